Context: an optimization exercise on an open-source flow, tuned for small area. The choices shown serve that exercise and are no tape-out recipe.
Where RTL was checked, it was by simulation tests only, not by an equivalence proof against the original.
Order is by start time. A run may have started before the one above it ended, and the first run may already hold edits.
The series may have gaps, and a smaller design here may also do less where the tests do not look.
Function not checked in runs 1 to 5: the RTL went through the layout flow alone.
No activity file was given, so power comes from the tool's default toggle rates. The clock port is modelled as an ideal driver; clocking choices that lean on that would not hold on a real chip.

## flow/run.sh

```bash
#!/bin/bash
# synth_recipe.tcl (not shown) runs the flow's synth.tcl, then flattens the netlist and writes it again
# the make line also repeats each setting of config.mk as NAME=value (left out here)
make -C /OpenROAD-flow-scripts/flow DESIGN_CONFIG=/design/flow/config.mk WORK_HOME=/design/flow/orfs CLKGATE_MAP_FILE= SYNTH_SCRIPT=/design/flow/synth_recipe.tcl finish
```

## flow/config.mk

```make
export PLATFORM = sky130hd
export DESIGN_NAME = draw_regctrl
export DESIGN_NICKNAME = draw_regctrl
export VERILOG_FILES = /design/flow/design.v
export SDC_FILE = /design/flow/constraint.sdc
export NUM_CORES = 4
export LEC_CHECK = 0
export CAP_MARGIN = 20
export CORE_MARGIN = 2
export CORE_UTILIZATION = 40
export SLEW_MARGIN = 20
```

## flow/constraint.sdc

```tcl
create_clock -name core_clock -period 3.3 [get_ports {CLK}]
set_input_delay 0.6600 -clock core_clock [delete_from_list [all_inputs] [get_ports {CLK}]]
set_output_delay 0.6600 -clock core_clock [all_outputs]
set_load 0.01 [all_outputs]
```

## flow/design.v

```verilog
module plusegen
(
  input  CLK,
  input  RST_X,
  input  IN,
  output OUT
);
reg r_in;
always @ (posedge CLK or negedge RST_X) begin
        if( !RST_X )
                r_in <= 0;
        else
                r_in <= IN;
end
assign OUT = IN & !r_in;
endmodule
module fifoSecond_32in32out_1024depth
(
  input         clk,
  input         rst,
  input  [31:0] din,
  input         wr_en,
  input         rd_en,
  output [31:0] dout,
  output        full,
  output        empty,
  output        valid,
  output        overflow,
  output        underflow,
  output [9:0]  data_count
);
parameter DEPTH = 16;
parameter AW    = 4;
reg [31:0]   mem [0:DEPTH-1];
reg [AW-1:0] wptr, rptr;
reg [AW:0]   count;
reg [31:0]   r_dout;
reg          r_valid, r_over, r_under;
wire do_wr = wr_en & (count != DEPTH);
wire do_rd = rd_en & (count != 0);
always @ (posedge clk) begin
        if(do_wr)
                mem[wptr] <= din;
end
always @ (posedge clk or posedge rst) begin
        if(rst) begin
                wptr    <= 0;
                rptr    <= 0;
                count   <= 0;
                r_dout  <= 0;
                r_valid <= 0;
                r_over  <= 0;
                r_under <= 0;
        end else begin
                if(do_wr)
                        wptr <= wptr + 1'b1;
                if(do_rd) begin
                        rptr   <= rptr + 1'b1;
                        r_dout <= mem[rptr];
                end
                if(do_wr & !do_rd)
                        count <= count + 1'b1;
                else if(do_rd & !do_wr)
                        count <= count - 1'b1;
                r_valid <= do_rd;
                r_over  <= wr_en & (count == DEPTH);
                r_under <= rd_en & (count == 0);
        end
end
assign dout       = r_dout;
assign full       = (count == DEPTH);
assign empty      = (count == 0);
assign valid      = r_valid;
assign overflow   = r_over;
assign underflow  = r_under;
assign data_count = {{(10-AW-1){1'b0}}, count};
endmodule
module draw_regctrl_reg
(
  input 		CLK,
  input 		RST_X,
  input 		INIT,
  input [11:0]	ERROR,
  input 		WORKINGDRW,
  input 		CIF_DRWSEL,
  input [3:0]	CIF_REGWRITE,
  input 		CIF_REGREAD,
  input [3:0]	CIF_REGADR,
  input [31:0]	CIF_REGWDATA,
  input       	RBUF_FULL,
  input       	RBUF_EMPTY,
  input [10:0]	RBUF_WCOUNT,
  output [31:0]	DRW_REGRDATA,
  output [31:0]	CMD,
  output       	ERR_REG,
  output 		INIT_REG,
  output       	EXE_FLAG,
  output       	BUF_WR,
  output [9:0]	REQ_ON_COUNT,
  output [9:0]	REQ_OFF_COUNT
);
parameter A_DRAWCTRL    = 0;
parameter A_DRAWSTAT    = 1;
parameter A_DRAWBUFSTAT = 2;
parameter A_DRAWCMD     = 3;
parameter A_REQ_ON_COUNT  = 4;
parameter A_REQ_OFF_COUNT = 5;
parameter A_DEBUG     = 6;
parameter INIT_EXE      = 2;
reg [1:0] r_EXE;
reg [31:0] r_CMD;
reg [3:0]  rWrSave;
reg [3:0] r_DEBUG;  
wire      wWrPlus;
reg [31:0] r_REGDATA;
reg [11:0] rErrSave;
reg r_ERR;
reg init_reg;
reg exe_reg;
reg [9:0] r_REQ_ON_COUNT;
reg [9:0] r_REQ_OFF_COUNT;
always @ (posedge CLK or negedge RST_X) begin
        if( !RST_X )
                r_EXE <= INIT_EXE;
        else if(INIT)
                r_EXE <= INIT_EXE;
        else if( CIF_DRWSEL == 1 && CIF_REGWRITE[0] == 1 && CIF_REGADR == A_DRAWCTRL ) begin
                r_EXE <= CIF_REGWDATA[0];
        end
end
always @ (posedge CLK or negedge RST_X) begin
        if( !RST_X )
                r_CMD <= 0;
        else if(INIT)
                r_CMD <= 0;
        else if( CIF_DRWSEL == 1 && CIF_REGADR == A_DRAWCMD ) begin
                if(CIF_REGWRITE[3] == 1)
                        r_CMD[31:24] <= CIF_REGWDATA[31:24];
                if(CIF_REGWRITE[2] == 1)
                        r_CMD[23:16] <= CIF_REGWDATA[23:16];
                if(CIF_REGWRITE[1] == 1)
                        r_CMD[15:8] <= CIF_REGWDATA[15:8];
                if(CIF_REGWRITE[0] == 1)
                        r_CMD[7:0] <= CIF_REGWDATA[7:0];
        end
end
always @ (posedge CLK or negedge RST_X) begin
        if( !RST_X )
                rWrSave <= 0;
        else if(INIT)
                rWrSave <= 0;
        else if(!CIF_DRWSEL)
                rWrSave <= 0;
        else if(CIF_REGADR != A_DRAWCMD)
                rWrSave <= 0;
        else begin
                if(CIF_REGWRITE[3] == 1)
                        rWrSave[3] <= 1'b1;
                else if(wWrPlus)
                        rWrSave[3] <= 0;
                if(CIF_REGWRITE[2] == 1)
                        rWrSave[2] <= 1'b1;
                else if(wWrPlus)
                        rWrSave[2] <= 0;
                if(CIF_REGWRITE[1] == 1)
                        rWrSave[1] <= 1'b1;
                else if(wWrPlus)
                        rWrSave[1] <= 0;
                if(CIF_REGWRITE[0] == 1)
                        rWrSave[0] <= 1'b1;
                else if(wWrPlus)
                        rWrSave[0] <= 0;
        end
end
assign wWrPlus = &(rWrSave);
always @ (posedge CLK or negedge RST_X) begin
        if( !RST_X )
                r_REQ_ON_COUNT <= 0;
        else if(INIT)
                r_REQ_ON_COUNT <= 0;
        else if( CIF_DRWSEL == 1 && CIF_REGADR == A_REQ_ON_COUNT ) begin
                r_REQ_ON_COUNT[9:0] <= CIF_REGWDATA[9:0];
        end
end
always @ (posedge CLK or negedge RST_X) begin
        if( !RST_X )
                r_REQ_OFF_COUNT <= 0;
        else if(INIT)
                r_REQ_OFF_COUNT <= 0;
        else if( CIF_DRWSEL == 1 && CIF_REGADR == A_REQ_OFF_COUNT ) begin
                r_REQ_OFF_COUNT[9:0] <= CIF_REGWDATA[9:0];
        end
end
always @ (posedge CLK or negedge RST_X) begin
        if( !RST_X )
                r_DEBUG <= 0;
        else
                r_DEBUG <= 8;
end
wire wErrDetect = |(ERROR);
always @ (posedge CLK or negedge RST_X) begin
        if( !RST_X )
                rErrSave <= 0;
        else if(INIT)
                rErrSave <= 0;
        else if(wErrDetect)
                rErrSave <= ERROR;
end
always @ (posedge CLK or negedge RST_X) begin
        if( !RST_X )
                r_REGDATA <= 0;
        else if(INIT)
                r_REGDATA <= 0;
        else if( CIF_DRWSEL == 1 && CIF_REGREAD == 1) begin
                case ( CIF_REGADR )
                        A_DRAWCTRL: begin
                                r_REGDATA[0]      <= r_EXE[0];
                                r_REGDATA[31:1]   <= 31'b0;
                        end
                        A_DRAWSTAT: begin
                                r_REGDATA[31:28]  <= 4'b0;
                                r_REGDATA[27:16]  <= rErrSave;
                                r_REGDATA[15:1]  <= 15'b0;
                                r_REGDATA[0]    <= WORKINGDRW;
                        end
                        A_DRAWBUFSTAT: begin
                                r_REGDATA[31:18]  <= 13'b0;
                                r_REGDATA[17]  <= RBUF_FULL;
                                r_REGDATA[16]  <= RBUF_EMPTY;
                                r_REGDATA[15:11]  <= 5'b0;
                                r_REGDATA[10:0]   <= RBUF_WCOUNT;
                        end
                        A_REQ_ON_COUNT: begin
                                r_REGDATA[31:10]   <= 0;
                                r_REGDATA[9:0]    <= r_REQ_ON_COUNT[9:0];
                        end
                        A_REQ_OFF_COUNT: begin
                                r_REGDATA[31:10]   <= 0;
                                r_REGDATA[9:0]    <= r_REQ_OFF_COUNT[9:0];
                        end
                        A_DEBUG: begin
                                r_REGDATA[31:4]   <= 0;
                                r_REGDATA[3:0]    <= r_DEBUG;
                        end
                        default:
                                r_REGDATA[31:0]     <= r_REGDATA[31:0];
                endcase  
        end       
end          
always @ (posedge CLK or negedge RST_X) begin
        if( !RST_X )
                r_ERR <= 0;
        else if(INIT)
                r_ERR <= 0;
        else if( (CIF_DRWSEL == 1) && (CIF_REGADR > A_DEBUG) ) begin
                r_ERR <= 1;
        end
end
always @* begin
        if(r_EXE == 0)
                init_reg <= 1;
        else
                init_reg <= 0;
end
always @* begin
        if(r_EXE == 1)
                exe_reg <= 1;
        else
                exe_reg <= 0;
end
       assign DRW_REGRDATA = r_REGDATA;
       assign ERR_REG = r_ERR;
       plusegen initpls
       (
               .CLK(CLK),
               .RST_X(RST_X),
               .OUT(INIT_REG),
               .IN(init_reg)
       );
       plusegen exepls
       (
               .CLK(CLK),
               .RST_X(RST_X),
               .OUT(EXE_FLAG),
               .IN(exe_reg)
       );
       assign CMD = r_CMD;
       assign BUF_WR = wWrPlus;
       assign REQ_ON_COUNT = r_REQ_ON_COUNT;
       assign REQ_OFF_COUNT = r_REQ_OFF_COUNT;
       endmodule
module draw_regctrl_buf
(
  input 		CLK,
  input 		RST_X,
  input 		INIT,
  input [31:0]	INDATA,
  input       	BUF_WR,
  input       	BUF_RD,
  output [31:0]	OUTDATA,
  output       	DATAVALID,
  output       	FULL_REG,
  output       	EMPTY_REG,
  output [10:0]	WCOUNT,
  output       	FULL_DEC,
  output       	EMPTY_DEC,
  output [1:0]	ERR_BUF
);
wire full_fifo, empty_fifo, over_fifo, under_fifo;
wire fvalid;
wire [31:0] fout;
wire [9:0]  wWcount;
fifoSecond_32in32out_1024depth cmd_fifo
(
        .clk          (CLK),
        .din          (INDATA),
        .rd_en        (BUF_RD),
        .rst          (!RST_X),
        .wr_en        (BUF_WR),
        .data_count (wWcount),
        .dout         (fout),
        .empty        (empty_fifo),
        .full         (full_fifo),
        .overflow     (over_fifo),
        .valid        (fvalid),
        .underflow    (under_fifo)
);
assign OUTDATA = fout;
assign DATAVALID = fvalid;
assign FULL_REG = full_fifo;
assign EMPTY_REG = empty_fifo;
assign FULL_DEC = full_fifo;
assign EMPTY_DEC = empty_fifo;
assign ERR_BUF = {over_fifo, under_fifo};
assign WCOUNT[10] = 0;
assign WCOUNT[9:0] = wWcount;
endmodule
module draw_regctrl_dec
(
  input 		CLK,
  input 		RST_X,
  input 		INIT,
  input       	EXE,
  input 		BUSY_PIXEL,
  input 		BUSY_ADD,
  input 		BUSY_INTERR,
  input [31:0]	BUFDATA,
  input       	DATAVALID,
  input       	FULL,
  input       	EMPTY,
  output       	BUF_RD,
  output 		EODL,
  output [22:0]	REG_SETFRAME_VRAMADR,
  output [9:0]	REG_SETFRAME_WIDTH,
  output [9:0]	REG_SETFRAME_HEIGHT,
  output [9:0]	REG_SETDRAWAREA_POSX,
  output [9:0]	REG_SETDRAWAREA_POSY,
  output [9:0]	REG_SETDRAWAREA_SIZX,
  output [9:0]	REG_SETDRAWAREA_SIZY,
  output 		REG_SETTEXTURE_FMT,
  output [22:0]	REG_SETTEXTURE_VRAMADR,
  output [9:0]	REG_SETTEXTURE_WIDTH,
  output [9:0]	REG_SETTEXTURE_HEIGHT,
  output [31:0]	REG_SETFCOLOR,
  output 		REG_SETSTMODE,
  output [3:0]	REG_SETSCOLOR_MASK,
  output [31:0]	REG_SETSCOLOR_L,
  output [31:0]	REG_SETSCOLOR_H,
  output 		REG_SETBLENDOFF,
  output [2:0]	REG_SETBLENDALPHA_A,
  output [2:0]	REG_SETBLENDALPHA_B,
  output [2:0]	REG_SETBLENDALPHA_C,
  output [2:0]	REG_SETBLENDALPHA_D,
  output [2:0]	REG_SETBLENDALPHA_E,
  output [7:0]	REG_SETBLENDALPHA_SRCCA,
  output [31:0]	REG_SETBLENDALPHA_COEF0,
  output [31:0]	REG_SETBLENDALPHA_COEF1,
  output [10:0]	REG_PATBLT_DPOSX,
  output [10:0]	REG_PATBLT_DPOSY,
  output [9:0]	REG_PATBLT_DSIZX,
  output [9:0]	REG_PATBLT_DSIZY,
  output [10:0]	REG_BITBLT_DPOSX,
  output [10:0]	REG_BITBLT_DPOSY,
  output [9:0]	REG_BITBLT_DSIZX,
  output [9:0]	REG_BITBLT_DSIZY,
  output [9:0]	REG_BITBLT_SPOSX,
  output [9:0]	REG_BITBLT_SPOSY,
  output 		READYPAT_ADD,
  output 		READYBIT_ADD,
  output 		STARTBLT_ADD,
  output 		READYPAT_PIXEL,
  output 		READYBIT_PIXEL,
  output 		STARTBLT_PIXEL,
  output       	ERR_DEC
);
parameter IDLE  = 0;
parameter CMD1 = 1;
parameter CMD2 = 2;
parameter CMD3 = 3;
parameter CMD4 = 4;
parameter NOP = 0;
parameter P_EODL = 8'h0F;
parameter SETFRAME = 8'h20;
parameter SETDRAWAREA = 8'h21;
parameter SETTEXTURE = 8'h22;
parameter SETFCOLOR = 8'h23;
parameter SETSTMODE = 8'h30;
parameter SETSCOLOR = 8'h31;
parameter SETBLENDOFF = 8'h32;
parameter SETBLENDALPHA = 8'h33;
parameter PATBLT = 8'h81;
parameter BITBLT = 8'h82;
reg exe_valid;
reg [3:0] current, next;
reg sNextCmd1;
reg [7:0] cmdName;
reg [31:0] r_stkdata;
reg r_eodl;
reg [22:0]	r_setframe_vramadr;
reg [9:0]	r_setframe_width;
reg [9:0]	r_setframe_height;
reg [9:0]	r_setdrawarea_posx;
reg [9:0]	r_setdrawarea_posy;
reg [9:0]	r_setdrawarea_sizx;
reg [9:0]	r_setdrawarea_sizy;
reg      	r_settexture_fmt;
reg [22:0]	r_settexture_vramadr;
reg [9:0]	r_settexture_width;
reg [9:0]	r_settexture_height;
reg [31:0]	r_setfcolor;
reg       	r_setstmode;
reg [3:0]	r_setscolor_mask;
reg [31:0]	r_setscolor_l;
reg [31:0]	r_setscolor_h;
reg      	r_setblendoff;
reg [2:0]	r_setblendalpha_a;
reg [2:0]	r_setblendalpha_b;
reg [2:0]	r_setblendalpha_c;
reg [2:0]	r_setblendalpha_d;
reg [2:0]	r_setblendalpha_e;
reg [7:0]	r_setblendalpha_srcca;
reg [31:0]	r_setblendalpha_coef0;
reg [31:0]	r_setblendalpha_coef1;
reg [10:0]	r_patblt_dposx;
reg [10:0]	r_patblt_dposy;
reg [9:0]	r_patblt_dsizx;
reg [9:0]	r_patblt_dsizy;
reg [10:0]	r_bitblt_dposx;
reg [10:0]	r_bitblt_dposy;
reg [9:0]	r_bitblt_dsizx;
reg [9:0]	r_bitblt_dsizy;
reg [9:0]	r_bitblt_sposx;
reg [9:0]	r_bitblt_sposy;
reg  sEmpty;
wire ifRead;
wire executable;
wire wAnyBusy;
assign wAnyBusy = BUSY_PIXEL | BUSY_ADD | BUSY_INTERR;
assign ifRead = !EMPTY & exe_valid & !wAnyBusy;
assign executable = exe_valid & !wAnyBusy;
reg             r_readyBitAdd, r_readyPatAdd, r_readyPatPixel, r_readyBitPixel;
reg r_start;
always @ (posedge CLK or negedge RST_X) begin
        if( !RST_X )
                exe_valid <= 0;
        else if(INIT)
                exe_valid <= 0;
        else if(EXE)
                exe_valid <= 1;
end
always @ (posedge CLK or negedge RST_X) begin
        if( !RST_X )
                cmdName <= 0;
        else if(INIT)
                cmdName <= 0;
        else if(!executable)
                cmdName <= cmdName;
        else if(next == CMD1)
                cmdName <= BUFDATA[31:24];
end
always @ (posedge CLK or negedge RST_X) begin
        if( !RST_X )
                r_stkdata <= 0;
        else if(INIT)
                r_stkdata <= 0;
        else if(!executable)
                r_stkdata <= r_stkdata;
        else
                r_stkdata <= BUFDATA;
end
always @ (posedge CLK or negedge RST_X) begin
        if( !RST_X )
                current <= IDLE;
        else if(INIT)
                current <= IDLE;
        else
                current <= next;
end
always @ (posedge CLK or negedge RST_X) begin
        if( !RST_X )
                sNextCmd1 <= IDLE;
        else if(INIT)
                sNextCmd1 <= IDLE;
        else if(executable)
                sNextCmd1 <= 1;
end
always @ (posedge CLK or negedge RST_X) begin
        if( !RST_X )
                sEmpty <= 0;
        else if(INIT)
                sEmpty <= 0;
        else if(EMPTY)
                sEmpty <= 1;
        else
                sEmpty <= 0;
end
always @* begin
        case(current)
                IDLE: begin
                        if(sNextCmd1)
                                next <= CMD1;
                        else
                                next <= IDLE;
                end
                CMD1: begin
                        if(!executable)
                                next <= CMD1;
                        else if(
                                r_stkdata[31:24] == P_EODL        ||
                                r_stkdata[31:24] == NOP           ||
                                r_stkdata[31:24] == SETSTMODE     ||
                                r_stkdata[31:24] == SETBLENDOFF
                        )
                        next <= CMD1;
                        else if(
                                r_stkdata[31:24] == SETFRAME       ||
                                r_stkdata[31:24] == SETDRAWAREA    ||
                                r_stkdata[31:24] == SETTEXTURE     ||
                                r_stkdata[31:24] == SETFCOLOR      ||
                                r_stkdata[31:24] == SETSCOLOR      ||
                                r_stkdata[31:24] == SETBLENDALPHA  ||
                                r_stkdata[31:24] == PATBLT         ||
                                r_stkdata[31:24] == BITBLT           
                        )
                        next <= CMD2;
                        else
                                next <= CMD1;
                end
                CMD2: begin
                        if(!executable)
                                next <= CMD2;
                        else if(
                                cmdName == SETFRAME       ||
                                cmdName == SETDRAWAREA    ||
                                cmdName == SETTEXTURE     ||
                                cmdName == SETSCOLOR      ||
                                cmdName == SETBLENDALPHA  ||
                                cmdName == PATBLT         ||
                                cmdName == BITBLT           
                        )
                                next <= CMD3;
                        else
                                next <= CMD1;
                end
                CMD3: begin
                        if(!executable)
                                next <= CMD3;
                        else if(cmdName == BITBLT)
                                next <= CMD4;
                        else
                                next <= CMD1;
                end
                CMD4: begin
                        if(!executable)
                                next <= CMD4;
                        else
                                next <= CMD1;
                end
                default: begin
                        next <= IDLE;
                end
        endcase
end
always @ (posedge CLK or negedge RST_X) begin
        if( !RST_X )
                r_eodl <= 0;
        else if(INIT)
                r_eodl <= 0;
        else if(current == CMD1 && r_stkdata[31:24] == P_EODL && executable )
                r_eodl <= 1;
        else
                r_eodl <= 0;
end
always @ (posedge CLK or negedge RST_X) begin
        if( !RST_X )
                r_setframe_vramadr <= 0;
        else if(INIT)
                r_setframe_vramadr <= 0;
        else if(current == CMD2 && cmdName == SETFRAME && executable )
                r_setframe_vramadr <= r_stkdata[22:0];
end
always @ (posedge CLK or negedge RST_X) begin
        if( !RST_X )
                r_setframe_width <= 0;
        else if(INIT)
                r_setframe_width <= 0;
        else if(current == CMD3 && cmdName == SETFRAME && executable )
                r_setframe_width <= r_stkdata[25:16];
end
always @ (posedge CLK or negedge RST_X) begin
        if( !RST_X )
                r_setframe_height <= 0;
        else if(INIT)
                r_setframe_height <= 0;
        else if(current == CMD3 && cmdName == SETFRAME && executable )
                r_setframe_height <= r_stkdata[9:0];
end
always @ (posedge CLK or negedge RST_X) begin
        if( !RST_X )
                r_setdrawarea_posx <= 0;
        else if(INIT)
                r_setdrawarea_posx <= 0;
        else if(current == CMD2 && cmdName == SETDRAWAREA && executable )
                r_setdrawarea_posx <= r_stkdata[25:16];
end
always @ (posedge CLK or negedge RST_X) begin
        if( !RST_X )
                r_setdrawarea_posy <= 0;
        else if(INIT)
                r_setdrawarea_posy <= 0;
        else if(current == CMD2 && cmdName == SETDRAWAREA && executable )
                r_setdrawarea_posy <= r_stkdata[9:0];
end
always @ (posedge CLK or negedge RST_X) begin
        if( !RST_X )
                r_setdrawarea_sizx <= 0;
        else if(INIT)
                r_setdrawarea_sizx <= 0;
        else if(current == CMD3 && cmdName == SETDRAWAREA && executable )
                r_setdrawarea_sizx <= r_stkdata[25:16];
end
always @ (posedge CLK or negedge RST_X) begin
        if( !RST_X )
                r_setdrawarea_sizy <= 0;
        else if(INIT)
                r_setdrawarea_sizy <= 0;
        else if(current == CMD3 && cmdName == SETDRAWAREA && executable )
                r_setdrawarea_sizy <= r_stkdata[9:0];
end
always @ (posedge CLK or negedge RST_X) begin
        if( !RST_X )
                r_settexture_fmt <= 0;
        else if(INIT)
                r_settexture_fmt <= 0;
        else if(current == CMD1 && r_stkdata[31:24] == SETTEXTURE && executable )
                r_settexture_fmt <= r_stkdata[0];
end
always @ (posedge CLK or negedge RST_X) begin
        if( !RST_X )
                r_settexture_vramadr <= 0;
        else if(INIT)
                r_settexture_vramadr <= 0;
        else if(current == CMD2 && cmdName == SETTEXTURE && executable )
                r_settexture_vramadr <= r_stkdata[22:0];
end
always @ (posedge CLK or negedge RST_X) begin
        if( !RST_X )
                r_settexture_width <= 0;
        else if(INIT)
                r_settexture_width <= 0;
        else if(current == CMD3 && cmdName == SETTEXTURE && executable )
                r_settexture_width <= r_stkdata[25:16];
end
always @ (posedge CLK or negedge RST_X) begin
        if( !RST_X )
                r_settexture_height <= 0;
        else if(INIT)
                r_settexture_height <= 0;
        else if(current == CMD3 && cmdName == SETTEXTURE && executable )
                r_settexture_height <= r_stkdata[9:0];
end
always @ (posedge CLK or negedge RST_X) begin
        if( !RST_X )
                r_setfcolor <= 0;
        else if(INIT)
                r_setfcolor <= 0;
        else if(current == CMD2 && cmdName == SETFCOLOR && executable )
                r_setfcolor <= r_stkdata[31:0];
end
always @ (posedge CLK or negedge RST_X) begin
        if( !RST_X )
                r_setstmode <= 0;
        else if(INIT)
                r_setstmode <= 0;
        else if(current == CMD1 && r_stkdata[31:24] == SETSTMODE && executable )
                r_setstmode <= r_stkdata[0];
end
always @ (posedge CLK or negedge RST_X) begin
        if( !RST_X )
                r_setscolor_mask <= 0;
        else if(INIT)
                r_setscolor_mask <= 0;
        else if(current == CMD1 && r_stkdata[31:24] == SETSCOLOR && executable )
                r_setscolor_mask <= r_stkdata[3:0];
end
always @ (posedge CLK or negedge RST_X) begin
        if( !RST_X )
                r_setscolor_l <= 0;
        else if(INIT)
                r_setscolor_l <= 0;
        else if(current == CMD2 && cmdName == SETSCOLOR && executable )
                r_setscolor_l <= r_stkdata[31:0];
end
always @ (posedge CLK or negedge RST_X) begin
        if( !RST_X )
                r_setscolor_h <= 0;
        else if(INIT)
                r_setscolor_h <= 0;
        else if(current == CMD3 && cmdName == SETSCOLOR && executable )
                r_setscolor_h <= r_stkdata[31:0];
end
always @ (posedge CLK or negedge RST_X) begin
        if( !RST_X )
                r_setblendoff <= 0;
        else if(INIT)
                r_setblendoff <= 0;
        else if(current == CMD1 && r_stkdata[31:24] == SETBLENDOFF && executable )
                r_setblendoff <= 1;
        else if(current == CMD1 && r_stkdata[31:24] == SETBLENDALPHA && executable )
                r_setblendoff <= 0;
end
always @ (posedge CLK or negedge RST_X) begin
        if( !RST_X )
                r_setblendalpha_a <= 0;
        else if(INIT)
                r_setblendalpha_a <= 0;
        else if(current == CMD1 && r_stkdata[31:24] == SETBLENDALPHA && executable )
                r_setblendalpha_a <= r_stkdata[22:20];
        else if(current == CMD1 && r_stkdata[31:24] == SETBLENDOFF && executable )
                r_setblendalpha_a <= 0;
end
always @ (posedge CLK or negedge RST_X) begin
        if( !RST_X )
                r_setblendalpha_b <= 0;
        else if(INIT)
                r_setblendalpha_b <= 0;
        else if(current == CMD1 && r_stkdata[31:24] == SETBLENDALPHA && executable )
                r_setblendalpha_b <= r_stkdata[19:17];
        else if(current == CMD1 && r_stkdata[31:24] == SETBLENDOFF && executable )
                r_setblendalpha_b <= 0;
end
always @ (posedge CLK or negedge RST_X) begin
        if( !RST_X )
                r_setblendalpha_c <= 0;
        else if(INIT)
                r_setblendalpha_c <= 0;
        else if(current == CMD1 && r_stkdata[31:24] == SETBLENDALPHA && executable )
                r_setblendalpha_c <= r_stkdata[16:14];
        else if(current == CMD1 && r_stkdata[31:24] == SETBLENDOFF && executable )
                r_setblendalpha_c <= 0;
end
always @ (posedge CLK or negedge RST_X) begin
        if( !RST_X )
                r_setblendalpha_d <= 0;
        else if(INIT)
                r_setblendalpha_d <= 0;
        else if(current == CMD1 && r_stkdata[31:24] == SETBLENDALPHA && executable )
                r_setblendalpha_d <= r_stkdata[13:11];
        else if(current == CMD1 && r_stkdata[31:24] == SETBLENDOFF && executable )
                r_setblendalpha_d <= 0;
end
always @ (posedge CLK or negedge RST_X) begin
        if( !RST_X )
                r_setblendalpha_e <= 0;
        else if(INIT)
                r_setblendalpha_e <= 0;
        else if(current == CMD1 && r_stkdata[31:24] == SETBLENDALPHA && executable )
                r_setblendalpha_e <= r_stkdata[10:8];
        else if(current == CMD1 && r_stkdata[31:24] == SETBLENDOFF && executable )
                r_setblendalpha_e <= 0;
end
always @ (posedge CLK or negedge RST_X) begin
        if( !RST_X )
                r_setblendalpha_srcca <= 0;
        else if(INIT)
                r_setblendalpha_srcca <= 0;
        else if(current == CMD1 && r_stkdata[31:24] == SETBLENDALPHA && executable )
                r_setblendalpha_srcca <= r_stkdata[7:0];
        else if(current == CMD1 && r_stkdata[31:24] == SETBLENDOFF && executable )
                r_setblendalpha_srcca <= 0;
end
always @ (posedge CLK or negedge RST_X) begin
        if( !RST_X )
                r_setblendalpha_coef0 <= 0;
        else if(INIT)
                r_setblendalpha_coef0 <= 0;
        else if(current == CMD2 && cmdName == SETBLENDALPHA && executable )
                r_setblendalpha_coef0 <= r_stkdata[31:0];
        else if(current == CMD1 && r_stkdata[31:24] == SETBLENDOFF && executable )
                r_setblendalpha_coef0 <= 0;
end
always @ (posedge CLK or negedge RST_X) begin
        if( !RST_X )
                r_setblendalpha_coef1 <= 0;
        else if(INIT)
                r_setblendalpha_coef1 <= 0;
        else if(current == CMD3 && cmdName == SETBLENDALPHA && executable )
                r_setblendalpha_coef1 <= r_stkdata[31:0];
end
always @ (posedge CLK or negedge RST_X) begin
        if( !RST_X )
                r_patblt_dposx <= 0;
        else if(INIT)
                r_patblt_dposx <= 0;
        else if(current == CMD2 && cmdName == PATBLT && executable )
                r_patblt_dposx <= r_stkdata[26:16];
end
always @ (posedge CLK or negedge RST_X) begin
        if( !RST_X )
                r_patblt_dposy <= 0;
        else if(INIT)
                r_patblt_dposy <= 0;
        else if(current == CMD2 && cmdName == PATBLT && executable )
                r_patblt_dposy <= r_stkdata[10:0];
end
always @ (posedge CLK or negedge RST_X) begin
        if( !RST_X )
                r_patblt_dsizx <= 0;
        else if(INIT)
                r_patblt_dsizx <= 0;
        else if(current == CMD3 && cmdName == PATBLT && executable )
                r_patblt_dsizx <= r_stkdata[25:16];
end
always @ (posedge CLK or negedge RST_X) begin
        if( !RST_X )
                r_patblt_dsizy <= 0;
        else if(INIT)
                r_patblt_dsizy <= 0;
        else if(current == CMD3 && cmdName == PATBLT && executable )
                r_patblt_dsizy <= r_stkdata[9:0];
end
always @ (posedge CLK or negedge RST_X) begin
        if( !RST_X )
                r_bitblt_dposx <= 0;
        else if(INIT)
                r_bitblt_dposx <= 0;
        else if(current == CMD2 && cmdName == BITBLT && executable )
                r_bitblt_dposx <= r_stkdata[26:16];
end
always @ (posedge CLK or negedge RST_X) begin
        if( !RST_X )
                r_bitblt_dposy <= 0;
        else if(INIT)
                r_bitblt_dposy <= 0;
        else if(current == CMD2 && cmdName == BITBLT && executable )
                r_bitblt_dposy <= r_stkdata[10:0];
end
always @ (posedge CLK or negedge RST_X) begin
        if( !RST_X )
                r_bitblt_dsizx <= 0;
        else if(INIT)
                r_bitblt_dsizx <= 0;
        else if(current == CMD3 && cmdName == BITBLT && executable )
                r_bitblt_dsizx <= r_stkdata[25:16];
end
always @ (posedge CLK or negedge RST_X) begin
        if( !RST_X )
                r_bitblt_dsizy <= 0;
        else if(INIT)
                r_bitblt_dsizy <= 0;
        else if(current == CMD3 && cmdName == BITBLT && executable )
                r_bitblt_dsizy <= r_stkdata[9:0];
end
always @ (posedge CLK or negedge RST_X) begin
        if( !RST_X )
                r_bitblt_sposx <= 0;
        else if(INIT)
                r_bitblt_sposx <= 0;
        else if(current == CMD4 && cmdName == BITBLT && executable )
                r_bitblt_sposx <= r_stkdata[25:16];
end
always @ (posedge CLK or negedge RST_X) begin
        if( !RST_X )
                r_bitblt_sposy <= 0;
        else if(INIT)
                r_bitblt_sposy <= 0;
        else if(current == CMD4 && cmdName == BITBLT && executable )
                r_bitblt_sposy <= r_stkdata[9:0];
end
always @ (posedge CLK or negedge RST_X) begin
        if( !RST_X )
                r_readyBitAdd <= 0;
        else if(INIT)
                r_readyBitAdd <= 0;
        else if(current == CMD4 && cmdName == BITBLT)
                r_readyBitAdd <= 1;
        else if(current == CMD3 && cmdName == PATBLT)
                r_readyBitAdd <= 0;
end
always @ (posedge CLK or negedge RST_X) begin
        if( !RST_X )
                r_readyPatAdd <= 0;
        else if(INIT)
                r_readyPatAdd <= 0;
        else if(current == CMD3 && cmdName == PATBLT)
                r_readyPatAdd <= 1;
        else if(current == CMD4 && cmdName == BITBLT)
                r_readyPatAdd <= 0;
end
always @ (posedge CLK or negedge RST_X) begin
        if( !RST_X )
                r_readyBitPixel <= 0;
        else if(INIT)
                r_readyBitPixel <= 0;
        else if(current == CMD4 && cmdName == BITBLT)
                r_readyBitPixel <= 1;
        else if(current == CMD3 && cmdName == PATBLT)
                r_readyBitPixel <= 0;
end
always @ (posedge CLK or negedge RST_X) begin
        if( !RST_X )
                r_readyPatPixel <= 0;
        else if(INIT)
                r_readyPatPixel <= 0;
        else if(current == CMD3 && cmdName == PATBLT)
                r_readyPatPixel <= 1;
        else if(current == CMD4 && cmdName == BITBLT)
                r_readyPatPixel <= 0;
end
assign BUF_RD = ifRead;
assign EODL = r_eodl;
assign REG_SETFRAME_VRAMADR =    r_setframe_vramadr;   
assign REG_SETFRAME_WIDTH =      r_setframe_width;     
assign REG_SETFRAME_HEIGHT =     r_setframe_height;    
assign REG_SETDRAWAREA_POSX =    r_setdrawarea_posx;   
assign REG_SETDRAWAREA_POSY =    r_setdrawarea_posy;   
assign REG_SETDRAWAREA_SIZX =    r_setdrawarea_sizx;   
assign REG_SETDRAWAREA_SIZY =    r_setdrawarea_sizy;   
assign REG_SETTEXTURE_FMT =      r_settexture_fmt;     
assign REG_SETTEXTURE_VRAMADR =  r_settexture_vramadr; 
assign REG_SETTEXTURE_WIDTH =    r_settexture_width;   
assign REG_SETTEXTURE_HEIGHT =   r_settexture_height;  
assign REG_SETFCOLOR =           r_setfcolor;          
assign REG_SETSTMODE =           r_setstmode;          
assign REG_SETSCOLOR_MASK =      r_setscolor_mask;     
assign REG_SETSCOLOR_L =         r_setscolor_l;        
assign REG_SETSCOLOR_H =         r_setscolor_h;        
assign REG_SETBLENDOFF =         r_setblendoff;        
assign REG_SETBLENDALPHA_A =     r_setblendalpha_a;    
assign REG_SETBLENDALPHA_B =     r_setblendalpha_b;    
assign REG_SETBLENDALPHA_C =     r_setblendalpha_c;    
assign REG_SETBLENDALPHA_D =     r_setblendalpha_d;    
assign REG_SETBLENDALPHA_E =     r_setblendalpha_e;    
assign REG_SETBLENDALPHA_SRCCA = r_setblendalpha_srcca;
assign REG_SETBLENDALPHA_COEF0 = r_setblendalpha_coef0;
assign REG_SETBLENDALPHA_COEF1 = r_setblendalpha_coef1;
assign REG_PATBLT_DPOSX =        r_patblt_dposx;       
assign REG_PATBLT_DPOSY =        r_patblt_dposy;       
assign REG_PATBLT_DSIZX =        r_patblt_dsizx;       
assign REG_PATBLT_DSIZY =        r_patblt_dsizy;       
assign REG_BITBLT_DPOSX =        r_bitblt_dposx;       
assign REG_BITBLT_DPOSY =        r_bitblt_dposy;       
assign REG_BITBLT_DSIZX =        r_bitblt_dsizx;       
assign REG_BITBLT_DSIZY =        r_bitblt_dsizy;       
assign REG_BITBLT_SPOSX =        r_bitblt_sposx;       
assign REG_BITBLT_SPOSY =        r_bitblt_sposy;       
assign READYBIT_ADD     =        r_readyBitAdd;
assign READYPAT_ADD     =        r_readyPatAdd;
assign READYBIT_PIXEL   =        r_readyBitPixel;
assign READYPAT_PIXEL   =        r_readyPatPixel;
always @ (posedge CLK or negedge RST_X) begin
        if( !RST_X )
                r_start <= 0;
        else if(INIT)
                r_start <= 0;
        else if((current == CMD4 && cmdName == BITBLT) || (current == CMD3 && cmdName == PATBLT))
                r_start <= 1;
        else
                r_start <= 0;
end
assign STARTBLT_ADD   = r_start;
assign STARTBLT_PIXEL = r_start;
assign ERR_DEC = 0;
endmodule
module draw_regctrl
(
  input       	CLK,
  input       	RST_X,
  input       	INIT,
  input [11:0]	ERROR,
  input       	CIF_DRWSEL,
  input [3:0]	CIF_REGWRITE,
  input       	CIF_REGREAD,
  input [3:0]	CIF_REGADR,
  input [31:0]	CIF_REGWDATA,
  input       	BUSY_PIXEL,
  input       	BUSY_ADD,
  input       	BUSY_INTERR,
  input       	WORKINGDRW,
  output [31:0]	DRW_REGRDATA,
  output       	REG_EODL,
  output [22:0]	REG_SETFRAME_VRAMADR,
  output [9:0]	REG_SETFRAME_WIDTH,
  output [9:0]	REG_SETFRAME_HEIGHT,
  output [9:0]	REG_SETDRAWAREA_POSX,
  output [9:0]	REG_SETDRAWAREA_POSY,
  output [9:0]	REG_SETDRAWAREA_SIZX,
  output [9:0]	REG_SETDRAWAREA_SIZY,
  output       	REG_SETTEXTURE_FMT,
  output [22:0]	REG_SETTEXTURE_VRAMADR,
  output [9:0]	REG_SETTEXTURE_WIDTH,
  output [9:0]	REG_SETTEXTURE_HEIGHT,
  output [31:0]	REG_SETFCOLOR,
  output       	REG_SETSTMODE,
  output [3:0]	REG_SETSCOLOR_MASK,
  output [31:0]	REG_SETSCOLOR_L,
  output [31:0]	REG_SETSCOLOR_H,
  output       	REG_SETBLENDOFF,
  output [2:0]	REG_SETBLENDALPHA_A,
  output [2:0]	REG_SETBLENDALPHA_B,
  output [2:0]	REG_SETBLENDALPHA_C,
  output [2:0]	REG_SETBLENDALPHA_D,
  output [2:0]	REG_SETBLENDALPHA_E,
  output [7:0]	REG_SETBLENDALPHA_SRCCA,
  output [31:0]	REG_SETBLENDALPHA_COEF0,
  output [31:0]	REG_SETBLENDALPHA_COEF1,
  output [10:0]	REG_PATBLT_DPOSX,
  output [10:0]	REG_PATBLT_DPOSY,
  output [9:0]	REG_PATBLT_DSIZX,
  output [9:0]	REG_PATBLT_DSIZY,
  output [10:0]	REG_BITBLT_DPOSX,
  output [10:0]	REG_BITBLT_DPOSY,
  output [9:0]	REG_BITBLT_DSIZX,
  output [9:0]	REG_BITBLT_DSIZY,
  output [9:0]	REG_BITBLT_SPOSX,
  output [9:0]	REG_BITBLT_SPOSY,
  output       	READYPAT_ADD,
  output       	READYBIT_ADD,
  output       	STARTBLT_ADD,
  output       	READYPAT_PIXEL,
  output       	READYBIT_PIXEL,
  output       	STARTBLT_PIXEL,
  output [3:0]	ERROR_REGCTRL,
  output       	INIT_REGCTRL,
  output [9:0]	REQ_ON_COUNT,
  output [9:0]	REQ_OFF_COUNT
);
wire err_RegOut;
wire exe_RegDec, wr_RegBuf;
wire [31:0] data_RegBuf;
wire full_BufReg, empty_BufReg;
wire [10:0] wcount_BufReg;
wire full_BufDec, empty_BufDec;
wire [31:0] data_BufDec;
wire valid_BufDec;
wire [1:0] err_BufOut;
wire rd_DecBuf;
wire err_DecOut;
assign ERROR_REGCTRL[3:0] = {err_DecOut, err_BufOut, err_RegOut};
draw_regctrl_reg regctrl_reg
(
        .CLK(CLK),
        .RST_X(RST_X),
        .INIT(INIT),
        .ERROR(ERROR),
        .WORKINGDRW(WORKINGDRW),
        .CIF_DRWSEL(CIF_DRWSEL),
        .CIF_REGWRITE(CIF_REGWRITE),
        .CIF_REGREAD(CIF_REGREAD),
        .CIF_REGADR(CIF_REGADR),
        .CIF_REGWDATA(CIF_REGWDATA),
        .RBUF_FULL(full_BufReg),
        .RBUF_EMPTY(empty_BufReg),
        .RBUF_WCOUNT(wcount_BufReg),
        .DRW_REGRDATA(DRW_REGRDATA),
        .CMD(data_RegBuf),
        .ERR_REG(err_RegOut),
        .INIT_REG(INIT_REGCTRL),
        .EXE_FLAG(exe_RegDec),
        .BUF_WR(wr_RegBuf),
        .REQ_ON_COUNT(REQ_ON_COUNT),
        .REQ_OFF_COUNT(REQ_OFF_COUNT)
);
draw_regctrl_buf regctrl_buf
(
        .CLK(CLK),
        .RST_X(RST_X),
        .INIT(INIT),
        .INDATA(data_RegBuf),
        .BUF_WR(wr_RegBuf),
        .BUF_RD(rd_DecBuf),
        .OUTDATA(data_BufDec),
        .DATAVALID(valid_BufDec),
        .FULL_REG(full_BufReg),
        .EMPTY_REG(empty_BufReg),
        .WCOUNT(wcount_BufReg),
        .FULL_DEC(full_BufDec),
        .EMPTY_DEC(empty_BufDec),
        .ERR_BUF(err_BufOut)
);
draw_regctrl_dec regctrl_dec
(
        .CLK(CLK),
        .RST_X(RST_X),
        .INIT(INIT),
        .EXE(exe_RegDec),
        .BUSY_PIXEL(BUSY_PIXEL),
        .BUSY_ADD(BUSY_ADD),
        .BUSY_INTERR(BUSY_INTERR),
        .BUFDATA(data_BufDec),
        .DATAVALID(valid_BufDec),
        .FULL(full_BufDec),
        .EMPTY(empty_BufDec),
        .BUF_RD(rd_DecBuf),
        .EODL(REG_EODL),
     .REG_SETFRAME_VRAMADR      (REG_SETFRAME_VRAMADR),
     .REG_SETFRAME_WIDTH        (REG_SETFRAME_WIDTH),
     .REG_SETFRAME_HEIGHT       (REG_SETFRAME_HEIGHT),
     .REG_SETDRAWAREA_POSX      (REG_SETDRAWAREA_POSX),
     .REG_SETDRAWAREA_POSY      (REG_SETDRAWAREA_POSY),
     .REG_SETDRAWAREA_SIZX      (REG_SETDRAWAREA_SIZX),
     .REG_SETDRAWAREA_SIZY      (REG_SETDRAWAREA_SIZY),
     .REG_SETTEXTURE_FMT    (REG_SETTEXTURE_FMT),
     .REG_SETTEXTURE_VRAMADR    (REG_SETTEXTURE_VRAMADR),
     .REG_SETTEXTURE_WIDTH      (REG_SETTEXTURE_WIDTH),
     .REG_SETTEXTURE_HEIGHT     (REG_SETTEXTURE_HEIGHT),
     .REG_SETFCOLOR             (REG_SETFCOLOR),
     .REG_SETSTMODE             (REG_SETSTMODE),
     .REG_SETSCOLOR_MASK        (REG_SETSCOLOR_MASK),
     .REG_SETSCOLOR_L           (REG_SETSCOLOR_L),
     .REG_SETSCOLOR_H           (REG_SETSCOLOR_H),
     .REG_SETBLENDOFF           (REG_SETBLENDOFF),
     .REG_SETBLENDALPHA_A       (REG_SETBLENDALPHA_A),
     .REG_SETBLENDALPHA_B       (REG_SETBLENDALPHA_B),
     .REG_SETBLENDALPHA_C       (REG_SETBLENDALPHA_C),
     .REG_SETBLENDALPHA_D       (REG_SETBLENDALPHA_D),
     .REG_SETBLENDALPHA_E       (REG_SETBLENDALPHA_E),
     .REG_SETBLENDALPHA_SRCCA   (REG_SETBLENDALPHA_SRCCA),
     .REG_SETBLENDALPHA_COEF0   (REG_SETBLENDALPHA_COEF0),
     .REG_SETBLENDALPHA_COEF1   (REG_SETBLENDALPHA_COEF1),
     .REG_PATBLT_DPOSX          (REG_PATBLT_DPOSX),
     .REG_PATBLT_DPOSY          (REG_PATBLT_DPOSY),
     .REG_PATBLT_DSIZX          (REG_PATBLT_DSIZX),
     .REG_PATBLT_DSIZY          (REG_PATBLT_DSIZY),
     .REG_BITBLT_DPOSX          (REG_BITBLT_DPOSX),
     .REG_BITBLT_DPOSY          (REG_BITBLT_DPOSY),
     .REG_BITBLT_DSIZX          (REG_BITBLT_DSIZX),
     .REG_BITBLT_DSIZY          (REG_BITBLT_DSIZY),
     .REG_BITBLT_SPOSX          (REG_BITBLT_SPOSX),
     .REG_BITBLT_SPOSY          (REG_BITBLT_SPOSY),
     .READYPAT_ADD              (READYPAT_ADD),
     .READYBIT_ADD              (READYBIT_ADD),
     .STARTBLT_ADD              (STARTBLT_ADD),
     .READYPAT_PIXEL               (READYPAT_PIXEL),
     .READYBIT_PIXEL               (READYBIT_PIXEL),
     .STARTBLT_PIXEL            (STARTBLT_PIXEL),
        .ERR_DEC(err_DecOut)
);
endmodule
```

==> summary.md, run 1 <==
The flow ran to the end and the layout has no timing, DRC or antenna violations. Cell family with the largest share of critical-path delay: simple AND/OR/NAND/NOR gates. The number of antenna violations at the first check in global routing was 1.

All-layer global routing usage: 0.2369. The run gives 28.51k as the via count of the first global-routing pass. The share of the clock period used by the worst path came out at 0.8961. The core utilization of the finished layout is 0.5091, and the mean routed wirelength per cell is 24.88 um. The tools report the initial core utilization as 0.4026. After the flow finishes, the layout carries non-filler instances totaling 5491. The worst-case IR drop observed on VDD is 417.0 uV. The number of nets at the end of the flow was 3973; the data arrival time of the worst path was 3.53 ns.

For the maximum clock insertion buffer count, the log shows 3. On the worst path, the slowest cell contributes a delay of 0.86 ns. The run gives 122 as the number of placement rows. The detailed router placed 29.17k vias in this run. Cell with the largest stage delay on the worst path: or4b_2.

TritonCTS built the clock tree. The class of the most critical hold timing path was input port to flop. The layout overhead on the synthesized area is 26.47%. The share of flip-flops with an asynchronous set or reset is 0.5445, and the mapped cell area is 44490 um^2. The least setup slack across all paths after layout was 0.3427 ns; the power density of the placed cells was 493.2 nW/um^2. The library cell used most frequently in the layout, excluding fill and tap cells, is nand2_1. The region available for standard cell placement spans 110500 um^2.

The post-synthesis average cell area came out at 13.23 um^2. The final period demand of the worst path is 2.957 ns. The critical path goes through clkdlybuf4s50_1, or4b_2, buf_4, or3_1, nor4_2, nor3_2, buf_12, a22o_1.

The height of the chip was 337.5 um. After layout, the design draws a total of 27750 uW. The worst setup timing slack at the placement stage came out at -0.3387 ns.

The die covers 113900 um^2. After detailed routing, the number of remaining DRC violations is 0. The setup slack of the worst register-to-register path is 0.41 ns. Yosys mapped the design onto 62 distinct sky130hd cell types. The number of enable flip-flop cells after synthesis was 512. The logs give 89310 um for the sum of net half-perimeters after detailed placement and 0 for the leftover overflow at the end of global routing. STA puts the critical path data required time at 3.87 ns. For the number of setup buffers added after CTS, the log shows 0. Setup repair after global routing left no endpoint under its margin. For the remaining antenna violation count after routing, the log shows 0.

The share of final-layout standard cells stronger than drive strength 1 was 0.1419. The critical path buffer and inverter count works out to 3. The worst setup path is captured at a flop.

The layout has 9544 filler cells. Along the worst path, the maximum fanout reaches 23. The logs give 198600 um for the first-pass GRT wire length and 0.6899 for the portion of the post-synthesis area used by sequential elements. The run gives 0 as the final number of hold-violating endpoints. After detailed routing, the number of vias per cell comes to 5.312. For the worst relative slew slack, the log shows 0.1949.

The most used flip-flop cell after synthesis is dfrtp_1. For the pin with the worst max-slew slack, the measured transition is 1.208 ns. The final estimated routing congestion in global placement is 0.8597. In this run the static leakage power is 0.01976 uW. Summed over all layers, the routed wires come to 136600 um.

The warning count from the yosys run is 4, and the source-to-sink clock delay at the later pin of the worst-skew pair is 0.70 ns. The setup path with the least slack is of type input port to flop. Buffers placed on the I/O ports in this run total 533.

In this run, the number of DRC markers left after iteration 0 of detailed routing was 2621. The run gives 115 as the number of buffers created by CTS. The number of detailed-routing iterations run before antenna repair was 5; the final count of pins violating max slew was 0.

For this design the top-level I/O count stands at 545. Type of origin of the critical path: an input port. The run gives 0.02937 ns as the clock skew.

The run gives 3 as the number of H-tree levels. CTS placed an instance of clkbuf_16 at the clock tree root. Largest net degree at the start of global routing: 148. Leaving out fill and tap cells, the most frequent cells in the layout are nand2_1 (787), dfrtp_1 (605), clkdlybuf4s50_1 (531). The maximum frequency from static timing analysis is 338.2 MHz, and the count of clock tree sinks is 1124. Chip width: 337.5 um. After clock tree synthesis, the clock-pin slew on the worst setup and hold paths is 0.06 ns. After detailed placement, the design holds a cell count of 5272.

Max-capacitance violation count: 0. Synthesis inferred 1124 register bits. The tools report the minimum hold slack as 0.3599 ns. Synthesis produced a netlist whose cell count is 3362. For the setup-violating endpoint count in the final report, the log shows 0.
cell type report:
class,count,area [um^2],area share
diodes,1,2.502,0.00004447
clock buffers,181,3362,0.05975
clock inverters,36,287.8,0.005115
inverters,28,105.1,0.001868
multi-input cells,1936,12630,0.2244
flip-flops and latches,1124,30700,0.5457
well taps,1488,1862,0.03309
repair buffers,697,7317,0.1300
logic make-up (layout without fill, tap and decap cells):
kind of cell	count (synthesis)	in the layout	share of synthesized area
AO/OA/AOI/OAI	546	546	0.06753
XOR/XNOR	13	13	0.002559
adder cells (fa/ha/maj)	10	10	0.002981
buffers and inverters	313	942	0.02956
flip-flops	1124	1124	0.6899
multiplexers	254	254	0.1031
other	2	14	0.0001688
AND/OR/NAND/NOR	1100	1100	0.1042
layer usage:
layer | GRT usage | vias up | part of all wire
met4 | 0.09135 | 0 | 0.038
met3 | 0.03619 | 206 | 0.062
met5 | 0 | - | 0
met1 | 0.3227 | 14950 | 0.42
met2 | 0.3841 | 993 | 0.48
li1 | - | 13019 | -
registers in the layout, summed over array words and instances, names as in the netlist, 11 cells and up:
register                           flops
regctrl_buf.cmd_fifo.mem             512
regctrl_buf.cmd_fifo.r_dout           32
regctrl_dec.r_bitblt_dposx            11
regctrl_dec.r_bitblt_dposy            11
regctrl_dec.r_patblt_dposx            11
regctrl_dec.r_patblt_dposy            11
regctrl_dec.r_setblendalpha_coef0     32
regctrl_dec.r_setblendalpha_coef1     32
regctrl_dec.r_setfcolor               32
regctrl_dec.r_setframe_vramadr        23
regctrl_dec.r_setscolor_h             32
regctrl_dec.r_setscolor_l             32
regctrl_dec.r_settexture_vramadr      23
regctrl_dec.r_stkdata                 32
regctrl_reg.rErrSave                  12
regctrl_reg.r_CMD                     32
regctrl_reg.r_REGDATA                 22
stage by stage:
step           TNS, ns  cell area (um^2)
6_report             0             56270
2_1_floorplan        0             44530
3_3_place_gp    -59.84             52600
5_1_grt              0             56260
3_5_place_dp    -69.40             52600
4_1_cts              0             56260
report_power, final:
part           switching [uW]  internal [uW]
Sequential               24.2          14600
Combinational             382            159
Clock                    5450           7150
Total                    5860          21900
repair_timing:
action / 4_1_cts / 5_1_grt
endpoints found under the hold margin: 38 / 0
hold buffers: 1 / 0
gates resized for setup: 0 / 0
path summary, 6_finish.rpt:
check                                                    from                                    end  depth (start not counted)
worst max register to register          regctrl_dec.exe_valid  regctrl_dec.r_setblendalpha_coef0[10]                          7
worst max-delay path                                 BUSY_ADD  regctrl_dec.r_setblendalpha_coef0[10]                          8
min in group asynchronous                               RST_X          regctrl_dec.r_bitblt_sposx[0]                          2
worst min register to register  regctrl_dec.r_bitblt_sposy[9]          regctrl_dec.r_bitblt_sposy[9]                          2
worst min-delay path                                     INIT           regctrl_dec.r_setscolor_l[6]                          2
max in group asynchronous                               RST_X              regctrl_dec.r_stkdata[17]                          3
cells in the mapped netlist (5+ instances only):
cell      instances  area (um^2)
nand2b_1         25        156.4
clkbuf_1        206        773.2
buf_4            19        142.6
xnor2_1          11        96.34
mux2i_1          59        590.6
and2_1           22        137.6
o21ai_0          46        230.2
nand4_1           6        37.54
nor2_1           97        364.1
mux4_2          160         3603
a22o_1           47        411.6
mux2_2           35        394.1
nor2b_1           5        31.28
edfxtp_1        512        15370
nor3_1           17        85.08
nand3_1          92        460.4
buf_1            20        75.07
nand2_1         787         2954
a211oi_1          8        60.06
nor4b_1           6        52.55
ha_1              9        112.6
nor4_1            6        37.54
buf_2            37        185.2
inv_1            27        101.4
dfrtp_1         611        15290
a21oi_1         421         2107
or2_2             5        31.28
or3_1             7        43.79
==> inputs of run 2 (changes only) <==
==> flow/design.v (replaced) <==
module draw_regctrl
(
  input       	CLK,
  input       	RST_X,
  input       	INIT,
  input [11:0]	ERROR,
  input       	CIF_DRWSEL,
  input [3:0]	CIF_REGWRITE,
  input       	CIF_REGREAD,
  input [3:0]	CIF_REGADR,
  input [31:0]	CIF_REGWDATA,
  input       	BUSY_PIXEL,
  input       	BUSY_ADD,
  input       	BUSY_INTERR,
  input       	WORKINGDRW,
  output [31:0]	DRW_REGRDATA,
  output       	REG_EODL,
  output [22:0]	REG_SETFRAME_VRAMADR,
  output [9:0]	REG_SETFRAME_WIDTH,
  output [9:0]	REG_SETFRAME_HEIGHT,
  output [9:0]	REG_SETDRAWAREA_POSX,
  output [9:0]	REG_SETDRAWAREA_POSY,
  output [9:0]	REG_SETDRAWAREA_SIZX,
  output [9:0]	REG_SETDRAWAREA_SIZY,
  output       	REG_SETTEXTURE_FMT,
  output [22:0]	REG_SETTEXTURE_VRAMADR,
  output [9:0]	REG_SETTEXTURE_WIDTH,
  output [9:0]	REG_SETTEXTURE_HEIGHT,
  output [31:0]	REG_SETFCOLOR,
  output       	REG_SETSTMODE,
  output [3:0]	REG_SETSCOLOR_MASK,
  output [31:0]	REG_SETSCOLOR_L,
  output [31:0]	REG_SETSCOLOR_H,
  output       	REG_SETBLENDOFF,
  output [2:0]	REG_SETBLENDALPHA_A,
  output [2:0]	REG_SETBLENDALPHA_B,
  output [2:0]	REG_SETBLENDALPHA_C,
  output [2:0]	REG_SETBLENDALPHA_D,
  output [2:0]	REG_SETBLENDALPHA_E,
  output [7:0]	REG_SETBLENDALPHA_SRCCA,
  output [31:0]	REG_SETBLENDALPHA_COEF0,
  output [31:0]	REG_SETBLENDALPHA_COEF1,
  output [10:0]	REG_PATBLT_DPOSX,
  output [10:0]	REG_PATBLT_DPOSY,
  output [9:0]	REG_PATBLT_DSIZX,
  output [9:0]	REG_PATBLT_DSIZY,
  output [10:0]	REG_BITBLT_DPOSX,
  output [10:0]	REG_BITBLT_DPOSY,
  output [9:0]	REG_BITBLT_DSIZX,
  output [9:0]	REG_BITBLT_DSIZY,
  output [9:0]	REG_BITBLT_SPOSX,
  output [9:0]	REG_BITBLT_SPOSY,
  output       	READYPAT_ADD,
  output       	READYBIT_ADD,
  output       	STARTBLT_ADD,
  output       	READYPAT_PIXEL,
  output       	READYBIT_PIXEL,
  output       	STARTBLT_PIXEL,
  output [3:0]	ERROR_REGCTRL,
  output       	INIT_REGCTRL,
  output [9:0]	REQ_ON_COUNT,
  output [9:0]	REQ_OFF_COUNT
);
wire acc       = CIF_DRWSEL;
wire a_ctrl    = (CIF_REGADR == 4'd0);
wire a_cmd     = (CIF_REGADR == 4'd3);
wire rd_acc    = acc & CIF_REGREAD;
reg ex_wr, ex_val;
always @ (posedge CLK or negedge RST_X) begin
        if( !RST_X ) begin
                ex_wr  <= 1'b0;
                ex_val <= 1'b0;
        end else if(INIT) begin
                ex_wr  <= 1'b0;
                ex_val <= 1'b0;
        end else if(acc & CIF_REGWRITE[0] & a_ctrl) begin
                ex_wr  <= 1'b1;
                ex_val <= CIF_REGWDATA[0];
        end
end
wire exe_is0 = ex_wr & !ex_val;
wire exe_is1 = ex_wr &  ex_val;
reg init_q, exe_q;
always @ (posedge CLK or negedge RST_X) begin
        if( !RST_X ) begin
                init_q <= 1'b0;
                exe_q  <= 1'b0;
        end else begin
                init_q <= exe_is0;
                exe_q  <= exe_is1;
        end
end
assign INIT_REGCTRL = exe_is0 & !init_q;
wire   exe_pls      = exe_is1 & !exe_q;
reg [31:0] r_CMD;
always @ (posedge CLK) begin
        if(acc & a_cmd) begin
                if(CIF_REGWRITE[3]) r_CMD[31:24] <= CIF_REGWDATA[31:24];
                if(CIF_REGWRITE[2]) r_CMD[23:16] <= CIF_REGWDATA[23:16];
                if(CIF_REGWRITE[1]) r_CMD[15:8]  <= CIF_REGWDATA[15:8];
                if(CIF_REGWRITE[0]) r_CMD[7:0]   <= CIF_REGWDATA[7:0];
        end
end
reg  [3:0] rWrSave;
wire       push = &rWrSave;
always @ (posedge CLK or negedge RST_X) begin
        if( !RST_X )
                rWrSave <= 4'd0;
        else if(INIT | !(acc & a_cmd))
                rWrSave <= 4'd0;
        else
                rWrSave <= CIF_REGWRITE | (rWrSave & {4{!push}});
end
reg [9:0] r_REQ_ON_COUNT, r_REQ_OFF_COUNT;
always @ (posedge CLK or negedge RST_X) begin
        if( !RST_X )
                r_REQ_ON_COUNT <= 10'd0;
        else if(INIT)
                r_REQ_ON_COUNT <= 10'd0;
        else if(acc & (CIF_REGADR == 4'd4))
                r_REQ_ON_COUNT <= CIF_REGWDATA[9:0];
end
always @ (posedge CLK or negedge RST_X) begin
        if( !RST_X )
                r_REQ_OFF_COUNT <= 10'd0;
        else if(INIT)
                r_REQ_OFF_COUNT <= 10'd0;
        else if(acc & (CIF_REGADR == 4'd5))
                r_REQ_OFF_COUNT <= CIF_REGWDATA[9:0];
end
assign REQ_ON_COUNT  = r_REQ_ON_COUNT;
assign REQ_OFF_COUNT = r_REQ_OFF_COUNT;
reg dbg;
always @ (posedge CLK or negedge RST_X) begin
        if( !RST_X )
                dbg <= 1'b0;
        else
                dbg <= 1'b1;
end
reg [11:0] rErrSave;
always @ (posedge CLK or negedge RST_X) begin
        if( !RST_X )
                rErrSave <= 12'd0;
        else if(INIT)
                rErrSave <= 12'd0;
        else if(|ERROR)
                rErrSave <= ERROR;
end
reg r_ERR;
always @ (posedge CLK or negedge RST_X) begin
        if( !RST_X )
                r_ERR <= 1'b0;
        else if(INIT)
                r_ERR <= 1'b0;
        else if(acc & (CIF_REGADR > 4'd6))
                r_ERR <= 1'b1;
end
reg [31:0] mem [0:15];
reg [3:0]  wptr, rptr;
reg [4:0]  count;
reg [31:0] r_dout;
reg        r_over;
wire       full  = count[4];
wire       empty = (count == 5'd0);
wire       executable;
wire       do_wr = push & !full;
wire       do_rd = executable & !empty;
integer i;
always @ (posedge CLK) begin
        for(i = 0; i < 16; i = i + 1)
                if(do_wr && wptr == i)
                        mem[i] <= r_CMD;
end
reg [31:0] rdata;
always @* begin
        rdata = 32'd0;
        for(i = 0; i < 16; i = i + 1)
                rdata = rdata | ({32{rptr == i}} & mem[i]);
end
always @ (posedge CLK or negedge RST_X) begin
        if( !RST_X ) begin
                wptr   <= 4'd0;
                rptr   <= 4'd0;
                count  <= 5'd0;
                r_dout <= 32'd0;
                r_over <= 1'b0;
        end else begin
                if(do_wr)
                        wptr <= wptr + 1'b1;
                if(do_rd) begin
                        rptr   <= rptr + 1'b1;
                        r_dout <= rdata;
                end
                if(do_wr & !do_rd)
                        count <= count + 1'b1;
                else if(do_rd & !do_wr)
                        count <= count - 1'b1;
                r_over <= push & full;
        end
end
reg [31:0] r_REGDATA;
always @ (posedge CLK or negedge RST_X) begin
        if( !RST_X )
                r_REGDATA <= 32'd0;
        else if(INIT)
                r_REGDATA <= 32'd0;
        else if(rd_acc) begin
                case(CIF_REGADR)
                        4'd0: r_REGDATA <= {31'd0, ex_val};
                        4'd1: r_REGDATA <= {4'd0, rErrSave, 15'd0, WORKINGDRW};
                        4'd2: r_REGDATA <= {14'd0, full, empty, 11'd0, count};
                        4'd4: r_REGDATA <= {22'd0, r_REQ_ON_COUNT};
                        4'd5: r_REGDATA <= {22'd0, r_REQ_OFF_COUNT};
                        4'd6: r_REGDATA <= {28'd0, dbg, 3'd0};
                        default: r_REGDATA <= r_REGDATA;
                endcase
        end
end
assign DRW_REGRDATA = r_REGDATA;
localparam P_IDLE0 = 3'd0, P_IDLE1 = 3'd1, P_CMD1 = 3'd2, P_CMD1S = 3'd3,
           P_CMD2  = 3'd4, P_CMD2S = 3'd5, P_CMD3 = 3'd6, P_CMD4  = 3'd7;
localparam C_FRAME = 3'd0, C_DRAWAREA = 3'd1, C_TEXTURE = 3'd2, C_FCOLOR = 3'd3,
           C_SCOLOR = 3'd4, C_BLENDALPHA = 3'd5, C_PATBLT = 3'd6, C_BITBLT = 3'd7;
reg exe_valid;
always @ (posedge CLK or negedge RST_X) begin
        if( !RST_X )
                exe_valid <= 1'b0;
        else if(INIT)
                exe_valid <= 1'b0;
        else if(exe_pls)
                exe_valid <= 1'b1;
end
assign executable = exe_valid & !(BUSY_PIXEL | BUSY_ADD | BUSY_INTERR);
reg [31:0] r_stkdata;
always @ (posedge CLK) begin
        if(executable)
                r_stkdata <= r_dout;
end
wire [7:0] op = r_stkdata[31:24];
reg        op_multi;
reg  [2:0] op_cls;
always @* begin
        op_multi = 1'b1;
        op_cls   = C_FRAME;
        case(op)
                8'h20: op_cls = C_FRAME;
                8'h21: op_cls = C_DRAWAREA;
                8'h22: op_cls = C_TEXTURE;
                8'h23: op_cls = C_FCOLOR;
                8'h31: op_cls = C_SCOLOR;
                8'h33: op_cls = C_BLENDALPHA;
                8'h81: op_cls = C_PATBLT;
                8'h82: op_cls = C_BITBLT;
                default: op_multi = 1'b0;
        endcase
end
reg [2:0] ph;
reg [2:0] cls;   
always @ (posedge CLK or negedge RST_X) begin
        if( !RST_X )
                ph <= P_IDLE0;
        else if(INIT)
                ph <= P_IDLE0;
        else case(ph)
                P_IDLE0: if(executable) ph <= P_IDLE1;
                P_IDLE1: ph <= executable ? P_CMD1 : P_CMD1S;
                P_CMD1:  if(executable & op_multi) ph <= P_CMD2;
                P_CMD1S: if(executable) ph <= op_multi ? P_CMD2S : P_CMD1;
                P_CMD2:  if(executable) ph <= (cls == C_FCOLOR) ? P_CMD1 : P_CMD3;
                P_CMD2S: if(executable) ph <= P_CMD1;
                P_CMD3:  if(executable) ph <= (cls == C_BITBLT) ? P_CMD4 : P_CMD1;
                P_CMD4:  if(executable) ph <= P_CMD1;
        endcase
end
always @ (posedge CLK) begin
        if(ph == P_CMD1 && executable)
                cls <= op_cls;
end
wire in1 = ((ph == P_CMD1) | (ph == P_CMD1S)) & executable;
wire in2 = (ph == P_CMD2) & executable;
wire in3 = (ph == P_CMD3) & executable;
wire in4 = (ph == P_CMD4) & executable;
wire ld1_eodl   = in1 & (op == 8'h0F);
wire ld1_tex    = in1 & (op == 8'h22);
wire ld1_stmode = in1 & (op == 8'h30);
wire ld1_scolor = in1 & (op == 8'h31);
wire ld1_boff   = in1 & (op == 8'h32);
wire ld1_balpha = in1 & (op == 8'h33);
wire ld2_frame  = in2 & (cls == C_FRAME);
wire ld2_area   = in2 & (cls == C_DRAWAREA);
wire ld2_tex    = in2 & (cls == C_TEXTURE);
wire ld2_fcolor = in2 & (cls == C_FCOLOR);
wire ld2_scolor = in2 & (cls == C_SCOLOR);
wire ld2_balpha = in2 & (cls == C_BLENDALPHA);
wire ld2_pat    = in2 & (cls == C_PATBLT);
wire ld2_bit    = in2 & (cls == C_BITBLT);
wire ld3_frame  = in3 & (cls == C_FRAME);
wire ld3_area   = in3 & (cls == C_DRAWAREA);
wire ld3_tex    = in3 & (cls == C_TEXTURE);
wire ld3_scolor = in3 & (cls == C_SCOLOR);
wire ld3_balpha = in3 & (cls == C_BLENDALPHA);
wire ld3_pat    = in3 & (cls == C_PATBLT);
wire ld3_bit    = in3 & (cls == C_BITBLT);
wire ld4_bit    = in4;
reg         r_eodl;
reg [22:0]  r_setframe_vramadr;
reg [9:0]   r_setframe_width, r_setframe_height;
reg [9:0]   r_setdrawarea_posx, r_setdrawarea_posy, r_setdrawarea_sizx, r_setdrawarea_sizy;
reg         r_settexture_fmt;
reg [22:0]  r_settexture_vramadr;
reg [9:0]   r_settexture_width, r_settexture_height;
reg [31:0]  r_setfcolor;
reg         r_setstmode;
reg [3:0]   r_setscolor_mask;
reg [31:0]  r_setscolor_l, r_setscolor_h;
reg         r_setblendoff;
reg [14:0]  r_setblendalpha_abcde;
reg [7:0]   r_setblendalpha_srcca;
reg [31:0]  r_setblendalpha_coef0, r_setblendalpha_coef1;
reg [10:0]  r_patblt_dposx, r_patblt_dposy;
reg [9:0]   r_patblt_dsizx, r_patblt_dsizy;
reg [10:0]  r_bitblt_dposx, r_bitblt_dposy;
reg [9:0]   r_bitblt_dsizx, r_bitblt_dsizy, r_bitblt_sposx, r_bitblt_sposy;
reg         r_readyBit, r_readyPat, r_start;
wire [31:0] sd = r_stkdata;
always @ (posedge CLK or negedge RST_X) begin
        if( !RST_X ) begin
                r_eodl                <= 1'b0;
                r_setframe_vramadr    <= 23'd0;
                r_setframe_width      <= 10'd0;
                r_setframe_height     <= 10'd0;
                r_setdrawarea_posx    <= 10'd0;
                r_setdrawarea_posy    <= 10'd0;
                r_setdrawarea_sizx    <= 10'd0;
                r_setdrawarea_sizy    <= 10'd0;
                r_settexture_fmt      <= 1'b0;
                r_settexture_vramadr  <= 23'd0;
                r_settexture_width    <= 10'd0;
                r_settexture_height   <= 10'd0;
                r_setfcolor           <= 32'd0;
                r_setstmode           <= 1'b0;
                r_setscolor_mask      <= 4'd0;
                r_setscolor_l         <= 32'd0;
                r_setscolor_h         <= 32'd0;
                r_setblendoff         <= 1'b0;
                r_setblendalpha_abcde <= 15'd0;
                r_setblendalpha_srcca <= 8'd0;
                r_setblendalpha_coef0 <= 32'd0;
                r_setblendalpha_coef1 <= 32'd0;
                r_patblt_dposx        <= 11'd0;
                r_patblt_dposy        <= 11'd0;
                r_patblt_dsizx        <= 10'd0;
                r_patblt_dsizy        <= 10'd0;
                r_bitblt_dposx        <= 11'd0;
                r_bitblt_dposy        <= 11'd0;
                r_bitblt_dsizx        <= 10'd0;
                r_bitblt_dsizy        <= 10'd0;
                r_bitblt_sposx        <= 10'd0;
                r_bitblt_sposy        <= 10'd0;
                r_readyBit            <= 1'b0;
                r_readyPat            <= 1'b0;
                r_start               <= 1'b0;
        end else if(INIT) begin
                r_eodl                <= 1'b0;
                r_setframe_vramadr    <= 23'd0;
                r_setframe_width      <= 10'd0;
                r_setframe_height     <= 10'd0;
                r_setdrawarea_posx    <= 10'd0;
                r_setdrawarea_posy    <= 10'd0;
                r_setdrawarea_sizx    <= 10'd0;
                r_setdrawarea_sizy    <= 10'd0;
                r_settexture_fmt      <= 1'b0;
                r_settexture_vramadr  <= 23'd0;
                r_settexture_width    <= 10'd0;
                r_settexture_height   <= 10'd0;
                r_setfcolor           <= 32'd0;
                r_setstmode           <= 1'b0;
                r_setscolor_mask      <= 4'd0;
                r_setscolor_l         <= 32'd0;
                r_setscolor_h         <= 32'd0;
                r_setblendoff         <= 1'b0;
                r_setblendalpha_abcde <= 15'd0;
                r_setblendalpha_srcca <= 8'd0;
                r_setblendalpha_coef0 <= 32'd0;
                r_setblendalpha_coef1 <= 32'd0;
                r_patblt_dposx        <= 11'd0;
                r_patblt_dposy        <= 11'd0;
                r_patblt_dsizx        <= 10'd0;
                r_patblt_dsizy        <= 10'd0;
                r_bitblt_dposx        <= 11'd0;
                r_bitblt_dposy        <= 11'd0;
                r_bitblt_dsizx        <= 10'd0;
                r_bitblt_dsizy        <= 10'd0;
                r_bitblt_sposx        <= 10'd0;
                r_bitblt_sposy        <= 10'd0;
                r_readyBit            <= 1'b0;
                r_readyPat            <= 1'b0;
                r_start               <= 1'b0;
        end else begin
                r_eodl <= ld1_eodl;
                if(ld2_frame) r_setframe_vramadr <= sd[22:0];
                if(ld3_frame) begin
                        r_setframe_width  <= sd[25:16];
                        r_setframe_height <= sd[9:0];
                end
                if(ld2_area) begin
                        r_setdrawarea_posx <= sd[25:16];
                        r_setdrawarea_posy <= sd[9:0];
                end
                if(ld3_area) begin
                        r_setdrawarea_sizx <= sd[25:16];
                        r_setdrawarea_sizy <= sd[9:0];
                end
                if(ld1_tex) r_settexture_fmt <= sd[0];
                if(ld2_tex) r_settexture_vramadr <= sd[22:0];
                if(ld3_tex) begin
                        r_settexture_width  <= sd[25:16];
                        r_settexture_height <= sd[9:0];
                end
                if(ld2_fcolor) r_setfcolor <= sd;
                if(ld1_stmode) r_setstmode <= sd[0];
                if(ld1_scolor) r_setscolor_mask <= sd[3:0];
                if(ld2_scolor) r_setscolor_l <= sd;
                if(ld3_scolor) r_setscolor_h <= sd;
                if(ld1_boff) begin
                        r_setblendoff         <= 1'b1;
                        r_setblendalpha_abcde <= 15'd0;
                        r_setblendalpha_srcca <= 8'd0;
                        r_setblendalpha_coef0 <= 32'd0;
                end
                if(ld1_balpha) begin
                        r_setblendoff         <= 1'b0;
                        r_setblendalpha_abcde <= sd[22:8];
                        r_setblendalpha_srcca <= sd[7:0];
                end
                if(ld2_balpha) r_setblendalpha_coef0 <= sd;
                if(ld3_balpha) r_setblendalpha_coef1 <= sd;
                if(ld2_pat) begin
                        r_patblt_dposx <= sd[26:16];
                        r_patblt_dposy <= sd[10:0];
                end
                if(ld3_pat) begin
                        r_patblt_dsizx <= sd[25:16];
                        r_patblt_dsizy <= sd[9:0];
                end
                if(ld2_bit) begin
                        r_bitblt_dposx <= sd[26:16];
                        r_bitblt_dposy <= sd[10:0];
                end
                if(ld3_bit) begin
                        r_bitblt_dsizx <= sd[25:16];
                        r_bitblt_dsizy <= sd[9:0];
                end
                if(ld4_bit) begin
                        r_bitblt_sposx <= sd[25:16];
                        r_bitblt_sposy <= sd[9:0];
                end
                if(ph == P_CMD4) begin
                        r_readyBit <= 1'b1;
                        r_readyPat <= 1'b0;
                end else if(ph == P_CMD3 && cls == C_PATBLT) begin
                        r_readyBit <= 1'b0;
                        r_readyPat <= 1'b1;
                end
                r_start <= (ph == P_CMD4) | (ph == P_CMD3 && cls == C_PATBLT);
        end
end
assign REG_EODL                = r_eodl;
assign REG_SETFRAME_VRAMADR    = r_setframe_vramadr;
assign REG_SETFRAME_WIDTH      = r_setframe_width;
assign REG_SETFRAME_HEIGHT     = r_setframe_height;
assign REG_SETDRAWAREA_POSX    = r_setdrawarea_posx;
assign REG_SETDRAWAREA_POSY    = r_setdrawarea_posy;
assign REG_SETDRAWAREA_SIZX    = r_setdrawarea_sizx;
assign REG_SETDRAWAREA_SIZY    = r_setdrawarea_sizy;
assign REG_SETTEXTURE_FMT      = r_settexture_fmt;
assign REG_SETTEXTURE_VRAMADR  = r_settexture_vramadr;
assign REG_SETTEXTURE_WIDTH    = r_settexture_width;
assign REG_SETTEXTURE_HEIGHT   = r_settexture_height;
assign REG_SETFCOLOR           = r_setfcolor;
assign REG_SETSTMODE           = r_setstmode;
assign REG_SETSCOLOR_MASK      = r_setscolor_mask;
assign REG_SETSCOLOR_L         = r_setscolor_l;
assign REG_SETSCOLOR_H         = r_setscolor_h;
assign REG_SETBLENDOFF         = r_setblendoff;
assign REG_SETBLENDALPHA_A     = r_setblendalpha_abcde[14:12];
assign REG_SETBLENDALPHA_B     = r_setblendalpha_abcde[11:9];
assign REG_SETBLENDALPHA_C     = r_setblendalpha_abcde[8:6];
assign REG_SETBLENDALPHA_D     = r_setblendalpha_abcde[5:3];
assign REG_SETBLENDALPHA_E     = r_setblendalpha_abcde[2:0];
assign REG_SETBLENDALPHA_SRCCA = r_setblendalpha_srcca;
assign REG_SETBLENDALPHA_COEF0 = r_setblendalpha_coef0;
assign REG_SETBLENDALPHA_COEF1 = r_setblendalpha_coef1;
assign REG_PATBLT_DPOSX        = r_patblt_dposx;
assign REG_PATBLT_DPOSY        = r_patblt_dposy;
assign REG_PATBLT_DSIZX        = r_patblt_dsizx;
assign REG_PATBLT_DSIZY        = r_patblt_dsizy;
assign REG_BITBLT_DPOSX        = r_bitblt_dposx;
assign REG_BITBLT_DPOSY        = r_bitblt_dposy;
assign REG_BITBLT_DSIZX        = r_bitblt_dsizx;
assign REG_BITBLT_DSIZY        = r_bitblt_dsizy;
assign REG_BITBLT_SPOSX        = r_bitblt_sposx;
assign REG_BITBLT_SPOSY        = r_bitblt_sposy;
assign READYPAT_ADD            = r_readyPat;
assign READYBIT_ADD            = r_readyBit;
assign STARTBLT_ADD            = r_start;
assign READYPAT_PIXEL          = r_readyPat;
assign READYBIT_PIXEL          = r_readyBit;
assign STARTBLT_PIXEL          = r_start;
assign ERROR_REGCTRL           = {1'b0, r_over, 1'b0, r_ERR};
endmodule
==> flow/flow/run.sh (new file) <==
#!/bin/bash
# Standard ORFS layout with two changes: port buffers use the smallest
# buffer cell, and the clock tree uses smaller buffers and clusters.
set -euo pipefail
export BUFFER_PORTS_ARGS="-buffer_cell sky130_fd_sc_hd__buf_1"
export CTS_ARGS="-sink_clustering_enable -repair_clock_nets -buf_list sky130_fd_sc_hd__clkbuf_16 -sink_clustering_size 30 -sink_clustering_max_diameter 80 -dont_use_dummy_load"
bash standard.sh > standard.log 2>&1
==> flow/standard.sh (new file) <==
#!/bin/bash
# synth_recipe.tcl (not shown) runs the flow's synth.tcl, then flattens the netlist and writes it again
# the make line also repeats each setting of config.mk as NAME=value (left out here)
make -C /OpenROAD-flow-scripts/flow DESIGN_CONFIG=/design/flow/config.mk WORK_HOME=/design/flow/orfs CLKGATE_MAP_FILE= SYNTH_SCRIPT=/design/flow/synth_recipe.tcl "${@:-finish}"
--- a/flow/config.mk
+++ b/flow/config.mk
@@ -5,6 +5,7 @@
 export SDC_FILE = /design/flow/constraint.sdc
 export NUM_CORES = 4
 export LEC_CHECK = 0
+export ABC_AREA = 1
 export CAP_MARGIN = 20
 export CORE_MARGIN = 2
 export CORE_UTILIZATION = 40
removed: flow/run.sh
==> summary.md, run 2 <==
The flow ran to the end and the layout has no timing, DRC or antenna violations. In this run the critical register-to-register path is launched from rWrSave[2]. The run gives 2.99 ns as the data arrival time of the worst path.

The worst hold path begins at CIF_REGWDATA[30]. CTS built an H-tree with a depth of 2. The run gives 3.61 ns as the required time reported for the critical path endpoint.

The number of detailed-routing iterations run before antenna repair was 5; the remaining antenna violation count after routing was 0. TritonCTS built the clock tree. The first global-routing pass estimated 184000 um of wire. After global routing the overflow that remains totals 0.

Across the run, the number of max-cap violations was 0. For this run, the top clock speed supported by timing is 372.1 MHz. The HPWL after detailed placement is 81880 um. The tools report the source-to-sink clock delay at the later pin of the worst-skew pair as 0.68 ns. The completed layout was analyzed and its total power is 23830 uW.

After floorplanning, the core was divided into 118 placement rows. Post-cts hold buffer count: 1. The mapped cell area is 41940 um^2. The clock skew is 0.09460 ns, and the number of antenna violations at the first check in global routing is 5. Counting flops and latches in the post-synthesis netlist gives 1117.

STA classifies the critical path startpoint as a flop. The share of flip-flops with an asynchronous set or reset works out to 0.4816. Entering global routing, the biggest net connects 65 pins. For this run, design rule violations remaining after detail routing come to 0.

The tools report the worst relative slew slack as 0.2900. More flip-flops sit in one register than any other, and that register is mem. At the pin with the least slew margin, the transition time is 1.065 ns.

The count of buffers added on input and output ports is 532. The setup-violating endpoint count in the final report came out at 0. After detailed routing, the number of vias per cell comes to 5.145. Along the worst path, the maximum fanout reaches 20. Yosys mapped the design onto 45 distinct sky130hd cell types. The register with the most flip-flops in the layout has 512 of them. The maximum clock insertion buffer count was 3. The main flop type after synthesis was edfxtp_1.

The final period demand of the worst path is 2.688 ns. Yosys attributes the largest share of cell area to edfxtp_1 (41%), dfrtp_1 (32%), nand2_1 (7.5%), inv_1 (2.6%), o21ai_0 (2.5%). The worst hold path belongs to the class input port to flop. The setup slack of the worst register-to-register path is 0.61 ns, and the chip width is 327.8 um. In this run, CTS created clock tree buffers numbering 51. The portion of the post-synthesis area used by sequential elements is 0.7356. Walking the worst path, the cells encountered are nand4_1, nor2_1, nand2_1, nor2_4, buf_12.

The logs give 26.60k for the via count of the first global-routing pass and 28.18k for the via count. The slowest stage of the critical path belongs to the cell nor2_4. Start-to-end type of the worst setup path: flop to flop. Initial core utilization: 0.4041. Category of the worst setup path capture point: a flop. The area growth from synthesis to layout is 12.83%. The tree is rooted in a clkbuf_16.

Height of the chip: 327.8 um. Yosys mapped a number of flops with a built-in enable equal to 579. The end of the worst hold path is r_CMD[30]. The fraction of post-synthesis cell area in the top cell type by area came out at 0.4146.

For this run, the slowest stage of the critical path takes 0.58 ns. The final estimated routing congestion in global placement was 0.8456. The number of cells on the worst reg-to-reg path is 5. The number of nets at the end of the flow is 4172.

The number of cells traversed by the worst hold path was 1. The endpoint identified for the worst register-to-register timing path is mem[12][12]. The all-layer global routing usage was 0.2318. Leaving out fill and tap cells, the most frequent cells in the layout are nand2_1 (839), edfxtp_1 (579), dfrtp_1 (538). In this run the count of I/O pins placed on the die edge is 545. Setup repair after global routing left no endpoint under its margin.

Mean routed wirelength per cell: 23.26 um. The final count of pins violating max slew is 0, and the first-iteration detailed-routing DRC count is 2998. After routing, the total negative slack on setup checks comes to 0 ns. Clock tree synthesis found a total of 1117 sinks. The share of final-layout standard cells stronger than drive strength 1 is 0.05542.

Sorting the synthesized cells by how often they occur yields nand2_1 (839), edfxtp_1 (579), dfrtp_1 (538). The final number of hold-violating endpoints is 0, and the warning count from the yosys run is 2. The share of the clock period used by the worst path was 0.8145. Number of diodes added for antenna fixing: 0.

The routed design has 127400 um of wire. The die covers 107500 um^2. The leakage power total was 0.01852 uW. After technology mapping, the gate count stands at 3582. The worst ir drop on vdd came out at 399.6 uV.

The power density of the placed cells was 503.5 nW/um^2; the clock-pin transition on the worst setup and hold timing paths was 0.11 ns. The total core area is 103800 um^2. Cell type with the largest total area after synthesis: edfxtp_1.

After clock tree synthesis, the setup repair step added 0 buffers. For the number of resized instances in the post-cts repair step, the log shows 0. The post-synthesis average cell area was 11.71 um^2. The leading cell type in the layout, fill and taps excluded was nand2_1.

The most numerous cell in the Yosys netlist was nand2_1.
## run 2: worst max-delay path by stage
| stage | from | end | slack, ns | cells after the start |
|---|---|---|---|---|
| 2_1_floorplan | BUSY_ADD | count[4] | 0.15 | 15 |
| 3_3_place_gp | BUSY_PIXEL | count[4] | 0.52 | 15 |
| 3_5_place_dp | BUSY_PIXEL | count[4] | 0.54 | 15 |
| 4_1_cts | rWrSave[2] | mem[12][12] | 0.56 | 5 |
| 5_1_grt | rWrSave[3] | count[4] | 0.39 | 12 |
| 6_report | rWrSave[2] | mem[12][12] | 0.61 | 5 |
## run 2: cell families (layout without fill, tap and decap cells)
logic type / count (synthesis) / after routing / synth area share
buffers and inverters: 508 / 1011 / 0.04902
flip-flops: 1117 / 1117 / 0.7356
multiplexers: 4 / 4 / 0.001074
XOR/XNOR: 8 / 8 / 0.001671
AND/OR/NAND/NOR: 1277 / 1277 / 0.1228
other: 2 / 13 / 0.0001791
adder cells (fa/ha/maj): 13 / 13 / 0.004057
AO/OA/AOI/OAI: 653 / 653 / 0.08559
## run 2: per-layer routing
layer	wire length (um)	vias to the layer above	GRT usage
li1	-	13022	-
met1	53450	14027	0.3154
met2	62220	977	0.3910
met3	8471	147	0.03321
met4	3241	2	0.06103
met5	12	-	0
## run 2: layout make-up
type                    count  area (um^2)
clock buffers              51         1276
flip-flops and latches   1117        30850
well taps                1380         1727
fillers                  9748        56470
inverters                 320         1202
multi-input cells        1968         9213
repair buffers            640         3052
## run 2: power by group
part           switching, uW  internal, uW  total, uW  leakage [uW]
combinational           1180           454       1630       0.00566
clock                   4230          2770       7000      0.000628
sequential               260         14900      15200        0.0122
## run 2: critical path, delay by kind of cell (launching register included)
kind | cells | cell delay [ns]
and+or+nand+nor | 4 | 1.70
DFF | 1 | 0.35
buffers and inverters | 1 | 0.27
## run 2: per-stage QoR
| stage | area [um^2] | setup WS, ns | utilization | hold WS [ns] | instances |
|---|---|---|---|---|---|
| after CTS | 47320 | 0.5647 | 0.4559 | 0.1013 | 5476 |
| final | 47320 | 0.6123 | 0.4559 | 0.1503 | 5476 |
| after floorplan | 41990 | 0.1512 | - | 0.3644 | 3593 |
| after global placement | 46030 | 0.5199 | 0.4435 | 0.4306 | 5424 |
| after detailed placement | 46030 | 0.5376 | 0.4435 | 0.4332 | 5424 |
| after global routing | 47320 | 0.3883 | 0.4559 | 0.1257 | 5476 |
==> inputs of run 3 (changes only) <==
==> flow/flow/run.sh (replaced) <==
#!/bin/bash
# Standard ORFS layout with two changes: port buffers use the smallest
# buffer cell, and the clock tree uses smaller buffers and clusters.
set -euo pipefail
export BUFFER_PORTS_ARGS="-buffer_cell sky130_fd_sc_hd__buf_1"
export CTS_ARGS="-sink_clustering_enable -repair_clock_nets -buf_list sky130_fd_sc_hd__clkbuf_4 -sink_clustering_size 10 -sink_clustering_max_diameter 40 -dont_use_dummy_load"
bash standard.sh > standard.log 2>&1
==> summary.md, run 3 <==
Across all layers, the routed design uses 28.99k vias. Mapped cell area: 41940 um^2. The highest fanout seen on the critical path works out to 21.

The count of input and output buffers is 532, and the number of filler cells placed in the layout is 9808. For the largest net degree at the start of global routing, the log shows 65. The mean routed wirelength per cell works out to 22.90 um.

The logs give 107500 um^2 for the full die area and 0 for the setup-violating endpoint count in the final report. The all-layer global routing usage came out at 0.2370. The count of clock tree sinks came out at 1117. The worst relative slew slack is 0.2955. Power spread over the standard cell area amounts to 491.4 nW/um^2. After synthesis the netlist holds a flip-flop and latch count of 1117. After detailed routing, the number of remaining DRC violations is 0. The logs give 81880 um for the sum of net half-perimeters after detailed placement and 0.8456 for the final estimated routing congestion in global placement.

Yosys attributes the largest share of cell area to edfxtp_1 (41%), dfrtp_1 (32%), nand2_1 (7.5%), inv_1 (2.6%), o21ai_0 (2.5%). The final number of hold-violating endpoints is 0. For this run the aggregate overflow at the end of global routing stands at 0. The logs give 0 for the final count of pins violating max slew and 367.5 MHz for the maximum frequency from static timing analysis. Leakage power total: 0.01882 uW. At the pin with the least slew margin, the transition time is 1.057 ns. STA puts the critical path data arrival time at 3.38 ns.

The die is 327.8 um wide. The tools report the met3 track demand over resource as 0.04360. The library cell used most frequently in the layout, excluding fill and tap cells, is nand2_1. Clock-pin transition on the worst setup and hold timing paths: 0.10 ns. The tools report the initial core utilization as 0.4041.

Global routing met2 resource utilization: 0.3914. The portion of the post-synthesis area used by sequential elements came out at 0.7356. The share of flip-flops with an asynchronous set or reset was 0.4816. The run finished with no timing, DRC or antenna violations. The synthesized design contains 579 enable-type register cells.

Clock skew: 0.1228 ns. IR analysis of the VDD net gives a maximum drop of 285.5 uV. The count of nets left with antenna violations once routing finished came out at 0. In this run the deepest clock path goes through 3 buffers. The netlist uses 45 different library cells. In the synthesized netlist, the cells that appear most often are nand2_1 (839), edfxtp_1 (579), dfrtp_1 (538).

Setup repair after global routing left no endpoint under its margin. The total core area was 103800 um^2; the flip-flop count of the largest register, all copies and words added was 512. TritonCTS built the clock tree. The H-tree was split into 4 levels.

Each instance of the synthesized netlist takes up on average 11.71 um^2. The most used flip-flop cell after synthesis is edfxtp_1. In the final design database the tool counted 4327 nets. Using the TritonRoute via totals, the vias-per-cell ratio works out to 5.147. The number of instances in the synthesized netlist is 3582, and the final period demand of the worst path is 2.721 ns. The tools report the type of origin of the critical path as a flop.

For the met1 routing resource usage after global routing, the log shows 0.3168. Prior to clock tree synthesis, the placed netlist has a worst setup slack of 0.5376 ns. The number of resized instances in the post-cts repair step is 0, and the first-iteration detailed-routing DRC count is 2812. The die is 327.8 um tall. The fraction of post-synthesis cell area in the top cell type by area was 0.4146; the post-route setup TNS was 0 ns.

mem holds more flip-flops than any other register. The logs give 129000 um for the overall routed net length and 1.06 ns for the source-to-sink clock delay at the later pin of the worst-skew pair. Once routing completed, OpenROAD measured the worst setup slack at 0.5793 ns. The max-capacitance violation count came out at 0.

The number of antenna violations at the first check in global routing is 7. In the layout the commonest cells are nand2_1 (839), edfxtp_1 (579), dfrtp_1 (538). The most numerous cell in the Yosys netlist is nand2_1. Number of top-level pins: 545.

The first-pass GRT wire length came out at 186900 um. The number of placement rows is 118, and the share of final-layout standard cells stronger than drive strength 1 is 0.07763. The logs give 2 for the warning count from the yosys run and 27.71k for the via count of the first global-routing pass. Compared with the post-synthesis result, the final layout area differs by 13.80%. In this run the most used layer during global routing was met2. The class of the most critical hold timing path is input port to async pin. The start-to-end type of the worst setup path is flop to flop. Cell type with the largest total area after synthesis: edfxtp_1. The tools report the required time reported for the critical path endpoint as 3.96 ns.

The buffer cell driving the clock tree root was clkbuf_4. The number of detailed-routing iterations run before antenna repair came out at 6. Category of the worst setup path capture point: a flop. The share of the clock period used by the worst path came out at 0.8245.

The number of buffers created by CTS is 154.
==> run 3: cell counts after synthesis <==
No cell type changed its count.
==> run 3: cells by family (layout without fill, tap and decap cells) <==
logic type	count (synthesis)	in the layout	share of synthesized area
XOR/XNOR	8	8	0.001671
other	2	15	0.0001791
adder cells (fa/ha/maj)	13	13	0.004057
multiplexers	4	4	0.001074
AND/OR/NAND/NOR	1277	1277	0.1228
AO/OA/AOI/OAI	653	653	0.08559
flip-flops	1117	1117	0.7356
buffers and inverters	508	1166	0.04902
==> run 3: stage by stage <==
stage	power, uW	hold slack (ns)	std cells	util	area [um^2]
after detailed placement	17130	0.4332	5424	0.4435	46030
after floorplan	16280	0.3644	3593	-	41990
final	23450	0.1449	5633	0.4598	47720
after global placement	17110	0.4306	5424	0.4435	46030
after CTS	23640	0.003703	5631	0.4597	47720
after global routing	24410	0.07278	5633	0.4598	47720
==> run 3: cell type report <==
| cell class | count | area, um^2 | share of cell area |
|---|---|---|---|
| inverter | 320 | 1202 | 0.02519 |
| antenna | 2 | 5.005 | 0.0001049 |
| timing repair buffer | 692 | 3572 | 0.07485 |
| tap | 1380 | 1727 | 0.03618 |
| clock buffer | 154 | 1156 | 0.02422 |
| multi-input combinational | 1968 | 9213 | 0.1930 |
| sequential | 1117 | 30850 | 0.6464 |
==> run 3: timing repair <==
item	in CTS	in global routing
hold endpoints to repair	284	0
endpoints found under the setup margin	0	0
hold buffers	53	0
setup buffers	0	0
==> run 3: per-layer routing <==
layer  vias up  wire, um  part of all wire
met1     14219     53810              0.42
met2      1132     62320              0.48
li1      13400         -                 -
met3       240      9065             0.070
met5         -        16           0.00012
met4         2      3786             0.029
==> run 3: path summary, 6_finish.rpt <==
path,start,end,slack [ns],cells past startpoint
worst max register to register,rWrSave[0],mem[11][10],0.58,5
worst min-delay path,RST_X,r_setfcolor[22],0.14,2
worst min register to register,r_dout[12],r_stkdata[12],0.44,0
max in group asynchronous,RST_X,r_setdrawarea_posy[2],2.10,4
min in group core_clock,CIF_REGADR[3],r_ERR,0.16,5
worst max-delay path,rWrSave[0],mem[11][10],0.58,5
==> run 3: critical path: stages, from the launching register on <==
cell and delay, ns:
dfrtp_1 0.36, nand4_1 0.20, nor2_1 0.53, nand2_1 0.41
nor2_4 0.55, buf_12 0.28
==> run 3: power breakdown <==
group	internal, uW	total, uW	switching [uW]
combinational	493	1680	1190
sequential	14900	15200	260
clock	2140	6580	4440
total	17600	23500	5890
==> inputs of run 4 (changes only) <==
--- a/flow/design.v
+++ b/flow/design.v
@@ -171,12 +171,7 @@
                 if(do_wr && wptr == i)
                         mem[i] <= r_CMD;
 end
-reg [31:0] rdata;
-always @* begin
-        rdata = 32'd0;
-        for(i = 0; i < 16; i = i + 1)
-                rdata = rdata | ({32{rptr == i}} & mem[i]);
-end
+wire [31:0] rdata = mem[rptr];
 always @ (posedge CLK or negedge RST_X) begin
         if( !RST_X ) begin
                 wptr   <= 4'd0;
==> flow/flow/run.sh (replaced) <==
#!/bin/bash
# ORFS layout (standard.sh) with these changes:
#  - synthesis is synth_recipe.tcl unchanged, except that ABC maps the
#    combinational logic with an area script (flow/area.abc);
#  - port buffers use the smallest buffer cell;
#  - the clock tree uses explicit buffer type and clustering.
set -euo pipefail
HERE=$(pwd)
export MY_ABC_SCRIPT=$HERE/flow/area.abc
export BUFFER_PORTS_ARGS="-buffer_cell sky130_fd_sc_hd__buf_1"
export CTS_ARGS="-sink_clustering_enable -repair_clock_nets -buf_list sky130_fd_sc_hd__clkbuf_16 -sink_clustering_size 30 -sink_clustering_max_diameter 80 -dont_use_dummy_load"
cat flow/abc_override.tcl synth_recipe.tcl > my_synth.tcl
sed "s#SYNTH_SCRIPT=[^ ]*#SYNTH_SCRIPT=$HERE/my_synth.tcl#" standard.sh > my_standard.sh
grep -q "SYNTH_SCRIPT=$HERE/my_synth.tcl" my_standard.sh
bash my_standard.sh > standard.log 2>&1
==> flow/flow/abc_override.tcl (new file) <==
# Run ABC with an area-oriented mapping script (amap) instead of ORFS's
# delay-oriented one. Registers are mapped before ABC and are untouched.
proc abc {args} {
  set i [lsearch $args -script]
  if {$i >= 0} { lset args [expr {$i+1}] $::env(MY_ABC_SCRIPT) }
  yosys abc {*}$args
}
==> flow/flow/area.abc (new file) <==
strash; dch -f; amap; topo
==> summary.md, run 4 <==
Clock skew: 0.07726 ns. Setup repair after global routing left no endpoint under its margin. In the routed layout, each cell is associated on average with a via count of 5.414. Summing over every cut layer, the via total after detailed routing is 26.22k.

The fraction of post-synthesis cell area in the top cell type by area works out to 0.4377. The count of nets left with antenna violations once routing finished came out at 0. The run gives 0 as the final count of pins violating max slew. For the mapped cell area, the log shows 39720 um^2. The critical path is of the flop to flop type.

The cell type with the largest total area after synthesis is edfxtp_1. The portion of the post-synthesis area used by sequential elements was 0.7766. The first-iteration detailed-routing DRC count is 2526. The final period demand of the worst path was 2.788 ns; the number of H-tree levels was 2.

The worst register-to-register path ends at r_dout[10]. STA classifies the critical path startpoint as a flop. The worst register-to-register path has a depth of 8.

Cell internal power was estimated by the tool at 18100 uW. For the number of buffers created by CTS, the log shows 48. Number of instances in the synthesized netlist: 2869. After synthesis, the most frequently instantiated cells are edfxtp_1 (579), dfrtp_1 (538), nand2_1 (475).

The tools report the final estimated routing congestion in global placement as 0.8149. The logs give 545 for the number of top-level pins and 0 for the setup-violating endpoint count in the final report. The register with the most flip-flops in the layout has 512 of them. For this design the ratio of total power to cell area is 517.5 nW/um^2. The logs give 0 for the number of resized instances in the post-cts repair step and 116300 um for the overall routed net length. The die covers 101800 um^2. Dividing the detail-routed wire length by the instance count gives 24.00 um.

The highest fanout seen on the critical path is 32. Leaving out filler cells and counting taps, the final layout contains 4843. The post-cts hold buffer count is 0, and the final number of hold-violating endpoints is 0. The main flop type after synthesis is edfxtp_1. The switching share of power is 0.2378. For the worst-skew pair, the clock arrives at the later sink with an insertion delay of 0.67 ns.

The buffer cell driving the clock tree root was clkbuf_16. The total area inside the core boundary comes to 98420 um^2. For this run, the post-layout net count is 3632.

Via count of the first global-routing pass: 24.96k. The class of the most critical hold timing path was input port to async pin. The core utilization of the finished layout is 0.4662, and the share of the clock period used by the worst path is 0.8448. The count of input and output buffers was 532; the net switching power figure was 5647 uW.

The library cells used most frequently in the layout, excluding fill and tap cells, are edfxtp_1 (579), dfrtp_1 (538), buf_1 (530). The remaining design rule violation count is 0, and the share of final-layout standard cells stronger than drive strength 1 is 0.06074. The proportion of synthesized area in mux cells works out to 0. The basic-gate share of the synthesized area counting and, or, nand and nor cells was 0.08375. The startpoint identified for the worst register-to-register timing path is rptr[1]. Category of the worst setup path capture point: a flop.

After legalization and detailed placement, the total HPWL measured 75720 um. Yosys instantiated no cell more often than edfxtp_1. In this run the worst setup path terminates at r_dout[10]. The die is 319.1 um wide.

Register with the most flip-flops: mem. Power comes to 23750 uW. After clock tree synthesis, the clock-pin slew on the worst setup and hold paths is 0.11 ns. The logs give 0.283 for the clock share of power and 171400 um for the first-pass GRT wire length.

The number of diodes added for antenna fixing was 0. The sequential fraction of design power was 0.641; the initial core utilization was 0.4036. STA puts the critical path data required time at 3.83 ns.

The launching instance or port of the critical path is rptr[1]. Post-route setup TNS: 0 ns. The worst relative slew slack was 0.2425.

The flow ran to the end and the layout has no timing, DRC or antenna violations. Synthesis inferred 1117 register bits. The compound-cell area share of the yosys netlist came out at 0.1213. The analysis attributes to cell leakage a power of 0.01682 uW. Measured along the y axis, the die boundary spans 319.1 um. The tools report the all-layer global routing usage as 0.2243.

The number of distinct standard cells referenced by the synthesized netlist came out at 39. The setup check on the worst reg-to-reg path leaves a slack of 0.51 ns. Largest net degree at the start of global routing: 99. Once placement completed, the tool counted placed cells totaling 4793. The layout overhead on the synthesized area came out at 15.51%. For the data arrival time of the worst path, the log shows 3.32 ns. The library cell used most frequently in the layout, excluding fill and tap cells, is edfxtp_1. The maximum clock insertion buffer count is 3. For this run, the number of Yosys warnings is 2. Row generation in the floorplan step produced 115 rows. The share of flip-flops with an asynchronous set or reset came out at 0.4816. The count of clock tree sinks was 1117; the number of enable flip-flop cells after synthesis was 579. TritonCTS built the clock tree. At the pin with the least slew margin, the transition time is 1.134 ns. Combinational family with the most area after synthesis: compound AO/OA/AOI/OAI gates. The XOR/XNOR share of the synthesized area is 0.

The first TritonRoute pass finished after 7 iterations. The max-capacitance violation count is 0. For the part of the power in combinational logic, the log shows 0.076.

After synthesis, the cell types taking the most area are edfxtp_1 (44%), dfrtp_1 (34%), o21ai_0 (4.6%), nand2_1 (4.5%), a22oi_1 (2.3%). The tools report the worst ir drop on vdd as 413.5 uV. Share of synthesized cell area in full adder, half adder and majority cells: 0.004284.

The logs give 358.7 MHz for the maximum frequency from static timing analysis and 2 for the number of antenna violations at the first check in global routing. A synthesized cell averages 13.85 um^2. The leftover overflow at the end of global routing was 0; the number of setup buffers added after CTS was 0.
run 4: cell types whose count changed after synthesis, sizes merged, moves of 35 or more:
cell    delta
a222oi    +48
nand2    -365
clkbuf   -107
buf       -64
nor2      -37
inv      -319
clkinv   +112
a22oi    +122
nand3     -35
run 4: cell type report:
class / count / area [um^2]
Timing Repair Buffer: 645 / 3128
Tap cell: 1287 / 1610
Clock buffer: 48 / 1201
Fill cell: 8952 / 52540
Multi-Input combinational cell: 1633 / 8670
Sequential cell: 1117 / 30850
Inverter: 113 / 425.4
run 4: worst min-delay path by stage:
stage	endpoint	startpoint	depth (start not counted)	slack, ns
after floorplan	count[0]	RST_X	0	0.36
after CTS	r_setblendalpha_coef1[6]	RST_X	1	0.02
final	r_setblendalpha_coef1[6]	RST_X	1	0.05
after global placement	r_stkdata[9]	r_dout[9]	0	0.43
after detailed placement	r_stkdata[20]	r_dout[20]	0	0.43
after global routing	r_setblendalpha_coef1[6]	RST_X	1	0.03
run 4: metal layers:
metal	global-route usage	up-vias	wire length (um)
met2	0.3748	919	56420
met1	0.3103	13202	49880
met5	0	-	0
met3	0.03296	145	7221
met4	0.05356	0	2728
li1	-	11954	-
run 4: cells by family (layout without fill, tap and decap cells):
family	after synthesis	count (layout)
adders and majority gates	13	13
and+or+nand+nor	823	823
DFF	1117	1117
other	2	13
buffers and inverters	130	806
AOI/OAI and AO/OA	784	784
run 4: power by group through the flow:
stage / sequential [uW] / clock [uW] / combinational (uW)
final: 15200 / 6720 / 1800
after detailed placement: 15500 / 0 / 1810
after floorplan: 15600 / 0 / 697
after global placement: 15500 / 0 / 1800
after global routing: 15300 / 7290 / 1990
after CTS: 15200 / 6850 / 1820
run 4: per-stage QoR:
stage                     setup WS [ns]  cell area, um^2  hold WS (ns)
final                            0.5122            45880       0.04593
after global routing             0.3028            45880       0.02787
after CTS                        0.5870            45830       0.02223
after detailed placement         0.3714            44630        0.4334
after global placement           0.3311            44630        0.4301
after floorplan                 0.01425            39780        0.3644
run 4: worst max-delay path, cell delays in order (launching register included):
cell	delay (ns)
dfrtp_1	0.43
ha_1	0.19
clkinv_1	0.18
nor2_2	0.07
buf_4	0.32
a222oi_1	0.48
nand3_1	0.21
a211oi_1	0.60
a31oi_1	0.15
==> inputs of run 5 (changes only) <==
--- a/flow/config.mk
+++ b/flow/config.mk
@@ -8,5 +8,5 @@
 export ABC_AREA = 1
 export CAP_MARGIN = 20
 export CORE_MARGIN = 2
-export CORE_UTILIZATION = 40
+export CORE_UTILIZATION = 65
 export SLEW_MARGIN = 20
==> summary.md, run 5 <==
The run finished with no timing, DRC or antenna violations. The run gives 0 as the number of setup buffers added after CTS. Among all flip-flop cells after synthesis, the most frequent one is edfxtp_1.

The height of the chip was 251.2 um. The clock share of power is 0.272. Signal routing reaches up to met5. The final route contains 27.57k vias. The tools report the overall routed net length as 116200 um. By area the synthesized netlist is led by edfxtp_1 (44%), dfrtp_1 (34%), o21ai_0 (4.6%), nand2_1 (4.5%), a22oi_1 (2.3%). The sequential fraction of design power is 0.649, and the number of H-tree levels is 2. For the maximum clock insertion buffer count, the log shows 3. The logs give 3.38 ns for the data arrival time of the worst path and 9952 um for the routed wire length on met3.

Summed over all nets, the half-perimeter wirelength after detailed placement is 76970 um. The setup path with the least slack is of type flop to flop. For this design the top-level I/O count stands at 545.

The max-capacitance violation count was 0; the source-to-sink clock delay at the later pin of the worst-skew pair was 0.65 ns. Clock-pin slew was measured on the worst setup and hold paths at 0.11 ns. The number of vias per cell is 6.352, and the mean routed wirelength per cell is 26.78 um. TritonCTS built the clock tree. For this run, the post-layout net count is 3631. Warning count from the yosys run: 2. The type of origin of the critical path was a flop. Setup slack on the critical path of the routed design comes to 0.4472 ns. The smallest clock period supported by the final layout is computed as 2.853 ns. In this run the remaining antenna-violating nets after routing total 0. Of all nets on the critical path, the largest fanout is 6. STA puts the critical path data required time at 3.82 ns. The share of flip-flops with an asynchronous set or reset is 0.4816, and the number of buffers created by CTS is 45. The flip-flop and latch count after synthesis is 1117, and the final estimated routing congestion in global placement is 0.9414.

After routing the design area is 45170 um^2. The switching share of power was 0.2357. The cell sitting at the root of the clock tree is a clkbuf_16. Timing would allow up to 350.5 MHz. Ranked by instance count, the synthesized netlist is headed by edfxtp_1 (579), dfrtp_1 (538), nand2_1 (475).

The number of antenna violations at the first check in global routing was 1. After global routing the overflow that remains totals 0. Wire segments on met2 add up to 57770 um in the final route. The power density of the placed cells came out at 520.2 nW/um^2.

Counting every sink on the clock net gives 1117. The path class of the tightest hold or removal check is input port to flop. Register with the most flip-flops: mem.

After detailed routing, the number of remaining DRC violations is 0. For this design the total switching power over the nets is 5539 uW. Fraction of post-synthesis cell area in the top cell type by area: 0.4377.

In this run the tool buffered the top-level ports with 532 buffer cells. The internal power component is 17960 uW, and the final number of hold-violating endpoints is 0. The library cell used most frequently in the layout, excluding fill and tap cells, is edfxtp_1.

The share of final-layout standard cells stronger than drive strength 1 is 0.05963, and the via count of the first global-routing pass is 26.36k. The share of the clock period used by the worst path was 0.8645. Portion of the post-synthesis area used by sequential elements: 0.7766. Of all cell types, the one taking the most synthesized area is edfxtp_1. In the layout the commonest cells are edfxtp_1 (579), dfrtp_1 (538), buf_1 (530). The layout overhead on the synthesized area is 13.72%. The number of instances in the synthesized netlist was 2869; the post-route setup TNS was 0 ns. The category of the worst setup path capture point was a flop. For this run, the number of standard cells in the final layout without fillers is 4340. The all-layer global routing usage was 0.3677; the number of distinct standard cells referenced by the synthesized netlist was 39. The post-synthesis average cell area is 13.85 um^2, and the first-pass GRT wire length is 170600 um. For the pin with the worst max-slew slack, the measured transition is 1.064 ns.

The tools report the initial core utilization as 0.6581. In this run, synthesis inferred 579 flip-flops with an integrated enable. The worst-case IR drop observed on VDD is 626.8 uV. In this run the cell area of the synthesized design comes to 39720 um^2. At the placement stage, the worst setup path has a slack of 0.3042 ns. After detailed placement, the total cell area comes to 44030 um^2. In this run the core area contains 90 standard-cell rows. For this block, the initial DRC count from the detailed router was 3322. The number of placed instances with taps included is 4291, and the total core area is 60360 um^2.

The register with the most flip-flops in the layout has 512 of them. The final count of pins violating max slew is 0. Setup violations remaining at the end of the flow were counted as 0.

In the final routing, the length of wire on met1 measures 42510 um. Setup repair after global routing left no endpoint under its margin. Entering global routing, the biggest net connects 87 pins. The worst relative slew slack is 0.2892, and the full die area is 63110 um^2. Part of the power in combinational logic: 0.079. Summed over all cells, the static leakage comes to 0.01681 uW. The pre-antenna-repair detailed-routing pass consisted of 6 iterations. edfxtp_1 is the most common cell in the netlist. The die is 251.2 um wide. The clock skew came out at 0.05404 ns.
-- run 5: area by class of cell --
| class | instances | area (um^2) |
|---|---|---|
| Antenna cell | 3 | 7.507 |
| Clock buffer | 45 | 1126 |
| Fill cell | 3987 | 15180 |
| Inverter | 113 | 425.4 |
| Multi-Input combinational cell | 1633 | 8581 |
| Sequential cell | 1117 | 30850 |
| Tap cell | 782 | 978.4 |
| Timing Repair Buffer | 647 | 3206 |
-- run 5: through the flow --
step,hold WS [ns],utilization,total power [uW]
2_1_floorplan,0.3644,-,16320
3_3_place_gp,0.4313,0.7295,17290
3_5_place_dp,0.4330,0.7295,17360
4_1_cts,0.1637,0.7483,23500
5_1_grt,0.1783,0.7483,24130
6_report,0.1792,0.7484,23500
-- run 5: what timing repair did --
item	CTS	global route
gates resized for setup	0	0
hold buffers	1	0
hold endpoints to repair	14	0
-- run 5: path summary, 6_finish.rpt --
| path | start | end | slack [ns] | cells past startpoint |
|---|---|---|---|---|
| max in group asynchronous | RST_X | r_settexture_width[7] | 1.80 | 3 |
| hold reg to reg | r_dout[1] | r_stkdata[1] | 0.46 | 0 |
| hold / removal | CIF_REGWDATA[28] | r_CMD[28] | 0.18 | 1 |
| setup / recovery | rWrSave[2] | count[4] | 0.45 | 12 |
| setup reg to reg | rWrSave[2] | count[4] | 0.45 | 12 |
| min in group asynchronous | RST_X | wptr[2] | 0.49 | 2 |
-- run 5: cells by family after synthesis --
logic type,synth area share
adder cells (fa/ha/maj),0.004284
buffers and inverters,0.01389
AND/OR/NAND/NOR,0.08375
other,0.0001891
flip-flops,0.7766
AO/OA/AOI/OAI,0.1213
-- run 5: power by group through the flow --
stage | Sequential (uW) | Clock (uW) | Combinational (uW)
2_1_floorplan | 15600 | 0 | 697
3_3_place_gp | 15500 | 0 | 1780
3_5_place_dp | 15500 | 0 | 1830
4_1_cts | 15200 | 6420 | 1840
5_1_grt | 15300 | 6840 | 2000
6_report | 15200 | 6400 | 1850
-- run 5: per-layer routing --
layer	track usage	vias up
met3	0.05933	304
li1	-	11929
met4	0.1713	2
met5	0	-
met1	0.4824	13831
met2	0.6131	1503
-- run 5: critical path, stage by stage, from the launching register on --
cell	delay, ns
dfrtp_1	0.37
nand4_1	0.34
nor2_1	0.31
ha_1	0.21
clkinv_1	0.09
buf_4	0.16
fa_1	0.41
a21o_1	0.18
a21oi_1	0.18
nor2_1	0.06
a211oi_1	0.24
nor2_1	0.07
a21oi_1	0.12
==> inputs of run 6 (changes only) <==
--- a/flow/design.v
+++ b/flow/design.v
@@ -1,3 +1,41 @@
+module sel2
+(
+  input  a,
+  input  s,
+  input  b,
+  input  sn,
+  output y
+);
+assign y = (a & s) | (b & sn);
+endmodule
+module aoi222
+(
+  input  a1, b1, a2, b2, a3, b3,
+  output y
+);
+assign y = !((a1 & b1) | (a2 & b2) | (a3 & b3));
+endmodule
+module aoi22
+(
+  input  a1, b1, a2, b2,
+  output y
+);
+assign y = !((a1 & b1) | (a2 & b2));
+endmodule
+module nand3g
+(
+  input  a, b, c,
+  output y
+);
+assign y = !(a & b & c);
+endmodule
+module or2g
+(
+  input  a, b,
+  output y
+);
+assign y = a | b;
+endmodule
 module draw_regctrl
 (
   input       	CLK,
@@ -92,15 +130,15 @@
 end
 assign INIT_REGCTRL = exe_is0 & !init_q;
 wire   exe_pls      = exe_is1 & !exe_q;
-reg [31:0] r_CMD;
-always @ (posedge CLK) begin
-        if(acc & a_cmd) begin
-                if(CIF_REGWRITE[3]) r_CMD[31:24] <= CIF_REGWDATA[31:24];
-                if(CIF_REGWRITE[2]) r_CMD[23:16] <= CIF_REGWDATA[23:16];
-                if(CIF_REGWRITE[1]) r_CMD[15:8]  <= CIF_REGWDATA[15:8];
-                if(CIF_REGWRITE[0]) r_CMD[7:0]   <= CIF_REGWDATA[7:0];
-        end
-end
+reg  [31:0] r_CMD;
+wire [31:0] cmd_d;
+wire [3:0]  cmd_we = {4{acc & a_cmd}} & CIF_REGWRITE;
+genvar gb;
+generate for(gb = 0; gb < 32; gb = gb + 1) begin : CMDB
+        sel2 m(.a(CIF_REGWDATA[gb]), .s(cmd_we[gb/8]), .b(r_CMD[gb]), .sn(!cmd_we[gb/8]), .y(cmd_d[gb]));
+end endgenerate
+always @ (posedge CLK)
+        r_CMD <= cmd_d;
 reg  [3:0] rWrSave;
 wire       push = &rWrSave;
 always @ (posedge CLK or negedge RST_X) begin
@@ -155,8 +193,7 @@
         else if(acc & (CIF_REGADR > 4'd6))
                 r_ERR <= 1'b1;
 end
-reg [31:0] mem [0:15];
-reg [3:0]  wptr, rptr;
+reg [3:0]  rptr;
 reg [4:0]  count;
 reg [31:0] r_dout;
 reg        r_over;
@@ -165,27 +202,49 @@
 wire       executable;
 wire       do_wr = push & !full;
 wire       do_rd = executable & !empty;
-integer i;
-always @ (posedge CLK) begin
-        for(i = 0; i < 16; i = i + 1)
-                if(do_wr && wptr == i)
-                        mem[i] <= r_CMD;
+wire [3:0] wptr  = rptr + count[3:0];
+wire [15:0] wsel = {16{do_wr}} & (16'd1 << wptr);
+wire [15:0] rsel = {16{do_rd}} & (16'd1 << rptr);
+wire [31:0] word [0:15];
+genvar gw;
+generate for(gw = 0; gw < 16; gw = gw + 1) begin : MEM
+        reg  [31:0] w;
+        wire [31:0] d;
+        for(gb = 0; gb < 32; gb = gb + 1) begin : B
+                sel2 m(.a(r_CMD[gb]), .s(wsel[gw]), .b(w[gb]), .sn(!wsel[gw]), .y(d[gb]));
+        end
+        always @ (posedge CLK)
+                w <= d;
+        assign word[gw] = w;
+end endgenerate
+wire [31:0] dout_d;
+generate for(gb = 0; gb < 32; gb = gb + 1) begin : RD
+        wire [5:0] t;
+        wire [1:0] v;
+        aoi222 a0(.a1(word[0][gb]),  .b1(rsel[0]),  .a2(word[1][gb]),  .b2(rsel[1]),  .a3(word[2][gb]),  .b3(rsel[2]),  .y(t[0]));
+        aoi222 a1(.a1(word[3][gb]),  .b1(rsel[3]),  .a2(word[4][gb]),  .b2(rsel[4]),  .a3(word[5][gb]),  .b3(rsel[5]),  .y(t[1]));
+        aoi222 a2(.a1(word[6][gb]),  .b1(rsel[6]),  .a2(word[7][gb]),  .b2(rsel[7]),  .a3(word[8][gb]),  .b3(rsel[8]),  .y(t[2]));
+        aoi222 a3(.a1(word[9][gb]),  .b1(rsel[9]),  .a2(word[10][gb]), .b2(rsel[10]), .a3(word[11][gb]), .b3(rsel[11]), .y(t[3]));
+        aoi222 a4(.a1(word[12][gb]), .b1(rsel[12]), .a2(word[13][gb]), .b2(rsel[13]), .a3(word[14][gb]), .b3(rsel[14]), .y(t[4]));
+        aoi22  a5(.a1(word[15][gb]), .b1(rsel[15]), .a2(r_dout[gb]),   .b2(!do_rd),   .y(t[5]));
+        nand3g n0(.a(t[0]), .b(t[1]), .c(t[2]), .y(v[0]));
+        nand3g n1(.a(t[3]), .b(t[4]), .c(t[5]), .y(v[1]));
+        or2g   o(.a(v[0]), .b(v[1]), .y(dout_d[gb]));
+end endgenerate
+always @ (posedge CLK or negedge RST_X) begin
+        if( !RST_X )
+                r_dout <= 32'd0;
+        else
+                r_dout <= dout_d;
 end
-wire [31:0] rdata = mem[rptr];
 always @ (posedge CLK or negedge RST_X) begin
         if( !RST_X ) begin
-                wptr   <= 4'd0;
                 rptr   <= 4'd0;
                 count  <= 5'd0;
-                r_dout <= 32'd0;
                 r_over <= 1'b0;
         end else begin
-                if(do_wr)
-                        wptr <= wptr + 1'b1;
-                if(do_rd) begin
-                        rptr   <= rptr + 1'b1;
-                        r_dout <= rdata;
-                end
+                if(do_rd)
+                        rptr <= rptr + 1'b1;
                 if(do_wr & !do_rd)
                         count <= count + 1'b1;
                 else if(do_rd & !do_wr)
@@ -226,11 +285,13 @@
                 exe_valid <= 1'b1;
 end
 assign executable = exe_valid & !(BUSY_PIXEL | BUSY_ADD | BUSY_INTERR);
-reg [31:0] r_stkdata;
-always @ (posedge CLK) begin
-        if(executable)
-                r_stkdata <= r_dout;
-end
+reg  [31:0] r_stkdata;
+wire [31:0] stk_d;
+generate for(gb = 0; gb < 32; gb = gb + 1) begin : STK
+        sel2 m(.a(r_dout[gb]), .s(executable), .b(r_stkdata[gb]), .sn(!executable), .y(stk_d[gb]));
+end endgenerate
+always @ (posedge CLK)
+        r_stkdata <= stk_d;
 wire [7:0] op = r_stkdata[31:24];
 reg        op_multi;
 reg  [2:0] op_cls;
--- a/flow/config.mk
+++ b/flow/config.mk
@@ -8,5 +8,7 @@
 export ABC_AREA = 1
 export CAP_MARGIN = 20
 export CORE_MARGIN = 2
-export CORE_UTILIZATION = 65
+export CORE_UTILIZATION = 60
 export SLEW_MARGIN = 20
+export SYNTH_HIERARCHICAL = 1
+export SYNTH_MINIMUM_KEEP_SIZE = 0
==> summary.md, run 6 <==
The die is 258.0 um wide. Initial core utilization: 0.6035. The number of placement rows came out at 93. The critical path is of the flop to flop type. The number of antenna violations at the first check in global routing is 0. Most numerous cell in the Yosys netlist: a22o_1. In the final design database the tool counted 4104 nets. The leading cell type in the layout, fill and taps excluded is a22o_1. The maximum frequency from static timing analysis is 322.4 MHz, and the met1 routing resource usage after global routing is 0.5178. For the final count of pins violating max slew, the log shows 0. The least setup slack across all paths after layout is 0.1986 ns. Setup violations remaining at the end of the flow were counted as 0. After detailed routing, the number of vias per cell comes to 6.623. The warning count from the yosys run was 7; the largest net degree at the start of global routing was 85.

The height of the chip is 258.0 um. The highest-utilization routing layer at the global route stage is met2. VDD sags by at most 507.4 uV. Prior to clock tree synthesis, the placed netlist has a worst setup slack of 0.1100 ns. The register with the most flip-flops in the layout has 512 of them. The count of input and output buffers is 532, and the switching share of power is 0.2540. The first-iteration detailed-routing DRC count is 4593. In the layout the commonest cells are a22o_1 (577), dfxtp_1 (576), dfrtp_1 (534). The register with the most flip-flops was MEM.w.

The number of H-tree levels was 2; the layout overhead on the synthesized area was 14.52%. The flow ran to the end and the layout has no timing, DRC or antenna violations. Cell with the largest stage delay on the worst path: dfrtp_1. The critical path contains buffers and inverters numbering 4 combined. Sorting the synthesized cells by how often they occur yields a22o_1 (577), dfxtp_1 (576), dfrtp_1 (534). Number of enable flip-flop cells after synthesis: 3. Maximum clock insertion buffer count: 3. The logs give 0.6456 for the portion of the post-synthesis area used by sequential elements and 0 for the leftover overflow at the end of global routing.

The count of clock tree sinks is 1113, and the via count of the first global-routing pass is 31.56k. TritonCTS built the clock tree. The internal portion of the total power is 16580 uW. Walking the worst path, the cells encountered are nor3_1, nand3_1, nand2_4, clkinv_1, buf_4, nand2_1, buf_4, nor2_2, buf_4, a222oi_1, nand3_1, or2_0. The sequential fraction of design power came out at 0.647. Yosys attributes the largest share of cell area to dfrtp_1 (35%), dfxtp_1 (30%), a22o_1 (13%), o21ai_0 (4.7%), a222oi_1 (4.1%). The tools report the clock skew as 0.02745 ns. Overall power consumption after layout is estimated at 22230 uW.

In this run the power spent charging and discharging nets is 5646 uW. The wire-length estimate of the detail-placed layout is 87420 um. The layout has 4845 filler cells.

The main flop type after synthesis was dfxtp_1. The type of origin of the critical path is a flop. By area, the combinational part of the netlist is dominated by compound AO/OA/AOI/OAI gates.

Along the worst path, the maximum fanout reaches 32. Across the run, the number of max-cap violations was 0. For the pin with the worst max-slew slack, the measured transition is 1.109 ns. The final number of hold-violating endpoints is 0, and the share of the clock period used by the worst path is 0.9398.

The tools report the number of detailed-routing iterations run before antenna repair as 12. The final route contains 32.34k vias. Power spread over the standard cell area amounts to 501.6 nW/um^2. The share of final-layout standard cells stronger than drive strength 1 was 0.05688; the number of buffers created by CTS was 44. In this run the clock root is driven by a clkbuf_16. The final estimated routing congestion in global placement was 0.9709. The clock share of power is 0.290.

The core region is 64120 um^2. The source-to-sink clock delay at the later pin of the worst-skew pair was 0.64 ns. The XOR/XNOR share of the synthesized area works out to 0. Worst relative slew slack: 0.2589. For the worst setup path, the data required time is 3.82 ns.

The cell count after synthesis came out at 3343. The tools report the met3 track demand over resource as 0.05889. Share of flip-flops with an asynchronous set or reset: 0.4798. The final period demand of the worst path was 3.101 ns; the post-synthesis average cell area was 11.58 um^2. Synthesis inferred 1113 register bits.

The logs give 38700 um^2 for the mapped cell area and 3.62 ns for the data arrival time of the worst path. The first global-routing pass estimated 197700 um of wire. The share of synthesized cell area in full adder, half adder and majority cells was 0.005238. The number of top-level pins was 545.

Setup repair after global routing left no endpoint under its margin. The cell family with the largest share of critical-path delay is simple AND/OR/NAND/NOR gates. The tightest min-delay check is of the input port to flop type. The tools report the overall routed net length as 130200 um. Counting distinct cell types in the post-synthesis netlist gives 36.

The part of the power in combinational logic is 0.063, and the compound-cell area share of the yosys netlist is 0.2513. For this run, design rule violations remaining after detail routing come to 0. The global routing met2 resource utilization is 0.6175, and the fraction of post-synthesis cell area in the top cell type by area is 0.3453. In this run the remaining antenna-violating nets after routing total 0. The mean routed wirelength per cell came out at 26.68 um. For this design the static power due to leakage is 0.01804 uW. The library cell appearing most often on the critical path is buf_4.

The worst stage delay on the critical path is 0.47 ns. STA classifies the critical path endpoint as a flop. The proportion of synthesized area in mux cells was 0.

The all-layer global routing usage came out at 0.3853. Cell type with the largest total area after synthesis: dfrtp_1. After clock tree synthesis, the clock-pin slew on the worst setup and hold paths is 0.12 ns. Basic-gate share of the synthesized area counting and, or, nand and nor cells: 0.08132.

For the full die area, the log shows 66540 um^2.
## run 6: cell types whose count changed after synthesis, moves of 11 or more
cell / change
a22oi_1: -92
a222oi_1: +112
a21oi_1: -11
nor2_1: -47
or2_0: +32
a22o_1: +563
nand3_1: +27
edfxtp_1: -576
a221oi_1: -18
clkinv_1: +21
nand2_1: -57
a31oi_1: -23
dfxtp_1: +576
## run 6: Yosys stat by module (local to each module, per instance)
| module | cells inside | times used | area, um^2 |
|---|---|---|---|
| or2g | 1 | 32 | 6.256 |
| aoi22 | 1 | 32 | 7.507 |
| aoi222 | 1 | 160 | 10.01 |
| draw_regctrl | 2479 | 1 | 31290 |
| sel2 | 1 | 576 | 8.758 |
| nand3g | 1 | 64 | 5.005 |
## run 6: worst register-to-register path, cell delays in order, from the launching register on
cell      delay, ns
dfrtp_1        0.47
nor3_1         0.23
nand3_1        0.24
nand2_4        0.19
clkinv_1       0.09
buf_4          0.14
nand2_1        0.25
buf_4          0.20
nor2_2         0.03
buf_4          0.26
a222oi_1       0.32
nand3_1        0.28
or2_0          0.30
## run 6: path summary, 6_finish.rpt
check                             startpoint                 end  slack [ns]  cells after the start
setup / recovery                    count[0]           r_dout[3]        0.20                     12
hold / removal              CIF_REGWDATA[29]           r_CMD[29]        0.22                      2
setup reg to reg                    count[0]           r_dout[3]        0.20                     12
hold reg to reg            r_setscolor_h[10]   r_setscolor_h[10]        0.49                      2
max in group asynchronous              RST_X   r_patblt_dposy[5]        1.69                      4
min in group asynchronous              RST_X  r_REQ_OFF_COUNT[1]        0.55                      2
## run 6: cells by family (layout without fill, tap and decap cells)
group	after synthesis	count (layout)
DFF	1113	1113
adders and majority gates	15	15
other	2	14
AOI/OAI and AO/OA	1304	1304
and+or+nand+nor	758	758
buffers and inverters	151	823
## run 6: timing repair
action | CTS | global route
setup buffers | 0 | 0
endpoints found under the hold margin | 9 | 0
resized for setup | 0 | 0
hold buffers | 1 | 0
endpoints found under the setup margin | 0 | 0
## run 6: layer usage
metal | part of all wire | wire length [um]
met1 | 0.39 | 50920
met2 | 0.47 | 60770
met3 | 0.087 | 11360
met4 | 0.055 | 7184
met5 | 0 | 0
## run 6: area by class of cell
class	count	area, um^2	area share
Sequential cell	1113	24980	0.5638
Timing Repair Buffer	645	3248	0.07329
Clock buffer	44	1101	0.02485
Tap cell	855	1070	0.02414
Multi-Input combinational cell	2090	13390	0.3020
Inverter	134	525.5	0.01186
Antenna cell	1	2.502	0.00005647
## run 6: power by group through the flow
stage	Clock, uW	Sequential, uW	Combinational (uW)
6_report	6460	14400	1400
5_1_grt	6930	14400	1540
4_1_cts	6440	14400	1390
3_5_place_dp	0	14600	1380
3_3_place_gp	0	14600	1350
2_1_floorplan	0	14500	723
## run 6: through the flow
| stage | utilization | instance area [um^2] | setup TNS, ns | hold slack [ns] | std cells |
|---|---|---|---|---|---|
| after floorplan | - | 38920 | -3.040 | 0.3644 | 3354 |
| after global placement | 0.6731 | 43160 | 0 | 0.4591 | 4834 |
| after detailed placement | 0.6734 | 43180 | 0 | 0.4678 | 4835 |
| after CTS | 0.6907 | 44290 | 0 | 0.2051 | 4880 |
| after global routing | 0.6912 | 44310 | 0 | 0.2080 | 4881 |
| final | 0.6912 | 44320 | 0 | 0.2153 | 4882 |
==> inputs of run 7 (changes only) <==
--- a/flow/config.mk
+++ b/flow/config.mk
@@ -8,7 +8,7 @@
 export ABC_AREA = 1
 export CAP_MARGIN = 20
 export CORE_MARGIN = 2
-export CORE_UTILIZATION = 60
+export CORE_UTILIZATION = 40
 export SLEW_MARGIN = 20
 export SYNTH_HIERARCHICAL = 1
 export SYNTH_MINIMUM_KEEP_SIZE = 0
==> summary.md, run 7 <==
After synthesis, the netlist uses 36 different library cells. The clock-pin transition on the worst setup and hold timing paths was 0.10 ns; the largest net degree at the start of global routing was 124. The register with the most flip-flops in the layout has 512 of them.

The mapped netlist covers 38700 um^2. During synthesis, Yosys emitted a total of 7 warnings. The all-layer global routing usage was 0.2522. Among all cell types in the netlist, the one instantiated most often is a22o_1.

Derived from the worst setup path, the maximum achievable clock frequency is 333.4 MHz. The floorplan step defined a die boundary enclosing 99240 um^2. For the worst setup path, the data arrival time is 3.56 ns. Sorting the synthesized cells by area gives the leading types as dfrtp_1 (35%), dfxtp_1 (30%), a22o_1 (13%), o21ai_0 (4.7%), a222oi_1 (4.1%). The share of flip-flops with an asynchronous set or reset was 0.4798; the mean routed wirelength per cell was 24.34 um.

The required time reported for the critical path endpoint is 3.86 ns, and the height of the chip is 315.0 um. The final number of hold-violating endpoints is 0. The number of vias per cell came out at 5.770.

Across the VDD grid, the largest voltage drop is 373.0 uV. The flip-flop and latch count after synthesis works out to 1113. The net count of the finished layout is 4129.

The clock period could shrink to 3.000 ns. The share of the clock period used by the worst path was 0.9089. Among all flip-flop cells after synthesis, the most frequent one is dfxtp_1.

The number of top-level pins was 545. dfrtp_1 takes more of the synthesized area than any other cell. OpenSTA, run right after detailed placement, puts the worst setup slack at -0.1586 ns. The fraction of post-synthesis cell area in the top cell type by area was 0.3453. After the first detailed-routing iteration, the DRC count stood at 3367. The class of the most critical hold timing path is input port to flop. The clock skew is 0.05359 ns, and the power density of the placed cells is 500.4 nW/um^2.

More flip-flops sit in one register than any other, and that register is MEM.w. The via count of the first global-routing pass came out at 29.46k. STA classifies the critical path endpoint as a flop. Post-synthesis average cell area: 11.58 um^2. In this run the static leakage power is 0.01821 uW. For the final count of pins violating max slew, the log shows 0.

Setup violations remaining at the end of the flow were counted as 0. The worst path meets setup with 0.3005 ns of slack. The floorplan step set the die width to 315.0 um. The total core area was 96280 um^2. The logs give 1113 for the count of clock tree sinks and 0 for the remaining antenna violation count after routing. The tools report the initial core utilization as 0.4019. The flow ran to the end and the layout has no timing, DRC or antenna violations.

By count the netlist is led by a22o_1 (577), dfxtp_1 (576), dfrtp_1 (534). The count of input and output buffers is 532. The slew at the pin with the worst max-slew slack works out to 1.226 ns. The detailed router placed 30.74k vias in this run. The logs give 0 for the max-capacitance violation count and 0 for the number of diodes added for antenna fixing. The tools report the worst relative slew slack as 0.1816. The tools report the buffer cell driving the clock tree root as clkbuf_16. TritonCTS built the clock tree.

Yosys mapped a number of flops with a built-in enable equal to 3. The number of clock buffers added by TritonCTS is 48. The tools report the source-to-sink clock delay at the later pin of the worst-skew pair as 0.67 ns.

For this block, the routed nets add up to 129700 um of wire. Along the worst path, the maximum fanout reaches 19. The run gives 3 as the maximum clock insertion buffer count. In the routed design, unresolved DRC markers number 0. The run gives 84790 um as the sum of net half-perimeters after detailed placement. The run gives 0 as the number of antenna violations at the first check in global routing. The share of final-layout standard cells stronger than drive strength 1 was 0.06295; the number of placement rows was 114. Leaving out fill and tap cells, the most frequent cell in the layout is a22o_1. The first TritonRoute pass finished after 11 iterations. The first-pass GRT wire length came out at 192800 um.

The start-to-end type of the worst setup path is flop to flop. After technology mapping, the gate count stands at 3343. The number of H-tree levels was 2. For the portion of the post-synthesis area used by sequential elements, the log shows 0.6456. The layout overhead on the synthesized area was 16.65%.

STA classifies the critical path startpoint as a flop. Routability-driven placement finished with a final weighted congestion of 0.8366. Setup repair after global routing left no endpoint under its margin. The top cell types in the final layout, fill and taps aside, are a22o_1 (577), dfxtp_1 (576), dfrtp_1 (534).

The run gives 22590 uW as the total power consumption of the routed design. Global routing finished with a remaining overflow of 0.
==> run 7: power breakdown <==
group,total [uW],switching [uW],internal (uW)
Combinational,1410,981,424
Sequential,14400,615,13800
Clock,6800,4190,2620
==> run 7: area by class of cell <==
cell class,count,area [um^2]
multi-input combinational,2090,13400
timing repair buffer,666,3431
tap,1276,1597
sequential,1113,24980
fill,9069,51140
inverter,134,525.5
clock buffer,48,1201
==> run 7: what timing repair did <==
item                                    in CTS  in global routing
hold buffers                                 1                  0
hold endpoints to repair                    13                  0
endpoints found under the setup margin       0                 24
resized for setup                            0                  1
setup buffers                                0                  0
==> run 7: worst max-delay path, cell delays in order (launching register included) <==
cell      delay [ns]
dfrtp_1         0.44
clkinv_1        0.19
nand3_1         0.21
nand2_4         0.08
clkinv_1        0.07
nand2_1         0.21
nor2_2          1.00
buf_4           0.40
a222oi_1        0.13
nand3_1         0.10
or2_0           0.11
==> run 7: cells by family after synthesis <==
family / Yosys count / share of synthesized area
buf+inv: 151 / 0.01630
flops: 1113 / 0.6456
fa+ha+maj: 15 / 0.005238
other cells: 2 / 0.0001941
compound gates: 1304 / 0.2513
simple gates: 758 / 0.08132
==> run 7: routing by layer <==
metal	global-route usage	routed length, um	vias to the layer above
met5	0	0	-
met2	0.4217	61960	1164
li1	-	-	14082
met3	0.03684	8010	197
met1	0.3378	55680	15296
met4	0.07814	3995	0
==> run 7: Yosys stat by module, one instance, submodules excluded <==
module / copies in the design / flops+latches / area (um^2)
aoi22: 32 / 0 / 7.507
aoi222: 160 / 0 / 10.01
draw_regctrl: 1 / 1113 / 31290
nand3g: 64 / 0 / 5.005
or2g: 32 / 0 / 6.256
sel2: 576 / 0 / 8.758
==> run 7: final timing paths <==
check	to	slack (ns)	from	cells after the start
hold / removal	r_CMD[29]	0.20	CIF_REGWDATA[29]	2
setup reg to reg	r_dout[8]	0.30	count[1]	10
min in group asynchronous	r_REQ_ON_COUNT[9]	0.50	RST_X	2
hold reg to reg	init_q	0.47	ex_val	1
setup / recovery	r_dout[8]	0.30	count[1]	10
max in group asynchronous	r_setblendalpha_srcca[1]	1.80	RST_X	3
==> run 7: metrics by stage <==
stage | instances | hold slack [ns] | setup TNS, ns | utilization | cell area, um^2
floorplan | 3354 | 0.3644 | -3.040 | - | 38920
global placement | 5277 | 0.4598 | -2.131 | 0.4558 | 43880
detailed placement | 5277 | 0.4675 | -2.853 | 0.4558 | 43880
CTS | 5326 | 0.1658 | 0 | 0.4684 | 45100
global route | 5327 | 0.1864 | 0 | 0.4688 | 45140
finish | 5327 | 0.1996 | 0 | 0.4688 | 45140
==> inputs of run 8 (changes only) <==
--- a/flow/design.v
+++ b/flow/design.v
@@ -36,6 +36,19 @@
 );
 assign y = a | b;
 endmodule
+module selw #(parameter W = 1)
+(
+  input  [W-1:0] a,
+  input          s,
+  input  [W-1:0] b,
+  input          sn,
+  output [W-1:0] y
+);
+genvar k;
+generate for(k = 0; k < W; k = k + 1) begin : B
+        sel2 m(.a(a[k]), .s(s), .b(b[k]), .sn(sn), .y(y[k]));
+end endgenerate
+endmodule
 module draw_regctrl
 (
   input       	CLK,
@@ -175,15 +188,12 @@
         else
                 dbg <= 1'b1;
 end
-reg [11:0] rErrSave;
-always @ (posedge CLK or negedge RST_X) begin
-        if( !RST_X )
-                rErrSave <= 12'd0;
-        else if(INIT)
-                rErrSave <= 12'd0;
-        else if(|ERROR)
-                rErrSave <= ERROR;
-end
+reg  [11:0] rErrSave;
+wire [11:0] err_d;
+wire        err_ld = |ERROR;
+selw #(12) m_err(.a(ERROR), .s(err_ld & !INIT), .b(rErrSave), .sn(!err_ld & dbg & !INIT), .y(err_d));
+always @ (posedge CLK)
+        rErrSave <= err_d;
 reg r_ERR;
 always @ (posedge CLK or negedge RST_X) begin
         if( !RST_X )
@@ -218,6 +228,7 @@
         assign word[gw] = w;
 end endgenerate
 wire [31:0] dout_d;
+wire        dout_hold = !do_rd & dbg;
 generate for(gb = 0; gb < 32; gb = gb + 1) begin : RD
         wire [5:0] t;
         wire [1:0] v;
@@ -226,17 +237,13 @@
         aoi222 a2(.a1(word[6][gb]),  .b1(rsel[6]),  .a2(word[7][gb]),  .b2(rsel[7]),  .a3(word[8][gb]),  .b3(rsel[8]),  .y(t[2]));
         aoi222 a3(.a1(word[9][gb]),  .b1(rsel[9]),  .a2(word[10][gb]), .b2(rsel[10]), .a3(word[11][gb]), .b3(rsel[11]), .y(t[3]));
         aoi222 a4(.a1(word[12][gb]), .b1(rsel[12]), .a2(word[13][gb]), .b2(rsel[13]), .a3(word[14][gb]), .b3(rsel[14]), .y(t[4]));
-        aoi22  a5(.a1(word[15][gb]), .b1(rsel[15]), .a2(r_dout[gb]),   .b2(!do_rd),   .y(t[5]));
+        aoi22  a5(.a1(word[15][gb]), .b1(rsel[15]), .a2(r_dout[gb]),   .b2(dout_hold),   .y(t[5]));
         nand3g n0(.a(t[0]), .b(t[1]), .c(t[2]), .y(v[0]));
         nand3g n1(.a(t[3]), .b(t[4]), .c(t[5]), .y(v[1]));
         or2g   o(.a(v[0]), .b(v[1]), .y(dout_d[gb]));
 end endgenerate
-always @ (posedge CLK or negedge RST_X) begin
-        if( !RST_X )
-                r_dout <= 32'd0;
-        else
-                r_dout <= dout_d;
-end
+always @ (posedge CLK)
+        r_dout <= dout_d;
 always @ (posedge CLK or negedge RST_X) begin
         if( !RST_X ) begin
                 rptr   <= 4'd0;
@@ -261,7 +268,7 @@
         else if(rd_acc) begin
                 case(CIF_REGADR)
                         4'd0: r_REGDATA <= {31'd0, ex_val};
-                        4'd1: r_REGDATA <= {4'd0, rErrSave, 15'd0, WORKINGDRW};
+                        4'd1: r_REGDATA <= {4'd0, rErrSave & {12{dbg}}, 15'd0, WORKINGDRW};
                         4'd2: r_REGDATA <= {14'd0, full, empty, 11'd0, count};
                         4'd4: r_REGDATA <= {22'd0, r_REQ_ON_COUNT};
                         4'd5: r_REGDATA <= {22'd0, r_REQ_OFF_COUNT};
@@ -358,159 +365,188 @@
 wire ld3_pat    = in3 & (cls == C_PATBLT);
 wire ld3_bit    = in3 & (cls == C_BITBLT);
 wire ld4_bit    = in4;
-reg         r_eodl;
-reg [22:0]  r_setframe_vramadr;
-reg [9:0]   r_setframe_width, r_setframe_height;
-reg [9:0]   r_setdrawarea_posx, r_setdrawarea_posy, r_setdrawarea_sizx, r_setdrawarea_sizy;
-reg         r_settexture_fmt;
-reg [22:0]  r_settexture_vramadr;
-reg [9:0]   r_settexture_width, r_settexture_height;
-reg [31:0]  r_setfcolor;
-reg         r_setstmode;
-reg [3:0]   r_setscolor_mask;
-reg [31:0]  r_setscolor_l, r_setscolor_h;
-reg         r_setblendoff;
-reg [14:0]  r_setblendalpha_abcde;
-reg [7:0]   r_setblendalpha_srcca;
-reg [31:0]  r_setblendalpha_coef0, r_setblendalpha_coef1;
-reg [10:0]  r_patblt_dposx, r_patblt_dposy;
-reg [9:0]   r_patblt_dsizx, r_patblt_dsizy;
-reg [10:0]  r_bitblt_dposx, r_bitblt_dposy;
-reg [9:0]   r_bitblt_dsizx, r_bitblt_dsizy, r_bitblt_sposx, r_bitblt_sposy;
-reg         r_readyBit, r_readyPat, r_start;
 wire [31:0] sd = r_stkdata;
+wire        nI = !INIT;
+reg  [23-1:0] r_setframe_vramadr; 
+wire [23-1:0] r_setframe_vramadr_d; 
+wire ld_r_setframe_vramadr = (ld2_frame) & nI; 
+wire hd_r_setframe_vramadr = (!ld2_frame) & nI; 
+selw #(23) m_r_setframe_vramadr(.a(sd[22:0]), .s(ld_r_setframe_vramadr), .b(r_setframe_vramadr), .sn(hd_r_setframe_vramadr), .y(r_setframe_vramadr_d)); 
+always @ (posedge CLK or negedge RST_X) 
+        if( !RST_X ) r_setframe_vramadr <= {23{1'b0}}; 
+        else r_setframe_vramadr <= r_setframe_vramadr_d;
+reg  [20-1:0] r_setframe_wh; 
+wire [20-1:0] r_setframe_wh_d; 
+wire ld_r_setframe_wh = (ld3_frame) & nI; 
+wire hd_r_setframe_wh = (!ld3_frame) & nI; 
+selw #(20) m_r_setframe_wh(.a({sd[25:16], sd[9:0]}), .s(ld_r_setframe_wh), .b(r_setframe_wh), .sn(hd_r_setframe_wh), .y(r_setframe_wh_d)); 
+always @ (posedge CLK or negedge RST_X) 
+        if( !RST_X ) r_setframe_wh <= {20{1'b0}}; 
+        else r_setframe_wh <= r_setframe_wh_d;
+reg  [20-1:0] r_setdrawarea_pos; 
+wire [20-1:0] r_setdrawarea_pos_d; 
+wire ld_r_setdrawarea_pos = (ld2_area) & nI; 
+wire hd_r_setdrawarea_pos = (!ld2_area) & nI; 
+selw #(20) m_r_setdrawarea_pos(.a({sd[25:16], sd[9:0]}), .s(ld_r_setdrawarea_pos), .b(r_setdrawarea_pos), .sn(hd_r_setdrawarea_pos), .y(r_setdrawarea_pos_d)); 
+always @ (posedge CLK or negedge RST_X) 
+        if( !RST_X ) r_setdrawarea_pos <= {20{1'b0}}; 
+        else r_setdrawarea_pos <= r_setdrawarea_pos_d;
+reg  [20-1:0] r_setdrawarea_siz; 
+wire [20-1:0] r_setdrawarea_siz_d; 
+wire ld_r_setdrawarea_siz = (ld3_area) & nI; 
+wire hd_r_setdrawarea_siz = (!ld3_area) & nI; 
+selw #(20) m_r_setdrawarea_siz(.a({sd[25:16], sd[9:0]}), .s(ld_r_setdrawarea_siz), .b(r_setdrawarea_siz), .sn(hd_r_setdrawarea_siz), .y(r_setdrawarea_siz_d)); 
+always @ (posedge CLK or negedge RST_X) 
+        if( !RST_X ) r_setdrawarea_siz <= {20{1'b0}}; 
+        else r_setdrawarea_siz <= r_setdrawarea_siz_d;
+reg  [1-1:0] r_settexture_fmt; 
+wire [1-1:0] r_settexture_fmt_d; 
+wire ld_r_settexture_fmt = (ld1_tex) & nI; 
+wire hd_r_settexture_fmt = (!ld1_tex) & nI; 
+selw #(1) m_r_settexture_fmt(.a(sd[0]), .s(ld_r_settexture_fmt), .b(r_settexture_fmt), .sn(hd_r_settexture_fmt), .y(r_settexture_fmt_d)); 
+always @ (posedge CLK or negedge RST_X) 
+        if( !RST_X ) r_settexture_fmt <= {1{1'b0}}; 
+        else r_settexture_fmt <= r_settexture_fmt_d;
+reg  [23-1:0] r_settexture_vramadr; 
+wire [23-1:0] r_settexture_vramadr_d; 
+wire ld_r_settexture_vramadr = (ld2_tex) & nI; 
+wire hd_r_settexture_vramadr = (!ld2_tex) & nI; 
+selw #(23) m_r_settexture_vramadr(.a(sd[22:0]), .s(ld_r_settexture_vramadr), .b(r_settexture_vramadr), .sn(hd_r_settexture_vramadr), .y(r_settexture_vramadr_d)); 
+always @ (posedge CLK or negedge RST_X) 
+        if( !RST_X ) r_settexture_vramadr <= {23{1'b0}}; 
+        else r_settexture_vramadr <= r_settexture_vramadr_d;
+reg  [20-1:0] r_settexture_wh; 
+wire [20-1:0] r_settexture_wh_d; 
+wire ld_r_settexture_wh = (ld3_tex) & nI; 
+wire hd_r_settexture_wh = (!ld3_tex) & nI; 
+selw #(20) m_r_settexture_wh(.a({sd[25:16], sd[9:0]}), .s(ld_r_settexture_wh), .b(r_settexture_wh), .sn(hd_r_settexture_wh), .y(r_settexture_wh_d)); 
+always @ (posedge CLK or negedge RST_X) 
+        if( !RST_X ) r_settexture_wh <= {20{1'b0}}; 
+        else r_settexture_wh <= r_settexture_wh_d;
+reg  [32-1:0] r_setfcolor; 
+wire [32-1:0] r_setfcolor_d; 
+wire ld_r_setfcolor = (ld2_fcolor) & nI; 
+wire hd_r_setfcolor = (!ld2_fcolor) & nI; 
+selw #(32) m_r_setfcolor(.a(sd), .s(ld_r_setfcolor), .b(r_setfcolor), .sn(hd_r_setfcolor), .y(r_setfcolor_d)); 
+always @ (posedge CLK or negedge RST_X) 
+        if( !RST_X ) r_setfcolor <= {32{1'b0}}; 
+        else r_setfcolor <= r_setfcolor_d;
+reg  [1-1:0] r_setstmode; 
+wire [1-1:0] r_setstmode_d; 
+wire ld_r_setstmode = (ld1_stmode) & nI; 
+wire hd_r_setstmode = (!ld1_stmode) & nI; 
+selw #(1) m_r_setstmode(.a(sd[0]), .s(ld_r_setstmode), .b(r_setstmode), .sn(hd_r_setstmode), .y(r_setstmode_d)); 
+always @ (posedge CLK or negedge RST_X) 
+        if( !RST_X ) r_setstmode <= {1{1'b0}}; 
+        else r_setstmode <= r_setstmode_d;
+reg  [4-1:0] r_setscolor_mask; 
+wire [4-1:0] r_setscolor_mask_d; 
+wire ld_r_setscolor_mask = (ld1_scolor) & nI; 
+wire hd_r_setscolor_mask = (!ld1_scolor) & nI; 
+selw #(4) m_r_setscolor_mask(.a(sd[3:0]), .s(ld_r_setscolor_mask), .b(r_setscolor_mask), .sn(hd_r_setscolor_mask), .y(r_setscolor_mask_d)); 
+always @ (posedge CLK or negedge RST_X) 
+        if( !RST_X ) r_setscolor_mask <= {4{1'b0}}; 
+        else r_setscolor_mask <= r_setscolor_mask_d;
+reg  [32-1:0] r_setscolor_l; 
+wire [32-1:0] r_setscolor_l_d; 
+wire ld_r_setscolor_l = (ld2_scolor) & nI; 
+wire hd_r_setscolor_l = (!ld2_scolor) & nI; 
+selw #(32) m_r_setscolor_l(.a(sd), .s(ld_r_setscolor_l), .b(r_setscolor_l), .sn(hd_r_setscolor_l), .y(r_setscolor_l_d)); 
+always @ (posedge CLK or negedge RST_X) 
+        if( !RST_X ) r_setscolor_l <= {32{1'b0}}; 
+        else r_setscolor_l <= r_setscolor_l_d;
+reg  [32-1:0] r_setscolor_h; 
+wire [32-1:0] r_setscolor_h_d; 
+wire ld_r_setscolor_h = (ld3_scolor) & nI; 
+wire hd_r_setscolor_h = (!ld3_scolor) & nI; 
+selw #(32) m_r_setscolor_h(.a(sd), .s(ld_r_setscolor_h), .b(r_setscolor_h), .sn(hd_r_setscolor_h), .y(r_setscolor_h_d)); 
+always @ (posedge CLK or negedge RST_X) 
+        if( !RST_X ) r_setscolor_h <= {32{1'b0}}; 
+        else r_setscolor_h <= r_setscolor_h_d;
+reg  [23-1:0] r_setblendalpha_abcds; 
+wire [23-1:0] r_setblendalpha_abcds_d; 
+wire ld_r_setblendalpha_abcds = (ld1_balpha) & nI; 
+wire hd_r_setblendalpha_abcds = (!ld1_balpha & !ld1_boff) & nI; 
+selw #(23) m_r_setblendalpha_abcds(.a(sd[22:0]), .s(ld_r_setblendalpha_abcds), .b(r_setblendalpha_abcds), .sn(hd_r_setblendalpha_abcds), .y(r_setblendalpha_abcds_d)); 
+always @ (posedge CLK or negedge RST_X) 
+        if( !RST_X ) r_setblendalpha_abcds <= {23{1'b0}}; 
+        else r_setblendalpha_abcds <= r_setblendalpha_abcds_d;
+reg  [32-1:0] r_setblendalpha_coef0; 
+wire [32-1:0] r_setblendalpha_coef0_d; 
+wire ld_r_setblendalpha_coef0 = (ld2_balpha) & nI; 
+wire hd_r_setblendalpha_coef0 = (!ld2_balpha & !ld1_boff) & nI; 
+selw #(32) m_r_setblendalpha_coef0(.a(sd), .s(ld_r_setblendalpha_coef0), .b(r_setblendalpha_coef0), .sn(hd_r_setblendalpha_coef0), .y(r_setblendalpha_coef0_d)); 
+always @ (posedge CLK or negedge RST_X) 
+        if( !RST_X ) r_setblendalpha_coef0 <= {32{1'b0}}; 
+        else r_setblendalpha_coef0 <= r_setblendalpha_coef0_d;
+reg  [32-1:0] r_setblendalpha_coef1; 
+wire [32-1:0] r_setblendalpha_coef1_d; 
+wire ld_r_setblendalpha_coef1 = (ld3_balpha) & nI; 
+wire hd_r_setblendalpha_coef1 = (!ld3_balpha) & nI; 
+selw #(32) m_r_setblendalpha_coef1(.a(sd), .s(ld_r_setblendalpha_coef1), .b(r_setblendalpha_coef1), .sn(hd_r_setblendalpha_coef1), .y(r_setblendalpha_coef1_d)); 
+always @ (posedge CLK or negedge RST_X) 
+        if( !RST_X ) r_setblendalpha_coef1 <= {32{1'b0}}; 
+        else r_setblendalpha_coef1 <= r_setblendalpha_coef1_d;
+reg  [22-1:0] r_patblt_dpos; 
+wire [22-1:0] r_patblt_dpos_d; 
+wire ld_r_patblt_dpos = (ld2_pat) & nI; 
+wire hd_r_patblt_dpos = (!ld2_pat) & nI; 
+selw #(22) m_r_patblt_dpos(.a({sd[26:16], sd[10:0]}), .s(ld_r_patblt_dpos), .b(r_patblt_dpos), .sn(hd_r_patblt_dpos), .y(r_patblt_dpos_d)); 
+always @ (posedge CLK or negedge RST_X) 
+        if( !RST_X ) r_patblt_dpos <= {22{1'b0}}; 
+        else r_patblt_dpos <= r_patblt_dpos_d;
+reg  [20-1:0] r_patblt_dsiz; 
+wire [20-1:0] r_patblt_dsiz_d; 
+wire ld_r_patblt_dsiz = (ld3_pat) & nI; 
+wire hd_r_patblt_dsiz = (!ld3_pat) & nI; 
+selw #(20) m_r_patblt_dsiz(.a({sd[25:16], sd[9:0]}), .s(ld_r_patblt_dsiz), .b(r_patblt_dsiz), .sn(hd_r_patblt_dsiz), .y(r_patblt_dsiz_d)); 
+always @ (posedge CLK or negedge RST_X) 
+        if( !RST_X ) r_patblt_dsiz <= {20{1'b0}}; 
+        else r_patblt_dsiz <= r_patblt_dsiz_d;
+reg  [22-1:0] r_bitblt_dpos; 
+wire [22-1:0] r_bitblt_dpos_d; 
+wire ld_r_bitblt_dpos = (ld2_bit) & nI; 
+wire hd_r_bitblt_dpos = (!ld2_bit) & nI; 
+selw #(22) m_r_bitblt_dpos(.a({sd[26:16], sd[10:0]}), .s(ld_r_bitblt_dpos), .b(r_bitblt_dpos), .sn(hd_r_bitblt_dpos), .y(r_bitblt_dpos_d)); 
+always @ (posedge CLK or negedge RST_X) 
+        if( !RST_X ) r_bitblt_dpos <= {22{1'b0}}; 
+        else r_bitblt_dpos <= r_bitblt_dpos_d;
+reg  [20-1:0] r_bitblt_dsiz; 
+wire [20-1:0] r_bitblt_dsiz_d; 
+wire ld_r_bitblt_dsiz = (ld3_bit) & nI; 
+wire hd_r_bitblt_dsiz = (!ld3_bit) & nI; 
+selw #(20) m_r_bitblt_dsiz(.a({sd[25:16], sd[9:0]}), .s(ld_r_bitblt_dsiz), .b(r_bitblt_dsiz), .sn(hd_r_bitblt_dsiz), .y(r_bitblt_dsiz_d)); 
+always @ (posedge CLK or negedge RST_X) 
+        if( !RST_X ) r_bitblt_dsiz <= {20{1'b0}}; 
+        else r_bitblt_dsiz <= r_bitblt_dsiz_d;
+reg  [20-1:0] r_bitblt_spos; 
+wire [20-1:0] r_bitblt_spos_d; 
+wire ld_r_bitblt_spos = (ld4_bit) & nI; 
+wire hd_r_bitblt_spos = (!ld4_bit) & nI; 
+selw #(20) m_r_bitblt_spos(.a({sd[25:16], sd[9:0]}), .s(ld_r_bitblt_spos), .b(r_bitblt_spos), .sn(hd_r_bitblt_spos), .y(r_bitblt_spos_d)); 
+always @ (posedge CLK or negedge RST_X) 
+        if( !RST_X ) r_bitblt_spos <= {20{1'b0}}; 
+        else r_bitblt_spos <= r_bitblt_spos_d;
+reg r_eodl, r_setblendoff, r_readyBit, r_readyPat, r_start;
 always @ (posedge CLK or negedge RST_X) begin
         if( !RST_X ) begin
-                r_eodl                <= 1'b0;
-                r_setframe_vramadr    <= 23'd0;
-                r_setframe_width      <= 10'd0;
-                r_setframe_height     <= 10'd0;
-                r_setdrawarea_posx    <= 10'd0;
-                r_setdrawarea_posy    <= 10'd0;
-                r_setdrawarea_sizx    <= 10'd0;
-                r_setdrawarea_sizy    <= 10'd0;
-                r_settexture_fmt      <= 1'b0;
-                r_settexture_vramadr  <= 23'd0;
-                r_settexture_width    <= 10'd0;
-                r_settexture_height   <= 10'd0;
-                r_setfcolor           <= 32'd0;
-                r_setstmode           <= 1'b0;
-                r_setscolor_mask      <= 4'd0;
-                r_setscolor_l         <= 32'd0;
-                r_setscolor_h         <= 32'd0;
-                r_setblendoff         <= 1'b0;
-                r_setblendalpha_abcde <= 15'd0;
-                r_setblendalpha_srcca <= 8'd0;
-                r_setblendalpha_coef0 <= 32'd0;
-                r_setblendalpha_coef1 <= 32'd0;
-                r_patblt_dposx        <= 11'd0;
-                r_patblt_dposy        <= 11'd0;
-                r_patblt_dsizx        <= 10'd0;
-                r_patblt_dsizy        <= 10'd0;
-                r_bitblt_dposx        <= 11'd0;
-                r_bitblt_dposy        <= 11'd0;
-                r_bitblt_dsizx        <= 10'd0;
-                r_bitblt_dsizy        <= 10'd0;
-                r_bitblt_sposx        <= 10'd0;
-                r_bitblt_sposy        <= 10'd0;
-                r_readyBit            <= 1'b0;
-                r_readyPat            <= 1'b0;
-                r_start               <= 1'b0;
+                r_eodl        <= 1'b0;
+                r_setblendoff <= 1'b0;
+                r_readyBit    <= 1'b0;
+                r_readyPat    <= 1'b0;
+                r_start       <= 1'b0;
         end else if(INIT) begin
-                r_eodl                <= 1'b0;
-                r_setframe_vramadr    <= 23'd0;
-                r_setframe_width      <= 10'd0;
-                r_setframe_height     <= 10'd0;
-                r_setdrawarea_posx    <= 10'd0;
-                r_setdrawarea_posy    <= 10'd0;
-                r_setdrawarea_sizx    <= 10'd0;
-                r_setdrawarea_sizy    <= 10'd0;
-                r_settexture_fmt      <= 1'b0;
-                r_settexture_vramadr  <= 23'd0;
-                r_settexture_width    <= 10'd0;
-                r_settexture_height   <= 10'd0;
-                r_setfcolor           <= 32'd0;
-                r_setstmode           <= 1'b0;
-                r_setscolor_mask      <= 4'd0;
-                r_setscolor_l         <= 32'd0;
-                r_setscolor_h         <= 32'd0;
-                r_setblendoff         <= 1'b0;
-                r_setblendalpha_abcde <= 15'd0;
-                r_setblendalpha_srcca <= 8'd0;
-                r_setblendalpha_coef0 <= 32'd0;
-                r_setblendalpha_coef1 <= 32'd0;
-                r_patblt_dposx        <= 11'd0;
-                r_patblt_dposy        <= 11'd0;
-                r_patblt_dsizx        <= 10'd0;
-                r_patblt_dsizy        <= 10'd0;
-                r_bitblt_dposx        <= 11'd0;
-                r_bitblt_dposy        <= 11'd0;
-                r_bitblt_dsizx        <= 10'd0;
-                r_bitblt_dsizy        <= 10'd0;
-                r_bitblt_sposx        <= 10'd0;
-                r_bitblt_sposy        <= 10'd0;
-                r_readyBit            <= 1'b0;
-                r_readyPat            <= 1'b0;
-                r_start               <= 1'b0;
+                r_eodl        <= 1'b0;
+                r_setblendoff <= 1'b0;
+                r_readyBit    <= 1'b0;
+                r_readyPat    <= 1'b0;
+                r_start       <= 1'b0;
         end else begin
                 r_eodl <= ld1_eodl;
-                if(ld2_frame) r_setframe_vramadr <= sd[22:0];
-                if(ld3_frame) begin
-                        r_setframe_width  <= sd[25:16];
-                        r_setframe_height <= sd[9:0];
-                end
-                if(ld2_area) begin
-                        r_setdrawarea_posx <= sd[25:16];
-                        r_setdrawarea_posy <= sd[9:0];
-                end
-                if(ld3_area) begin
-                        r_setdrawarea_sizx <= sd[25:16];
-                        r_setdrawarea_sizy <= sd[9:0];
-                end
-                if(ld1_tex) r_settexture_fmt <= sd[0];
-                if(ld2_tex) r_settexture_vramadr <= sd[22:0];
-                if(ld3_tex) begin
-                        r_settexture_width  <= sd[25:16];
-                        r_settexture_height <= sd[9:0];
-                end
-                if(ld2_fcolor) r_setfcolor <= sd;
-                if(ld1_stmode) r_setstmode <= sd[0];
-                if(ld1_scolor) r_setscolor_mask <= sd[3:0];
-                if(ld2_scolor) r_setscolor_l <= sd;
-                if(ld3_scolor) r_setscolor_h <= sd;
-                if(ld1_boff) begin
-                        r_setblendoff         <= 1'b1;
-                        r_setblendalpha_abcde <= 15'd0;
-                        r_setblendalpha_srcca <= 8'd0;
-                        r_setblendalpha_coef0 <= 32'd0;
-                end
-                if(ld1_balpha) begin
-                        r_setblendoff         <= 1'b0;
-                        r_setblendalpha_abcde <= sd[22:8];
-                        r_setblendalpha_srcca <= sd[7:0];
-                end
-                if(ld2_balpha) r_setblendalpha_coef0 <= sd;
-                if(ld3_balpha) r_setblendalpha_coef1 <= sd;
-                if(ld2_pat) begin
-                        r_patblt_dposx <= sd[26:16];
-                        r_patblt_dposy <= sd[10:0];
-                end
-                if(ld3_pat) begin
-                        r_patblt_dsizx <= sd[25:16];
-                        r_patblt_dsizy <= sd[9:0];
-                end
-                if(ld2_bit) begin
-                        r_bitblt_dposx <= sd[26:16];
-                        r_bitblt_dposy <= sd[10:0];
-                end
-                if(ld3_bit) begin
-                        r_bitblt_dsizx <= sd[25:16];
-                        r_bitblt_dsizy <= sd[9:0];
-                end
-                if(ld4_bit) begin
-                        r_bitblt_sposx <= sd[25:16];
-                        r_bitblt_sposy <= sd[9:0];
-                end
+                if(ld1_boff)
+                        r_setblendoff <= 1'b1;
+                else if(ld1_balpha)
+                        r_setblendoff <= 1'b0;
                 if(ph == P_CMD4) begin
                         r_readyBit <= 1'b1;
                         r_readyPat <= 1'b0;
@@ -523,40 +559,40 @@
 end
 assign REG_EODL                = r_eodl;
 assign REG_SETFRAME_VRAMADR    = r_setframe_vramadr;
-assign REG_SETFRAME_WIDTH      = r_setframe_width;
-assign REG_SETFRAME_HEIGHT     = r_setframe_height;
-assign REG_SETDRAWAREA_POSX    = r_setdrawarea_posx;
-assign REG_SETDRAWAREA_POSY    = r_setdrawarea_posy;
-assign REG_SETDRAWAREA_SIZX    = r_setdrawarea_sizx;
-assign REG_SETDRAWAREA_SIZY    = r_setdrawarea_sizy;
+assign REG_SETFRAME_WIDTH      = r_setframe_wh[19:10];
+assign REG_SETFRAME_HEIGHT     = r_setframe_wh[9:0];
+assign REG_SETDRAWAREA_POSX    = r_setdrawarea_pos[19:10];
+assign REG_SETDRAWAREA_POSY    = r_setdrawarea_pos[9:0];
+assign REG_SETDRAWAREA_SIZX    = r_setdrawarea_siz[19:10];
+assign REG_SETDRAWAREA_SIZY    = r_setdrawarea_siz[9:0];
 assign REG_SETTEXTURE_FMT      = r_settexture_fmt;
 assign REG_SETTEXTURE_VRAMADR  = r_settexture_vramadr;
-assign REG_SETTEXTURE_WIDTH    = r_settexture_width;
-assign REG_SETTEXTURE_HEIGHT   = r_settexture_height;
+assign REG_SETTEXTURE_WIDTH    = r_settexture_wh[19:10];
+assign REG_SETTEXTURE_HEIGHT   = r_settexture_wh[9:0];
 assign REG_SETFCOLOR           = r_setfcolor;
 assign REG_SETSTMODE           = r_setstmode;
 assign REG_SETSCOLOR_MASK      = r_setscolor_mask;
 assign REG_SETSCOLOR_L         = r_setscolor_l;
 assign REG_SETSCOLOR_H         = r_setscolor_h;
 assign REG_SETBLENDOFF         = r_setblendoff;
-assign REG_SETBLENDALPHA_A     = r_setblendalpha_abcde[14:12];
-assign REG_SETBLENDALPHA_B     = r_setblendalpha_abcde[11:9];
-assign REG_SETBLENDALPHA_C     = r_setblendalpha_abcde[8:6];
-assign REG_SETBLENDALPHA_D     = r_setblendalpha_abcde[5:3];
-assign REG_SETBLENDALPHA_E     = r_setblendalpha_abcde[2:0];
-assign REG_SETBLENDALPHA_SRCCA = r_setblendalpha_srcca;
+assign REG_SETBLENDALPHA_A     = r_setblendalpha_abcds[22:20];
+assign REG_SETBLENDALPHA_B     = r_setblendalpha_abcds[19:17];
+assign REG_SETBLENDALPHA_C     = r_setblendalpha_abcds[16:14];
+assign REG_SETBLENDALPHA_D     = r_setblendalpha_abcds[13:11];
+assign REG_SETBLENDALPHA_E     = r_setblendalpha_abcds[10:8];
+assign REG_SETBLENDALPHA_SRCCA = r_setblendalpha_abcds[7:0];
 assign REG_SETBLENDALPHA_COEF0 = r_setblendalpha_coef0;
 assign REG_SETBLENDALPHA_COEF1 = r_setblendalpha_coef1;
-assign REG_PATBLT_DPOSX        = r_patblt_dposx;
-assign REG_PATBLT_DPOSY        = r_patblt_dposy;
-assign REG_PATBLT_DSIZX        = r_patblt_dsizx;
-assign REG_PATBLT_DSIZY        = r_patblt_dsizy;
-assign REG_BITBLT_DPOSX        = r_bitblt_dposx;
-assign REG_BITBLT_DPOSY        = r_bitblt_dposy;
-assign REG_BITBLT_DSIZX        = r_bitblt_dsizx;
-assign REG_BITBLT_DSIZY        = r_bitblt_dsizy;
-assign REG_BITBLT_SPOSX        = r_bitblt_sposx;
-assign REG_BITBLT_SPOSY        = r_bitblt_sposy;
+assign REG_PATBLT_DPOSX        = r_patblt_dpos[21:11];
+assign REG_PATBLT_DPOSY        = r_patblt_dpos[10:0];
+assign REG_PATBLT_DSIZX        = r_patblt_dsiz[19:10];
+assign REG_PATBLT_DSIZY        = r_patblt_dsiz[9:0];
+assign REG_BITBLT_DPOSX        = r_bitblt_dpos[21:11];
+assign REG_BITBLT_DPOSY        = r_bitblt_dpos[10:0];
+assign REG_BITBLT_DSIZX        = r_bitblt_dsiz[19:10];
+assign REG_BITBLT_DSIZY        = r_bitblt_dsiz[9:0];
+assign REG_BITBLT_SPOSX        = r_bitblt_spos[19:10];
+assign REG_BITBLT_SPOSY        = r_bitblt_spos[9:0];
 assign READYPAT_ADD            = r_readyPat;
 assign READYBIT_ADD            = r_readyBit;
 assign STARTBLT_ADD            = r_start;
--- a/flow/config.mk
+++ b/flow/config.mk
@@ -6,9 +6,9 @@
 export NUM_CORES = 4
 export LEC_CHECK = 0
 export ABC_AREA = 1
-export CAP_MARGIN = 20
+export CAP_MARGIN = 0
 export CORE_MARGIN = 2
-export CORE_UTILIZATION = 40
-export SLEW_MARGIN = 20
+export CORE_UTILIZATION = 50
+export SLEW_MARGIN = 0
 export SYNTH_HIERARCHICAL = 1
 export SYNTH_MINIMUM_KEEP_SIZE = 0
==> summary.md, run 8 <==
The class of the most critical hold timing path is input port to async pin. After synthesis, the largest family of logic cells by area is compound AO/OA/AOI/OAI gates. Ranked by total cell area, the synthesized netlist is headed by dfxtp_1 (32%), dfrtp_1 (32%), a22o_1 (23%), a222oi_1 (4.2%), nor2_1 (1.2%).

In the detailed route, the total length drawn on met3 is 11570 um. The number of H-tree levels is 2. The tools report the footprint of the flip-flops and latches as 24760 um^2. The met1 wire length was 56620 um; the remaining design rule violation count was 0.

The register with the most flip-flops in the layout has 512 of them. The area taken by multi-input logic gates came out at 13510 um^2. The portion of the post-synthesis area used by sequential elements came out at 0.6447. The tools report the number of detailed-routing iterations run before antenna repair as 10. Derived from the worst setup path, the maximum achievable clock frequency is 328.4 MHz.

The number of enable flip-flop cells after synthesis came out at 3. The register with the most flip-flops was MEM.w. In this run, post-CTS hold repair placed 0 buffers. The highest metal layer carrying signal wires in the routed design is met4. Share of synthesized cell area in full adder, half adder and majority cells: 0.005277. Once routing completed, OpenROAD measured the worst setup slack at 0.2550 ns. Final number of hold-violating endpoints: 0.

In this run the tool buffered the top-level ports with 532 buffer cells. For the final database, setup skew stands at 0.06375 ns. The critical path is of the flop to flop type.

The all-layer global routing usage is 0.3384, and the number of placement rows is 101. Clock tree synthesis selected as its root buffer the cell clkbuf_16. The clock-pin transition on the worst setup and hold timing paths is 0.11 ns, and the number of filler cells placed in the layout is 6310.

The number of diodes added for antenna fixing was 0; the total power consumption of the routed design was 22000 uW. The finished layout holds 4639 standard cells, fillers aside. In this run, placement finished with an instance count of 4592. In this run the horizontal extent of the chip is 281.2 um. Maximum clock insertion buffer count: 3. The share of flip-flops with an asynchronous set or reset is 0.4403. The core region is 75950 um^2.

In the layout the commonest cells are a22o_1 (1007), dfxtp_1 (620), buf_1 (530). The fraction of post-synthesis cell area in the top cell type by area is 0.3231, and the sum of net half-perimeters after detailed placement is 91780 um. The run finished with no timing, DRC or antenna violations.

The number of nets at the end of the flow came out at 3687. The share of the clock period used by the worst path is 0.9227, and the largest net degree at the start of global routing is 85. The count of clock tree sinks was 1113; the number of top-level pins was 545. The proportion of synthesized area in mux cells is 0, and the height of the chip is 281.2 um. In this run the critical register-to-register path is captured at MEM[6].w[25].

Prior to clock tree synthesis, the placed netlist has a worst setup slack of 0.04024 ns. At the pin with the least slew margin, the transition time is 1.312 ns. The compound-cell area share of the yosys netlist is 0.2943. The most used flip-flop cell after synthesis is dfxtp_1. For this block, the via count after detailed routing is 31.00k. For this design the static power due to leakage is 0.01845 uW. The XOR/XNOR share of the synthesized area is 0. The final period demand of the worst path works out to 3.045 ns.

Post-CTS repair changed the size of 0 cells. Setup repair after global routing left no endpoint under its margin. Dividing the detail-routed via count by the number of cells gives 6.682. In this design, the stage delay of the slowest critical-path cell is 0.61 ns.

The setup-violating endpoint count in the final report is 0. Data arrival time of the worst path: 3.55 ns. For the met2 layer wire length in the routed design, the log shows 64840 um. Along the worst path, the maximum fanout reaches 32. The cell type with the largest total area after synthesis was dfxtp_1.

The number of antenna violations at the first check in global routing was 0. Synthesis inferred 1113 register bits. The max-capacitance violation count was 0.

The library cell appearing most often on the critical path was clkinv_1. The number of setup buffers added after CTS was 0. The startpoint identified for the worst register-to-register timing path is count[0]. For this run, the number of Yosys warnings is 7. For the final estimated routing congestion in global placement, the log shows 0.9239. The clock reaches the later pin of the worst-skew pair after 0.62 ns. The worst ir drop on vdd is 393.6 uV. The leftover overflow at the end of global routing is 0.

STA classifies the critical path startpoint as a flop. Most numerous cell in the Yosys netlist: a22o_1. The first global-routing pass estimated 202900 um of wire. The routed design has 137700 um of wire. The power density of the placed cells is 495.4 nW/um^2.

The run gives 0.5057 as the initial core utilization. The layout overhead on the synthesized area is 15.62%. The tools report the remaining antenna violation count after routing as 0. The die covers 79050 um^2.

STA classifies the critical path endpoint as a flop. The number of cells on the worst reg-to-reg path works out to 10. Basic-gate share of the synthesized area counting and, or, nand and nor cells: 0.04362.

TritonCTS built the clock tree. The tools report the number of distinct standard cells referenced by the synthesized netlist as 35. In this run, the number of DRC markers left after iteration 0 of detailed routing was 3549. Data on the critical path is required at its endpoint by 3.80 ns. The share of final-layout standard cells stronger than drive strength 1 was 0.07537.

The mean routed wirelength per cell was 29.69 um. The signal on the critical path passes through ha_1, clkinv_1, fa_1, nor2_1, a21oi_1, clkinv_1, nand4_1, nor2_2, clkinv_2, a22o_1. The setup slack of the worst register-to-register path was 0.25 ns; the worst relative slew slack was 0.1247. The via count of the first global-routing pass is 29.66k. Among all stages on the critical path, the largest delay is contributed by clkinv_2. Final count of pins violating max slew: 0. Leaving out fill and tap cells, the most frequent cell in the layout is a22o_1. The mapped cell area was 38410 um^2.

For the number of instances in the synthesized netlist, the log shows 2890. By count the netlist is led by a22o_1 (1007), dfxtp_1 (620), dfrtp_1 (490). Post-synthesis average cell area: 13.29 um^2.

Counting the buffers created by CTS gives 47.
-- run 8: cell count changes in the layout (fill, tap and decap cells not counted), sizes merged, moves of 14 or more --
cell	before	now
nand2	418	44
dfxtp	576	620
nor3	15	33
nor2	173	118
clkinv	133	88
dfrtp	534	490
a22o	577	1007
a21oi	82	20
o21ai	367	25
buf	663	677
o22ai	61	29
-- run 8: cells by family after synthesis --
kind of cell,Yosys count
buf+inv,105
fa+ha+maj,15
simple gates,355
other cells,2
compound gates,1300
flops,1113
-- run 8: worst max path at each step --
stage / slack [ns] / endpoint / startpoint
after global placement: 0.04 / r_dout[0] / BUSY_ADD
final: 0.25 / MEM[6].w[25] / count[0]
after floorplan: -0.18 / r_setfcolor[0] / BUSY_ADD
after CTS: 0.31 / MEM[6].w[2] / count[0]
after detailed placement: 0.04 / r_dout[5] / BUSY_ADD
after global routing: 0.11 / MEM[15].w[7] / count[0]
-- run 8: metrics by stage --
stage / hold slack [ns] / cell area [um^2] / utilization / setup TNS (ns)
final: 0.02149 / 44410 / 0.5847 / 0
after global routing: 0.02926 / 44410 / 0.5847 / 0
after CTS: 0.01122 / 44410 / 0.5847 / 0
after detailed placement: 0.4629 / 43230 / 0.5692 / 0
after global placement: 0.4583 / 43230 / 0.5692 / 0
after floorplan: 0.3644 / 38750 / - / -18.27
-- run 8: layout make-up --
type	count	share of cell area
flip-flops and latches	1113	0.5576
clock buffers	47	0.02648
repair buffers	678	0.07455
multi-input cells	1683	0.3043
well taps	1030	0.02902
inverters	88	0.008030
-- run 8: modules after synthesis, one instance, submodules excluded, excerpt --
module        cells inside  flops+latches  copies in the design
draw_regctrl          1595           1113                     1
aoi222                   1              0                   160
sel2                     1              0                  1007
aoi22                    1              0                    32
or2g                     1              0                    32
nand3g                   1              0                    64
-- run 8: worst max-delay path, delay by kind of cell, from the launching register on --
family,cells,cell delay (ns)
AOI/OAI and AO/OA,2,0.52
adders and majority gates,2,0.61
buffers and inverters,3,0.82
DFF,1,0.49
and+or+nand+nor,3,0.50
-- run 8: per-layer routing --
metal | global-route usage | up-vias
met5 | 0 | -
met4 | 0.1111 | 0
met3 | 0.05453 | 239
met2 | 0.5478 | 1582
met1 | 0.4650 | 15944
li1 | - | 13233
-- run 8: power breakdown --
group | total, uW | internal, uW | switching, uW
sequential | 14200 | 13700 | 571
clock | 6660 | 2570 | 4100
combinational | 1090 | 328 | 766
total | 22000 | 16600 | 5430
==> inputs of run 9 (changes only) <==
--- a/flow/flow/run.sh
+++ b/flow/flow/run.sh
@@ -8,7 +8,7 @@
 HERE=$(pwd)
 export MY_ABC_SCRIPT=$HERE/flow/area.abc
 export BUFFER_PORTS_ARGS="-buffer_cell sky130_fd_sc_hd__buf_1"
-export CTS_ARGS="-sink_clustering_enable -repair_clock_nets -buf_list sky130_fd_sc_hd__clkbuf_16 -sink_clustering_size 30 -sink_clustering_max_diameter 80 -dont_use_dummy_load"
+export CTS_ARGS="-sink_clustering_enable -repair_clock_nets -buf_list sky130_fd_sc_hd__clkbuf_16 -sink_clustering_size 28 -sink_clustering_max_diameter 70 -dont_use_dummy_load"
 cat flow/abc_override.tcl synth_recipe.tcl > my_synth.tcl
 sed "s#SYNTH_SCRIPT=[^ ]*#SYNTH_SCRIPT=$HERE/my_synth.tcl#" standard.sh > my_standard.sh
 grep -q "SYNTH_SCRIPT=$HERE/my_synth.tcl" my_standard.sh
--- a/flow/config.mk
+++ b/flow/config.mk
@@ -6,9 +6,9 @@
 export NUM_CORES = 4
 export LEC_CHECK = 0
 export ABC_AREA = 1
-export CAP_MARGIN = 0
+export CAP_MARGIN = 20
 export CORE_MARGIN = 2
 export CORE_UTILIZATION = 50
-export SLEW_MARGIN = 0
+export SLEW_MARGIN = 20
 export SYNTH_HIERARCHICAL = 1
 export SYNTH_MINIMUM_KEEP_SIZE = 0
==> summary.md, run 9 <==
For this run, the top clock speed supported by timing is 334.1 MHz. The clock share of power was 0.315. Leaving out fill and tap cells, the most frequent cells in the layout are a22o_1 (1007), dfxtp_1 (620), buf_1 (530). Dividing total power by cell area gives a power density of 502.5 nW/um^2. The number of distinct standard cells referenced by the synthesized netlist is 35.

The category of the worst setup path capture point was a flop. The setup-violating endpoint count in the final report is 0. For the worst relative slew slack, the log shows 0.2581. The logs give 0.5447 for the global routing met2 resource utilization and 0.03066 ns for the minimum hold slack. Global routing finished with a remaining overflow of 0.

The share of flip-flops with an asynchronous set or reset came out at 0.4403. The floorplan has 101 rows. The worst register-to-register path ends at MEM[6].w[25]. After synthesis the netlist holds a flip-flop and latch count of 1113. The switching share of power works out to 0.2468.

In this run the power spent charging and discharging nets is 5526 uW. The logs give 7 for the warning count from the yosys run and 0 for the number of setup buffers added after CTS. The biggest area contributor in the post-synthesis netlist is dfxtp_1.

The clock net in this run drives a total of 1113 sinks. The type of origin of the critical path is a flop. The run finished with no timing, DRC or antenna violations. The share of final-layout standard cells stronger than drive strength 1 came out at 0.07690.

The share of the clock period used by the worst path was 0.9070; the data arrival time of the worst path was 3.50 ns. The setup slack of the worst register-to-register path came out at 0.31 ns. Clock-pin slew was measured on the worst setup and hold paths at 0.11 ns.

The final period demand of the worst path is 2.993 ns. The least setup slack across all paths after layout is 0.3070 ns. The longest clock path from root to sink contains 3 buffers. Entering global routing, the biggest net connects 85 pins.

The register with the most flip-flops in the layout has 512 of them. The H-tree was split into 2 levels. The post-synthesis average cell area came out at 13.29 um^2.

TritonCTS built the clock tree. 545 I/O pins were placed. The logs give 10 for the number of detailed-routing iterations run before antenna repair and 0.01853 uW for the leakage power total.

Startpoint of the worst register-to-register path: count[0]. The logs give 24760 um^2 for the footprint of the flip-flops and latches and 0 for the number of resized instances in the post-cts repair step. The required time reported for the critical path endpoint was 3.81 ns; the overall routed net length was 137800 um. Setup repair after global routing left no endpoint under its margin. The all-layer global routing usage was 0.3387. Start-to-end type of the worst setup path: flop to flop.

For the pin with the worst max-slew slack, the measured transition is 1.111 ns. Yosys attributes the largest share of cell area to dfxtp_1 (32%), dfrtp_1 (32%), a22o_1 (23%), a222oi_1 (4.2%), nor2_1 (1.2%). Routability-driven placement finished with a final weighted congestion of 0.9239.

The tools report the area taken by multi-input logic gates as 13520 um^2. For the worst-skew pair, the clock arrives at the later sink with an insertion delay of 0.67 ns. The met3 track demand over resource was 0.06451. The number of hold buffers added after CTS was 0. Sorting the synthesized cells by how often they occur yields a22o_1 (1007), dfxtp_1 (620), dfrtp_1 (490). The via count is 31.10k, and the core utilization of the finished layout is 0.5868. Counting every instance in the synthesized netlist gives 2890. The first global-routing pass estimated 203100 um of wire. Timing analysis after detailed placement gives a worst setup slack of 0.06143 ns. Fraction of post-synthesis cell area in the top cell type by area: 0.3231. Measured along the y axis, the die boundary spans 281.2 um. The chip width is 281.2 um, and the remaining antenna violation count after routing is 0. The highest fanout seen on the critical path was 32; the max-capacitance violation count was 0. The internal power component was 16870 uW. Yosys mapped a number of flops with a built-in enable equal to 3. Leading cell type in the layout, fill and taps excluded: a22o_1. Number of vias per cell: 6.695.

Power comes to 22390 uW. The min-delay analysis places its worst path in the category input port to async pin. The layout has 6277 filler cells.

Between clock sinks in the finished design, the worst skew comes to 0.07761 ns. The number of antenna violations at the first check in global routing is 1, and the total core area is 75950 um^2. Detailed placement ended at an HPWL of 91780 um. Most numerous cell in the Yosys netlist: a22o_1. Counting flops per register, the top entry is MEM.w. The number of buffers created by CTS came out at 53. The logs give 0 for the final number of hold-violating endpoints and 79050 um^2 for the full die area. The tools report the final count of pins violating max slew as 0. The count of input and output buffers came out at 532.

The tools report the portion of the post-synthesis area used by sequential elements as 0.6447. Part of the power in combinational logic: 0.049. The most used flip-flop cell after synthesis is dfxtp_1. met2 is the most crowded layer.

The run gives 30.00k as the via count of the first global-routing pass. In the routed design, unresolved DRC markers number 0. In this run the clock root is driven by a clkbuf_16.

The mean routed wirelength per cell is 29.66 um. IR analysis of the VDD net gives a maximum drop of 472.2 uV. Initial core utilization: 0.5057.

Met1 routing resource usage after global routing: 0.4582. In this run the cell area of the synthesized design comes to 38410 um^2. Layout overhead on the synthesized area: 16.02%.

The number of cells on the worst reg-to-reg path was 10; the first-iteration detailed-routing DRC count was 3835. 0 antenna diodes ended up in the layout. For this run, the post-layout net count is 3693. The sequential fraction of design power came out at 0.636.
-- run 9: changes by cell type in the layout (fill, tap and decap cells not counted), sizes merged --
cell / delta
clkbuf: +6
-- run 9: worst max path at each step --
| stage | from | to | slack, ns | cells after the start |
|---|---|---|---|---|
| finish | count[0] | MEM[6].w[25] | 0.31 | 10 |
| global route | count[1] | MEM[6].w[24] | 0.15 | 9 |
| CTS | count[1] | MEM[6].w[2] | 0.32 | 9 |
| detailed placement | BUSY_ADD | r_dout[5] | 0.06 | 14 |
| global placement | BUSY_ADD | r_dout[0] | 0.04 | 14 |
| floorplan | BUSY_ADD | r_setfcolor[0] | -0.18 | 7 |
-- run 9: cell type report --
cell class,count,share of cell area
inverter,88,0.008002
tap,1030,0.02892
multi-input combinational,1683,0.3033
clock buffer,53,0.02976
sequential,1113,0.5557
timing repair buffer,678,0.07429
-- run 9: per-module statistics from Yosys (local to each module, per instance), excerpt --
| module | cells inside | cell area (um^2) |
|---|---|---|
| or2g | 1 | 6.256 |
| draw_regctrl | 1595 | 27230 |
| sel2 | 1 | 8.758 |
| aoi222 | 1 | 10.01 |
| aoi22 | 1 | 7.507 |
| nand3g | 1 | 5.005 |
-- run 9: layer usage --
layer,up-vias,part of all wire
met5,-,0
met4,0,0.037
met3,262,0.087
met2,1621,0.47
met1,15969,0.41
li1,13245,-
-- run 9: logic make-up after synthesis --
kind of cell    after synthesis  share of synthesized area
simple gates                355                    0.04362
compound gates             1300                     0.2943
flops                      1113                     0.6447
buf+inv                     105                    0.01192
fa+ha+maj                    15                   0.005277
other cells                   2                  0.0001955
-- run 9: stage by stage --
step	cell area [um^2]	setup TNS [ns]	instances
3_3_place_gp	43230	0	4592
2_1_floorplan	38750	-18.27	2901
3_5_place_dp	43240	0	4592
6_report	44560	0	4645
5_1_grt	44560	0	4645
4_1_cts	44560	0	4645
-- run 9: power groups by stage --
stage          sequential [uW]  clock [uW]  combinational [uW]
3_3_place_gp             14500           0                1050
5_1_grt                  14300        7590                1210
3_5_place_dp             14500           0                1090
4_1_cts                  14200        7120                1090
2_1_floorplan            14300           0                 626
6_report                 14200        7060                1100
-- run 9: critical path, stage by stage (launching register included) --
cell	delay (ns)
dfrtp_1	0.48
ha_1	0.22
clkinv_1	0.08
fa_1	0.39
nor2_1	0.10
a21oi_1	0.11
clkinv_1	0.13
nand4_1	0.19
nor2_2	0.20
clkinv_2	0.59
a22o_1	0.41
==> inputs of run 10 (changes only) <==
--- a/flow/config.mk
+++ b/flow/config.mk
@@ -8,7 +8,7 @@
 export ABC_AREA = 1
 export CAP_MARGIN = 20
 export CORE_MARGIN = 2
-export CORE_UTILIZATION = 50
+export CORE_UTILIZATION = 60
 export SLEW_MARGIN = 20
 export SYNTH_HIERARCHICAL = 1
 export SYNTH_MINIMUM_KEEP_SIZE = 0
==> summary.md, run 10 <==
The final count of pins violating max slew is 0. The congestion estimate from routability-driven global placement came to 0.9168. The final period demand of the worst path came out at 3.172 ns. For the number of H-tree levels, the log shows 2. The run gives 199000 um as the first-pass GRT wire length.

In this run the tool buffered the top-level ports with 532 buffer cells. STA classifies the critical path startpoint as a flop. Yosys printed 7 warnings. The post-synthesis average cell area is 13.29 um^2. For the largest net degree at the start of global routing, the log shows 80.

The share of final-layout standard cells stronger than drive strength 1 was 0.07485. The fraction of post-synthesis cell area in the top cell type by area is 0.3231. Setup slack of the worst register-to-register path: 0.13 ns. By area the synthesized netlist is led by dfxtp_1 (32%), dfrtp_1 (32%), a22o_1 (23%), a222oi_1 (4.2%), nor2_1 (1.2%). The switching share of power works out to 0.2464. Most numerous cell in the Yosys netlist: a22o_1. For the worst setup path, the data arrival time is 3.70 ns. The share of flip-flops with an asynchronous set or reset is 0.4403, and the overall routed net length is 132300 um.

The flip-flop count of the largest register, all copies and words added is 512, and the post-route setup TNS is 0 ns. Sorting the synthesized cells by how often they occur yields a22o_1 (1007), dfxtp_1 (620), dfrtp_1 (490). The highest fanout seen on the critical path came out at 32.

Clock skew on the completed layout was measured at 0.05211 ns. The top cell types in the final layout, fill and taps aside, are a22o_1 (1007), dfxtp_1 (620), buf_1 (530). The total core area is 63200 um^2, and the mapped cell area is 38410 um^2. For the number of nets at the end of the flow, the log shows 3685. Relative to the synthesized area, the layout overhead comes to 15.20%. The worst setup timing slack at the placement stage was 0.09963 ns; the number of top-level pins was 545.

The number of placement rows is 92, and the final number of hold-violating endpoints is 0. The tools report the internal power component as 16710 uW. In the post-route analysis, the smallest setup slack over all paths is 0.1278 ns.

After legalization and detailed placement, the total HPWL measured 88870 um. The number of detailed-routing iterations run before antenna repair was 10; the worst relative slew slack was 0.1972. Max-cap violations in this run came to 0. TritonCTS built the clock tree. The tools report the buffer cell driving the clock tree root as clkbuf_16. The clock-pin transition on the worst setup and hold timing paths was 0.10 ns; the sequential fraction of design power was 0.642. The tools report the end of the worst register-to-register path as MEM[15].w[12]. Setup violations remaining at the end of the flow were counted as 0. The die covers 66050 um^2. The number of cells on the worst reg-to-reg path is 9. The run finished with no timing, DRC or antenna violations.

Global routing finished with a remaining overflow of 0. In this run the power spent charging and discharging nets is 5464 uW. For the clock share of power, the log shows 0.307.

Data on the critical path is required at its endpoint by 3.82 ns. After clock tree synthesis, the repair step resized 0 gates. The post-cts hold buffer count is 0, and the maximum clock insertion buffer count is 3. The slew at the pin with the worst max-slew slack was 1.203 ns.

The register with the most flip-flops was MEM.w. The logs give 0.01846 uW for the leakage power total and 35 for the number of distinct standard cells referenced by the synthesized netlist. Once the clock tree was built, the setup fixing pass inserted 0 buffers.

The start-to-end type of the worst setup path was flop to flop. Category of the worst setup path capture point: a flop. Via count of the first global-routing pass: 30.27k.

In this run, synthesis inferred 3 flip-flops with an integrated enable. The all-layer global routing usage was 0.3901; the via count was 31.59k. For the total power consumption of the routed design, the log shows 22180 uW.

The logs give 0.051 for the part of the power in combinational logic and 50 for the number of buffers created by CTS. At the later pin of the worst-skew pair, clock insertion delay measures 0.65 ns. The tools report the startpoint of the worst register-to-register path as rptr[1]. For this run, the leading register cell type out of synthesis is dfxtp_1.

In the final routed layout, each cell accounts on average for 29.71 um. The run gives 1 as the number of antenna violations at the first check in global routing. The library cell used most frequently in the layout, excluding fill and tap cells, is a22o_1.

The worst-case IR drop observed on VDD is 487.1 uV. Setup repair after global routing left no endpoint under its margin. The maximum frequency from static timing analysis was 315.2 MHz; the share of the clock period used by the worst path was 0.9613. The number of vias per cell is 7.092.

The power density of the placed cells was 501.2 nW/um^2. The floorplan step set the die height to 257.0 um. Number of instances in the synthesized netlist: 2890. For the remaining antenna violation count after routing, the log shows 0.

After detailed routing, the number of remaining DRC violations is 0. The largest total area in the synthesized netlist belongs to dfxtp_1. The flip-flop and latch count after synthesis came out at 1113. Chip width: 257.0 um.

The run gives 0.6447 as the portion of the post-synthesis area used by sequential elements. Launching instance or port of the critical path: rptr[1]. The count of clock tree sinks was 1113; the initial core utilization was 0.6078. The tightest min-delay check is of the input port to async pin type. After the first detailed-routing iteration, the DRC count stood at 4352.
==> run 10: worst max path at each step <==
stage	end	cells after the start	slack (ns)
2_1_floorplan	r_setfcolor[0]	7	-0.18
3_3_place_gp	r_dout[27]	12	0.14
3_5_place_dp	r_dout[27]	12	0.1
4_1_cts	MEM[15].w[9]	9	0.25
5_1_grt	MEM[15].w[12]	9	0.05
6_report	MEM[15].w[12]	9	0.13
==> run 10: cells by family after synthesis <==
kind of cell / after synthesis / synth area share
and+or+nand+nor: 355 / 0.04362
buffers and inverters: 105 / 0.01192
DFF: 1113 / 0.6447
adders and majority gates: 15 / 0.005277
other: 2 / 0.0001955
AOI/OAI and AO/OA: 1300 / 0.2943
==> run 10: layout make-up <==
cell class              count  area, um^2
clock buffers              50        1251
repair buffers            673        3298
flip-flops and latches   1113       24760
diodes                      1       2.502
well taps                 846        1059
inverters                  88       356.6
fillers                  4672       18950
multi-input cells        1683       13520
==> run 10: stage by stage <==
stage / hold slack [ns] / instances / instance area (um^2) / util
2_1_floorplan: 0.3644 / 2901 / 38750 / -
3_3_place_gp: 0.4632 / 4403 / 42990 / 0.6802
3_5_place_dp: 0.4610 / 4403 / 42990 / 0.6803
4_1_cts: 0.1018 / 4453 / 44240 / 0.7001
5_1_grt: 0.1222 / 4453 / 44250 / 0.7001
6_report: 0.09140 / 4454 / 44250 / 0.7002
==> run 10: worst max-delay path, stage by stage (launching register included) <==
cell	delay, ns
dfrtp_1	0.44
ha_1	0.31
a21o_1	0.18
a21oi_1	0.18
nand2_1	0.06
o21ai_1	0.24
clkinv_2	0.39
nor2_4	0.20
clkinv_2	0.60
a22o_1	0.43
==> run 10: Yosys stat by module, one instance, submodules excluded, a selection <==
module / flip-flops and latches / cell area (um^2) / copies in the design / cells
draw_regctrl: 1113 / 27230 / 1 / 1595
or2g: 0 / 6.256 / 32 / 1
aoi22: 0 / 7.507 / 32 / 1
nand3g: 0 / 5.005 / 64 / 1
sel2: 0 / 8.758 / 1007 / 1
aoi222: 0 / 10.01 / 160 / 1
==> run 10: power by group through the flow <==
stage | Sequential [uW] | Clock, uW | Combinational (uW)
after detailed placement | 14500 | 0 | 1120
after global placement | 14500 | 0 | 1070
final | 14200 | 6800 | 1130
after global routing | 14300 | 7290 | 1230
after CTS | 14200 | 6800 | 1120
after floorplan | 14300 | 0 | 626
==> run 10: routing by layer <==
metal / share of wire / vias to the layer above / global-route usage / routed length [um]
met5: 0 / - / 0 / 0
met2: 0.47 / 2024 / 0.6223 / 61630
li1: - / 13227 / - / -
met4: 0.053 / 0 / 0.1789 / 6950
met1: 0.38 / 15942 / 0.5212 / 50800
met3: 0.098 / 393 / 0.07260 / 12960
==> inputs of run 11 (changes only) <==
--- a/flow/config.mk
+++ b/flow/config.mk
@@ -8,7 +8,7 @@
 export ABC_AREA = 1
 export CAP_MARGIN = 20
 export CORE_MARGIN = 2
-export CORE_UTILIZATION = 60
+export CORE_UTILIZATION = 70
 export SLEW_MARGIN = 20
 export SYNTH_HIERARCHICAL = 1
 export SYNTH_MINIMUM_KEEP_SIZE = 0
==> summary.md, run 11 <==
The run finished with no timing, DRC or antenna violations. After synthesis, the netlist uses 35 different library cells. The register with the most flip-flops in the layout has 512 of them. Compared with the post-synthesis result, the final layout area differs by 14.25%.

dfxtp_1 takes more of the synthesized area than any other cell. Traced cell by cell, the critical path runs through ha_1, clkinv_1, fa_2, nor2_2, a21oi_2, inv_2, nand4_1, nor2_4, clkinv_8, a22o_1. The logs give 12 for the number of detailed-routing iterations run before antenna repair and 3673 for the number of nets at the end of the flow. Power spread over the standard cell area amounts to 502.6 nW/um^2. Highest fanout seen on the critical path: 33.

Buffer cell driving the clock tree root: clkbuf_16. The HPWL after detailed placement is 82610 um. Clock-pin slew was measured on the worst setup and hold paths at 0.11 ns.

Dividing the detail-routed wire length by the instance count gives 30.22 um. The logs give 0.302 for the clock share of power and 85 for the number of placement rows. The maximum clock insertion buffer count was 3; the fraction of post-synthesis cell area in the top cell type by area was 0.3231. The floorplan step defined a die boundary enclosing 56760 um^2. Register with the most flip-flops: MEM.w.

The worst-case IR drop observed on VDD is 520.4 uV. The most numerous cell in the Yosys netlist was a22o_1. Post-route setup TNS: 0 ns. Counting instances in the post-synthesis netlist gives the leading cell types as a22o_1 (1007), dfxtp_1 (620), dfrtp_1 (490).

The final cell area excluding filler cells was 43880 um^2. The logs give 0.646 for the sequential fraction of design power and 318.4 MHz for the maximum frequency from static timing analysis. The run gives -0.2362 ns as the worst setup timing slack at the placement stage. The all-layer global routing usage is 0.4435, and the max-capacitance violation count is 0. Entering global routing, the biggest net connects 128 pins. The class of the most critical hold timing path is input port to flop. The remaining design rule violation count is 0, and the warning count from the yosys run is 7. The count of input and output buffers works out to 532. The mapped cell area was 38410 um^2. The leakage power total is 0.01836 uW, and the final count of pins violating max slew is 0. The via count was 32.19k. Number of instances in the synthesized netlist: 2890. The number of vias per cell is 7.496. The run gives 0.9082 as the final estimated routing congestion in global placement. The via count of the first global-routing pass was 31.42k. Setup violations remaining at the end of the flow were counted as 0.

The share of flip-flops with an asynchronous set or reset was 0.4403; the switching share of power was 0.2454. The portion of the post-synthesis area used by sequential elements is 0.6447. The share of final-layout standard cells stronger than drive strength 1 is 0.07288, and the clock skew is 0.05516 ns.

The library cells used most frequently in the layout, excluding fill and tap cells, are a22o_1 (1007), dfxtp_1 (620), buf_1 (530). Once the clock tree was built, the setup fixing pass inserted 0 buffers. The leftover overflow at the end of global routing is 0. TritonCTS built the clock tree. The number of H-tree levels came out at 2. The number of enable flip-flop cells after synthesis works out to 3. The data arrival time of the worst path is 3.67 ns.

The share of the clock period used by the worst path was 0.9516. In this run the horizontal extent of the chip is 238.2 um. The overall routed net length is 129800 um, and the first-iteration detailed-routing DRC count is 4675. The clock reaches the later pin of the worst-skew pair after 0.66 ns.

The number of cells traversed by the worst hold path is 2, and the worst relative slew slack is 0.1669. On the worst path, the slowest cell contributes a delay of 0.87 ns. Cell with the largest stage delay on the worst path: nor2_4.

At the worst endpoint, the required time is 3.83 ns. The final number of hold-violating endpoints came out at 0. Leading cell type in the layout, fill and taps excluded: a22o_1. For the number of filler cells placed in the layout, the log shows 3242. STA classifies the critical path startpoint as a flop. In this run the power spent charging and discharging nets is 5411 uW. The flip-flop and latch count after synthesis was 1113; the number of placed instances with taps included was 4240. Sorting the synthesized cells by area gives the leading types as dfxtp_1 (32%), dfrtp_1 (32%), a22o_1 (23%), a222oi_1 (4.2%), nor2_1 (1.2%). For the initial core utilization, the log shows 0.7109. The least setup slack across all paths after layout is 0.1597 ns, and the minimum hold slack is 0.2036 ns.

The run gives 48 as the number of buffers created by CTS. Remaining antenna violation count after routing: 0. The worst register-to-register path has a depth of 10. The main flop type after synthesis is dfxtp_1.

In this run the standard cell core region covers 54030 um^2. The critical path is of the flop to flop type. The tools report the count of clock tree sinks as 1113. The post-synthesis average cell area is 13.29 um^2, and the number of antenna violations at the first check in global routing is 3. The count of cells in the finished layout, fillers not included, comes to 4294. Slew at the pin with the worst max-slew slack: 1.248 ns. The number of top-level pins came out at 545. The first global-routing pass estimated 192300 um of wire. From bottom edge to top edge, the die measures 238.2 um. The logs give 0.052 for the part of the power in combinational logic and 16640 uW for the internal power component. Category of the worst setup path capture point: a flop.

In this run the cell area measured after placement is 42590 um^2. The clock period could shrink to 3.140 ns.
## run 11: logic make-up (layout without fill, tap and decap cells)
kind of cell	after synthesis	count (layout)	share of synthesized area
AO/OA/AOI/OAI	1300	1300	0.2943
flip-flops	1113	1113	0.6447
adder cells (fa/ha/maj)	15	15	0.005277
AND/OR/NAND/NOR	355	356	0.04362
other	2	16	0.0001955
buffers and inverters	105	798	0.01192
## run 11: metrics by stage
step / total power [uW] / utilization
4_1_cts: 21920 / 0.8112
5_1_grt: 22610 / 0.8121
6_report: 22050 / 0.8122
3_3_place_gp: 15530 / 0.7883
3_5_place_dp: 15600 / 0.7884
2_1_floorplan: 14920 / -
## run 11: final timing paths
| kind | from | slack (ns) | end |
|---|---|---|---|
| setup / recovery | rptr[0] | 0.16 | MEM[13].w[24] |
| hold / removal | CIF_REGWDATA[27] | 0.20 | r_CMD[27] |
| setup reg to reg | rptr[0] | 0.16 | MEM[13].w[24] |
| hold reg to reg | r_dout[8] | 0.47 | r_stkdata[8] |
| max in group asynchronous | RST_X | 1.68 | r_setscolor_h[29] |
| min in group asynchronous | RST_X | 0.58 | r_setblendalpha_coef0[24] |
## run 11: area by class of cell
type | instances | area (um^2) | share of cell area
antenna | 3 | 7.507 | 0.0001711
clock buffer | 48 | 1201 | 0.02737
inverter | 88 | 376.6 | 0.008582
multi-input combinational | 1684 | 13540 | 0.3085
sequential | 1113 | 24760 | 0.5643
tap | 696 | 870.8 | 0.01984
timing repair buffer | 662 | 3126 | 0.07122
## run 11: metal layers
metal | track usage | vias to the layer above | wire length [um]
li1 | - | 13190 | -
met1 | 0.5732 | 15961 | 46220
met2 | 0.6921 | 2460 | 58980
met3 | 0.1037 | 572 | 15920
met4 | 0.2557 | 4 | 8566
met5 | 0 | - | 80
## run 11: critical path, delay by kind of cell, from the launching register on
kind	cells	cell delay (ns)
AOI/OAI and AO/OA	2	0.38
DFF	1	0.36
adders and majority gates	2	0.56
and+or+nand+nor	3	1.18
buffers and inverters	3	0.54
## run 11: power groups by stage
stage	logic [uW]	clock network, uW	registers, uW
floorplan	626	0	14300
detailed placement	1100	0	14500
global placement	1060	0	14500
CTS	1110	6590	14200
finish	1160	6660	14200
global route	1270	7070	14300
## run 11: per-module statistics from Yosys, one instance, submodules excluded, a selection
module | times used | flip-flops and latches | cells inside
draw_regctrl | 1 | 1113 | 1595
aoi22 | 32 | 0 | 1
nand3g | 64 | 0 | 1
aoi222 | 160 | 0 | 1
or2g | 32 | 0 | 1
sel2 | 1007 | 0 | 1
## run 11: what timing repair did
action | in CTS | in global routing
resized for setup | 3 | 8
endpoints found under the setup margin | 96 | 96
cloned | 1 | 0
pin swaps | 1 | 2
hold buffers | 1 | 0
hold endpoints to repair | 11 | 0
==> inputs of run 12 (changes only) <==
--- a/flow/flow/run.sh
+++ b/flow/flow/run.sh
@@ -8,7 +8,7 @@
 HERE=$(pwd)
 export MY_ABC_SCRIPT=$HERE/flow/area.abc
 export BUFFER_PORTS_ARGS="-buffer_cell sky130_fd_sc_hd__buf_1"
-export CTS_ARGS="-sink_clustering_enable -repair_clock_nets -buf_list sky130_fd_sc_hd__clkbuf_16 -sink_clustering_size 28 -sink_clustering_max_diameter 70 -dont_use_dummy_load"
+export CTS_ARGS="-sink_clustering_enable -repair_clock_nets -buf_list sky130_fd_sc_hd__clkbuf_16 -sink_clustering_size 30 -sink_clustering_max_diameter 80 -dont_use_dummy_load"
 cat flow/abc_override.tcl synth_recipe.tcl > my_synth.tcl
 sed "s#SYNTH_SCRIPT=[^ ]*#SYNTH_SCRIPT=$HERE/my_synth.tcl#" standard.sh > my_standard.sh
 grep -q "SYNTH_SCRIPT=$HERE/my_synth.tcl" my_standard.sh
--- a/flow/config.mk
+++ b/flow/config.mk
@@ -8,7 +8,7 @@
 export ABC_AREA = 1
 export CAP_MARGIN = 20
 export CORE_MARGIN = 2
-export CORE_UTILIZATION = 70
+export CORE_UTILIZATION = 60
 export SLEW_MARGIN = 20
 export SYNTH_HIERARCHICAL = 1
 export SYNTH_MINIMUM_KEEP_SIZE = 0
==> summary.md, run 12 <==
The number of buffers created by CTS is 44. The synthesized netlist occupies a cell area of 38410 um^2. Leaving out filler cells and counting taps, the final layout contains 4450. The run gives 0.9168 as the final estimated routing congestion in global placement. The run finished with no timing, DRC or antenna violations. For the portion of the post-synthesis area used by sequential elements, the log shows 0.6447. The number of detailed-routing iterations run before antenna repair is 12, and the number of antenna violations at the first check in global routing is 3.

The source-to-sink clock delay at the later pin of the worst-skew pair was 0.63 ns. The final number of hold-violating endpoints is 0, and the number of resized instances in the post-cts repair step is 0. The mean routed wirelength per cell came out at 29.68 um.

For the worst ir drop on vdd, the log shows 481.2 uV. The post-synthesis average cell area works out to 13.29 um^2. From bottom edge to top edge, the die measures 257.0 um. The library cell used most frequently in the layout, excluding fill and tap cells, is a22o_1. The worst setup path is launched from a flop. The power density of the placed cells came out at 494.7 nW/um^2. The chip width was 257.0 um. The remaining design rule violation count came out at 0.

The number of distinct standard cells referenced by the synthesized netlist is 35. Among all cell types in the netlist, the one instantiated most often is a22o_1. The share of final-layout standard cells stronger than drive strength 1 was 0.07331. The total core area is 63200 um^2, and the number of H-tree levels is 2. STA puts the critical path data arrival time at 3.67 ns. The logs give 198300 um for the first-pass GRT wire length and 0 for the setup-violating endpoint count in the final report. The flip-flop count of the largest register, all copies and words added came out at 512. The floorplan has 92 rows. The logs give 0.1989 for the worst relative slew slack and 0.6078 for the initial core utilization. The count of input and output buffers was 532.

Yosys attributes the largest share of cell area to dfxtp_1 (32%), dfrtp_1 (32%), a22o_1 (23%), a222oi_1 (4.2%), nor2_1 (1.2%). TritonCTS built the clock tree. The total power consumption of the routed design was 21820 uW. Of all cell types, the one taking the most synthesized area is dfxtp_1. The slew at the pin with the worst max-slew slack is 1.200 ns. The number of vias per cell was 7.063. On the final layout, the worst clock skew is 0.04164 ns. The share of the clock period used by the worst path is 0.9622. STA puts the critical path data required time at 3.79 ns. The library cells used most frequently in the layout, excluding fill and tap cells, are a22o_1 (1007), dfxtp_1 (620), buf_1 (530).

In this run the static leakage power is 0.01839 uW. The number of nets at the end of the flow is 3679, and the number of instances in the synthesized netlist is 2890. The run gives 0 as the final count of pins violating max slew. By startpoint and endpoint, the worst setup path is classified as flop to flop. Entering global routing, the biggest net connects 80 pins. After synthesis, the most frequently instantiated cells are a22o_1 (1007), dfxtp_1 (620), dfrtp_1 (490). The routed layout has 31.43k vias. The post-cts hold buffer count is 0, and the warning count from the yosys run is 7.

The fraction of post-synthesis cell area in the top cell type by area came out at 0.3231. The sum of net half-perimeters after detailed placement is 88870 um, and the number of enable flip-flop cells after synthesis is 3. The maximum frequency from static timing analysis came out at 314.9 MHz.

In this run the count of I/O pins placed on the die edge is 545. Setup repair after global routing left no endpoint under its margin. The run gives 4659 as the number of filler cells placed in the layout. The buffer cell driving the clock tree root is clkbuf_16.

The register with the most flip-flops is MEM.w. Of all nets on the critical path, the largest fanout is 32. The main flop type after synthesis is dfxtp_1.

After clock tree synthesis, the clock-pin slew on the worst setup and hold paths is 0.11 ns. The all-layer global routing usage is 0.3890. Class of the most critical hold timing path: input port to async pin. The die covers 66050 um^2.

In this run the post-CTS setup repair buffer count came out at 0. Across the run, the number of max-cap violations was 0. In this run, the number of DRC markers left after iteration 0 of detailed routing was 4349. The flip-flop and latch count after synthesis was 1113.

Counting tap cells, the placed design contains a total of 4403 instances. The share of flip-flops with an asynchronous set or reset works out to 0.4403. The run gives 30.30k as the via count of the first global-routing pass. The smallest clock period supported by the final layout is computed as 3.175 ns.

The leftover overflow at the end of global routing is 0, and the count of clock tree sinks is 1113. Category of the worst setup path capture point: a flop. The overall routed net length is 132100 um, and the layout overhead on the synthesized area is 14.82%.

In this run the remaining antenna-violating nets after routing total 0. The maximum clock insertion buffer count was 3.
## run 12: cell types whose count changed in the layout (fill, tap and decap cells not counted), sizes merged
| cell | previous run | this run |
|---|---|---|
| inv | 4 | 0 |
| buf | 660 | 672 |
| clkinv | 84 | 88 |
| dlygate4sd3 | 1 | 0 |
| nor2 | 119 | 118 |
| clkbuf | 49 | 45 |
## run 12: logic make-up after synthesis
group / count (synthesis) / synth area share
other: 2 / 0.0001955
AOI/OAI and AO/OA: 1300 / 0.2943
and+or+nand+nor: 355 / 0.04362
adders and majority gates: 15 / 0.005277
buffers and inverters: 105 / 0.01192
DFF: 1113 / 0.6447
## run 12: layer usage
metal / vias up / share of wire / track usage
li1: 13212 / - / -
met3: 379 / 0.096 / 0.07220
met5: - / 0 / 0
met1: 15868 / 0.39 / 0.5177
met4: 0 / 0.052 / 0.1770
met2: 1970 / 0.47 / 0.6235
## run 12: per-stage QoR
| step | util | setup slack, ns | area (um^2) | setup TNS (ns) | hold slack, ns |
|---|---|---|---|---|---|
| finish | 0.6979 | 0.1246 | 44100 | 0 | 0.09958 |
| global route | 0.6978 | 0.03801 | 44100 | 0 | 0.1307 |
| CTS | 0.6977 | 0.2451 | 44090 | 0 | 0.1092 |
| detailed placement | 0.6803 | 0.09963 | 42990 | 0 | 0.4610 |
| global placement | 0.6802 | 0.1392 | 42990 | 0 | 0.4632 |
| floorplan | - | -0.1783 | 38750 | -18.27 | 0.3644 |
## run 12: where the power goes
group / switching [uW] / total, uW / internal (uW)
Sequential: 576 / 14300 / 13700
Clock: 4020 / 6440 / 2410
Combinational: 806 / 1130 / 327
## run 12: cell type report
class | instances | area, um^2 | area share
sequential | 1113 | 24760 | 0.5615
timing repair buffer | 673 | 3298 | 0.07478
clock buffer | 44 | 1101 | 0.02497
tap | 846 | 1059 | 0.02400
antenna | 3 | 7.507 | 0.0001702
inverter | 88 | 356.6 | 0.008085
multi-input combinational | 1683 | 13520 | 0.3065
## run 12: worst paths after layout
kind | startpoint | endpoint | slack, ns | cells past startpoint
worst max-delay path | rptr[1] | MEM[15].w[1] | 0.12 | 9
worst min-delay path | RST_X | r_settexture_vramadr[16] | 0.1 | 1
worst max register to register | rptr[1] | MEM[15].w[1] | 0.12 | 9
worst min register to register | r_dout[19] | r_stkdata[19] | 0.48 | 1
max in group asynchronous | RST_X | r_REGDATA[22] | 2.23 | 2
min in group core_clock | CIF_REGWDATA[13] | r_CMD[13] | 0.22 | 2
## run 12: per-module statistics from Yosys (local to each module, per instance), a selection
module	copies in the design	area, um^2	cells inside	flip-flops and latches
or2g	32	6.256	1	0
aoi22	32	7.507	1	0
aoi222	160	10.01	1	0
nand3g	64	5.005	1	0
draw_regctrl	1	27230	1595	1113
sel2	1007	8.758	1	0
## run 12: critical path: stages (launching register included)
cell	delay, ns
dfrtp_1	0.45
ha_1	0.31
a21o_1	0.18
a21oi_1	0.18
nand2_1	0.07
o21ai_1	0.25
clkinv_2	0.39
nor2_4	0.20
clkinv_2	0.59
a22o_1	0.42
==> inputs of run 13 (changes only) <==
--- a/flow/design.v
+++ b/flow/design.v
@@ -49,6 +49,34 @@
         sel2 m(.a(a[k]), .s(s), .b(b[k]), .sn(sn), .y(y[k]));
 end endgenerate
 endmodule
+module ao3
+(
+  input  a1, b1, a2, b2, a3, b3,
+  output y
+);
+assign y = (a1 & b1) | (a2 & b2) | (a3 & b3);
+endmodule
+module ao4
+(
+  input  a1, b1, a2, b2, a3, b3, a4, b4,
+  output y
+);
+assign y = (a1 & b1) | (a2 & b2) | (a3 & b3) | (a4 & b4);
+endmodule
+module ao5
+(
+  input  a1, b1, a2, b2, a3, b3, a4, b4, a5, b5,
+  output y
+);
+assign y = (a1 & b1) | (a2 & b2) | (a3 & b3) | (a4 & b4) | (a5 & b5);
+endmodule
+module ao6
+(
+  input  a1, b1, a2, b2, a3, b3, a4, b4, a5, b5, a6, b6,
+  output y
+);
+assign y = (a1 & b1) | (a2 & b2) | (a3 & b3) | (a4 & b4) | (a5 & b5) | (a6 & b6);
+endmodule
 module draw_regctrl
 (
   input       	CLK,
@@ -162,23 +190,25 @@
         else
                 rWrSave <= CIF_REGWRITE | (rWrSave & {4{!push}});
 end
-reg [9:0] r_REQ_ON_COUNT, r_REQ_OFF_COUNT;
-always @ (posedge CLK or negedge RST_X) begin
-        if( !RST_X )
-                r_REQ_ON_COUNT <= 10'd0;
-        else if(INIT)
-                r_REQ_ON_COUNT <= 10'd0;
-        else if(acc & (CIF_REGADR == 4'd4))
-                r_REQ_ON_COUNT <= CIF_REGWDATA[9:0];
-end
-always @ (posedge CLK or negedge RST_X) begin
-        if( !RST_X )
-                r_REQ_OFF_COUNT <= 10'd0;
-        else if(INIT)
-                r_REQ_OFF_COUNT <= 10'd0;
-        else if(acc & (CIF_REGADR == 4'd5))
-                r_REQ_OFF_COUNT <= CIF_REGWDATA[9:0];
-end
+wire nI = !INIT;
+wire a_on  = acc & (CIF_REGADR == 4'd4);
+wire a_off = acc & (CIF_REGADR == 4'd5);
+reg  [10-1:0] r_REQ_ON_COUNT; 
+wire [10-1:0] r_REQ_ON_COUNT_d; 
+wire ld_r_REQ_ON_COUNT = (a_on) & nI; 
+wire hd_r_REQ_ON_COUNT = (!a_on) & nI; 
+selw #(10) m_r_REQ_ON_COUNT(.a(CIF_REGWDATA[9:0]), .s(ld_r_REQ_ON_COUNT), .b(r_REQ_ON_COUNT), .sn(hd_r_REQ_ON_COUNT), .y(r_REQ_ON_COUNT_d)); 
+always @ (posedge CLK or negedge RST_X) 
+        if( !RST_X ) r_REQ_ON_COUNT <= {10{1'b0}}; 
+        else r_REQ_ON_COUNT <= r_REQ_ON_COUNT_d;
+reg  [10-1:0] r_REQ_OFF_COUNT; 
+wire [10-1:0] r_REQ_OFF_COUNT_d; 
+wire ld_r_REQ_OFF_COUNT = (a_off) & nI; 
+wire hd_r_REQ_OFF_COUNT = (!a_off) & nI; 
+selw #(10) m_r_REQ_OFF_COUNT(.a(CIF_REGWDATA[9:0]), .s(ld_r_REQ_OFF_COUNT), .b(r_REQ_OFF_COUNT), .sn(hd_r_REQ_OFF_COUNT), .y(r_REQ_OFF_COUNT_d)); 
+always @ (posedge CLK or negedge RST_X) 
+        if( !RST_X ) r_REQ_OFF_COUNT <= {10{1'b0}}; 
+        else r_REQ_OFF_COUNT <= r_REQ_OFF_COUNT_d;
 assign REQ_ON_COUNT  = r_REQ_ON_COUNT;
 assign REQ_OFF_COUNT = r_REQ_OFF_COUNT;
 reg dbg;
@@ -203,7 +233,7 @@
         else if(acc & (CIF_REGADR > 4'd6))
                 r_ERR <= 1'b1;
 end
-reg [3:0]  rptr;
+reg [3:0]  wptr, rptr;
 reg [4:0]  count;
 reg [31:0] r_dout;
 reg        r_over;
@@ -212,7 +242,6 @@
 wire       executable;
 wire       do_wr = push & !full;
 wire       do_rd = executable & !empty;
-wire [3:0] wptr  = rptr + count[3:0];
 wire [15:0] wsel = {16{do_wr}} & (16'd1 << wptr);
 wire [15:0] rsel = {16{do_rd}} & (16'd1 << rptr);
 wire [31:0] word [0:15];
@@ -246,10 +275,13 @@
         r_dout <= dout_d;
 always @ (posedge CLK or negedge RST_X) begin
         if( !RST_X ) begin
+                wptr   <= 4'd0;
                 rptr   <= 4'd0;
                 count  <= 5'd0;
                 r_over <= 1'b0;
         end else begin
+                if(do_wr)
+                        wptr <= wptr + 1'b1;
                 if(do_rd)
                         rptr <= rptr + 1'b1;
                 if(do_wr & !do_rd)
@@ -259,25 +291,40 @@
                 r_over <= push & full;
         end
 end
-reg [31:0] r_REGDATA;
+wire [6:0]  rs;
+genvar ga;
+generate for(ga = 0; ga < 7; ga = ga + 1) begin : RS
+        assign rs[ga] = rd_acc & (CIF_REGADR == ga) & nI;
+end endgenerate
+wire        rhd  = !(rd_acc & (CIF_REGADR != 4'd3) & (CIF_REGADR < 4'd7)) & nI;
+wire        rs1d = rs[1] & dbg;
+reg  [27:0] r_REGDATA;
+wire [27:0] rdd;
+ao6 rb0(.a1(rs[0]), .b1(ex_val), .a2(rs[1]), .b2(WORKINGDRW), .a3(rs[2]), .b3(count[0]),
+        .a4(rs[4]), .b4(r_REQ_ON_COUNT[0]), .a5(rs[5]), .b5(r_REQ_OFF_COUNT[0]), .a6(rhd), .b6(r_REGDATA[0]), .y(rdd[0]));
+generate for(ga = 1; ga < 5; ga = ga + 1) begin : RB4
+        if(ga == 3) begin : D
+                ao5 m(.a1(rs[2]), .b1(count[ga]), .a2(rs[4]), .b2(r_REQ_ON_COUNT[ga]), .a3(rs[5]), .b3(r_REQ_OFF_COUNT[ga]),
+                      .a4(rs[6]), .b4(dbg), .a5(rhd), .b5(r_REGDATA[ga]), .y(rdd[ga]));
+        end else begin : C
+                ao4 m(.a1(rs[2]), .b1(count[ga]), .a2(rs[4]), .b2(r_REQ_ON_COUNT[ga]), .a3(rs[5]), .b3(r_REQ_OFF_COUNT[ga]),
+                      .a4(rhd), .b4(r_REGDATA[ga]), .y(rdd[ga]));
+        end
+end endgenerate
+generate for(ga = 5; ga < 10; ga = ga + 1) begin : RB3
+        ao3 m(.a1(rs[4]), .b1(r_REQ_ON_COUNT[ga]), .a2(rs[5]), .b2(r_REQ_OFF_COUNT[ga]), .a3(rhd), .b3(r_REGDATA[ga]), .y(rdd[ga]));
+end endgenerate
+assign rdd[15:10] = 6'd0;
+ao3 rb16(.a1(rs1d), .b1(rErrSave[0]), .a2(rs[2]), .b2(empty), .a3(rhd), .b3(r_REGDATA[16]), .y(rdd[16]));
+ao3 rb17(.a1(rs1d), .b1(rErrSave[1]), .a2(rs[2]), .b2(full),  .a3(rhd), .b3(r_REGDATA[17]), .y(rdd[17]));
+selw #(10) rb18(.a(rErrSave[11:2]), .s(rs1d), .b(r_REGDATA[27:18]), .sn(rhd), .y(rdd[27:18]));
 always @ (posedge CLK or negedge RST_X) begin
         if( !RST_X )
-                r_REGDATA <= 32'd0;
-        else if(INIT)
-                r_REGDATA <= 32'd0;
-        else if(rd_acc) begin
-                case(CIF_REGADR)
-                        4'd0: r_REGDATA <= {31'd0, ex_val};
-                        4'd1: r_REGDATA <= {4'd0, rErrSave & {12{dbg}}, 15'd0, WORKINGDRW};
-                        4'd2: r_REGDATA <= {14'd0, full, empty, 11'd0, count};
-                        4'd4: r_REGDATA <= {22'd0, r_REQ_ON_COUNT};
-                        4'd5: r_REGDATA <= {22'd0, r_REQ_OFF_COUNT};
-                        4'd6: r_REGDATA <= {28'd0, dbg, 3'd0};
-                        default: r_REGDATA <= r_REGDATA;
-                endcase
-        end
+                r_REGDATA <= 28'd0;
+        else
+                r_REGDATA <= rdd;
 end
-assign DRW_REGRDATA = r_REGDATA;
+assign DRW_REGRDATA = {4'd0, r_REGDATA};
 localparam P_IDLE0 = 3'd0, P_IDLE1 = 3'd1, P_CMD1 = 3'd2, P_CMD1S = 3'd3,
            P_CMD2  = 3'd4, P_CMD2S = 3'd5, P_CMD3 = 3'd6, P_CMD4  = 3'd7;
 localparam C_FRAME = 3'd0, C_DRAWAREA = 3'd1, C_TEXTURE = 3'd2, C_FCOLOR = 3'd3,
@@ -366,7 +413,6 @@
 wire ld3_bit    = in3 & (cls == C_BITBLT);
 wire ld4_bit    = in4;
 wire [31:0] sd = r_stkdata;
-wire        nI = !INIT;
 reg  [23-1:0] r_setframe_vramadr; 
 wire [23-1:0] r_setframe_vramadr_d; 
 wire ld_r_setframe_vramadr = (ld2_frame) & nI; 
--- a/flow/flow/run.sh
+++ b/flow/flow/run.sh
@@ -8,7 +8,7 @@
 HERE=$(pwd)
 export MY_ABC_SCRIPT=$HERE/flow/area.abc
 export BUFFER_PORTS_ARGS="-buffer_cell sky130_fd_sc_hd__buf_1"
-export CTS_ARGS="-sink_clustering_enable -repair_clock_nets -buf_list sky130_fd_sc_hd__clkbuf_16 -sink_clustering_size 30 -sink_clustering_max_diameter 80 -dont_use_dummy_load"
+export CTS_ARGS="-sink_clustering_enable -repair_clock_nets -buf_list sky130_fd_sc_hd__clkbuf_16 -sink_clustering_size 30 -sink_clustering_max_diameter 75 -dont_use_dummy_load"
 cat flow/abc_override.tcl synth_recipe.tcl > my_synth.tcl
 sed "s#SYNTH_SCRIPT=[^ ]*#SYNTH_SCRIPT=$HERE/my_synth.tcl#" standard.sh > my_standard.sh
 grep -q "SYNTH_SCRIPT=$HERE/my_synth.tcl" my_standard.sh
--- a/flow/config.mk
+++ b/flow/config.mk
@@ -8,7 +8,7 @@
 export ABC_AREA = 1
 export CAP_MARGIN = 20
 export CORE_MARGIN = 2
-export CORE_UTILIZATION = 60
+export CORE_UTILIZATION = 70
 export SLEW_MARGIN = 20
 export SYNTH_HIERARCHICAL = 1
 export SYNTH_MINIMUM_KEEP_SIZE = 0
==> summary.md, run 13 <==
The proportion of synthesized area in mux cells is 0, and the share of the clock period used by the worst path is 0.9306. Measured along the y axis, the die boundary spans 238.1 um. The first detailed-routing pass took 13 iterations. In the synthesized netlist the dominant register cell turns out to be dfxtp_1.

The post-place instance area came out at 42720 um^2. The number of resized instances in the post-cts repair step is 0. The share of flip-flops with an asynchronous set or reset was 0.4423; the portion of the post-synthesis area used by sequential elements was 0.6480. The detailed router finished its first iteration with 4951 violations. Once layout is done, the placed cells without fillers occupy 43830 um^2. Highest fanout seen on the critical path: 6. The flip-flop count of the largest register, all copies and words added works out to 512. For the post-cts hold buffer count, the log shows 0. The critical path is of the flop to flop type.

Across the routed clock network, the largest skew measured is 0.06079 ns. The maximum clock insertion buffer count was 3; the number of instances in the synthesized netlist was 2841. The design draws 21240 uW.

Mean routed wirelength per cell: 30.22 um. Leading cell type in the layout, fill and taps excluded: a22o_1. During placement, the flow inserted port buffers numbering 532. Setup repair after global routing left no endpoint under its margin. For the via count of the first global-routing pass, the log shows 30.65k. The run finished with no timing, DRC or antenna violations. At the worst endpoint, the arrival time is 3.61 ns. For the worst setup timing slack at the placement stage, the log shows 0.004557 ns. For the worst setup path, the data required time is 3.84 ns.

The number of placed instances, taps included, is 4200. Across all register-to-register paths, the minimum setup slack is 0.23 ns. Entering global routing, the biggest net connects 84 pins. The H-tree generated during clock tree synthesis spans 2 levels. In this run the power density over the cells is 484.6 nW/um^2.

The minimum hold slack is 0.1471 ns, and the basic-gate share of the synthesized area counting and, or, nand and nor cells is 0.04053. The post-synthesis average cell area works out to 13.51 um^2. The cell area that synthesis handed to floorplanning was 38370 um^2.

Ranked by instance count, the synthesized netlist is headed by a22o_1 (1037), dfxtp_1 (620), dfrtp_1 (494). The final estimated routing congestion in global placement came out at 0.9509. The share of synthesized cell area in full adder, half adder and majority cells was 0.005739.

Post-CTS timing repair inserted 0 buffers for setup. The logs give 128300 um for the overall routed net length and 191900 um for the first-pass GRT wire length. The number of antenna violations at the first check in global routing is 2. The die is 238.1 um wide. By area the synthesized netlist is led by dfxtp_1 (32%), dfrtp_1 (32%), a22o_1 (24%), a222oi_1 (4.5%), nand3_1 (1.0%). The leftover overflow at the end of global routing is 0. a22o_1 is the most common cell in the netlist. In this run, distinct cell masters in the synthesized netlist total 35. The via count was 31.92k; the number of placement rows was 85. Setup violations remaining at the end of the flow were counted as 0.

The remaining design rule violation count is 0. Static timing analysis puts the maximum clock frequency at 325.6 MHz. The area growth from synthesis to layout is 14.24%.

In this run, synthesis produced a sequential element count of 1117. The fraction of post-synthesis cell area in the top cell type by area was 0.3235; the share of final-layout standard cells stronger than drive strength 1 was 0.07046. Counting cells, the worst reg-to-reg path comes to 17. The worst register-to-register path ends at count[4]. Worst relative slew slack: 0.2571.

The tightest min-delay check is of the input port to async pin type. Register with the most flip-flops: MEM.w. The cell type with the largest total area after synthesis is dfxtp_1. TritonCTS built the clock tree. The slew at the pin with the worst max-slew slack was 1.113 ns. For the leakage power total, the log shows 0.01846 uW. Leaving out fill and tap cells, the most frequent cells in the layout are a22o_1 (1037), dfxtp_1 (613), buf_1 (530). The run gives 469.8 uV as the worst ir drop on vdd.

Final number of hold-violating endpoints: 0. After synthesis, the largest family of logic cells by area is compound AO/OA/AOI/OAI gates. Final standard cell count with taps included and fillers excluded: 4244.

Sum of net half-perimeters after detailed placement: 81530 um. The max-capacitance violation count was 0; the least setup slack across all paths after layout was 0.2290 ns. The initial core utilization is 0.7102.

The final period demand of the worst path came out at 3.071 ns. The startpoint identified for the worst register-to-register timing path is count[1]. The source-to-sink clock delay at the later pin of the worst-skew pair was 0.64 ns; the total core area was 54030 um^2.

The logs give 545 for the number of top-level pins and 0 for the remaining antenna violation count after routing. The tools report the type of origin of the critical path as a flop. For the count of clock tree sinks, the log shows 1117. For the number of diodes added for antenna fixing, the log shows 0.

The category of the worst setup path capture point was a flop. The buffer cell driving the clock tree root is clkbuf_16. The logs give 56700 um^2 for the full die area and 3628 for the number of nets at the end of the flow. In this run, synthesis inferred 3 flip-flops with an integrated enable. The run gives 44 as the number of buffers created by CTS. The tools report the all-layer global routing usage as 0.4418. For this run, the number of Yosys warnings is 7. The clock-pin transition on the worst setup and hold timing paths was 0.11 ns. The XOR/XNOR share of the synthesized area is 0, and the final count of pins violating max slew is 0. The number of vias per cell was 7.520; the compound-cell area share of the yosys netlist was 0.2953.
## run 13: cell families (layout without fill, tap and decap cells)
family,count (synthesis),count (layout)
compound gates,1289,1289
buf+inv,88,784
other cells,2,13
fa+ha+maj,17,17
flops,1117,1117
simple gates,328,328
## run 13: final cells by class
cell class,count,area (um^2)
well taps,696,870.8
fillers,3203,10190
flip-flops and latches,1117,24870
repair buffers,669,3318
inverters,71,279.0
clock buffers,44,1101
multi-input cells,1647,13390
## run 13: worst max-delay path, cell delays in order, from the launching register on
cell	delay, ns
dfrtp_1	0.46
clkinv_1	0.11
nand2_1	0.05
nor4_1	0.27
buf_4	0.18
nor2_1	0.05
clkinv_1	0.11
ha_1	0.26
clkinv_1	0.14
ha_1	0.29
clkinv_1	0.08
nor2_1	0.05
or2_0	0.20
a21oi_1	0.19
nor2_1	0.06
a211oi_1	0.28
nor2_1	0.10
a21oi_1	0.13
## run 13: layer usage
metal  global-route usage  routed length [um]
met1               0.5863               46310
met2               0.6801               58110
met3               0.1025               15920
met4               0.2411                7900
met5                    0                  22
## run 13: per-module statistics from Yosys (local to each module, per instance), a selection
module | flip-flops and latches | times used
draw_regctrl | 1117 | 1
ao6 | 0 | 1
ao5 | 0 | 1
ao4 | 0 | 3
ao3 | 0 | 7
aoi222 | 0 | 160
sel2 | 0 | 1037
aoi22 | 0 | 32
or2g | 0 | 32
nand3g | 0 | 64
## run 13: per-stage QoR
stage	TNS, ns	util
after floorplan	-150.40	-
after global placement	-0.001500	0.7907
after detailed placement	0	0.7908
after CTS	0	0.8112
after global routing	0	0.8113
final	0	0.8113
## run 13: how the worst max path moves through the flow
stage	startpoint	endpoint	slack, ns
after floorplan	rWrSave[0]	MEM[10].w[0]	-0.30
after global placement	BUSY_ADD	count[4]	-0.001
after detailed placement	BUSY_ADD	count[4]	0.005
after CTS	count[1]	count[4]	0.27
after global routing	count[1]	count[4]	0.03
final	count[1]	count[4]	0.23
## run 13: report_power, final
group	switching, uW	internal, uW	total (uW)
Combinational	430	196	626
Clock	3990	2420	6410
Sequential	523	13700	14200
Total	4950	16300	21200
==> inputs of run 14 (changes only) <==
--- a/flow/flow/run.sh
+++ b/flow/flow/run.sh
@@ -8,7 +8,7 @@
 HERE=$(pwd)
 export MY_ABC_SCRIPT=$HERE/flow/area.abc
 export BUFFER_PORTS_ARGS="-buffer_cell sky130_fd_sc_hd__buf_1"
-export CTS_ARGS="-sink_clustering_enable -repair_clock_nets -buf_list sky130_fd_sc_hd__clkbuf_16 -sink_clustering_size 30 -sink_clustering_max_diameter 75 -dont_use_dummy_load"
+export CTS_ARGS="-sink_clustering_enable -repair_clock_nets -buf_list sky130_fd_sc_hd__clkbuf_16 -sink_clustering_size 28 -sink_clustering_max_diameter 70 -dont_use_dummy_load"
 cat flow/abc_override.tcl synth_recipe.tcl > my_synth.tcl
 sed "s#SYNTH_SCRIPT=[^ ]*#SYNTH_SCRIPT=$HERE/my_synth.tcl#" standard.sh > my_standard.sh
 grep -q "SYNTH_SCRIPT=$HERE/my_synth.tcl" my_standard.sh
==> summary.md, run 14 <==
The flow ran to the end and the layout has no timing, DRC or antenna violations. Clock-pin slew was measured on the worst setup and hold paths at 0.10 ns. The count of input and output buffers works out to 532. Setup repair after global routing left no endpoint under its margin.

The initial core utilization was 0.7102. The netlist uses 35 different library cells. Of all cell types, the one taking the most synthesized area is dfxtp_1.

The first global-routing pass estimated 192800 um of wire. Entering global routing, the biggest net connects 84 pins. The tools report the leakage power total as 0.01852 uW. The top cell types in the final layout, fill and taps aside, are a22o_1 (1037), dfxtp_1 (613), buf_1 (530).

Start-to-end type of the worst setup path: flop to flop. The class of the most critical hold timing path is input port to async pin. In this run the power density over the cells is 489.6 nW/um^2. MEM.w holds more flip-flops than any other register. The number of placed instances with taps included is 4200.

The final count of pins violating max slew is 0, and the number of instances in the synthesized netlist is 2841. In this run the register-to-register setup slack is 0.30 ns. The fraction of post-synthesis cell area in the top cell type by area was 0.3235. The tools report the data arrival time of the worst path as 3.55 ns. The tools report the worst relative slew slack as 0.2545.

At the pin with the least slew margin, the transition time is 1.117 ns. After clock tree synthesis, the setup repair step added 0 buffers. The number of top-level pins was 545; the full die area was 56700 um^2. After layout, the minimum clock period comes to 3.003 ns.

Relative to the synthesized area, the layout overhead comes to 14.53%. After floorplanning, the core was sized to cover 54030 um^2. TritonCTS built the clock tree. The worst register-to-register path begins at count[1].

The flip-flop and latch count after synthesis was 1117. Yosys attributes the largest share of cell area to dfxtp_1 (32%), dfrtp_1 (32%), a22o_1 (24%), a222oi_1 (4.5%), nand3_1 (1.0%). Among cell families on the critical path, the largest total delay comes from simple AND/OR/NAND/NOR gates.

Across all setup checks in the final design, the least slack found is 0.2969 ns. The source-to-sink clock delay at the later pin of the worst-skew pair was 0.64 ns. The required time reported for the critical path endpoint came out at 3.85 ns.

By count the netlist is led by a22o_1 (1037), dfxtp_1 (620), dfrtp_1 (494). The first TritonRoute pass finished after 12 iterations. In this run, synthesis inferred 3 flip-flops with an integrated enable. In the final design database the tool counted 3632 nets. Detailed routing inserted a total of 32.01k vias.

The floorplan has 85 rows. The number of clock buffers added by TritonCTS is 48. Leaving out filler cells and counting taps, the final layout contains 4250.

Walking the worst path, the cells encountered are clkinv_1, nand2_1, nor4_2, buf_4, nor2_1, clkinv_1, ha_1, clkinv_1, ha_1, clkinv_1, nor2_1, or2_0, a21oi_1, nor2_1, a211oi_1, nor2_1, a21oi_1. The via count of the first global-routing pass came out at 30.83k. Main flop type after synthesis: dfxtp_1. The tools report the first-iteration detailed-routing DRC count as 5198. The library cell used most frequently in the layout, excluding fill and tap cells, is a22o_1. From bottom edge to top edge, the die measures 238.1 um. Yosys instantiated no cell more often than a22o_1. Power comes to 21520 uW.

At the end of routability-driven placement, the weighted congestion stood at 0.9509. The worst stage delay on the critical path was 0.45 ns. The max-capacitance violation count was 0; the number of antenna violations at the first check in global routing was 3. For the remaining design rule violation count, the log shows 0. The end of the worst register-to-register path was count[4]. The maximum clock insertion buffer count came out at 3. The share of the clock period used by the worst path is 0.9100, and the sum of net half-perimeters after detailed placement is 81530 um. Clock tree synthesis selected as its root buffer the cell clkbuf_16. The cell with the largest stage delay on the worst path is dfrtp_1.

The core utilization of the finished layout is 0.8134. STA classifies the critical path endpoint as a flop. For this run, the top clock speed supported by timing is 333.0 MHz.

The number of resized instances in the post-cts repair step is 0, and the worst setup timing slack at the placement stage is 0.004557 ns. The share of flip-flops with an asynchronous set or reset was 0.4423; the post-synthesis average cell area was 13.51 um^2. The most critical setup path has its startpoint at count[1].

The floorplan step set the die width to 238.1 um. The tools report the overall routed net length as 128700 um. Final number of hold-violating endpoints: 0. The clock drives 1117 sinks. The highest fanout seen on the critical path works out to 6. The count of nets left with antenna violations once routing finished came out at 0. The share of final-layout standard cells stronger than drive strength 1 is 0.07179, and the worst ir drop on vdd is 530.7 uV. On the final layout, the worst clock skew is 0.06408 ns. In the final routed layout, each cell accounts on average for 30.28 um. Warning count from the yosys run: 7.

Counting cells, the worst reg-to-reg path comes to 17. The post-cts hold buffer count came out at 0. Counting both buffers and inverters, the worst setup path holds a total of 5. On the final layout, the worst hold slack is 0.1137 ns.

Setup violations remaining at the end of the flow were counted as 0. After detailed routing, the number of vias per cell comes to 7.533. The synthesized netlist occupies a cell area of 38370 um^2. The leftover overflow at the end of global routing was 0. The all-layer global routing usage was 0.4446; the flip-flop count of the largest register, all copies and words added was 512. The tools report the portion of the post-synthesis area used by sequential elements as 0.6480. The worst setup path is launched from a flop. The clock tree synthesis step divided the H-tree into 2 levels.
## run 14: cell counts after synthesis
No cell type changed its count.
## run 14: cell families after synthesis
kind of cell,Yosys count,share of synthesized area
AND/OR/NAND/NOR,328,0.04053
other,2,0.0001957
AO/OA/AOI/OAI,1289,0.2953
flip-flops,1117,0.6480
adder cells (fa/ha/maj),17,0.005739
buffers and inverters,88,0.01027
## run 14: where the power goes
part           leakage [uW]  internal, uW  switching [uW]  total (uW)
clock              0.000592          2620            4070        6690
combinational       0.00602           196             430         627
sequential           0.0119         13700             523       14200
total                0.0185         16500            5020       21500
## run 14: per-stage QoR
stage / setup TNS [ns] / cell area (um^2)
2_1_floorplan: -150.40 / 38550
3_5_place_dp: 0 / 42720
3_3_place_gp: -0.001500 / 42720
4_1_cts: 0 / 43930
5_1_grt: 0 / 43940
6_report: 0 / 43940
## run 14: worst reg2reg max path, delay by kind of cell (launching register included)
kind	cells	cell delay, ns
AO/OA/AOI/OAI	3	0.58
adder cells (fa/ha/maj)	2	0.52
buffers and inverters	5	0.68
flip-flops	1	0.45
AND/OR/NAND/NOR	7	0.70
## run 14: worst max path at each step
stage | end | slack (ns) | depth (start not counted)
floorplan | MEM[10].w[0] | -0.30 | 6
global placement | count[4] | -0.001 | 16
detailed placement | count[4] | 0.005 | 16
CTS | count[4] | 0.24 | 17
global route | count[4] | 0.02 | 17
finish | count[4] | 0.30 | 17
## run 14: routing by layer
metal  global-route usage  up-vias  wire, um  part of all wire
met4               0.2532        6      8045             0.063
li1                     -    13067         -                 -
met5                    0        -        36           0.00028
met1               0.5841    15906     46400              0.36
met2               0.6856     2521     58570              0.46
met3               0.1039      514     15650              0.12
## run 14: modules after synthesis, one instance, submodules excluded, a selection
module	cells inside	cell area, um^2	flops+latches	copies in the design
draw_regctrl	1485	26730	1117	1
sel2	1	8.758	0	1037
ao6	5	27.53	0	1
or2g	1	6.256	0	32
ao4	3	17.52	0	3
nand3g	1	5.005	0	64
ao3	2	13.76	0	7
aoi22	1	7.507	0	32
ao5	3	21.27	0	1
aoi222	1	10.01	0	160
## run 14: layout make-up
class / instances / area, um^2
multi-input combinational: 1647 / 13400
clock buffer: 48 / 1201
tap: 696 / 870.8
inverter: 71 / 279.0
sequential: 1117 / 24870
fill: 3165 / 10080
antenna: 2 / 5.005
timing repair buffer: 669 / 3318
==> inputs of run 15 (changes only) <==
--- a/flow/flow/run.sh
+++ b/flow/flow/run.sh
@@ -8,7 +8,7 @@
 HERE=$(pwd)
 export MY_ABC_SCRIPT=$HERE/flow/area.abc
 export BUFFER_PORTS_ARGS="-buffer_cell sky130_fd_sc_hd__buf_1"
-export CTS_ARGS="-sink_clustering_enable -repair_clock_nets -buf_list sky130_fd_sc_hd__clkbuf_16 -sink_clustering_size 28 -sink_clustering_max_diameter 70 -dont_use_dummy_load"
+export CTS_ARGS="-sink_clustering_enable -repair_clock_nets -buf_list sky130_fd_sc_hd__clkbuf_16 -sink_clustering_size 32 -sink_clustering_max_diameter 75 -dont_use_dummy_load"
 cat flow/abc_override.tcl synth_recipe.tcl > my_synth.tcl
 sed "s#SYNTH_SCRIPT=[^ ]*#SYNTH_SCRIPT=$HERE/my_synth.tcl#" standard.sh > my_standard.sh
 grep -q "SYNTH_SCRIPT=$HERE/my_synth.tcl" my_standard.sh
==> summary.md, run 15 <==
The first-iteration detailed-routing DRC count was 4892; the total power consumption of the routed design was 21080 uW. After routing the design area is 43790 um^2. Source-to-sink clock delay at the later pin of the worst-skew pair: 0.63 ns.

Full die area: 56700 um^2. Traced cell by cell, the critical path runs through clkinv_1, nand2_1, nor4_1, buf_4, nor2_1, clkinv_1, ha_1, clkinv_1, ha_1, clkinv_1, nor2_1, or2_0, a21oi_1, nor2_1, a211oi_1, nor2_1, a21oi_1. The portion of the post-synthesis area used by sequential elements came out at 0.6480. For this run the aggregate overflow at the end of global routing stands at 0. The run finished with no timing, DRC or antenna violations. By count the netlist is led by a22o_1 (1037), dfxtp_1 (620), dfrtp_1 (494).

The cell with the largest stage delay on the worst path was dfrtp_1. The initial core utilization is 0.7102. The end point of the critical path was count[4]. The all-layer global routing usage was 0.4406. Category of the worst setup path capture point: a flop. Detailed routing inserted a total of 31.90k vias. The fraction of post-synthesis cell area in the top cell type by area works out to 0.3235. The worst setup path is launched from a flop. The library cell used most frequently in the layout, excluding fill and tap cells, is a22o_1. Number of vias per cell: 7.514. Power spread over the standard cell area amounts to 481.4 nW/um^2. In this run, synthesis inferred 3 flip-flops with an integrated enable.

Final count of pins violating max slew: 0. The share of final-layout standard cells stronger than drive strength 1 came out at 0.06994. The run gives 30.68k as the via count of the first global-routing pass. Count of input and output buffers: 532.

In the post-synthesis netlist, the biggest area contributors are dfxtp_1 (32%), dfrtp_1 (32%), a22o_1 (24%), a222oi_1 (4.5%), nand3_1 (1.0%). The height of the chip was 238.1 um; the data arrival time of the worst path was 3.61 ns. TritonCTS created 42 clock buffers. In the routed design, unresolved DRC markers number 0. Across all hold checks on the routed design, the worst slack comes to 0.1470 ns.

The number of cells on the worst reg-to-reg path is 17. The first global-routing pass estimated 191300 um of wire. By instance count, the leading cell after synthesis is a22o_1.

The clock drives 1117 sinks. Summed over all failing endpoints, the final setup total negative slack is 0 ns. Timing would allow up to 325.4 MHz.

At the worst endpoint, the required time is 3.83 ns. Summed over all instances, the cell type with the most area after synthesis is dfxtp_1. The launching instance or port of the critical path was count[1]. For the area taken by multi-input logic gates, the log shows 13390 um^2. Setup repair after global routing left no endpoint under its margin. The setup check on the worst reg-to-reg path leaves a slack of 0.23 ns. IR analysis of the VDD net gives a maximum drop of 486.8 uV. The mean routed wirelength per cell came out at 30.19 um. The tools report the end of the worst register-to-register path as count[4]. Clock-pin slew was measured on the worst setup and hold paths at 0.11 ns. The longest clock path from root to sink contains 3 buffers. Start-to-end type of the worst setup path: flop to flop.

The worst relative slew slack came out at 0.2828. TritonCTS built the clock tree. The tools report the warning count from the yosys run as 7.

The number of antenna violations at the first check in global routing came out at 2. In this run the static leakage power is 0.01844 uW. The run gives 2 as the number of H-tree levels. Main flop type after synthesis: dfxtp_1. For this block, the routed nets add up to 128200 um of wire. The netlist uses 35 different library cells. The share of the clock period used by the worst path was 0.9313. The top cell types in the final layout, fill and taps aside, are a22o_1 (1037), dfxtp_1 (613), buf_1 (530). The register with the most flip-flops in the layout has 512 of them. The slew at the pin with the worst max-slew slack came out at 1.074 ns. The cell area that synthesis handed to floorplanning was 38370 um^2. The post-place instance area was 42720 um^2; the worst stage delay on the critical path was 0.46 ns. The tools report the final estimated routing congestion in global placement as 0.9509. The final number of hold-violating endpoints came out at 0.

In the final layout, flip-flops and latches occupy 24870 um^2. The flip-flop and latch count after synthesis is 1117, and the largest net degree at the start of global routing is 84. In this run the critical register-to-register path is launched from count[1]. Setup violations remaining at the end of the flow were counted as 0. The clock arrives with 0.06138 ns of skew.

The layout overhead on the synthesized area was 14.13%. The post-synthesis average cell area was 13.51 um^2. The run gives 3626 as the number of nets at the end of the flow. The class of the most critical hold timing path was input port to async pin. MEM.w holds more flip-flops than any other register. For this run, the detailed router's first-pass iteration total came to 10.

The number of filler cells placed in the layout was 3192. The core region is 54030 um^2. The worst setup timing slack at the placement stage was 0.004557 ns; the post-cts hold buffer count was 0. The share of flip-flops with an asynchronous set or reset was 0.4423; the number of placement rows was 85. Synthesis produced a netlist whose cell count is 2841.

Number of resized instances in the post-cts repair step: 0. The number of top-level pins was 545; the remaining antenna violation count after routing was 0. After legalization and detailed placement, the total HPWL measured 81530 um. In this run the worst path has a maximum fanout of 6. The final period demand of the worst path works out to 3.073 ns. Chip width: 238.1 um.

Setup slack closes at 0.2268 ns. Clock tree synthesis selected as its root buffer the cell clkbuf_16. The number of setup buffers added after CTS is 0, and the max-capacitance violation count is 0.
## run 15: cell counts after synthesis
Identical to the previous run, type by type.
## run 15: through the flow
stage | util | std cells
floorplan | - | 2852
global placement | 0.7907 | 4200
detailed placement | 0.7908 | 4200
CTS | 0.8103 | 4242
global route | 0.8104 | 4242
finish | 0.8105 | 4245
## run 15: power breakdown
group          internal (uW)  switching [uW]
Sequential             13700             520
Combinational            196             434
Clock                   2310            3930
Total                  16200            4890
## run 15: logic make-up (layout without fill, tap and decap cells)
| group | count (synthesis) | count (layout) | synth area share |
|---|---|---|---|
| other | 2 | 16 | 0.0001957 |
| and+or+nand+nor | 328 | 328 | 0.04053 |
| DFF | 1117 | 1117 | 0.6480 |
| buffers and inverters | 88 | 782 | 0.01027 |
| adders and majority gates | 17 | 17 | 0.005739 |
| AOI/OAI and AO/OA | 1289 | 1289 | 0.2953 |
## run 15: cell type report
type,count,share of cell area
clock buffer,42,0.02400
tap,696,0.01989
timing repair buffer,669,0.07577
multi-input combinational,1647,0.3058
sequential,1117,0.5680
inverter,71,0.006372
antenna,3,0.0001714
## run 15: per-module statistics from Yosys, one instance, submodules excluded, excerpt
module / cells / flip-flops and latches
ao5: 3 / 0
sel2: 1 / 0
aoi222: 1 / 0
draw_regctrl: 1485 / 1117
nand3g: 1 / 0
or2g: 1 / 0
ao6: 5 / 0
aoi22: 1 / 0
## run 15: layer usage
metal	track usage	up-vias	part of all wire
met5	0	-	0.00011
li1	-	13056	-
met2	0.6888	2581	0.46
met3	0.1030	432	0.13
met4	0.2282	2	0.055
met1	0.5798	15824	0.36
## run 15: critical path, delay by kind of cell (launching register included)
family | cells | cell delay (ns)
compound gates | 3 | 0.59
simple gates | 7 | 0.78
buf+inv | 5 | 0.63
flops | 1 | 0.46
fa+ha+maj | 2 | 0.56
## run 15: how the worst min path moves through the flow
stage                    start                        to  cells past startpoint
floorplan                RST_X                  count[0]                      0
global placement    r_dout[28]             r_stkdata[28]                      1
detailed placement  r_dout[25]             r_stkdata[25]                      1
CTS                      RST_X  r_setblendalpha_coef1[7]                      1
global route             RST_X          r_setscolor_l[6]                      1
finish                   RST_X  r_setblendalpha_coef1[7]                      1
==> inputs of run 16 (changes only) <==
--- a/flow/flow/run.sh
+++ b/flow/flow/run.sh
@@ -8,7 +8,10 @@
 HERE=$(pwd)
 export MY_ABC_SCRIPT=$HERE/flow/area.abc
 export BUFFER_PORTS_ARGS="-buffer_cell sky130_fd_sc_hd__buf_1"
-export CTS_ARGS="-sink_clustering_enable -repair_clock_nets -buf_list sky130_fd_sc_hd__clkbuf_16 -sink_clustering_size 32 -sink_clustering_max_diameter 75 -dont_use_dummy_load"
+# keep the timing-driven placement's trial buffering virtual; repair_design
+# buffers the placed design afterwards
+export GPL_KEEP_OVERFLOW=0
+export CTS_ARGS="-sink_clustering_enable -repair_clock_nets -buf_list sky130_fd_sc_hd__clkbuf_16 -sink_clustering_size 30 -sink_clustering_max_diameter 75 -dont_use_dummy_load"
 cat flow/abc_override.tcl synth_recipe.tcl > my_synth.tcl
 sed "s#SYNTH_SCRIPT=[^ ]*#SYNTH_SCRIPT=$HERE/my_synth.tcl#" standard.sh > my_standard.sh
 grep -q "SYNTH_SCRIPT=$HERE/my_synth.tcl" my_standard.sh
==> summary.md, run 16 <==
The part of the power in combinational logic was 0.032. The buffer cell driving the clock tree root is clkbuf_16. The mapped cell area came out at 38370 um^2. The source-to-sink clock delay at the later pin of the worst-skew pair came out at 0.64 ns. The worst setup path is captured at a flop. Yosys mapped a number of flops with a built-in enable equal to 3.

For this run, design rule violations remaining after detail routing come to 0. The commonest cells after synthesis are a22o_1 (1037), dfxtp_1 (620), dfrtp_1 (494). The analysis attributes to net switching a power of 5007 uW. The sum of net half-perimeters after detailed placement came out at 85440 um. The setup-violating endpoint count in the final report is 1. The post-route setup TNS was -0.01695 ns. The final layout contains routed wiring with a total length of 133100 um.

The start-to-end type of the worst setup path was input port to flop. After synthesis, the cell types taking the most area are dfxtp_1 (32%), dfrtp_1 (32%), a22o_1 (24%), a222oi_1 (4.5%), nand3_1 (1.0%). The worst stage delay on the critical path works out to 0.44 ns.

The full die area is 56700 um^2, and the largest net degree at the start of global routing is 41. The die is 238.1 um tall. STA puts the critical path data required time at 3.87 ns.

Tracing the worst setup path back leads to its startpoint at BUSY_ADD. The analysis attributes to cell leakage a power of 0.01863 uW. The tools report the startpoint of the worst register-to-register path as exe_valid.

Core utilization of the finished layout: 0.8275. The library cells used most frequently in the layout, excluding fill and tap cells, are a22o_1 (1037), dfxtp_1 (607), buf_1 (530). The number of distinct standard cells referenced by the synthesized netlist is 35, and the switching share of power is 0.2346. The fraction of post-synthesis cell area in the top cell type by area works out to 0.3235. Share of flip-flops with an asynchronous set or reset: 0.4423.

The all-layer global routing usage is 0.4510. The cell type with the largest total area after synthesis was dfxtp_1. The tools report the number of antenna violations at the first check in global routing as 4. For this design, the slowest cell found on the critical path is nor3_4. The via count of the first global-routing pass is 30.93k, and the internal power component is 16330 uW. The run gives 0.6480 as the portion of the post-synthesis area used by sequential elements. For this design, the CTS-stage hold fixing added 0 buffers.

The number of buffers created by CTS came out at 44. The layout overhead on the synthesized area is 16.52%, and the sequential fraction of design power is 0.666. The data arrival time of the worst path is 3.89 ns, and the via count is 32.40k. In the synthesized netlist, the number of instances is 2841.

Using the TritonRoute via totals, the vias-per-cell ratio works out to 7.707. Yosys printed 7 warnings. For the post-place instance area, the log shows 43300 um^2. The least setup slack across all paths after layout was -0.01695 ns; the remaining antenna violation count after routing was 0.

The final number of hold-violating endpoints was 0; the worst ir drop on vdd was 587.1 uV. Pin placement for this block handled 545 I/O pins. The share of final-layout standard cells stronger than drive strength 1 is 0.07214. Counting the fill cells in the layout gives 3006.

Share of the clock period used by the worst path: 1.005. Leaving out fill and tap cells, the most frequent cell in the layout is a22o_1. The clock-pin transition on the worst setup and hold timing paths came out at 0.11 ns. The worst relative slew slack came out at 0.1837. The critical path goes through buf_1, nor3_4, nand2_8, nor2_4, clkinv_1, ha_1, clkinv_1, ha_1, clkinv_1, nor2_1, or2_0, a21oi_1, nor2_1, a211oi_1, nor2_1, a21oi_1. Power comes to 21340 uW. The run gives 44710 um^2 as the final cell area excluding filler cells. The average instance in the mapped netlist occupies 13.51 um^2. The worst setup path is launched from an input port. Input and output buffers added on the ports amount to 532.

The clock net in this run drives a total of 1117 sinks. The highest fanout seen on the critical path came out at 20. The class of the most critical hold timing path was input port to async pin. The clock share of power came out at 0.302.

The run gives 0 as the leftover overflow at the end of global routing. Initial core utilization: 0.7102. For the number of detailed-routing iterations run before antenna repair, the log shows 11. The flow ran to the end, but the layout failed its checks. The first global-routing pass estimated 195500 um of wire. The tools report the first-iteration detailed-routing DRC count as 5432.

In this run the layout check failures are negative setup slack. The number of nets at the end of the flow was 3587; the total core area was 54030 um^2. The run gives 0 as the final count of pins violating max slew.

The flip-flop and latch count after synthesis came out at 1117. TritonCTS built the clock tree. Between clock sinks in the finished design, the worst skew comes to 0.03409 ns. The logs give 0 for the max-capacitance violation count and 3 for the maximum clock insertion buffer count. For the number of placement rows, the log shows 85. The chip width came out at 238.1 um. The final estimated routing congestion in global placement was 0.9167; the flip-flop count of the largest register, all copies and words added was 512.

At the pin with the least slew margin, the transition time is 1.223 ns. The power density of the placed cells was 477.2 nW/um^2; the number of H-tree levels was 2. MEM.w holds more flip-flops than any other register.

In the final routed layout, each cell accounts on average for 31.66 um. Yosys instantiated no cell more often than a22o_1. The most used flip-flop cell after synthesis is dfxtp_1. Static timing analysis puts the maximum clock frequency at 301.5 MHz. The final period demand of the worst path works out to 3.317 ns.
run 16: cell counts after synthesis:
Identical to the previous run, type by type.
run 16: area by class of cell:
type                    instances  area (um^2)  area share
inverters                      71        320.3    0.007164
diodes                          1        2.502  0.00005597
flip-flops and latches       1117        24880      0.5565
repair buffers                626         3786     0.08469
clock buffers                  44         1101     0.02463
well taps                     696        870.8     0.01948
multi-input cells            1649        13750      0.3075
run 16: kinds of logic (layout without fill, tap and decap cells):
group / count (synthesis) / count (layout) / share of synthesized area
AO/OA/AOI/OAI: 1289 / 1289 / 0.2953
flip-flops: 1117 / 1117 / 0.6480
AND/OR/NAND/NOR: 328 / 330 / 0.04053
buffers and inverters: 88 / 741 / 0.01027
adder cells (fa/ha/maj): 17 / 17 / 0.005739
other: 2 / 14 / 0.0001957
run 16: what timing repair did:
action	4_1_cts	5_1_grt
gates cloned	1	1
pin swaps	8	5
endpoints found under the setup margin	630	458
gates resized for setup	10	9
buffers inserted	8	16
run 16: final timing paths:
| check | end | slack [ns] | depth (start not counted) |
|---|---|---|---|
| worst max register to register | count[4] | 0.01 | 14 |
| max in group asynchronous | r_REQ_OFF_COUNT[7] | 1.15 | 9 |
| worst min-delay path | r_setblendalpha_coef1[7] | 0.02 | 1 |
| worst min register to register | r_stkdata[6] | 0.47 | 1 |
| worst max-delay path | count[4] | -0.02 | 16 |
| min in group core_clock | r_CMD[26] | 0.23 | 2 |
run 16: per-layer routing:
layer,global-route usage,up-vias,share of wire
met1,0.5901,16009,0.35
met3,0.09579,632,0.12
met5,0,-,0.00020
met4,0.2688,4,0.070
li1,-,12979,-
met2,0.7000,2776,0.46
run 16: power by group through the flow:
stage	clock network, uW	logic (uW)	registers (uW)
4_1_cts	6380	663	14200
2_1_floorplan	0	297	14300
6_report	6450	679	14200
3_3_place_gp	0	520	14400
3_5_place_dp	0	657	14500
5_1_grt	6830	736	14200
run 16: Yosys stat by module, one instance, submodules excluded, a selection:
module / cells inside / flip-flops and latches / times used
ao3: 2 / 0 / 7
aoi222: 1 / 0 / 160
aoi22: 1 / 0 / 32
sel2: 1 / 0 / 1037
ao5: 3 / 0 / 1
ao4: 3 / 0 / 3
run 16: critical path: cells and delay by family:
kind | cells | cell delay, ns
adder cells (fa/ha/maj) | 2 | 0.55
AND/OR/NAND/NOR | 7 | 1.44
AO/OA/AOI/OAI | 3 | 0.70
buffers and inverters | 4 | 0.53
run 16: through the flow:
step,worst slack [ns],std cells,hold slack (ns)
floorplan,-0.3036,2852,0.3644
global placement,-22.07,4063,0.4486
detailed placement,-1.462,4133,0.4582
CTS,-0.1189,4186,0.01284
global route,-0.1442,4203,0.05154
finish,-0.01695,4204,0.02150
==> inputs of run 17 (changes only) <==
--- a/flow/flow/run.sh
+++ b/flow/flow/run.sh
@@ -11,7 +11,7 @@
 # keep the timing-driven placement's trial buffering virtual; repair_design
 # buffers the placed design afterwards
 export GPL_KEEP_OVERFLOW=0
-export CTS_ARGS="-sink_clustering_enable -repair_clock_nets -buf_list sky130_fd_sc_hd__clkbuf_16 -sink_clustering_size 30 -sink_clustering_max_diameter 75 -dont_use_dummy_load"
+export CTS_ARGS="-sink_clustering_enable -repair_clock_nets -buf_list sky130_fd_sc_hd__clkbuf_16 -sink_clustering_size 28 -sink_clustering_max_diameter 70 -dont_use_dummy_load"
 cat flow/abc_override.tcl synth_recipe.tcl > my_synth.tcl
 sed "s#SYNTH_SCRIPT=[^ ]*#SYNTH_SCRIPT=$HERE/my_synth.tcl#" standard.sh > my_standard.sh
 grep -q "SYNTH_SCRIPT=$HERE/my_synth.tcl" my_standard.sh
==> summary.md, run 17 <==
The flow ran to the end and the layout has no timing, DRC or antenna violations. During placement, the flow inserted port buffers numbering 532. The final estimated routing congestion in global placement was 0.9167. The setup slack of the worst register-to-register path was 0.12 ns; the maximum frequency from static timing analysis was 314.3 MHz.

Clock-pin slew was measured on the worst setup and hold paths at 0.11 ns. The required time reported for the critical path endpoint is 3.89 ns, and the highest fanout seen on the critical path is 20. The flip-flop count of the largest register, all copies and words added was 512.

The number of enable flip-flop cells after synthesis was 3. Across all hold checks on the routed design, the worst slack comes to 0.004670 ns. The leftover overflow at the end of global routing is 0, and the count of clock tree sinks is 1117. Fill cells in the final layout number 3042. In this run the clock root is driven by a clkbuf_16. The run gives 0.310 as the clock share of power. The start-to-end type of the worst setup path was input port to flop. Setup violations remaining at the end of the flow were counted as 0.

The number of H-tree levels came out at 2. The die is 238.1 um tall. The analysis attributes to cell leakage a power of 0.01859 uW. Layout overhead on the synthesized area: 16.41%. After the first detailed-routing iteration, the DRC count stood at 4890. The run gives 3.77 ns as the data arrival time of the worst path.

After detailed routing, the average wire length per cell comes to 31.44 um. The share of flip-flops with an asynchronous set or reset works out to 0.4423. The source-to-sink clock delay at the later pin of the worst-skew pair was 0.65 ns. The met1 routing resource usage after global routing came out at 0.5861.

The class of the most critical hold timing path is input port to async pin. The logs give 30.99k for the via count of the first global-routing pass and 35 for the number of distinct standard cells referenced by the synthesized netlist. The tools report the category of the worst setup path capture point as a flop. For this design the total switching power over the nets is 5046 uW.

The tools report the post-route setup TNS as 0 ns. The endpoint identified for the worst register-to-register timing path is count[4]. The run gives 54030 um^2 as the total core area.

Row generation in the floorplan step produced 85 rows. The pre-antenna-repair detailed-routing pass consisted of 10 iterations. The logs give 0.031 for the part of the power in combinational logic and 0.7102 for the initial core utilization.

By area the synthesized netlist is led by dfxtp_1 (32%), dfrtp_1 (32%), a22o_1 (24%), a222oi_1 (4.5%), nand3_1 (1.0%). For this block, the via count after detailed routing is 32.23k. The final number of hold-violating endpoints was 0.

The synthesized design spends more area on one cell type than any other, namely dfxtp_1. The share of final-layout standard cells stronger than drive strength 1 was 0.06922. The first global-routing pass estimated 195600 um of wire. During synthesis, Yosys emitted a total of 7 warnings. The tools report the sequential fraction of design power as 0.658. The number of cells on the worst reg-to-reg path was 14. Number of antenna violations at the first check in global routing: 6.

Across the run, the number of max-cap violations was 0. The most numerous cell in the Yosys netlist was a22o_1. Startpoint of the worst register-to-register path: exe_valid. Highest-utilization routing layer at the global route stage: met2. The type of origin of the critical path is an input port.

The die covers 56700 um^2. The count of nets left with antenna violations once routing finished came out at 0. The flip-flop and latch count after synthesis was 1117; the switching share of power was 0.2339.

The number of buffers created by CTS was 48; the number of vias per cell was 7.687. The post-synthesis average cell area was 13.51 um^2. Ranked by instance count, the synthesized netlist is headed by a22o_1 (1037), dfxtp_1 (620), dfrtp_1 (494). The fraction of post-synthesis cell area in the top cell type by area is 0.3235, and the core utilization of the finished layout is 0.8268.

The run gives 0 as the post-cts hold buffer count. Chip width: 238.1 um. Counting flops per register, the top entry is MEM.w. The tools report the overall routed net length as 131800 um. The final count of pins violating max slew was 0.

The remaining design rule violation count is 0, and the met3 track demand over resource is 0.09961. The run gives 0.6480 as the portion of the post-synthesis area used by sequential elements. The all-layer global routing usage was 0.4515.

The number of instances in the synthesized netlist came out at 2841. The share of the clock period used by the worst path came out at 0.9641. The number of nets at the end of the flow came out at 3576.

The internal power component came out at 16530 uW. 545 I/O pins were placed. The library cell used most frequently in the layout, excluding fill and tap cells, is a22o_1. The clock skew came out at 0.04378 ns. The logs give 0.1641 for the worst relative slew slack and 440.4 uV for the worst ir drop on vdd. The placed instances occupy a cell area of 43300 um^2.

No sink is reached through more buffers than the 3 on the longest clock path. The cell area that synthesis handed to floorplanning was 38370 um^2. The final period demand of the worst path is 3.181 ns. For the global routing met2 resource utilization, the log shows 0.6985.

The most used flip-flop cell after synthesis is dfxtp_1. With fillers left out, the area of the finished cells amounts to 44670 um^2. Detailed placement ended at an HPWL of 85440 um. The power density of the placed cells works out to 483.0 nW/um^2.

TritonCTS built the clock tree. In the layout the commonest cells are a22o_1 (1037), dfxtp_1 (606), buf_1 (530). The slew at the pin with the worst max-slew slack is 1.252 ns, and the largest net degree at the start of global routing is 41.
-- run 17: logic make-up after synthesis --
kind of cell / after synthesis / share of synthesized area
other cells: 2 / 0.0001957
fa+ha+maj: 17 / 0.005739
simple gates: 328 / 0.04053
compound gates: 1289 / 0.2953
buf+inv: 88 / 0.01027
flops: 1117 / 0.6480
-- run 17: how the worst max path moves through the flow --
stage / startpoint / endpoint / slack [ns] / cells past startpoint
CTS: rWrSave[3] / MEM[13].w[3] / 0.007 / 7
finish: BUSY_ADD / count[4] / 0.12 / 16
global placement: RST_X / r_REGDATA[5] / -22.07 / 1
detailed placement: BUSY_ADD / r_setfcolor[17] / -1.46 / 8
floorplan: rWrSave[0] / MEM[10].w[0] / -0.30 / 6
global route: count[0] / count[4] / -0.01 / 16
-- run 17: per-layer routing --
layer  vias up  share of wire
met5         -        0.00039
met4         6          0.072
met3       648           0.12
met2      2634           0.45
met1     15970           0.35
li1      12975              -
-- run 17: area by class of cell --
cell class              count  area [um^2]  area share
multi-input cells        1648        13740      0.3076
repair buffers            612         3656     0.08185
well taps                 696        870.8     0.01950
clock buffers              48         1201     0.02689
inverters                  71        317.8    0.007115
flip-flops and latches   1117        24880      0.5570
diodes                      1        2.502  0.00005602
-- run 17: per-module statistics from Yosys, one instance, submodules excluded, excerpt --
module	cell area (um^2)	flops+latches	copies in the design	cells
draw_regctrl	26730	1117	1	1485
ao3	13.76	0	7	2
ao6	27.53	0	1	5
nand3g	5.005	0	64	1
aoi22	7.507	0	32	1
or2g	6.256	0	32	1
-- run 17: critical path, cell delays in order --
cell and delay (ns):
buf_1 0.10, nor3_4 0.47, nand2_8 0.28, nor2_4 0.29, clkinv_1 0.23, ha_1 0.31, clkinv_1 0.11, ha_1 0.24
clkinv_1 0.07, nor2_1 0.05, or2_0 0.21, a21oi_1 0.21, nor2_1 0.06, a211oi_1 0.27, nor2_1 0.07, a21oi_1 0.11
-- run 17: timing repair --
action | 4_1_cts | 5_1_grt
buffers inserted | 8 | 2
cloned | 1 | 0
setup endpoints to repair | 657 | 239
resized for setup | 12 | 5
pin swaps | 10 | 2
-- run 17: power by group through the flow --
stage	registers (uW)	clock network (uW)	logic (uW)
2_1_floorplan	14300	0	297
3_3_place_gp	14400	0	520
3_5_place_dp	14500	0	657
4_1_cts	14200	6640	664
5_1_grt	14200	7080	731
6_report	14200	6700	673
-- run 17: through the flow --
stage | power (uW) | setup WS (ns) | cells
3_3_place_gp | 14970 | -22.07 | 4063
2_1_floorplan | 14550 | -0.3036 | 2852
5_1_grt | 22040 | -0.01444 | 4193
6_report | 21580 | 0.1185 | 4193
4_1_cts | 21470 | 0.007473 | 4190
3_5_place_dp | 15120 | -1.462 | 4133

-- what the ideal ports hide --
No port has a modelled driver above. Below, the same layouts with a new extraction and two added sets of constraints. Step 1, drivers: a clkbuf_16 drives CLK and a buf_2 each remaining input, both assumed. Step 2 adds t to the input delays and takes it off the output delays; t is the mean of the earliest and latest rising clock arrival at the registers after step 1. Input paths then give back, and output paths get back, about the clock's delay inside the block. a / b / c = no drivers / after step 1 / after step 2; a / b = the first two.
| run | t (ns) | setup slack, ns | hold WS [ns] | slew at the worst register clock pin (ns) | worst data-port slew with drivers (ns) |
|---|---|---|---|---|---|
| run 1 | 0.749 | 0.343 / 0.386 / -0.363 | 0.360 / 0.336 / 0.479 | 0.06 / 0.06 | 0.05 |
| run 2 | 0.698 | 0.612 / 0.612 / 0.244 | 0.150 / 0.107 / 0.444 | 0.12 / 0.12 | 0.08 |
| run 3 | 1.073 | 0.579 / 0.579 / 0.264 | 0.145 / 0.102 / 0.442 | 0.12 / 0.12 | 0.05 |
| run 4 | 0.690 | 0.512 / 0.512 / 0.327 | 0.046 / 0.005 / 0.434 | 0.11 / 0.11 | 0.11 |
| run 5 | 0.681 | 0.447 / 0.447 / 0.209 | 0.179 / 0.141 / 0.456 | 0.11 / 0.11 | 0.09 |
| run 6 | 0.691 | 0.199 / 0.199 / 0.020 | 0.215 / 0.169 / 0.487 | 0.12 / 0.12 | 0.09 |
| run 7 | 0.706 | 0.300 / 0.300 / -0.271 | 0.200 / 0.155 / 0.469 | 0.12 / 0.12 | 0.06 |
| run 8 | 0.673 | 0.255 / 0.255 / 0.003 | 0.021 / -0.017 / 0.486 | 0.12 / 0.12 | 0.04 |
| run 9 | 0.695 | 0.307 / 0.307 / -0.041 | 0.031 / -0.009 / 0.481 | 0.11 / 0.11 | 0.04 |
| run 10 | 0.692 | 0.128 / 0.128 / -0.024 | 0.091 / 0.050 / 0.474 | 0.11 / 0.11 | 0.05 |
| run 11 | 0.692 | 0.160 / 0.160 / -0.111 | 0.204 / 0.163 / 0.471 | 0.11 / 0.11 | 0.04 |
| run 12 | 0.684 | 0.125 / 0.125 / -0.008 | 0.100 / 0.057 / 0.484 | 0.12 / 0.12 | 0.05 |
| run 13 | 0.681 | 0.229 / 0.229 / -0.022 | 0.147 / 0.118 / 0.477 | 0.11 / 0.11 | 0.05 |
| run 14 | 0.679 | 0.297 / 0.297 / -0.006 | 0.114 / 0.090 / 0.463 | 0.11 / 0.11 | 0.06 |
| run 15 | 0.661 | 0.227 / 0.227 / -0.013 | 0.147 / 0.120 / 0.486 | 0.12 / 0.12 | 0.06 |
| run 16 | 0.694 | -0.017 / 0.014 / -0.674 | 0.021 / -0.022 / 0.472 | 0.12 / 0.12 | 0.05 |
| run 17 | 0.699 | 0.119 / 0.123 / -0.541 | 0.005 / -0.041 / 0.482 | 0.11 / 0.11 | 0.05 |
Met with ideal ports but missed after step 2: setup timing in 10 of these runs. For run 1, which loses most, drivers alone change the setup slack by +0.043 ns; drivers and shift together by -0.706 ns.
